This is an optimization exercise on Yosys and OpenROAD, whose aim is small area, not a production implementation.
At most, simulation tests tie the RTL to the original design; equivalence was not proved.
The runs stand in the order in which they began. Some may have run side by side, so a run need not build on the results above it, and the first need not be the original design.
The series may have gaps, and a smaller design here may also do less where the tests do not look.
Only the layout flow was run in run 1; the RTL was not checked for function there.
Power is estimated from default activity; no workload was simulated. The clock port is modelled as an ideal driver; clocking choices that lean on that would not hold on a real chip.

[flow/run.sh]
#!/bin/bash
# synth_recipe.tcl (not shown) runs the flow's synth.tcl, then flattens the netlist and writes it again
# the make line also repeats each setting of config.mk as NAME=value (left out here)
make -C /OpenROAD-flow-scripts/flow DESIGN_CONFIG=/design/flow/config.mk WORK_HOME=/design/flow/orfs CLKGATE_MAP_FILE= SYNTH_SCRIPT=/design/flow/synth_recipe.tcl finish
[flow/config.mk]
export PLATFORM = sky130hd
export DESIGN_NAME = top
export DESIGN_NICKNAME = top
export VERILOG_FILES = /design/flow/design.v
export SDC_FILE = /design/flow/constraint.sdc
export NUM_CORES = 4
export LEC_CHECK = 0
export CAP_MARGIN = 20
export CORE_MARGIN = 2
export CORE_UTILIZATION = 40
export CTS_BUF_LIST = sky130_fd_sc_hd__clkbuf_4
export CTS_CLUSTER_SIZE = 20
export SLEW_MARGIN = 20
[flow/constraint.sdc]
create_clock -name core_clock -period 20.0 [get_ports {sysclk_in}]
set_input_delay 4.0000 -clock core_clock [delete_from_list [all_inputs] [get_ports {sysclk_in}]]
set_output_delay 4.0000 -clock core_clock [all_outputs]
set_load 0.01 [all_outputs]
[flow/design.v]
module freq_counter
    (
        input clk,
        input reset,
        input SIGNAL,
        output [15:0] frequency
    );
    reg [2:0] SIGr;
    reg [15:0] cnt1;
    reg [15:0] freq;
    assign frequency = freq;
    wire rise = (SIGr[2:1] == 2'b01);
    wire [16:0] c;
    assign c[0] = 1'b1;
    genvar i;
    generate
        for (i = 0; i < 16; i = i + 1) begin : g_inc
            assign c[i+1] = c[i] & cnt1[i];
        end
    endgenerate
    always @(posedge clk) begin
        if (reset) begin
            SIGr <= 3'd0;
            cnt1 <= 16'd1;
            freq <= 16'd0;
        end else begin
            SIGr <= {SIGr[1:0], SIGNAL};
            if (rise) begin
                freq <= cnt1;
                cnt1 <= 16'd1;
            end else begin
                cnt1 <= cnt1 ^ c[15:0];
            end
        end
    end
endmodule
module spi_slave
    (
        input clk,
        input reset,
        input SPI_SCK,
        input SPI_SSEL,
        input SPI_MOSI,
        input [199:0] tx_data,       
        output [207:0] rx_data,      
        output SPI_MISO,
        output pkg_timeout
    );
    reg [2:0] SCKr;
    reg [2:0] SSELr;
    wire SCK_risingedge = (SCKr[2:1] == 2'b01);
    wire SCK_fallingedge = (SCKr[2:1] == 2'b10);
    wire SSEL_active = ~SSELr[1];
    wire SSEL_startmessage = (SSELr[2:1] == 2'b10);
    wire SSEL_endmessage = (SSELr[2:1] == 2'b01);
    reg [15:0] bitcnt;
    wire bitcnt_fb = bitcnt[15] ^ bitcnt[13] ^ bitcnt[12] ^ bitcnt[10] ^ ~|bitcnt[14:0];
    wire bitcnt_zero = ~|bitcnt;
    reg [207:0] rxs;
    reg [5:0] ms;                
    reg [4:0] mf;                
    wire [31:0] MPAT = 32'hee4e962e;     
    always @* begin
        case (ms[4:0])
            5'd0: mf = 5'd0;   5'd1: mf = 5'd1;   5'd2: mf = 5'd1;   5'd3: mf = 5'd1;
            5'd4: mf = 5'd0;   5'd5: mf = 5'd1;   5'd6: mf = 5'd3;   5'd7: mf = 5'd2;
            5'd8: mf = 5'd2;   5'd9: mf = 5'd1;   5'd10: mf = 5'd1;  5'd11: mf = 5'd4;
            5'd12: mf = 5'd1;  5'd13: mf = 5'd3;  5'd14: mf = 5'd2;  5'd15: mf = 5'd1;
            5'd16: mf = 5'd3;  5'd17: mf = 5'd1;  5'd18: mf = 5'd1;  5'd19: mf = 5'd1;
            5'd20: mf = 5'd0;  5'd21: mf = 5'd6;  5'd22: mf = 5'd1;  5'd23: mf = 5'd3;
            5'd24: mf = 5'd2;  5'd25: mf = 5'd1;  5'd26: mf = 5'd1;  5'd27: mf = 5'd1;
            5'd28: mf = 5'd0;  5'd29: mf = 5'd1;  5'd30: mf = 5'd7;  default: mf = 5'd1;
        endcase
    end
    wire mbit = rxs[207];
    wire [5:0] ms_next = ms[5] ? (mbit ? 6'd0 : 6'd5) :
                         (mbit == MPAT[ms[4:0]]) ? ms + 6'd1 : {1'b0, mf};
    wire match = ms[5];
    reg [207:0] cmd;
    assign rx_data = cmd;
    reg [15:0] tcnt;
    wire tcnt_fb = tcnt[15] ^ tcnt[13] ^ tcnt[12] ^ tcnt[10] ^ ~|tcnt[14:0];
    wire timeout = (tcnt == 16'h8625);   
    assign pkg_timeout = timeout;
    wire accept = SSEL_endmessage & match;
    reg [199:0] txs;
    reg [5:0] hc;
    reg txz;
    wire [31:0] HPAT = 32'h26862e86;     
    wire hdone = hc[5];
    assign SPI_MISO = ~txz & (hdone ? txs[199] : HPAT[hc[4:0]]);
    always @(posedge clk) begin
        if (reset) begin
            SCKr <= 3'd0;
            SSELr <= 3'd0;
            bitcnt <= 16'd0;
            rxs <= 208'd0;
            ms <= 6'd1;
            cmd <= 208'd0;
            tcnt <= 16'd0;
            txz <= 1'b1;
        end else begin
            SCKr <= {SCKr[1:0], SPI_SCK};
            SSELr <= {SSELr[1:0], SPI_SSEL};
            if (~SSEL_active) begin
                bitcnt <= 16'd0;
            end else if (SCK_risingedge) begin
                bitcnt <= {bitcnt[14:0], bitcnt_fb};
                rxs <= {rxs[206:0], SPI_MOSI};
                ms <= ms_next;
            end
            if (accept) begin
                cmd <= rxs;
                tcnt <= 16'd1;
            end else if (~timeout) begin
                tcnt <= {tcnt[14:0], tcnt_fb};
            end
            if (SSEL_startmessage) begin
                txz <= 1'b0;
            end else if (SSEL_active & SCK_fallingedge & bitcnt_zero) begin
                txz <= 1'b1;
            end
        end
        if (SSEL_startmessage) begin
            txs <= tx_data;
            hc <= 6'd0;
        end else if (SSEL_active & SCK_fallingedge) begin
            if (hdone)
                txs <= {txs[198:0], 1'b0};
            else
                hc <= hc + 6'd1;
        end
    end
endmodule
module stepgen
    (
        input clk,
        input reset,
        input jointEnable,
        input signed [31:0] jointFreqCmd,
        output signed [31:0] jointFeedback,
        output DIR,
        output STP
    );
    wire [31:0] u = jointFreqCmd;
    wire nz = |u;
    assign DIR = ~u[31] & nz;
    wire special = u[31] & ~|u[30:0];
    wire [31:0] v = {u[31], u[31:1]} ^ {32{DIR}};
    reg [31:0] cnt;
    reg [31:0] pos;
    reg step;
    wire [32:0] k;
    assign k[0] = DIR | u[0];
    genvar i;
    generate
        for (i = 0; i < 32; i = i + 1) begin : g_cmp
            assign k[i+1] = (cnt[i] & v[i]) | (k[i] & (cnt[i] | v[i]));
        end
    endgenerate
    wire ge = special ? (cnt[31] & cnt[30]) : k[32];
    wire hit = jointEnable & nz & ge;
    wire [32:0] ci;
    assign ci[0] = 1'b1;
    generate
        for (i = 0; i < 32; i = i + 1) begin : g_inc
            assign ci[i+1] = ci[i] & cnt[i];
        end
    endgenerate
    wire [32:0] t;
    assign t[0] = hit & step;
    generate
        for (i = 0; i < 32; i = i + 1) begin : g_pos
            assign t[i+1] = t[i] & (pos[i] ~^ DIR);
        end
    endgenerate
    assign STP = step;
    assign jointFeedback = pos;
    always @(posedge clk) begin
        if (reset) begin
            cnt <= 32'd0;
            pos <= 32'd0;
            step <= 1'b0;
        end else begin
            cnt <= hit ? 32'd0 : (cnt ^ ci[31:0]);
            pos <= pos ^ t[31:0];
            step <= step ^ hit;
        end
    end
endmodule
module pwm
    (
        input clk,
        input reset,
        input [15:0] dty0,
        input [15:0] dty1,
        output pwm0,
        output pwm1
    );
    reg [15:0] cnt;
    reg rPwm0, rPwm1;
    wire [16:0] c;
    assign c[0] = 1'b1;
    genvar i;
    generate
        for (i = 0; i < 16; i = i + 1) begin : g_inc
            assign c[i+1] = c[i] & cnt[i];
        end
    endgenerate
    always @(posedge clk) begin
        if (reset) begin
            cnt <= 16'd0;
            rPwm0 <= 1'b0;
            rPwm1 <= 1'b0;
        end else begin
            cnt <= cnt ^ c[15:0];
            rPwm0 <= cnt < dty0;
            rPwm1 <= cnt < dty1;
        end
    end
    assign pwm0 = rPwm0;
    assign pwm1 = rPwm1;
endmodule
module top (
        input sysclk_in,
        input reset,
        output ERROR_OUT,
        input VIN0,
        input VIN1,
        input SPI_MOSI,
        output SPI_MISO,
        input SPI_SCK,
        input SPI_SSEL,
        output STP0,
        output DIR0,
        output STP1,
        output DIR1,
        output STP2,
        output DIR2,
        output STP3,
        output DIR3,
        output STP4,
        output DIR4,
        output DOUT0,
        output DOUT1,
        output DOUT2,
        output DOUT3,
        output DOUT4,
        output DOUT5,
        input DIN0,
        input DIN1,
        input DIN2,
        input DIN3,
        input DIN4,
        output PWMOUT0,
        output PWMOUT1,
        output ENA
    );
    wire ERROR;
    assign ERROR_OUT = ERROR;
    wire [207:0] rx_data;
    wire [31:0] jointFreqCmd0 = {rx_data[183:176], rx_data[191:184], rx_data[199:192], rx_data[207:200]};
    wire [31:0] jointFreqCmd1 = {rx_data[151:144], rx_data[159:152], rx_data[167:160], rx_data[175:168]};
    wire [31:0] jointFreqCmd2 = {rx_data[119:112], rx_data[127:120], rx_data[135:128], rx_data[143:136]};
    wire [31:0] jointFreqCmd3 = {rx_data[87:80], rx_data[95:88], rx_data[103:96], rx_data[111:104]};
    wire [31:0] jointFreqCmd4 = {rx_data[55:48], rx_data[63:56], rx_data[71:64], rx_data[79:72]};
    wire [15:0] setPoint0 = {rx_data[39:32], rx_data[47:40]};
    wire [15:0] setPoint1 = {rx_data[23:16], rx_data[31:24]};
    wire [4:0] jointEnable = rx_data[12:8];
    assign DOUT5 = rx_data[5];
    assign DOUT4 = rx_data[4];
    assign DOUT3 = rx_data[3];
    assign DOUT2 = rx_data[2];
    assign DOUT1 = rx_data[1];
    assign DOUT0 = rx_data[0];
    assign ENA = (|jointEnable) & ~ERROR;
    wire [31:0] jointFeedback0;
    wire [31:0] jointFeedback1;
    wire [31:0] jointFeedback2;
    wire [31:0] jointFeedback3;
    wire [31:0] jointFeedback4;
    wire [15:0] processVariable0;
    wire [15:0] processVariable1;
    wire [199:0] tx_data = {
        jointFeedback0[7:0], jointFeedback0[15:8], jointFeedback0[23:16], jointFeedback0[31:24],
        jointFeedback1[7:0], jointFeedback1[15:8], jointFeedback1[23:16], jointFeedback1[31:24],
        jointFeedback2[7:0], jointFeedback2[15:8], jointFeedback2[23:16], jointFeedback2[31:24],
        jointFeedback3[7:0], jointFeedback3[15:8], jointFeedback3[23:16], jointFeedback3[31:24],
        jointFeedback4[7:0], jointFeedback4[15:8], jointFeedback4[23:16], jointFeedback4[31:24],
        processVariable0[7:0], processVariable0[15:8],
        processVariable1[7:0], processVariable1[15:8],
        3'b000, DIN4, DIN3, DIN2, DIN1, DIN0
    };
    freq_counter freq_counter0 (
        .clk (sysclk_in),
        .reset (reset),
        .frequency (processVariable0),
        .SIGNAL (VIN0)
    );
    freq_counter freq_counter1 (
        .clk (sysclk_in),
        .reset (reset),
        .frequency (processVariable1),
        .SIGNAL (VIN1)
    );
    spi_slave spi1 (
        .clk (sysclk_in),
        .reset (reset),
        .SPI_SCK (SPI_SCK),
        .SPI_SSEL (SPI_SSEL),
        .SPI_MOSI (SPI_MOSI),
        .SPI_MISO (SPI_MISO),
        .rx_data (rx_data),
        .tx_data (tx_data),
        .pkg_timeout (ERROR)
    );
    stepgen stepgen0 (
        .clk (sysclk_in),
        .reset (reset),
        .jointEnable (jointEnable[0] & ~ERROR),
        .jointFreqCmd (jointFreqCmd0),
        .jointFeedback (jointFeedback0),
        .DIR (DIR0),
        .STP (STP0)
    );
    stepgen stepgen1 (
        .clk (sysclk_in),
        .reset (reset),
        .jointEnable (jointEnable[1] & ~ERROR),
        .jointFreqCmd (jointFreqCmd1),
        .jointFeedback (jointFeedback1),
        .DIR (DIR1),
        .STP (STP1)
    );
    stepgen stepgen2 (
        .clk (sysclk_in),
        .reset (reset),
        .jointEnable (jointEnable[2] & ~ERROR),
        .jointFreqCmd (jointFreqCmd2),
        .jointFeedback (jointFeedback2),
        .DIR (DIR2),
        .STP (STP2)
    );
    stepgen stepgen3 (
        .clk (sysclk_in),
        .reset (reset),
        .jointEnable (jointEnable[3] & ~ERROR),
        .jointFreqCmd (jointFreqCmd3),
        .jointFeedback (jointFeedback3),
        .DIR (DIR3),
        .STP (STP3)
    );
    stepgen stepgen4 (
        .clk (sysclk_in),
        .reset (reset),
        .jointEnable (jointEnable[4] & ~ERROR),
        .jointFreqCmd (jointFreqCmd4),
        .jointFeedback (jointFeedback4),
        .DIR (DIR4),
        .STP (STP4)
    );
    pwm pwm01 (
        .clk (sysclk_in),
        .reset (reset),
        .dty0 (setPoint0),
        .dty1 (setPoint1),
        .pwm0 (PWMOUT0),
        .pwm1 (PWMOUT1)
    );
endmodule
==> out/metrics.csv, run 1 <==
metric,value,unit
outcome,no timing/DRC/antenna violations,
seq_area_frac_synth,47.3,%
worstPathBufferInverterCount,3,
max_slew_margin,17.1,%
grt_max_degree,204,
met1_usage,23.5,%
rows,129,
die_w,357,um
routedWlPerCell,14.3,um
multiplexer_share_of_the_synthesized_area,1.18,%
worstSetupStartpointType,flip-flop,
synth_cells,5833,
cp_data_required_time,16000,ps
hold_violations,0,
cts_resized,0,
critical_path.endpoint_type,output pin,
grtUsageMet2,26.6,%
synth-warning-count,4,
cell_with_the_most_instances_after_synthesis,sky130_fd_sc_hd__nand2_1,
cts_inserted_buffers,310,
holdCritPathClass,flip-flop to flip-flop,
clockBufferDepth,4,
setup_viol,0,
cts_setup_buffers,0,
floorplan.initialDensity,40.3,%
synth_compound_area_share,14.4,%
antenna_violating_nets_post_route,0,
grt_overflow_total,0,
largestRegisters,"spi1.rxs: 208 flops, spi1.cmd: 203 flops, spi1.txs: 200 flops",
initial_antenna_violation_count,3,
top_usage_layer,met2,
fillCellCount,12420,
synthAdderAreaFrac,6.11,%
via_count,39261,
smallest_hold_slack,389,ps
critical_path_class,flip-flop to output pin,
synth_nets,6081,
worstPathCellList,nor4_1 > nand4_1 > o21ai_4 > buf_4 > inv_2 > clkdlybuf4s50_1,
number_of_global_route_vias_before_repair,37389,
final_skew,90.5,ps
timing.fmax,132,MHz
report.final.slew_viol_count,0,
tritoncts,built,
synth-simple-area-share,20.9,%
max_cap_viol_count,0,
async_set_or_reset_register_ratio_after_synthesis,0,%
place_hpwl,63.1,mm
min_period_over_period,38.0,%
critPathArrivalTime,3600,ps
grt_setup_unrepaired,false,
critical_path.max_fanout,34,
post_synth_xor_area_fraction,6.16,%
number_of_flip_flops_in_the_largest_register,208,
floorplan.die_area,0.127,sq mm
io_pins,33,
globalRouteTotalUtil,17.1,%
remaining_drc_errors,0,
final_layout_size_suffix_gt1_share,9.54,%
max_stage_delay,500,ps
synth_top_cell_by_area,sky130_fd_sc_hd__dfxtp_1,
clock_latency,1200,ps
place.gp.congestion,0.782,
number_of_enable_type_register_cells_in_the_synthesized_netlist,197,
yosys.area.top_type_share,35.4,%
nNetsFinal,6076,
avgViaCountPerCell,5.11,
place.port_buffers,32,
netlist-cell-type-count,84,
worst_pin_slew,1240,ps
ys_dominant_reg_cell,sky130_fd_sc_hd__dfxtp_1,
critical-path-top-delay-family,buffers and inverters,
core_area,0.124,sq mm
synth_top_family_by_area,simple AND/OR/NAND/NOR gates,
clk_root_buffer_cell,sky130_fd_sc_hd__clkbuf_4,
routed_wirelength,110,mm
top_register,spi1.rxs,
post_cts_hold_buffer_count,0,
grtUsageMet3,3.20,%
power.density,78.4,mW/mm^2
slowest_stage,sky130_fd_sc_hd__clkdlybuf4s50_1,
clock-sinks,1078,
cts.htree.levels,5,
first_pass_grt_wire_length,185,mm
detailedRoute.firstPassIterationCount,5,
irDropWorstVdd,0.0541,mV
chipHeight,357,um
worst_setup_hold_path_clk_slew,60,ps
synth.top_cells.by_count,"1447 x sky130_fd_sc_hd__nand2_1, 881 x sky130_fd_sc_hd__dfxtp_1, 686 x sky130_fd_sc_hd__a21oi_1",
areaGrowthSynthToFinish,10.3,%
synth_seq_cells,1078,
mean_cell_area_of_the_mapped_netlist,8.53,sq um
finalWorstPathRequiredPeriod,7600,ps
standby_leakage_power,20.5,nW
synth.top_cells.by_area,"sky130_fd_sc_hd__dfxtp_1 35%, sky130_fd_sc_hd__edfxtp_1 12%, sky130_fd_sc_hd__nand2_1 11%, sky130_fd_sc_hd__a21oi_1 6.9%, sky130_fd_sc_hd__ha_1 5.9%",
tns,0,ps
netlist_area,0.0498,sq mm
drt_iter0_drc,2566,
-- worst register-to-register path, delay by kind of cell, from the launching register on --
family / cells / cell delay [ps]
adder cells (fa/ha/maj): 30 / 5600
flip-flops: 1 / 340
AO/OA/AOI/OAI: 1 / 190
XOR/XNOR: 1 / 120
-- path summary, 6_finish.rpt --
check,from,end,slack (ps),cells past startpoint
max reg2reg,stepgen4.cnt[0]$_SDFF_PP0_,stepgen4.cnt[31]$_SDFF_PP0_,13630,32
min reg2reg,spi1.rxs[162]$_SDFFE_PP0P_,spi1.rxs[163]$_SDFFE_PP0P_,390,2
max,spi1.cmd[52]$_SDFFE_PP0P_,DIR4,12400,6
min,spi1.rxs[162]$_SDFFE_PP0P_,spi1.rxs[163]$_SDFFE_PP0P_,390,2
-- final cells by class --
class                      count  area (sq um)  area share [%]
clock buffer                 461          3460            6.30
sequential                  1078         23600            42.9
multi-input combinational   4250         24400            44.5
tap                         1637          2050            3.73
clock inverter                59           258           0.469
inverter                     113           424           0.772
antenna                        7          17.5          0.0319
timing repair buffer          75           711            1.29
-- cell families (layout without fill, tap and decap cells) --
| group | count (synthesis) | count (layout) |
|---|---|---|
| XOR/XNOR | 350 | 350 |
| flip-flops | 1078 | 1078 |
| AND/OR/NAND/NOR | 2339 | 2339 |
| adder cells (fa/ha/maj) | 245 | 245 |
| other | 0 | 7 |
| multiplexers | 58 | 58 |
| buffers and inverters | 505 | 708 |
| AO/OA/AOI/OAI | 1258 | 1258 |
-- metrics by stage --
| stage | std cells | setup WS (ps) | utilization (%) | total power [mW] | cell area [sq um] |
|---|---|---|---|---|---|
| final | 7680 | 12400 | 44.4 | 4.30 | 54900 |
| after global routing | 7680 | 12110 | 44.4 | 4.51 | 54900 |
| after CTS | 7673 | 12210 | 44.4 | 4.38 | 54900 |
| after detailed placement | 7153 | 13110 | 41.4 | 2.38 | 51200 |
| after global placement | 7153 | 13110 | 41.4 | 2.38 | 51200 |
| after floorplan | 5833 | 13760 | - | 2.35 | 49800 |
-- where the power goes --
| part | total, mW | switching [mW] | internal, mW |
|---|---|---|---|
| logic | 0.100 | 0.0696 | 0.0303 |
| registers | 2.23 | 0.0117 | 2.22 |
| clock network | 1.97 | 0.915 | 1.06 |
-- layer usage --
| layer | vias to the layer above | share of wire [%] |
|---|---|---|
| met2 | 627 | 44 |
| met5 | - | 0 |
| li1 | 20011 | - |
| met3 | 207 | 3.9 |
| met1 | 18416 | 50 |
| met4 | 0 | 2.1 |
-- cell usage in the layout (no fill, tap or decap), types with 11 or more instances in the layout --
cell,count
sky130_fd_sc_hd__a211oi_1,25
sky130_fd_sc_hd__a21o_1,20
sky130_fd_sc_hd__a21oi_1,685
sky130_fd_sc_hd__a221oi_1,16
sky130_fd_sc_hd__a22oi_1,28
sky130_fd_sc_hd__and2_1,49
sky130_fd_sc_hd__and3_1,30
sky130_fd_sc_hd__and4_1,16
sky130_fd_sc_hd__buf_4,38
sky130_fd_sc_hd__clkbuf_4,461
sky130_fd_sc_hd__clkdlybuf4s50_1,31
sky130_fd_sc_hd__clkinv_1,48
sky130_fd_sc_hd__dfxtp_1,881
sky130_fd_sc_hd__edfxtp_1,197
sky130_fd_sc_hd__ha_1,236
sky130_fd_sc_hd__inv_1,109
sky130_fd_sc_hd__mux2i_1,52
sky130_fd_sc_hd__nand2_1,1445
sky130_fd_sc_hd__nand2b_1,179
sky130_fd_sc_hd__nand3_1,63
sky130_fd_sc_hd__nand4_1,30
sky130_fd_sc_hd__nor2_1,263
sky130_fd_sc_hd__nor2b_1,50
sky130_fd_sc_hd__nor3_1,54
sky130_fd_sc_hd__nor4_1,62
sky130_fd_sc_hd__o2111ai_1,14
sky130_fd_sc_hd__o211ai_1,21
sky130_fd_sc_hd__o21ai_0,262
sky130_fd_sc_hd__o221ai_1,12
sky130_fd_sc_hd__o22ai_1,75
sky130_fd_sc_hd__or2_2,11
sky130_fd_sc_hd__or3_1,36
sky130_fd_sc_hd__or4_1,19
sky130_fd_sc_hd__xnor2_1,251
sky130_fd_sc_hd__xor2_1,99
==> run 2: changes to the inputs <==
--- a/flow/design.v
+++ b/flow/design.v
@@ -45,2 +45,3 @@
         output [207:0] rx_data,      
+        output rx_valid,             
         output SPI_MISO,
@@ -74,3 +75,6 @@
     end
-    wire mbit = rxs[207];
+    reg [7:0] sc;                
+    wire sc_fb = sc[7] ^ sc[5] ^ sc[4] ^ sc[3] ^ ~|sc[6:0];
+    wire sc_done = (sc == 8'hab);
+    wire mbit = sc_done & rxs[207];
     wire [5:0] ms_next = ms[5] ? (mbit ? 6'd0 : 6'd5) :
@@ -79,3 +83,5 @@
     reg [207:0] cmd;
+    reg cmd_valid;
     assign rx_data = cmd;
+    assign rx_valid = cmd_valid;
     reg [15:0] tcnt;
@@ -86,7 +92,13 @@
     reg [199:0] txs;
-    reg [5:0] hc;
+    reg [7:0] txi;
     reg txz;
-    wire [31:0] HPAT = 32'h26862e86;     
-    wire hdone = hc[5];
-    assign SPI_MISO = ~txz & (hdone ? txs[199] : HPAT[hc[4:0]]);
+    wire [255:0] txall = {32'h61746164, txs, 24'd0};
+    wire [255:0] txrev;
+    genvar gi;
+    generate
+        for (gi = 0; gi < 256; gi = gi + 1) begin : g_rev
+            assign txrev[gi] = txall[255 - gi];
+        end
+    endgenerate
+    assign SPI_MISO = ~txz & txrev[txi];
     always @(posedge clk) begin
@@ -96,5 +108,5 @@
             bitcnt <= 16'd0;
-            rxs <= 208'd0;
+            sc <= 8'd0;
             ms <= 6'd1;
-            cmd <= 208'd0;
+            cmd_valid <= 1'b0;
             tcnt <= 16'd0;
@@ -108,7 +120,8 @@
                 bitcnt <= {bitcnt[14:0], bitcnt_fb};
-                rxs <= {rxs[206:0], SPI_MOSI};
                 ms <= ms_next;
+                if (~sc_done)
+                    sc <= {sc[6:0], sc_fb};
             end
             if (accept) begin
-                cmd <= rxs;
+                cmd_valid <= 1'b1;
                 tcnt <= 16'd1;
@@ -123,10 +136,11 @@
         end
+        if (SSEL_active & SCK_risingedge)
+            rxs <= {rxs[206:0], SPI_MOSI};
+        if (accept)
+            cmd <= rxs;
         if (SSEL_startmessage) begin
             txs <= tx_data;
-            hc <= 6'd0;
-        end else if (SSEL_active & SCK_fallingedge) begin
-            if (hdone)
-                txs <= {txs[198:0], 1'b0};
-            else
-                hc <= hc + 6'd1;
+            txi <= 8'd0;
+        end else if (SSEL_active & SCK_fallingedge & (txi != 8'd232)) begin
+            txi <= txi + 8'd1;
         end
@@ -139,2 +153,3 @@
         input jointEnable,
+        input cmdValid,              
         input signed [31:0] jointFreqCmd,
@@ -146,3 +161,3 @@
     wire nz = |u;
-    assign DIR = ~u[31] & nz;
+    assign DIR = ~u[31] & nz & cmdValid;
     wire special = u[31] & ~|u[30:0];
@@ -194,2 +209,3 @@
         input reset,
+        input valid,                 
         input [15:0] dty0,
@@ -216,4 +232,4 @@
             cnt <= cnt ^ c[15:0];
-            rPwm0 <= cnt < dty0;
-            rPwm1 <= cnt < dty1;
+            rPwm0 <= valid & (cnt < dty0);
+            rPwm1 <= valid & (cnt < dty1);
         end
@@ -261,2 +277,3 @@
     wire [207:0] rx_data;
+    wire rx_valid;
     wire [31:0] jointFreqCmd0 = {rx_data[183:176], rx_data[191:184], rx_data[199:192], rx_data[207:200]};
@@ -268,9 +285,9 @@
     wire [15:0] setPoint1 = {rx_data[23:16], rx_data[31:24]};
-    wire [4:0] jointEnable = rx_data[12:8];
-    assign DOUT5 = rx_data[5];
-    assign DOUT4 = rx_data[4];
-    assign DOUT3 = rx_data[3];
-    assign DOUT2 = rx_data[2];
-    assign DOUT1 = rx_data[1];
-    assign DOUT0 = rx_data[0];
+    wire [4:0] jointEnable = rx_data[12:8] & {5{rx_valid}};
+    assign DOUT5 = rx_data[5] & rx_valid;
+    assign DOUT4 = rx_data[4] & rx_valid;
+    assign DOUT3 = rx_data[3] & rx_valid;
+    assign DOUT2 = rx_data[2] & rx_valid;
+    assign DOUT1 = rx_data[1] & rx_valid;
+    assign DOUT0 = rx_data[0] & rx_valid;
     assign ENA = (|jointEnable) & ~ERROR;
@@ -313,2 +330,3 @@
         .rx_data (rx_data),
+        .rx_valid (rx_valid),
         .tx_data (tx_data),
@@ -320,2 +338,3 @@
         .jointEnable (jointEnable[0] & ~ERROR),
+        .cmdValid (rx_valid),
         .jointFreqCmd (jointFreqCmd0),
@@ -329,2 +348,3 @@
         .jointEnable (jointEnable[1] & ~ERROR),
+        .cmdValid (rx_valid),
         .jointFreqCmd (jointFreqCmd1),
@@ -338,2 +358,3 @@
         .jointEnable (jointEnable[2] & ~ERROR),
+        .cmdValid (rx_valid),
         .jointFreqCmd (jointFreqCmd2),
@@ -347,2 +368,3 @@
         .jointEnable (jointEnable[3] & ~ERROR),
+        .cmdValid (rx_valid),
         .jointFreqCmd (jointFreqCmd3),
@@ -356,2 +378,3 @@
         .jointEnable (jointEnable[4] & ~ERROR),
+        .cmdValid (rx_valid),
         .jointFreqCmd (jointFreqCmd4),
@@ -364,2 +387,3 @@
         .reset (reset),
+        .valid (rx_valid),
         .dty0 (setPoint0),
--- a/flow/config.mk
+++ b/flow/config.mk
@@ -7,2 +7,3 @@
 export LEC_CHECK = 0
+export ABC_AREA = 1
 export CAP_MARGIN = 20
==> out/metrics.csv, run 2 <==
metric,value,unit,change
outcome,no timing/DRC/antenna violations,,
grt_max_degree,161,,-21%
report.final.slew_viol_count,0,,unchanged
irDropWorstVdd,0.0563,mV,+4.0%
critical-path-top-delay-family,buffers and inverters,,
final_cells,6957,,-9.4%
power.density,86.6,mW/mm^2,+11%
io_pins,33,,unchanged
via_count,32799,,-16%
place.port_buffers,32,,unchanged
max_cap_viol_count,0,,unchanged
rr_startpoint,spi1.cmd_valid$_SDFFE_PP0P_,,
number_of_flip_flops_in_the_largest_register,208,,unchanged
drt_iter0_drc,1857,,-28%
avgViaCountPerCell,4.71,,-7.8%
grt_setup_unrepaired,false,,
floorplan.initialDensity,40.4,%,+0.098 points
postLayoutCellArea,0.0534,sq mm,-2.7%
most_common_cell_after_layout_fill_and_taps_aside,sky130_fd_sc_hd__nand2_1,,
finalWorstPathRequiredPeriod,9010,ps,+1410 ps
synth_nets,5215,,-14%
timing.fmax,111,MHz,-16%
seq_area_frac_synth,58.3,%,+11 points
clk_root_buffer_cell,sky130_fd_sc_hd__clkbuf_4,,
nNetsFinal,5436,,-11%
initial_antenna_violation_count,3,,unchanged
commonest_non_fill_non_tap_cells_in_the_layout,"814 x sky130_fd_sc_hd__nand2_1, 735 x sky130_fd_sc_hd__inv_1, 608 x sky130_fd_sc_hd__edfxtp_1",,
r2r_setup_slack,12800,ps,-830 ps
final_layout_size_suffix_gt1_share,12.0,%,+2.5 points
critPathArrivalTime,5010,ps,+1410 ps
post_cts_hold_buffer_count,0,,unchanged
placedInstanceArea,0.0496,sq mm,-3.2%
r2r_cells,56,,+75%
netlist-cell-type-count,64,,-24%
yosys.area.top_type_share,38.3,%,+2.8 points
standby_leakage_power,22.6,nW,+10%
tritoncts,built,,
top_register,spi1.rxs,,
largestRegisters,"spi1.rxs: 208 flops, spi1.cmd: 203 flops, spi1.txs: 197 flops",,
areaGrowthSynthToFinish,12.0,%,
endpoint,SPI_MISO,,
synth_top_cell_by_area,sky130_fd_sc_hd__edfxtp_1,,
core_area,0.118,sq mm,-4.4%
netlist_area,0.0477,sq mm,-4.1%
crit_start,spi1.txi[0]$_SDFFE_PP0P_,,
place_hpwl,59.3,mm,-5.9%
min_period_over_period,45.0,%,+7.0 points
synth-warning-count,4,,unchanged
first_pass_grt_wire_length,156,mm,-16%
number_of_enable_type_register_cells_in_the_synthesized_netlist,608,,+210%
clockBufferDepth,4,,unchanged
routedWlPerCell,13.6,um,-4.5%
async_set_or_reset_register_ratio_after_synthesis,0,%,unchanged
worst_setup_hold_path_clk_slew,60,ps,about the same
critical_path.endpoint_type,output pin,,
critical_path.max_fanout,101,,+200%
synth_seq_cells,1086,,+0.74%
cts_resized,0,,unchanged
mean_cell_area_of_the_mapped_netlist,9.61,sq um,+13%
synth_cells,4966,,-15%
detailedRoute.firstPassIterationCount,7,,+2
cell_with_the_most_instances_after_synthesis,sky130_fd_sc_hd__nand2_1,,
remaining_drc_errors,0,,unchanged
cts.htree.levels,5,,unchanged
setup_viol,0,,unchanged
final_skew,85.7,ps,-4.74 ps
placed_cells,6418,,-10%
worstPathBufferInverterCount,3,,unchanged
worstPathCellList,inv_2 > buf_4 > o21ai_0 > o221ai_1 > nand3_1 > nand3_1 > nand3_1 > a31oi_1 > o21ai_0 > a21oi_1 > clkdlybuf4s50_1,,
globalRouteTotalUtil,15.7,%,-1.4 points
routed_wirelength,94.7,mm,-14%
antenna_violating_nets_post_route,0,,unchanged
clock-sinks,1086,,+0.74%
synth.top_cells.by_count,"816 x sky130_fd_sc_hd__nand2_1, 738 x sky130_fd_sc_hd__inv_1, 608 x sky130_fd_sc_hd__edfxtp_1",,
holdCritPathClass,flip-flop to flip-flop,,
grt_overflow_total,0,,unchanged
chipHeight,349,um,-2.1%
cts_setup_buffers,0,,unchanged
max_stage_delay,750,ps,+250 ps
place.gp.congestion,0.805,,+3.0%
number_of_global_route_vias_before_repair,31711,,-15%
path_common_cell,sky130_fd_sc_hd__nand3_1,,
synth.top_cells.by_area,"sky130_fd_sc_hd__edfxtp_1 38%, sky130_fd_sc_hd__dfxtp_1 20%, sky130_fd_sc_hd__nand2_1 6.4%, sky130_fd_sc_hd__ha_1 6.2%, sky130_fd_sc_hd__inv_1 5.8%",,
cts_inserted_buffers,303,,-2.3%
capture_point_of_the_worst_reg_to_reg_path,stepgen2.pos[21]$_SDFF_PP0_,,
slowest_stage,sky130_fd_sc_hd__inv_2,,
worst_pin_slew,1110,ps,-136 ps
design_power_total,4.63,mW,+7.5%
clock_latency,1180,ps,-20 ps
ys_dominant_reg_cell,sky130_fd_sc_hd__edfxtp_1,,
tns,0,ps,unchanged
die_w,349,um,-2.1%
total_number_of_cells_along_the_worst_setup_path,11,,+5
max_slew_margin,26.1,%,+9.0 points
hold_violations,0,,unchanged
rows,126,,-2.3%
floorplan.die_area,0.122,sq mm,-4.1%
critical_path_class,flip-flop to output pin,,
cp_data_required_time,16000,ps,about the same
worstSetupStartpointType,flip-flop,,
[run 2: cell count changes after synthesis, sizes merged, moves of 169 or more]
cell / before / now
a21oi: 686 / 242
clkbuf: 338 / 99
dfxtp: 881 / 478
edfxtp: 197 / 608
inv: 113 / 772
nand2: 1448 / 839
nand2b: 181 / 0
nor2: 265 / 611
xnor2: 251 / 82
[run 2: power breakdown]
group	switching [mW]	internal, mW	total, mW
Sequential	0.0330	2.38	2.41
Combinational	0.138	0.0650	0.203
Clock	0.905	1.11	2.02
[run 2: cells by family after synthesis]
kind of cell    count (synthesis)  share of synthesized area (%)
buf+inv                       914                           7.45
fa+ha+maj                     237                           6.21
compound gates                803                           9.33
flops                        1086                           58.3
simple gates                 1743                           15.3
xor+xnor                      183                           3.36
[run 2: worst register-to-register path: cells and delay by family, from the launching register on]
| kind | cells | cell delay, ps |
|---|---|---|
| AOI/OAI and AO/OA | 8 | 1280 |
| DFF | 1 | 690 |
| xor gates and xnor gates | 1 | 210 |
| and+or+nand+nor | 41 | 3720 |
| adders and majority gates | 1 | 270 |
| buffers and inverters | 5 | 950 |
[run 2: layout make-up]
type,instances,area [sq um]
antenna,8,20.0
clock buffer,467,3510
clock inverter,64,358
fill,11307,64800
inverter,774,2920
multi-input combinational,2966,16400
sequential,1086,27800
tap,1536,1920
timing repair buffer,56,531
[run 2: stage by stage]
step / setup WS (ps) / util, % / hold slack, ps
after floorplan: 3700 / - / 384
after global placement: 12220 / 41.9 / 391
after detailed placement: 12190 / 41.9 / 394
after CTS: 10860 / 45.2 / 395
after global routing: 10470 / 45.2 / 411
final: 10990 / 45.2 / 390
[run 2: layer usage]
metal / vias up / part of all wire, % / track usage, %
met5: - / 0 / 0
met4: 0 / 2.6 / 6.49
met3: 204 / 4.3 / 3.40
met2: 597 / 45 / 25.2
met1: 14956 / 48 / 20.5
li1: 17042 / - / -
[run 2: worst min path at each step]
stage                                                  end  slack [ps]                                 from  cells after the start
after floorplan           freq_counter0.cnt1[0]$_SDFF_PP1_         380     freq_counter0.cnt1[0]$_SDFF_PP1_                      1
after global placement    freq_counter1.SIGr[1]$_SDFF_PP0_         390     freq_counter1.SIGr[0]$_SDFF_PP0_                      2
after detailed placement  freq_counter1.SIGr[1]$_SDFF_PP0_         390     freq_counter1.SIGr[0]$_SDFF_PP0_                      2
after CTS                 freq_counter0.SIGr[1]$_SDFF_PP0_         390     freq_counter0.SIGr[0]$_SDFF_PP0_                      2
after global routing                spi1.txs[11]$_DFFE_PP_         410  freq_counter1.freq[11]$_SDFFE_PP0P_                      0
final                     freq_counter0.SIGr[1]$_SDFF_PP0_         390     freq_counter0.SIGr[0]$_SDFF_PP0_                      2
==> run 3: changes to the inputs <==
==> flow/flow/run.sh (new file) <==
#!/bin/bash
# Own layout flow: the standard layout (standard.sh, all ORFS steps) with two
# changes: synthesis maps the logic with an area-oriented ABC script (see
# area_synth.tcl; the registers are the standard synthesis's), and clock tree
# synthesis gets its own arguments (CTS_ARGS below: clkbuf_16 sink clusters,
# no dummy loads). The make output goes to flow_make.log in the work folder;
# each ORFS step's own log is under orfs/logs/.
set -euo pipefail
W=$(pwd)
export AREA_ABC_SCRIPT="$W/flow/abc_area.script"
export FLOW_SYNTH_TCL="$W/synth_recipe.tcl"
CTS='-sink_clustering_enable -repair_clock_nets -sink_clustering_size 25 -sink_clustering_max_diameter 60 -buf_list sky130_fd_sc_hd__clkbuf_16 -dont_use_dummy_load'
sed "s#SYNTH_SCRIPT=[^ ]*#SYNTH_SCRIPT=$W/flow/area_synth.tcl 'CTS_ARGS=$CTS'#" standard.sh > area_standard.sh
grep -q "SYNTH_SCRIPT=$W/flow/area_synth.tcl" area_standard.sh
bash area_standard.sh > flow_make.log 2>&1
test -f out/final.def
==> flow/flow/abc_area.script (new file) <==
strash
dch -f
amap
topo
==> flow/flow/area_synth.tcl (new file) <==
# The standard synthesis script (synth_recipe.tcl), run unchanged except that
# ABC maps the logic with an area-oriented script (abc_area.script) instead of
# ORFS's delay-oriented one. ABC only maps combinational logic: the registers
# are mapped before it runs, so they are exactly the standard synthesis's.
proc abc {args} {
  set i [lsearch -exact $args -script]
  if { $i >= 0 } {
    lset args [expr {$i + 1}] $::env(AREA_ABC_SCRIPT)
  }
  yosys abc {*}$args
}
source $::env(FLOW_SYNTH_TCL)
==> flow/standard.sh (new file) <==
#!/bin/bash
# synth_recipe.tcl (not shown) runs the flow's synth.tcl, then flattens the netlist and writes it again
# the make line also repeats each setting of config.mk as NAME=value (left out here)
make -C /OpenROAD-flow-scripts/flow DESIGN_CONFIG=/design/flow/config.mk WORK_HOME=/design/flow/orfs CLKGATE_MAP_FILE= SYNTH_SCRIPT=/design/flow/synth_recipe.tcl "${@:-finish}"
==> flow/config.mk (replaced) <==
export PLATFORM = sky130hd
export DESIGN_NAME = top
export DESIGN_NICKNAME = top
export VERILOG_FILES = /design/flow/design.v
export SDC_FILE = /design/flow/constraint.sdc
export NUM_CORES = 4
export LEC_CHECK = 0
export CAP_MARGIN = 20
export CORE_MARGIN = 2
export CORE_UTILIZATION = 60
export SLEW_MARGIN = 20
removed: flow/run.sh
==> out/metrics.csv, run 3 <==
metric,value,unit,change
number_of_global_route_vias_before_repair,27653,,-13%
design_power_total,3.95,mW,-15%
switchingPower,863,uW,-20%
timing.fmax,57.7,MHz,-48%
sequentialPowerShare,60.1,%,+8.0 points
tns,0,ps,unchanged
place.gp.congestion,0.804,,about the same
standby_leakage_power,16.3,nW,-28%
io_pins,33,,unchanged
detailedRoute.firstPassIterationCount,8,,+1
max_stage_delay,750,ps,about the same
avgViaCountPerCell,5.99,,+27%
sw_frac_of_total,21.8,%,-1.4 points
cts_inserted_buffers,74,,-76%
synth.top_cells.by_area,"sky130_fd_sc_hd__edfxtp_1 41%, sky130_fd_sc_hd__dfxtp_1 22%, sky130_fd_sc_hd__ha_1 6.7%, sky130_fd_sc_hd__clkinv_1 4.6%, sky130_fd_sc_hd__o221ai_1 3.7%",,
final_skew,49.8,ps,-35.9 ps
p_int,3.09,mW,-13%
tritoncts,built,,
smallest_hold_slack,405,ps,+15.2 ps
number_of_enable_type_register_cells_in_the_synthesized_netlist,608,,unchanged
largestRegisters,"spi1.rxs: 208 flops, spi1.cmd: 203 flops, spi1.txs: 197 flops",,
number_of_flip_flops_in_the_largest_register,208,,unchanged
cp_data_required_time,20500,ps,+4500 ps
clockBufferDepth,3,,-1
chipHeight,275,um,-21%
cts_resized,0,,unchanged
floorplan.initialDensity,60.5,%,+20 points
synth-warning-count,4,,unchanged
grt_overflow_total,0,,unchanged
routed_wirelength,84.0,mm,-11%
netlist-cell-type-count,47,,-27%
critical_path_class,flip-flop to flip-flop,,
comb_power_share,6.0,%,+1.6 points
setup_ws,2660,ps,-8330 ps
critical_path.endpoint_type,flip-flop,,
clock_latency,620,ps,-560 ps
netlist_area,0.0441,sq mm,-7.6%
yosys.area.top_type_share,41.4,%,+3.1 points
slowest_stage,sky130_fd_sc_hd__clkinv_1,,
fillCellCount,5488,,-51%
most_common_cell_after_layout_fill_and_taps_aside,sky130_fd_sc_hd__edfxtp_1,,
rows,99,,-21%
max_cap_viol_count,0,,unchanged
initial_antenna_violation_count,0,,-3
via_count,28482,,-13%
place.port_buffers,32,,unchanged
synth.top_cells.by_count,"608 x sky130_fd_sc_hd__edfxtp_1, 538 x sky130_fd_sc_hd__clkinv_1, 478 x sky130_fd_sc_hd__dfxtp_1",,
grt_setup_unrepaired,false,,
holdCritPathClass,flip-flop to flip-flop,,
die_w,275,um,-21%
pre_cts_slack,2920,ps,-9270 ps
worst_setup_hold_path_clk_slew,90,ps,+30 ps
final_layout_size_suffix_gt1_share,3.34,%,-8.7 points
hold_violations,0,,unchanged
layout.area.seq,0.0278,sq mm,unchanged
path_common_cell,sky130_fd_sc_hd__clkinv_1,,
antenna_violating_nets_post_route,0,,unchanged
multi_input_area,0.0143,sq mm,-13%
antenna_cells_inserted,0,,-8
outcome,no timing/DRC/antenna violations,,
synth_top_cell_by_area,sky130_fd_sc_hd__edfxtp_1,,
seq_area_frac_synth,63.1,%,+4.8 points
mean_cell_area_of_the_mapped_netlist,12.1,sq um,+25%
finalWorstPathRequiredPeriod,17340,ps,+8330 ps
top_register,spi1.rxs,,
irDropWorstVdd,0.0796,mV,+41%
globalRouteTotalUtil,22.4,%,+6.8 points
finalCoreUtilization,65.7,%,+20 points
worstSetupStartpointType,flip-flop,,
synth_nets,3907,,-25%
nNetsFinal,4049,,-26%
areaGrowthSynthToFinish,8.47,%,
critPathArrivalTime,17840,ps,+12830 ps
async_set_or_reset_register_ratio_after_synthesis,0,%,unchanged
first_pass_grt_wire_length,139,mm,-11%
post_cts_hold_buffer_count,0,,unchanged
cts_setup_buffers,0,,unchanged
ys_dominant_reg_cell,sky130_fd_sc_hd__edfxtp_1,,
drt_iter0_drc,1826,,-1.7%
clock_network_fraction_of_total_power,34.0,%,-9.6 points
cts.htree.levels,3,,-2
power.density,82.6,mW/mm^2,-4.6%
worst_pin_slew,1030,ps,-82.1 ps
setup_viol,0,,unchanged
critical_path.max_fanout,59,,-42%
commonest_non_fill_non_tap_cells_in_the_layout,"608 x sky130_fd_sc_hd__edfxtp_1, 533 x sky130_fd_sc_hd__clkinv_1, 476 x sky130_fd_sc_hd__dfxtp_1",,
remaining_drc_errors,0,,unchanged
grt_max_degree,150,,-6.8%
clock-sinks,1086,,unchanged
place_hpwl,52.3,mm,-12%
routedWlPerCell,17.7,um,+30%
cell_with_the_most_instances_after_synthesis,sky130_fd_sc_hd__edfxtp_1,,
report.final.slew_viol_count,0,,unchanged
min_period_over_period,86.7,%,+42 points
clk_root_buffer_cell,sky130_fd_sc_hd__clkbuf_16,,
core_area,0.0728,sq mm,-38%
synth_cells,3658,,-26%
floorplan.die_area,0.0757,sq mm,-38%
max_slew_margin,31.6,%,+5.5 points
synth_seq_cells,1086,,unchanged
run 3: worst paths after layout:
kind,slack (ps),from,depth (start not counted),endpoint
max reg2reg,2660,spi1.cmd_valid$_SDFFE_PP0P_,122,stepgen2.pos[31]$_SDFF_PP0_
min,410,freq_counter1.SIGr[1]$_SDFF_PP0_,2,freq_counter1.SIGr[2]$_SDFF_PP0_
max,2660,spi1.cmd_valid$_SDFFE_PP0P_,122,stepgen2.pos[31]$_SDFF_PP0_
min reg2reg,410,freq_counter1.SIGr[1]$_SDFF_PP0_,2,freq_counter1.SIGr[2]$_SDFF_PP0_
run 3: layout make-up:
cell class	count	area share, %
clock buffer	74	3.87
inverter	538	4.24
multi-input combinational	2032	29.9
sequential	1086	58.2
tap	959	2.51
timing repair buffer	68	1.30
run 3: worst max-delay path, delay by kind of cell, from the launching register on:
kind | cells | cell delay (ps)
DFF | 1 | 450
buffers and inverters | 32 | 5630
AOI/OAI and AO/OA | 76 | 9450
adders and majority gates | 1 | 260
and+or+nand+nor | 13 | 1340
run 3: power groups by stage:
stage          registers (mW)  logic, mW  clock network, mW
5_1_grt                  2.38      0.259               1.46
3_5_place_dp             2.42      0.237                  0
2_1_floorplan            2.44      0.130                  0
4_1_cts                  2.37      0.238               1.38
3_3_place_gp             2.42      0.234                  0
6_report                 2.37      0.236               1.34
run 3: layer usage:
metal	track usage, %	wire [um]
met1	30.6	38700
met2	38.1	40300
met3	2.92	3160
met4	5.87	1820
met5	0	0
run 3: cells by family after synthesis:
family | count (synthesis) | share of synthesized area (%)
and+or+nand+nor | 781 | 8.70
xor gates and xnor gates | 1 | 0.0199
buffers and inverters | 540 | 4.60
adders and majority gates | 237 | 6.72
AOI/OAI and AO/OA | 1013 | 16.9
DFF | 1086 | 63.1
run 3: metrics by stage:
stage | area [sq um] | std cells
floorplan | 44100 | 3658
global placement | 46000 | 4683
detailed placement | 46000 | 4683
CTS | 47800 | 4757
global route | 47800 | 4757
finish | 47800 | 4757
==> run 4: changes to the inputs <==
--- a/flow/flow/run.sh
+++ b/flow/flow/run.sh
@@ -11,3 +11,3 @@
 export FLOW_SYNTH_TCL="$W/synth_recipe.tcl"
-CTS='-sink_clustering_enable -repair_clock_nets -sink_clustering_size 25 -sink_clustering_max_diameter 60 -buf_list sky130_fd_sc_hd__clkbuf_16 -dont_use_dummy_load'
+CTS='-sink_clustering_enable -repair_clock_nets -sink_clustering_size 20 -sink_clustering_max_diameter 50 -buf_list sky130_fd_sc_hd__clkbuf_8 sky130_fd_sc_hd__clkbuf_16 -dont_use_dummy_load'
 sed "s#SYNTH_SCRIPT=[^ ]*#SYNTH_SCRIPT=$W/flow/area_synth.tcl 'CTS_ARGS=$CTS'#" standard.sh > area_standard.sh
==> out/metrics.csv, run 4 <==
metric,value,unit,change
firstError,[ERROR STA-0564] clock_tree_synthesis positional arguments not supported.,,
last-stage-reached,clock tree synthesis,,
place.gp.congestion,0.804,,unchanged
yosys.area.top_type_share,41.4,%,unchanged
synth_seq_cells,1086,,unchanged
io_pins,33,,unchanged
synth-warning-count,4,,unchanged
synth.top_cells.by_area,"sky130_fd_sc_hd__edfxtp_1 41%, sky130_fd_sc_hd__dfxtp_1 22%, sky130_fd_sc_hd__ha_1 6.7%, sky130_fd_sc_hd__clkinv_1 4.6%, sky130_fd_sc_hd__o221ai_1 3.7%",,
synth_nets,3907,,unchanged
netlist-cell-type-count,47,,unchanged
seq_area_frac_synth,63.1,%,unchanged
mean_cell_area_of_the_mapped_netlist,12.1,sq um,unchanged
async_set_or_reset_register_ratio_after_synthesis,0,%,unchanged
die_w,275,um,unchanged
place_hpwl,52.3,mm,unchanged
synth_cells,3658,,unchanged
outcome,stopped before the end,,
floorplan.initialDensity,60.5,%,unchanged
cell_with_the_most_instances_after_synthesis,sky130_fd_sc_hd__edfxtp_1,,
synth.top_cells.by_count,"608 x sky130_fd_sc_hd__edfxtp_1, 538 x sky130_fd_sc_hd__clkinv_1, 478 x sky130_fd_sc_hd__dfxtp_1",,
place.port_buffers,32,,unchanged
rows,99,,unchanged
synth_top_cell_by_area,sky130_fd_sc_hd__edfxtp_1,,
ys_dominant_reg_cell,sky130_fd_sc_hd__edfxtp_1,,
chipHeight,275,um,unchanged
pre_cts_slack,2920,ps,unchanged
number_of_enable_type_register_cells_in_the_synthesized_netlist,608,,unchanged
netlist_area,0.0441,sq mm,unchanged
==> run 4: cell counts after synthesis <==
Identical to the previous run, type by type.
==> run 4: per-stage QoR <==
stage	cells	instance area, sq um	hold WS, ps	util [%]
2_1_floorplan	3658	44100	400	-
3_3_place_gp	4683	46000	412	63.1
3_5_place_dp	4683	46000	407	63.1
==> run 4: power groups by stage <==
stage / combinational, mW / sequential [mW] / clock, mW
3_5_place_dp: 0.237 / 2.42 / 0
3_3_place_gp: 0.234 / 2.42 / 0
2_1_floorplan: 0.130 / 2.44 / 0
==> run 4: how the worst max path moves through the flow <==
stage | start | to | slack [ps] | cells past startpoint
after global placement | spi1.cmd_valid$_SDFFE_PP0P_ | stepgen2.pos[31]$_SDFF_PP0_ | 3610 | 122
after detailed placement | spi1.cmd_valid$_SDFFE_PP0P_ | stepgen2.pos[31]$_SDFF_PP0_ | 2920 | 122
after floorplan | spi1.cmd_valid$_SDFFE_PP0P_ | stepgen1.pos[31]$_SDFF_PP0_ | -2160 | 118
==> run 4: cells by family after synthesis <==
group                      share of synthesized area (%)
and+or+nand+nor                                     8.70
xor gates and xnor gates                          0.0199
AOI/OAI and AO/OA                                   16.9
DFF                                                 63.1
buffers and inverters                               4.60
adders and majority gates                           6.72
==> run 5: changes to the inputs <==
==> flow/flow/run.sh (replaced) <==
#!/bin/bash
# Own layout flow: the standard layout (standard.sh, all ORFS steps) with
# these changes:
# - synthesis maps the logic with an area-oriented ABC script (see
#   area_synth.tcl); the registers are exactly the standard synthesis's;
# - clock tree synthesis gets its own arguments (CTS below: clkbuf_16 sink
#   clusters, no dummy loads);
# - the port buffers are buf_1 cells (PORTBUF below); every port still gets one.
# The make output goes to flow_make.log in the work folder; each ORFS step's
# own log is under orfs/logs/.
set -euo pipefail
W=$(pwd)
export AREA_ABC_SCRIPT="$W/flow/abc_area.script"
export FLOW_SYNTH_TCL="$W/synth_recipe.tcl"
CTS='-sink_clustering_enable -repair_clock_nets -sink_clustering_size 30 -sink_clustering_max_diameter 70 -buf_list {sky130_fd_sc_hd__clkbuf_8 sky130_fd_sc_hd__clkbuf_16} -dont_use_dummy_load'
PORTBUF='-buffer_cell sky130_fd_sc_hd__buf_1'
sed "s#SYNTH_SCRIPT=[^ ]*#SYNTH_SCRIPT=$W/flow/area_synth.tcl 'CTS_ARGS=$CTS' 'BUFFER_PORTS_ARGS=$PORTBUF'#" standard.sh > area_standard.sh
grep -q "SYNTH_SCRIPT=$W/flow/area_synth.tcl" area_standard.sh
bash area_standard.sh > flow_make.log 2>&1
test -f out/final.def
==> out/metrics.csv, run 5 <==
metric,value,unit,change
detailedRoute.firstPassIterationCount,6,,
finalCoreUtilization,64.7,%,
top_register,spi1.rxs,,
synth_seq_cells,1086,,unchanged
globalRouteTotalUtil,22.1,%,
hold_violations,0,,
smallest_hold_slack,392,ps,
avgViaCountPerCell,5.95,,
synth_compound_area_share,16.9,%,unchanged
worst_setup_hold_path_clk_slew,100,ps,
antenna_cells_inserted,0,,
placed_cells,4683,,unchanged
number_of_global_route_vias_before_repair,27540,,
clock_latency,650,ps,
timing.hold.worst.start,freq_counter1.SIGr[1]$_SDFF_PP0_,,
grt_setup_unrepaired,false,,
ys_dominant_reg_cell,sky130_fd_sc_hd__edfxtp_1,,
max_slew_margin,28.7,%,
initial_antenna_violation_count,0,,
core_area,0.0728,sq mm,
antenna_violating_nets_post_route,0,,
tritoncts,built,,
path_common_cell,sky130_fd_sc_hd__o221ai_1,,
tns,0,ps,
met1_usage,30.1,%,
nNetsFinal,4027,,
sequentialPowerShare,63.9,%,
max_cap_viol_count,0,,
comb_power_share,6.2,%,
switchingPower,826,uW,
critical_path_class,flip-flop to flip-flop,,
power.density,79.0,mW/mm^2,
largestRegisters,"spi1.rxs: 208 flops, spi1.cmd: 203 flops, spi1.txs: 197 flops",,
clockBufferDepth,3,,
synth-warning-count,4,,unchanged
number_of_flip_flops_in_the_largest_register,208,,
max_stage_delay,520,ps,
post_synth_xor_area_fraction,0.0199,%,unchanged
seq_area_frac_synth,63.1,%,unchanged
synth_top_cell_by_area,sky130_fd_sc_hd__edfxtp_1,,
p_int,2.89,mW,
synth_cells,3658,,unchanged
irDropWorstVdd,0.0947,mV,
areaGrowthSynthToFinish,6.80,%,
holdCritPathClass,flip-flop to flip-flop,,
r2r_setup_slack,2730,ps,
final_skew,57.1,ps,
place.gp.congestion,0.802,,-0.27%
place.port_buffers,32,,unchanged
report.final.slew_viol_count,0,,
synth-simple-area-share,8.70,%,unchanged
capture_point_of_the_worst_reg_to_reg_path,stepgen4.pos[31]$_SDFF_PP0_,,
rows,99,,unchanged
netlist-cell-type-count,47,,unchanged
outcome,no timing/DRC/antenna violations,,
multiplexer_share_of_the_synthesized_area,0,%,unchanged
clock_network_fraction_of_total_power,29.9,%,
grtUsageMet2,38.0,%,
grtUsageMet3,2.44,%,
remaining_drc_errors,0,,
timing.fmax,57.9,MHz,
worstSetupStartpointType,flip-flop,,
async_set_or_reset_register_ratio_after_synthesis,0,%,unchanged
die_w,275,um,unchanged
netlist_area,0.0441,sq mm,unchanged
grt_max_degree,170,,
routedWlPerCell,17.6,um,
post_cts_hold_buffer_count,0,,
rr_startpoint,spi1.cmd_valid$_SDFFE_PP0P_,,
synthAdderAreaFrac,6.72,%,unchanged
standby_leakage_power,15.9,nW,
drt_iter0_drc,1753,,
clk_root_buffer_cell,sky130_fd_sc_hd__clkbuf_16,,
min_period_over_period,86.3,%,
chipHeight,275,um,unchanged
io_pins,33,,unchanged
design_power_total,3.72,mW,
cts.htree.levels,2,,
place_hpwl,52.4,mm,+0.15%
number_of_enable_type_register_cells_in_the_synthesized_netlist,608,,unchanged
first_pass_grt_wire_length,137,mm,
yosys.area.top_type_share,41.4,%,unchanged
sw_frac_of_total,22.2,%,
routed_wirelength,83.4,mm,
cts_inserted_buffers,52,,
critPathArrivalTime,17830,ps,
final_layout_size_suffix_gt1_share,2.83,%,
synth.top_cells.by_area,"sky130_fd_sc_hd__edfxtp_1 41%, sky130_fd_sc_hd__dfxtp_1 22%, sky130_fd_sc_hd__ha_1 6.7%, sky130_fd_sc_hd__clkinv_1 4.6%, sky130_fd_sc_hd__o221ai_1 3.7%",,
synth.top_cells.by_count,"608 x sky130_fd_sc_hd__edfxtp_1, 538 x sky130_fd_sc_hd__clkinv_1, 478 x sky130_fd_sc_hd__dfxtp_1",,
top_usage_layer,met2,,
hold_path_depth,2,,
worst_pin_slew,1070,ps,
floorplan.die_area,0.0757,sq mm,
synth_top_family_by_area,compound AO/OA/AOI/OAI gates,,
clock-sinks,1086,,
floorplan.initialDensity,60.5,%,unchanged
slowest_stage,sky130_fd_sc_hd__buf_4,,
mean_cell_area_of_the_mapped_netlist,12.1,sq um,unchanged
critical_path.endpoint_type,flip-flop,,
grt_overflow_total,0,,
setup_viol,0,,
r2r_cells,129,,
final_cells,4735,,
most_common_cell_after_layout_fill_and_taps_aside,sky130_fd_sc_hd__edfxtp_1,,
synth_nets,3907,,unchanged
commonest_non_fill_non_tap_cells_in_the_layout,"608 x sky130_fd_sc_hd__edfxtp_1, 532 x sky130_fd_sc_hd__clkinv_1, 476 x sky130_fd_sc_hd__dfxtp_1",,
min_to,freq_counter1.SIGr[2]$_SDFF_PP0_,,
cell_with_the_most_instances_after_synthesis,sky130_fd_sc_hd__edfxtp_1,,
finalWorstPathRequiredPeriod,17270,ps,
via_count,28174,,
critical_path.max_fanout,42,,
cp_data_required_time,20560,ps,
## run 5: power groups by stage
stage	registers (mW)	clock network, mW	logic [mW]
after global placement	2.43	0	0.229
after detailed placement	2.43	0	0.233
after global routing	2.38	1.22	0.253
after CTS	2.38	1.15	0.234
after floorplan	2.44	0	0.130
final	2.38	1.11	0.232
## run 5: kinds of logic after synthesis
| kind of cell | Yosys count |
|---|---|
| AO/OA/AOI/OAI | 1013 |
| XOR/XNOR | 1 |
| adder cells (fa/ha/maj) | 237 |
| buffers and inverters | 540 |
| flip-flops | 1086 |
| AND/OR/NAND/NOR | 781 |
## run 5: cell type report
type                    instances  area, sq um
flip-flops and latches       1086        27800
fillers                      5482        25700
multi-input cells            2032        14300
inverters                     538         2030
clock buffers                  52         1300
well taps                     959         1200
repair buffers                 68          427
## run 5: timing repair
item                                    in CTS  in global routing
endpoints found under the setup margin       0                  6
resized for setup                            0                  6
buffers inserted                             0                  0
## run 5: stage by stage
step	setup slack (ps)	cell area [sq um]
2_1_floorplan	-2160	44100
3_3_place_gp	3010	45800
3_5_place_dp	2360	45800
4_1_cts	2250	47100
5_1_grt	30.6	47100
6_report	2730	47100
## run 5: critical path: cells and delay by family, from the launching register on
kind                     cells  cell delay, ps
adder cells (fa/ha/maj)      1             290
buffers and inverters       32            4250
AO/OA/AOI/OAI               80           10520
flip-flops                   1             480
AND/OR/NAND/NOR             16            1700
## run 5: metal layers
| layer | part of all wire [%] | wire length (um) |
|---|---|---|
| met1 | 47 | 39100 |
| met2 | 48 | 39900 |
| met3 | 3.5 | 2950 |
| met4 | 1.8 | 1480 |
| met5 | 0 | 0 |
## run 5: how the worst max path moves through the flow
| stage | startpoint | to | cells past startpoint |
|---|---|---|---|
| 6_report | spi1.cmd_valid$_SDFFE_PP0P_ | stepgen4.pos[31]$_SDFF_PP0_ | 129 |
| 5_1_grt | spi1.cmd[79]$_DFFE_PP_ | stepgen4.pos[31]$_SDFF_PP0_ | 131 |
| 4_1_cts | spi1.cmd_valid$_SDFFE_PP0P_ | stepgen2.pos[31]$_SDFF_PP0_ | 123 |
| 3_5_place_dp | spi1.cmd_valid$_SDFFE_PP0P_ | stepgen2.pos[31]$_SDFF_PP0_ | 123 |
| 3_3_place_gp | spi1.cmd_valid$_SDFFE_PP0P_ | stepgen2.pos[31]$_SDFF_PP0_ | 123 |
| 2_1_floorplan | spi1.cmd_valid$_SDFFE_PP0P_ | stepgen1.pos[31]$_SDFF_PP0_ | 118 |
==> run 6: changes to the inputs <==
--- a/flow/flow/run.sh
+++ b/flow/flow/run.sh
@@ -14,3 +14,3 @@
 export FLOW_SYNTH_TCL="$W/synth_recipe.tcl"
-CTS='-sink_clustering_enable -repair_clock_nets -sink_clustering_size 30 -sink_clustering_max_diameter 70 -buf_list {sky130_fd_sc_hd__clkbuf_8 sky130_fd_sc_hd__clkbuf_16} -dont_use_dummy_load'
+CTS='-sink_clustering_enable -repair_clock_nets -sink_clustering_size 30 -sink_clustering_max_diameter 70 -buf_list sky130_fd_sc_hd__clkbuf_16 -dont_use_dummy_load'
 PORTBUF='-buffer_cell sky130_fd_sc_hd__buf_1'
--- a/flow/config.mk
+++ b/flow/config.mk
@@ -9,3 +9,3 @@
 export CORE_MARGIN = 2
-export CORE_UTILIZATION = 60
+export CORE_UTILIZATION = 70
 export SLEW_MARGIN = 20
==> out/metrics.csv, run 6 <==
metric,value,unit,change
cts_setup_buffers,0,,unchanged
drt_iter0_drc,2108,,+20%
smallest_hold_slack,421,ps,+28.5 ps
final_layout_size_suffix_gt1_share,2.89,%,+0.051 points
critical_path.max_fanout,45,,+7.1%
post_cts_hold_buffer_count,0,,unchanged
most_common_cell_after_layout_fill_and_taps_aside,sky130_fd_sc_hd__edfxtp_1,,
place.port_buffers,32,,unchanged
worstSetupStartpointType,flip-flop,,
timing.hold.worst.start,spi1.rxs[189]$_DFFE_PP_,,
die_w,255,um,-7.3%
synth.top_cells.by_area,"sky130_fd_sc_hd__edfxtp_1 41%, sky130_fd_sc_hd__dfxtp_1 22%, sky130_fd_sc_hd__ha_1 6.7%, sky130_fd_sc_hd__clkinv_1 4.6%, sky130_fd_sc_hd__o221ai_1 3.7%",,
synth_seq_cells,1086,,unchanged
largestRegisters,"spi1.rxs: 208 flops, spi1.cmd: 203 flops, spi1.txs: 197 flops",,
async_set_or_reset_register_ratio_after_synthesis,0,%,unchanged
cp_data_required_time,20560,ps,about the same
critical_path.endpoint_type,flip-flop,,
grt_setup_unrepaired,false,,
routed_wirelength,83.2,mm,-0.22%
min_period_over_period,87.0,%,+0.63 points
slowest_stage,sky130_fd_sc_hd__nor4b_1,,
setup_viol,0,,unchanged
yosys.area.top_type_share,41.4,%,unchanged
final_skew,48.7,ps,-8.49 ps
number_of_enable_type_register_cells_in_the_synthesized_netlist,608,,unchanged
path_common_cell,sky130_fd_sc_hd__o221ai_1,,
place_hpwl,54.9,mm,+4.7%
remaining_drc_errors,0,,unchanged
holdCritPathClass,flip-flop to flip-flop,,
irDropWorstVdd,0.106,mV,+12%
cts_inserted_buffers,49,,-5.8%
cts.htree.levels,2,,unchanged
commonest_non_fill_non_tap_cells_in_the_layout,"608 x sky130_fd_sc_hd__edfxtp_1, 532 x sky130_fd_sc_hd__clkinv_1, 476 x sky130_fd_sc_hd__dfxtp_1",,
netlist-cell-type-count,47,,unchanged
io_pins,33,,unchanged
avgViaCountPerCell,6.22,,+4.5%
grt_overflow_total,0,,unchanged
crit_start,spi1.cmd[79]$_DFFE_PP_,,
number_of_global_route_vias_before_repair,28243,,+2.6%
fillCellCount,4215,,-23%
synth_nets,3907,,unchanged
mean_cell_area_of_the_mapped_netlist,12.1,sq um,unchanged
initial_antenna_violation_count,1,,+1
rows,92,,-7.1%
chipHeight,255,um,-7.3%
nNetsFinal,4029,,+0.050%
worst_pin_slew,1140,ps,+66.0 ps
floorplan.initialDensity,70.4,%,+9.9 points
areaGrowthSynthToFinish,6.32,%,
first_pass_grt_wire_length,137,mm,about the same
grt_max_degree,129,,-24%
number_of_flip_flops_in_the_largest_register,208,,unchanged
clk_root_buffer_cell,sky130_fd_sc_hd__clkbuf_16,,
globalRouteTotalUtil,25.8,%,+3.8 points
floorplan.die_area,0.0650,sq mm,-14%
clockBufferDepth,3,,unchanged
synth_top_cell_by_area,sky130_fd_sc_hd__edfxtp_1,,
standby_leakage_power,15.9,nW,about the same
clock-sinks,1086,,unchanged
core_area,0.0626,sq mm,-14%
worst_setup_hold_path_clk_slew,110,ps,about the same
max_cap_viol_count,0,,unchanged
antenna_violating_nets_post_route,0,,unchanged
power.density,78.4,mW/mm^2,-0.74%
synth-warning-count,4,,unchanged
outcome,no timing/DRC/antenna violations,,
rr_startpoint,spi1.cmd[79]$_DFFE_PP_,,
report.final.slew_viol_count,0,,unchanged
layout.area.seq,0.0278,sq mm,unchanged
detailedRoute.firstPassIterationCount,6,,unchanged
routedWlPerCell,18.0,um,+2.2%
finalCoreUtilization,74.9,%,+10 points
critical_path_class,flip-flop to flip-flop,,
max_stage_delay,590,ps,+70 ps
antenna_cells_inserted,0,,unchanged
clock_latency,640,ps,about the same
cell_with_the_most_instances_after_synthesis,sky130_fd_sc_hd__edfxtp_1,,
top_register,spi1.rxs,,
synth_cells,3658,,unchanged
place.gp.congestion,0.826,,+3.0%
via_count,28745,,+2.0%
critPathArrivalTime,17950,ps,+120 ps
netlist_area,0.0441,sq mm,unchanged
hold_violations,0,,unchanged
tritoncts,built,,
finalWorstPathRequiredPeriod,17390,ps,+126 ps
ys_dominant_reg_cell,sky130_fd_sc_hd__edfxtp_1,,
max_slew_margin,22.3,%,-6.4 points
synth.top_cells.by_count,"608 x sky130_fd_sc_hd__edfxtp_1, 538 x sky130_fd_sc_hd__clkinv_1, 478 x sky130_fd_sc_hd__dfxtp_1",,
seq_area_frac_synth,63.1,%,unchanged
multi_input_area,0.0143,sq mm,about the same
timing.fmax,57.5,MHz,-0.73%
[run 6: final timing paths]
check / endpoint / slack (ps) / depth (start not counted)
worst max-delay path: stepgen4.pos[31]$_SDFF_PP0_ / 2610 / 131
worst min-delay path: spi1.rxs[190]$_DFFE_PP_ / 420 / 0
worst max register to register: stepgen4.pos[31]$_SDFF_PP0_ / 2610 / 131
worst min register to register: spi1.rxs[190]$_DFFE_PP_ / 420 / 0
[run 6: final cells by class]
| class | count | area share, % |
|---|---|---|
| flip-flops and latches | 1086 | 59.4 |
| repair buffers | 73 | 0.929 |
| well taps | 846 | 2.26 |
| clock buffers | 49 | 2.62 |
| inverters | 538 | 4.34 |
| multi-input cells | 2032 | 30.5 |
[run 6: logic make-up (layout without fill, tap and decap cells)]
logic type / after synthesis / in the layout / synth area share (%)
fa+ha+maj: 237 / 237 / 6.72
buf+inv: 540 / 660 / 4.60
compound gates: 1013 / 1013 / 16.9
simple gates: 781 / 781 / 8.70
flops: 1086 / 1086 / 63.1
xor+xnor: 1 / 1 / 0.0199
[run 6: power breakdown]
group / leakage [nW] / switching, mW / internal, mW / total [mW]
Combinational: 6.94 / 0.154 / 0.0748 / 0.229
Sequential: 8.36 / 0.0212 / 2.36 / 2.38
Clock: 0.604 / 0.631 / 0.439 / 1.07
Total: 15.9 / 0.807 / 2.87 / 3.68
[run 6: metrics by stage]
step	instances	power [mW]	cell area (sq um)	worst slack (ps)	TNS [ps]
floorplan	3658	2.57	44100	-2160	-27480
global route	4624	3.80	46900	44.2	0
detailed placement	4575	2.66	45600	2570	0
CTS	4624	3.70	46900	2400	0
global placement	4575	2.65	45600	3360	0
finish	4624	3.68	46900	2610	0
[run 6: worst max-delay path: cells and delay by family (launching register included)]
| kind | cells | cell delay (ps) |
|---|---|---|
| AOI/OAI and AO/OA | 79 | 10440 |
| and+or+nand+nor | 21 | 2870 |
| DFF | 1 | 450 |
| buffers and inverters | 30 | 3230 |
| adders and majority gates | 1 | 340 |
[run 6: timing repair]
action                                 CTS  global route
setup endpoints to repair                0             4
gates resized for setup                  0             5
endpoints found under the hold margin    0             0
[run 6: routing by layer]
layer	track usage (%)	routed length [um]	vias to the layer above
li1	-	-	14080
met1	33.7	36000	13830
met2	45.8	41400	697
met3	2.95	3820	138
met4	7.50	1970	0
met5	0	0	-
==> run 7: changes to the inputs <==
--- a/flow/config.mk
+++ b/flow/config.mk
@@ -10,2 +10,3 @@
 export CORE_UTILIZATION = 70
+export GPL_TIMING_DRIVEN = 0
 export SLEW_MARGIN = 20
==> out/metrics.csv, run 7 <==
metric,value,unit,change
timing.hold.worst.start,spi1.rxs[188]$_DFFE_PP_,,
core_area,0.0626,sq mm,unchanged
placedInstanceArea,0.0465,sq mm,+1.8%
cp_data_required_time,20570,ps,about the same
netlist_area,0.0441,sq mm,unchanged
postLayoutCellArea,0.0477,sq mm,+1.8%
worst_setup_hold_path_clk_slew,110,ps,about the same
max_slew_margin,26.9,%,+4.6 points
io_pins,33,,unchanged
antenna_violating_nets_post_route,0,,unchanged
critical_path.max_fanout,48,,+6.7%
routed_wirelength,81.1,mm,-2.5%
synth_top_cell_by_area,sky130_fd_sc_hd__edfxtp_1,,
final_skew,66.2,ps,+17.6 ps
smallest_hold_slack,405,ps,-15.8 ps
detailedRoute.firstPassIterationCount,5,,-1
synth_seq_cells,1086,,unchanged
synth_nets,3907,,unchanged
floorplan.die_area,0.0650,sq mm,unchanged
remaining_drc_errors,0,,unchanged
most_common_cell_after_layout_fill_and_taps_aside,sky130_fd_sc_hd__edfxtp_1,,
netlist-cell-type-count,47,,unchanged
antenna_cells_inserted,0,,unchanged
number_of_enable_type_register_cells_in_the_synthesized_netlist,608,,unchanged
clockBufferDepth,3,,unchanged
chipHeight,255,um,unchanged
worst_pin_slew,1090,ps,-42.2 ps
place.port_buffers,32,,unchanged
report.final.slew_viol_count,0,,unchanged
setup_viol,0,,unchanged
place.gp.congestion,0.802,,-2.9%
seq_area_frac_synth,63.1,%,unchanged
worstSetupStartpointType,flip-flop,,
clock_latency,650,ps,about the same
initial_antenna_violation_count,1,,unchanged
rows,92,,unchanged
mean_cell_area_of_the_mapped_netlist,12.1,sq um,unchanged
cts.htree.levels,2,,unchanged
fillCellCount,3987,,-5.4%
grt_setup_unrepaired,false,,
critical_path.endpoint_type,flip-flop,,
clock-sinks,1086,,unchanged
synth.top_cells.by_area,"sky130_fd_sc_hd__edfxtp_1 41%, sky130_fd_sc_hd__dfxtp_1 22%, sky130_fd_sc_hd__ha_1 6.7%, sky130_fd_sc_hd__clkinv_1 4.6%, sky130_fd_sc_hd__o221ai_1 3.7%",,
grt_overflow_total,0,,unchanged
critPathArrivalTime,18130,ps,+180 ps
avgViaCountPerCell,6.12,,-1.6%
tritoncts,built,,
standby_leakage_power,16.3,nW,+2.4%
outcome,no timing/DRC/antenna violations,,
globalRouteTotalUtil,25.0,%,-0.83 points
first_pass_grt_wire_length,133,mm,-2.9%
drt_iter0_drc,1992,,-5.5%
nNetsFinal,4066,,+0.92%
hold_violations,0,,unchanged
cell_with_the_most_instances_after_synthesis,sky130_fd_sc_hd__edfxtp_1,,
slowest_stage,sky130_fd_sc_hd__nor3_2,,
synth_cells,3658,,unchanged
place_hpwl,55.3,mm,+0.72%
final_layout_size_suffix_gt1_share,3.98,%,+1.1 points
commonest_non_fill_non_tap_cells_in_the_layout,"608 x sky130_fd_sc_hd__edfxtp_1, 528 x sky130_fd_sc_hd__clkinv_1, 475 x sky130_fd_sc_hd__dfxtp_1",,
synth-warning-count,4,,unchanged
path_common_cell,sky130_fd_sc_hd__o221ai_1,,
min_period_over_period,87.8,%,+0.87 points
timing.fmax,56.9,MHz,-0.99%
areaGrowthSynthToFinish,8.22,%,
crit_start,spi1.cmd_valid$_SDFFE_PP0P_,,
design_power_total,3.69,mW,+0.36%
ys_dominant_reg_cell,sky130_fd_sc_hd__edfxtp_1,,
number_of_flip_flops_in_the_largest_register,208,,unchanged
number_of_global_route_vias_before_repair,27755,,-1.7%
power.density,77.3,mW/mm^2,-1.4%
yosys.area.top_type_share,41.4,%,unchanged
grt_max_degree,88,,-32%
routedWlPerCell,17.4,um,-3.3%
rr_startpoint,spi1.cmd_valid$_SDFFE_PP0P_,,
max_cap_viol_count,0,,unchanged
cts_inserted_buffers,49,,unchanged
floorplan.initialDensity,70.4,%,unchanged
finalWorstPathRequiredPeriod,17570,ps,+174 ps
clk_root_buffer_cell,sky130_fd_sc_hd__clkbuf_16,,
top_register,spi1.rxs,,
post_cts_hold_buffer_count,0,,unchanged
largestRegisters,"spi1.rxs: 208 flops, spi1.cmd: 203 flops, spi1.txs: 197 flops",,
critical_path_class,flip-flop to flip-flop,,
irDropWorstVdd,0.113,mV,+7.0%
die_w,255,um,unchanged
max_stage_delay,630,ps,+40 ps
holdCritPathClass,flip-flop to flip-flop,,
via_count,28518,,-0.79%
async_set_or_reset_register_ratio_after_synthesis,0,%,unchanged
synth.top_cells.by_count,"608 x sky130_fd_sc_hd__edfxtp_1, 538 x sky130_fd_sc_hd__clkinv_1, 478 x sky130_fd_sc_hd__dfxtp_1",,
[run 7: repair_timing]
action / 4_1_cts / 5_1_grt
endpoints found under the setup margin: 0 / 4
buffers inserted: 0 / 0
resized for setup: 0 / 3
[run 7: cell type report]
class	instances	area (sq um)	share of cell area, %
well taps	846	1060	2.22
clock buffers	49	1230	2.57
inverters	538	2050	4.29
multi-input cells	2032	14300	30.0
flip-flops and latches	1086	27800	58.3
repair buffers	108	1240	2.59
plain buffers	2	7.51	0.0157
[run 7: power by group]
part	internal (mW)	switching (mW)	total [mW]	leakage, nW
combinational	0.0861	0.148	0.234	7.32
sequential	2.36	0.0290	2.39	8.36
clock	0.439	0.633	1.07	0.604
total	2.88	0.809	3.69	16.3
[run 7: worst paths after layout]
| check | to | slack [ps] | cells past startpoint |
|---|---|---|---|
| setup / recovery | stepgen4.pos[31]$_SDFF_PP0_ | 2430 | 129 |
| hold / removal | spi1.cmd[188]$_DFFE_PP_ | 400 | 0 |
| setup reg to reg | stepgen4.pos[31]$_SDFF_PP0_ | 2430 | 129 |
| hold reg to reg | spi1.cmd[188]$_DFFE_PP_ | 400 | 0 |
[run 7: through the flow]
step / worst slack (ps) / cells / setup TNS, ps / utilization (%)
floorplan: -2160 / 3658 / -27480 / -
global placement: -8960 / 4536 / -892830 / 72.3
detailed placement: 2060 / 4612 / 0 / 74.2
CTS: 1780 / 4661 / 0 / 76.2
global route: 96.1 / 4661 / 0 / 76.2
finish: 2430 / 4661 / 0 / 76.2
[run 7: logic make-up (layout without fill, tap and decap cells)]
family / Yosys count / in the layout / synth area share [%]
flip-flops: 1086 / 1086 / 63.1
AND/OR/NAND/NOR: 781 / 781 / 8.70
buffers and inverters: 540 / 697 / 4.60
AO/OA/AOI/OAI: 1013 / 1013 / 16.9
adder cells (fa/ha/maj): 237 / 237 / 6.72
XOR/XNOR: 1 / 1 / 0.0199
[run 7: critical path, delay by kind of cell (launching register included)]
family	cells	cell delay, ps
fa+ha+maj	1	320
compound gates	80	10580
flops	1	580
buf+inv	32	3820
simple gates	16	2110
[run 7: per-layer routing]
layer,GRT usage (%),wire [um],up-vias
met5,0,12,-
met4,6.43,1690,2
met3,3.23,3060,124
met2,45.3,41000,465
met1,31.8,35400,13762
li1,-,-,14165
==> run 8: changes to the inputs <==
==> flow/flow/abc_area.script (replaced) <==
strash
dc2
dch -f
amap -F 20 -A 20 -C 5000
topo
--- a/flow/config.mk
+++ b/flow/config.mk
@@ -10,3 +10,2 @@
 export CORE_UTILIZATION = 70
-export GPL_TIMING_DRIVEN = 0
 export SLEW_MARGIN = 20
==> out/metrics.csv, run 8 <==
metric,value,unit,change
outcome,no timing/DRC/antenna violations,,
cts_resized,0,,unchanged
io_pins,33,,unchanged
via_count,28844,,+1.1%
synth_seq_cells,1086,,unchanged
post_cts_hold_buffer_count,0,,unchanged
place_hpwl,55.5,mm,+0.41%
postLayoutCellArea,0.0462,sq mm,-3.2%
floorplan.initialDensity,70.6,%,+0.21 points
antenna_cells_inserted,0,,unchanged
setup_viol,0,,unchanged
placedInstanceArea,0.0450,sq mm,-3.2%
areaGrowthSynthToFinish,6.18,%,
detailedRoute.firstPassIterationCount,6,,+1
cell_with_the_most_instances_after_synthesis,sky130_fd_sc_hd__edfxtp_1,,
most_common_cell_after_layout_fill_and_taps_aside,sky130_fd_sc_hd__edfxtp_1,,
final_skew,44.9,ps,-21.3 ps
number_of_enable_type_register_cells_in_the_synthesized_netlist,608,,unchanged
synth_nets,3886,,-0.54%
fillCellCount,4045,,+1.5%
critical_path.endpoint_type,flip-flop,,
chipHeight,253,um,-0.66%
place.gp.congestion,0.831,,+3.6%
seq_area_frac_synth,64.0,%,+0.86 points
setup_ws,7810,ps,+5380 ps
ys_dominant_reg_cell,sky130_fd_sc_hd__edfxtp_1,,
cts_setup_buffers,0,,unchanged
worstSetupStartpointType,flip-flop,,
critical_path_class,flip-flop to flip-flop,,
synth.top_cells.by_count,"608 x sky130_fd_sc_hd__edfxtp_1, 542 x sky130_fd_sc_hd__nor2_1, 478 x sky130_fd_sc_hd__dfxtp_1",,
cts_inserted_buffers,48,,-2.0%
die_w,253,um,-0.66%
grt_overflow_total,0,,unchanged
synth.top_cells.by_area,"sky130_fd_sc_hd__edfxtp_1 42%, sky130_fd_sc_hd__dfxtp_1 22%, sky130_fd_sc_hd__ha_1 6.8%, sky130_fd_sc_hd__nor2_1 4.7%, sky130_fd_sc_hd__nor2b_1 3.7%",,
grt_max_degree,139,,+58%
slowest_stage,sky130_fd_sc_hd__clkinv_1,,
remaining_drc_errors,0,,unchanged
yosys.area.top_type_share,42.0,%,+0.56 points
worst_setup_hold_path_clk_slew,110,ps,about the same
min_period_over_period,60.9,%,-27 points
cts.htree.levels,2,,unchanged
cp_data_required_time,20530,ps,-40 ps
final_layout_size_suffix_gt1_share,2.67,%,-1.3 points
max_slew_margin,25.6,%,-1.3 points
design_power_total,3.65,mW,-1.2%
rr_startpoint,spi1.cmd_valid$_SDFFE_PP0P_,,
netlist-cell-type-count,52,,+11%
mean_cell_area_of_the_mapped_netlist,12.0,sq um,-0.78%
grt_setup_unrepaired,false,,
clockBufferDepth,3,,unchanged
capture_point_of_the_worst_reg_to_reg_path,stepgen4.pos[30]$_SDFF_PP0_,,
avgViaCountPerCell,6.29,,+2.7%
pre_cts_slack,7960,ps,+5900 ps
first_pass_grt_wire_length,138,mm,+3.8%
largestRegisters,"spi1.rxs: 208 flops, spi1.cmd: 203 flops, spi1.txs: 197 flops",,
floorplan.die_area,0.0642,sq mm,-1.3%
path_common_cell,sky130_fd_sc_hd__o221a_1,,
standby_leakage_power,15.7,nW,-3.3%
async_set_or_reset_register_ratio_after_synthesis,0,%,unchanged
max_cap_viol_count,0,,unchanged
tns,0,ps,unchanged
max_stage_delay,670,ps,+40 ps
rows,91,,-1.1%
core_area,0.0616,sq mm,-1.6%
top_register,spi1.rxs,,
initial_antenna_violation_count,1,,unchanged
synth-warning-count,4,,unchanged
r2r_setup_slack,7810,ps,+5380 ps
nNetsFinal,4003,,-1.5%
tritoncts,built,,
hold_path_depth,0,,unchanged
place.port_buffers,32,,unchanged
power.density,78.9,mW/mm^2,+2.1%
number_of_global_route_vias_before_repair,27705,,-0.18%
netlist_area,0.0435,sq mm,-1.3%
clk_root_buffer_cell,sky130_fd_sc_hd__clkbuf_16,,
placed_cells,4541,,-1.5%
number_of_flip_flops_in_the_largest_register,208,,unchanged
report.final.slew_viol_count,0,,unchanged
finalWorstPathRequiredPeriod,12190,ps,-5380 ps
commonest_non_fill_non_tap_cells_in_the_layout,"608 x sky130_fd_sc_hd__edfxtp_1, 538 x sky130_fd_sc_hd__nor2_1, 476 x sky130_fd_sc_hd__dfxtp_1",,
hold_violations,0,,unchanged
drt_iter0_drc,2330,,+17%
clock-sinks,1086,,unchanged
final_cells,4589,,-1.5%
routedWlPerCell,18.8,um,+8.1%
synth_top_cell_by_area,sky130_fd_sc_hd__edfxtp_1,,
holdCritPathClass,flip-flop to flip-flop,,
timing.fmax,82.1,MHz,+44%
globalRouteTotalUtil,26.7,%,+1.7 points
synth_cells,3637,,-0.57%
antenna_violating_nets_post_route,0,,unchanged
irDropWorstVdd,0.107,mV,-5.3%
min_to,spi1.txs[13]$_DFFE_PP_,,
r2r_cells,65,,-50%
clock_latency,620,ps,-30 ps
timing.hold.worst.start,freq_counter1.freq[13]$_SDFFE_PP0P_,,
worst_pin_slew,1120,ps,+22.0 ps
critical_path.max_fanout,64,,+33%
routed_wirelength,86.3,mm,+6.4%
critPathArrivalTime,12720,ps,-5410 ps
## run 8: worst max-delay path: cells and delay by family (launching register included)
family                     cells  cell delay, ps
buffers and inverters          4            1540
and+or+nand+nor               15            2070
adders and majority gates      1             190
DFF                            1             510
AOI/OAI and AO/OA             45            7720
## run 8: power breakdown
| part | total [mW] | switching, mW | internal (mW) |
|---|---|---|---|
| Sequential | 2.37 | 0.0123 | 2.36 |
| Combinational | 0.218 | 0.155 | 0.0629 |
| Clock | 1.06 | 0.628 | 0.430 |
| Total | 3.65 | 0.795 | 2.85 |
## run 8: area by class of cell
class	count	area, sq um	share of cell area, %
sequential	1086	27800	60.2
clock buffer	48	1200	2.60
timing repair buffer	69	414	0.897
multi-input combinational	2291	14700	31.9
tap	837	1050	2.27
inverter	258	976	2.11
## run 8: worst max path at each step
stage	end	start	slack (ps)	cells after the start
floorplan	spi1.mf[1]$_DFF_P_	spi1.SCKr[1]$_SDFF_PP0_	5080	12
global placement	stepgen4.pos[31]$_SDFF_PP0_	spi1.cmd_valid$_SDFFE_PP0P_	8380	66
detailed placement	stepgen4.pos[30]$_SDFF_PP0_	spi1.cmd_valid$_SDFFE_PP0P_	7960	65
CTS	stepgen4.pos[30]$_SDFF_PP0_	spi1.cmd_valid$_SDFFE_PP0P_	7860	65
global route	stepgen4.pos[30]$_SDFF_PP0_	spi1.cmd_valid$_SDFFE_PP0P_	6420	65
finish	stepgen4.pos[30]$_SDFF_PP0_	spi1.cmd_valid$_SDFFE_PP0P_	7810	65
## run 8: per-stage QoR
stage / utilization [%] / hold slack [ps]
final: 75.0 / 426
after global routing: 75.0 / 423
after CTS: 75.0 / 425
after detailed placement: 73.0 / 405
after global placement: 73.0 / 401
after floorplan: - / 400
## run 8: kinds of logic after synthesis
group / count (synthesis) / share of synthesized area (%)
AO/OA/AOI/OAI: 1010 / 15.6
AND/OR/NAND/NOR: 1044 / 11.4
flip-flops: 1086 / 64.0
buffers and inverters: 260 / 2.24
adder cells (fa/ha/maj): 237 / 6.82
## run 8: routing by layer
layer | share of wire, % | routed length [um] | track usage, % | up-vias
met5 | 0 | 0 | 0 | -
met4 | 2.8 | 2400 | 7.96 | 0
met3 | 5.7 | 4880 | 3.20 | 165
met2 | 49 | 41900 | 45.8 | 814
met1 | 43 | 37100 | 36.0 | 13970
li1 | - | - | - | 13895
==> run 9: changes to the inputs <==
--- a/flow/flow/run.sh
+++ b/flow/flow/run.sh
@@ -14,3 +14,3 @@
 export FLOW_SYNTH_TCL="$W/synth_recipe.tcl"
-CTS='-sink_clustering_enable -repair_clock_nets -sink_clustering_size 30 -sink_clustering_max_diameter 70 -buf_list sky130_fd_sc_hd__clkbuf_16 -dont_use_dummy_load'
+CTS='-sink_clustering_enable -repair_clock_nets -sink_clustering_size 32 -sink_clustering_max_diameter 70 -buf_list sky130_fd_sc_hd__clkbuf_16 -dont_use_dummy_load'
 PORTBUF='-buffer_cell sky130_fd_sc_hd__buf_1'
--- a/flow/config.mk
+++ b/flow/config.mk
@@ -9,3 +9,3 @@
 export CORE_MARGIN = 2
-export CORE_UTILIZATION = 70
+export CORE_UTILIZATION = 80
 export SLEW_MARGIN = 20
==> out/metrics.csv, run 9 <==
metric,value,unit,change
final_skew,38.4,ps,-6.48 ps
placed_cells,4397,,-3.2%
synth_top_cell_by_area,sky130_fd_sc_hd__edfxtp_1,,
cts.htree.levels,2,,unchanged
cell_with_the_most_instances_after_synthesis,sky130_fd_sc_hd__edfxtp_1,,
cts_setup_buffers,0,,unchanged
synth.top_cells.by_count,"608 x sky130_fd_sc_hd__edfxtp_1, 542 x sky130_fd_sc_hd__nor2_1, 478 x sky130_fd_sc_hd__dfxtp_1",,
switchingPower,800,uW,+0.64%
floorplan.initialDensity,80.8,%,+10 points
design_power_total,3.63,mW,-0.53%
synth.top_cells.by_area,"sky130_fd_sc_hd__edfxtp_1 42%, sky130_fd_sc_hd__dfxtp_1 22%, sky130_fd_sc_hd__ha_1 6.8%, sky130_fd_sc_hd__nor2_1 4.7%, sky130_fd_sc_hd__nor2b_1 3.7%",,
report.final.slew_viol_count,0,,unchanged
largestRegisters,"spi1.rxs: 208 flops, spi1.cmd: 203 flops, spi1.txs: 197 flops",,
clockBufferDepth,3,,unchanged
worst_pin_slew,1100,ps,-17.5 ps
ys_dominant_reg_cell,sky130_fd_sc_hd__edfxtp_1,,
final_cells,4443,,-3.2%
drt_iter0_drc,2786,,+20%
io_pins,33,,unchanged
top_register,spi1.rxs,,
detailedRoute.firstPassIterationCount,8,,+2
number_of_global_route_vias_before_repair,30106,,+8.7%
holdCritPathClass,flip-flop to flip-flop,,
commonest_non_fill_non_tap_cells_in_the_layout,"608 x sky130_fd_sc_hd__edfxtp_1, 538 x sky130_fd_sc_hd__nor2_1, 475 x sky130_fd_sc_hd__dfxtp_1",,
smallest_hold_slack,423,ps,-3.36 ps
post_cts_hold_buffer_count,0,,unchanged
initial_antenna_violation_count,0,,-1
final_layout_size_suffix_gt1_share,2.54,%,-0.13 points
antenna_cells_inserted,0,,unchanged
avgViaCountPerCell,6.71,,+6.8%
core_area,0.0538,sq mm,-13%
clock_latency,630,ps,about the same
number_of_enable_type_register_cells_in_the_synthesized_netlist,608,,unchanged
yosys.area.top_type_share,42.0,%,unchanged
min_period_over_period,67.2,%,+6.3 points
clock-sinks,1086,,unchanged
grt_overflow_total,0,,unchanged
slowest_stage,sky130_fd_sc_hd__clkinv_1,,
layout.area.seq,0.0278,sq mm,about the same
clock_network_fraction_of_total_power,28.5,%,-0.5 points
max_stage_delay,570,ps,-100 ps
netlist-cell-type-count,52,,unchanged
setup_viol,0,,unchanged
async_set_or_reset_register_ratio_after_synthesis,0,%,unchanged
standby_leakage_power,15.7,nW,-0.29%
comb_power_share,6.1,%,about the same
fillCellCount,2637,,-35%
critical_path.max_fanout,47,,-27%
sequentialPowerShare,65.4,%,+0.4 points
tritoncts,built,,
timing.fmax,74.4,MHz,-9.3%
irDropWorstVdd,0.0767,mV,-28%
clk_root_buffer_cell,sky130_fd_sc_hd__clkbuf_16,,
synth_cells,3637,,unchanged
max_cap_viol_count,0,,unchanged
grt_max_degree,165,,+19%
floorplan.die_area,0.0563,sq mm,-12%
netlist_area,0.0435,sq mm,unchanged
areaGrowthSynthToFinish,5.62,%,
via_count,29818,,+3.4%
multi_input_area,0.0147,sq mm,unchanged
cp_data_required_time,20520,ps,about the same
critical_path_class,flip-flop to flip-flop,,
number_of_flip_flops_in_the_largest_register,208,,unchanged
worstSetupStartpointType,flip-flop,,
chipHeight,237,um,-6.4%
place.port_buffers,32,,unchanged
nNetsFinal,3998,,-0.12%
grt_setup_unrepaired,false,,
routedWlPerCell,20.7,um,+9.9%
die_w,237,um,-6.4%
setup_ws,6560,ps,-1260 ps
synth-warning-count,4,,unchanged
place.gp.congestion,0.882,,+6.0%
cts_resized,0,,unchanged
p_int,2.83,mW,-0.85%
synth_seq_cells,1086,,unchanged
most_common_cell_after_layout_fill_and_taps_aside,sky130_fd_sc_hd__edfxtp_1,,
hold_violations,0,,unchanged
max_slew_margin,26.8,%,+1.2 points
sw_frac_of_total,22.1,%,+0.26 points
antenna_violating_nets_post_route,0,,unchanged
power.density,78.9,mW/mm^2,about the same
place_hpwl,58.3,mm,+5.1%
cts_inserted_buffers,45,,-6.3%
routed_wirelength,91.9,mm,+6.4%
remaining_drc_errors,0,,unchanged
tns,0,ps,unchanged
mean_cell_area_of_the_mapped_netlist,12.0,sq um,unchanged
seq_area_frac_synth,64.0,%,unchanged
path_common_cell,sky130_fd_sc_hd__o221a_1,,
critPathArrivalTime,13960,ps,+1240 ps
outcome,no timing/DRC/antenna violations,,
worst_setup_hold_path_clk_slew,110,ps,about the same
synth_nets,3886,,unchanged
critical_path.endpoint_type,flip-flop,,
pre_cts_slack,7050,ps,-912 ps
finalWorstPathRequiredPeriod,13440,ps,+1260 ps
globalRouteTotalUtil,32.6,%,+5.9 points
rows,85,,-6.6%
first_pass_grt_wire_length,148,mm,+7.1%
[run 9: cell counts after synthesis]
Identical to the previous run, type by type.
[run 9: logic make-up after synthesis]
logic type	after synthesis	share of synthesized area (%)
AO/OA/AOI/OAI	1010	15.6
adder cells (fa/ha/maj)	237	6.82
buffers and inverters	260	2.24
flip-flops	1086	64.0
AND/OR/NAND/NOR	1044	11.4
[run 9: layout make-up]
cell class | instances | area share (%)
clock buffers | 45 | 2.45
flip-flops and latches | 1086 | 60.6
inverters | 258 | 2.12
well taps | 696 | 1.90
multi-input cells | 2291 | 32.0
repair buffers | 67 | 0.920
[run 9: path summary, 6_finish.rpt]
| check | from | end | slack [ps] | cells after the start |
|---|---|---|---|---|
| worst max-delay path | spi1.cmd[71]$_DFFE_PP_ | stepgen4.pos[31]$_SDFF_PP0_ | 6560 | 71 |
| worst min-delay path | spi1.rxs[128]$_DFFE_PP_ | spi1.cmd[128]$_DFFE_PP_ | 420 | 0 |
| worst max register to register | spi1.cmd[71]$_DFFE_PP_ | stepgen4.pos[31]$_SDFF_PP0_ | 6560 | 71 |
| worst min register to register | spi1.rxs[128]$_DFFE_PP_ | spi1.cmd[128]$_DFFE_PP_ | 420 | 0 |
[run 9: critical path, delay by kind of cell, from the launching register on]
family                   cells  cell delay [ps]
AO/OA/AOI/OAI               46             8040
AND/OR/NAND/NOR             21             3260
buffers and inverters        3             1410
flip-flops                   1              430
adder cells (fa/ha/maj)      1              180
[run 9: power by group through the flow]
stage | clock network [mW] | registers (mW) | logic, mW
after floorplan | 0 | 2.43 | 0.114
after global placement | 0 | 2.42 | 0.205
after detailed placement | 0 | 2.42 | 0.213
after CTS | 1.04 | 2.37 | 0.216
after global routing | 1.11 | 2.37 | 0.233
final | 1.03 | 2.37 | 0.221
[run 9: layer usage]
metal  routed length [um]  part of all wire (%)  GRT usage (%)  up-vias
li1                     -                     -              -    13909
met1                35300                    38           40.3    14264
met2                46300                    50           57.9     1310
met3                 6400                   7.0           4.26      335
met4                 3870                   4.2           14.6        0
met5                    0                     0              0        -
[run 9: metrics by stage]
| stage | instance area (sq um) | utilization [%] |
|---|---|---|
| finish | 45900 | 85.4 |
| global route | 45900 | 85.4 |
| CTS | 45900 | 85.3 |
| detailed placement | 44800 | 83.2 |
| global placement | 44800 | 83.2 |
| floorplan | 43500 | - |
==> run 10: changes to the inputs <==
--- a/flow/design.v
+++ b/flow/design.v
@@ -160,6 +160,8 @@
     wire [31:0] u = jointFreqCmd;
-    wire nz = |u;
-    assign DIR = ~u[31] & nz & cmdValid;
-    wire special = u[31] & ~|u[30:0];
-    wire [31:0] v = {u[31], u[31:1]} ^ {32{DIR}};
+    wire z30 = ~|u[30:0];
+    wire nz = u[31] | ~z30;
+    wire dir = ~u[31] & ~z30;
+    assign DIR = dir & cmdValid;
+    wire special = u[31] & z30;
+    wire [31:0] v = {~special, 1'b1, u[30:1] ^ {30{dir}}};
     reg [31:0] cnt;
@@ -168,3 +170,3 @@
     wire [32:0] k;
-    assign k[0] = DIR | u[0];
+    assign k[0] = dir | u[0];
     genvar i;
@@ -175,4 +177,3 @@
     endgenerate
-    wire ge = special ? (cnt[31] & cnt[30]) : k[32];
-    wire hit = jointEnable & nz & ge;
+    wire hit = jointEnable & nz & k[32];
     wire [32:0] ci;
@@ -188,3 +189,3 @@
         for (i = 0; i < 32; i = i + 1) begin : g_pos
-            assign t[i+1] = t[i] & (pos[i] ~^ DIR);
+            assign t[i+1] = t[i] & (pos[i] ~^ dir);
         end
==> out/metrics.csv, run 10 <==
metric,value,unit,change
outcome,no timing/DRC/antenna violations,,
cp_data_required_time,20550,ps,+30 ps
antenna_violating_nets_post_route,0,,unchanged
timing.hold.worst.start,spi1.rxs[194]$_DFFE_PP_,,
timing.fmax,81.7,MHz,+9.9%
comb_power_share,6.3,%,+0.2 points
clock_latency,640,ps,about the same
placedInstanceArea,0.0450,sq mm,+0.43%
worst_setup_hold_path_clk_slew,110,ps,about the same
smallest_hold_slack,423,ps,+0.272 ps
clk_root_buffer_cell,sky130_fd_sc_hd__clkbuf_16,,
met1_usage,41.2,%,+0.96 points
sw_frac_of_total,22.1,%,about the same
seq_area_frac_synth,63.8,%,-0.21 points
worstPathBufferInverterCount,4,,+1
ys_dominant_reg_cell,sky130_fd_sc_hd__edfxtp_1,,
commonest_non_fill_non_tap_cells_in_the_layout,"608 x sky130_fd_sc_hd__edfxtp_1, 476 x sky130_fd_sc_hd__dfxtp_1, 455 x sky130_fd_sc_hd__nor2_1",,
worst_pin_slew,1000,ps,-96.4 ps
standby_leakage_power,15.6,nW,-0.40%
grt_max_degree,149,,-9.7%
routedWlPerCell,20.6,um,-0.14%
critical_path_class,flip-flop to flip-flop,,
sequentialPowerShare,65.3,%,about the same
critical_path.endpoint_type,flip-flop,,
slowest_stage,sky130_fd_sc_hd__nor4_1,,
grt_overflow_total,0,,unchanged
switchingPower,801,uW,+0.14%
clockBufferDepth,3,,unchanged
clock-sinks,1086,,unchanged
fillCellCount,2649,,+0.46%
synth_seq_cells,1086,,unchanged
avgViaCountPerCell,6.71,,about the same
areaGrowthSynthToFinish,5.66,%,about the same
setup_viol,0,,unchanged
place.port_buffers,32,,unchanged
crit_start,spi1.cmd[145]$_DFFE_PP_,,
max_slew_margin,32.8,%,+6.0 points
place.gp.congestion,0.838,,-4.9%
initial_antenna_violation_count,1,,+1
post_cts_hold_buffer_count,0,,unchanged
r2r_cells,64,,-9.9%
drt_iter0_drc,2808,,+0.79%
holdCritPathClass,flip-flop to flip-flop,,
via_count,29879,,+0.20%
final_skew,42.7,ps,+4.26 ps
worstSetupStartpointType,flip-flop,,
die_w,238,um,+0.16%
netlist_area,0.0436,sq mm,+0.33%
p_int,2.83,mW,+0.17%
grtUsageMet3,4.53,%,+0.27 points
first_pass_grt_wire_length,148,mm,+0.21%
number_of_flip_flops_in_the_largest_register,208,,unchanged
mean_cell_area_of_the_mapped_netlist,12.0,sq um,+0.17%
synth.top_cells.by_area,"sky130_fd_sc_hd__edfxtp_1 42%, sky130_fd_sc_hd__dfxtp_1 22%, sky130_fd_sc_hd__ha_1 6.8%, sky130_fd_sc_hd__nor2_1 4.0%, sky130_fd_sc_hd__nor2b_1 3.6%",,
place_hpwl,57.6,mm,-1.2%
top_register,spi1.rxs,,
report.final.slew_viol_count,0,,unchanged
remaining_drc_errors,0,,unchanged
detailedRoute.firstPassIterationCount,6,,-2
synth_nets,3892,,+0.15%
yosys.area.top_type_share,41.8,%,-0.14 points
power.density,78.8,mW/mm^2,-0.20%
globalRouteTotalUtil,32.7,%,+0.097 points
postLayoutCellArea,0.0461,sq mm,+0.36%
critical_path.max_fanout,54,,+15%
finalWorstPathRequiredPeriod,12240,ps,-1210 ps
largestRegisters,"spi1.rxs: 208 flops, spi1.cmd: 203 flops, spi1.txs: 197 flops",,
total_number_of_cells_along_the_worst_setup_path,64,,-9.9%
cts.htree.levels,2,,unchanged
rows,85,,unchanged
clock_network_fraction_of_total_power,28.4,%,about the same
top_usage_layer,met2,,
design_power_total,3.63,mW,+0.16%
final_layout_size_suffix_gt1_share,2.53,%,-0.0041 points
netlist-cell-type-count,50,,-3.8%
cts_resized,0,,unchanged
core_area,0.0539,sq mm,+0.20%
number_of_enable_type_register_cells_in_the_synthesized_netlist,608,,unchanged
tns,0,ps,unchanged
io_pins,33,,unchanged
synth_top_cell_by_area,sky130_fd_sc_hd__edfxtp_1,,
path_common_cell,sky130_fd_sc_hd__a211oi_1,,
max_cap_viol_count,0,,unchanged
tritoncts,built,,
min_period_over_period,61.2,%,-6.0 points
rr_startpoint,spi1.cmd[145]$_DFFE_PP_,,
hold_path_depth,0,,unchanged
cts_inserted_buffers,45,,unchanged
cts_setup_buffers,0,,unchanged
grtUsageMet2,57.7,%,-0.20 points
critPathArrivalTime,12790,ps,-1170 ps
max_stage_delay,610,ps,+40 ps
routed_wirelength,91.9,mm,about the same
grt_setup_unrepaired,false,,
hold_violations,0,,unchanged
async_set_or_reset_register_ratio_after_synthesis,0,%,unchanged
chipHeight,238,um,+0.16%
synth.top_cells.by_count,"608 x sky130_fd_sc_hd__edfxtp_1, 478 x sky130_fd_sc_hd__dfxtp_1, 463 x sky130_fd_sc_hd__nor2_1",,
synth_cells,3643,,+0.16%
synth-warning-count,4,,unchanged
floorplan.die_area,0.0564,sq mm,+0.32%
floorplan.initialDensity,80.9,%,+0.11 points
nNetsFinal,4004,,+0.15%
number_of_global_route_vias_before_repair,29883,,-0.74%
most_common_cell_after_layout_fill_and_taps_aside,sky130_fd_sc_hd__edfxtp_1,,
critical-path-top-delay-family,compound AO/OA/AOI/OAI gates,,
irDropWorstVdd,0.0984,mV,+28%
cell_with_the_most_instances_after_synthesis,sky130_fd_sc_hd__edfxtp_1,,
## run 10: power groups by stage
stage	combinational, mW	clock (mW)	sequential (mW)
after floorplan	0.122	0	2.43
after global routing	0.243	1.11	2.37
final	0.229	1.03	2.37
after CTS	0.225	1.05	2.37
after global placement	0.216	0	2.42
after detailed placement	0.224	0	2.42
## run 10: kinds of logic after synthesis
kind of cell	synth area share, %
buffers and inverters	2.90
adder cells (fa/ha/maj)	6.79
AO/OA/AOI/OAI	16.0
flip-flops	63.8
AND/OR/NAND/NOR	10.6
## run 10: worst paths after layout
path	endpoint	slack (ps)
setup / recovery	stepgen1.pos[30]$_SDFF_PP0_	7760
hold / removal	spi1.rxs[195]$_DFFE_PP_	420
setup reg to reg	stepgen1.pos[30]$_SDFF_PP0_	7760
hold reg to reg	spi1.rxs[195]$_DFFE_PP_	420
## run 10: layout make-up
class                      instances  area [sq um]  share of cell area, %
multi-input combinational       2220         14600                   31.7
sequential                      1086         27800                   60.3
timing repair buffer              67           403                  0.874
antenna                            1          2.50                0.00543
tap                              696           871                   1.89
clock buffer                      45          1130                   2.44
inverter                         335          1260                   2.74
## run 10: routing by layer
metal  vias up  part of all wire (%)
li1      13884                     -
met1     14421                    39
met2      1281                    50
met3       293                   6.8
met4         0                   3.7
met5         -                     0
## run 10: per-stage QoR
stage	setup slack (ps)	instances	utilization [%]
after floorplan	2260	3643	-
after global placement	8990	4404	83.4
after detailed placement	8170	4404	83.4
after CTS	8060	4449	85.5
after global routing	6600	4449	85.5
final	7760	4450	85.5
==> run 11: changes to the inputs <==
--- a/flow/config.mk
+++ b/flow/config.mk
@@ -7,5 +7,5 @@
 export LEC_CHECK = 0
-export CAP_MARGIN = 20
+export CAP_MARGIN = 0
 export CORE_MARGIN = 2
 export CORE_UTILIZATION = 80
-export SLEW_MARGIN = 20
+export SLEW_MARGIN = 0
==> out/metrics.csv, run 11 <==
metric,value,unit,change
outcome,no timing/DRC/antenna violations,,
grt_overflow_total,0,,unchanged
switchingPower,802,uW,+0.11%
avgViaCountPerCell,6.70,,-0.23%
finalWorstPathRequiredPeriod,12260,ps,+22.9 ps
most_common_cell_after_layout_fill_and_taps_aside,sky130_fd_sc_hd__edfxtp_1,,
worst_setup_hold_path_clk_slew,110,ps,about the same
number_of_enable_type_register_cells_in_the_synthesized_netlist,608,,unchanged
io_pins,33,,unchanged
largestRegisters,"spi1.rxs: 208 flops, spi1.cmd: 203 flops, spi1.txs: 197 flops",,
setup_viol,0,,unchanged
synth.top_cells.by_count,"608 x sky130_fd_sc_hd__edfxtp_1, 478 x sky130_fd_sc_hd__dfxtp_1, 463 x sky130_fd_sc_hd__nor2_1",,
mean_cell_area_of_the_mapped_netlist,12.0,sq um,unchanged
commonest_non_fill_non_tap_cells_in_the_layout,"608 x sky130_fd_sc_hd__edfxtp_1, 476 x sky130_fd_sc_hd__dfxtp_1, 455 x sky130_fd_sc_hd__nor2_1",,
synth-warning-count,4,,unchanged
floorplan.initialDensity,80.9,%,unchanged
rows,85,,unchanged
timing.hold.worst.start,spi1.rxs[194]$_DFFE_PP_,,
top_register,spi1.rxs,,
worstPathBufferInverterCount,4,,unchanged
worst_pin_slew,1160,ps,+155 ps
synth_top_cell_by_area,sky130_fd_sc_hd__edfxtp_1,,
sw_frac_of_total,22.1,%,about the same
synth.top_cells.by_area,"sky130_fd_sc_hd__edfxtp_1 42%, sky130_fd_sc_hd__dfxtp_1 22%, sky130_fd_sc_hd__ha_1 6.8%, sky130_fd_sc_hd__nor2_1 4.0%, sky130_fd_sc_hd__nor2b_1 3.6%",,
report.final.slew_viol_count,0,,unchanged
nNetsFinal,4004,,unchanged
netlist_area,0.0436,sq mm,unchanged
areaGrowthSynthToFinish,5.65,%,about the same
routed_wirelength,91.9,mm,about the same
synth_seq_cells,1086,,unchanged
p_int,2.83,mW,about the same
crit_start,spi1.cmd[145]$_DFFE_PP_,,
clock_latency,640,ps,about the same
synth_cells,3643,,unchanged
hold_violations,0,,unchanged
max_stage_delay,610,ps,about the same
critical_path_class,flip-flop to flip-flop,,
path_common_cell,sky130_fd_sc_hd__a211oi_1,,
setup_ws,7740,ps,-22.9 ps
cp_data_required_time,20550,ps,about the same
grt_max_degree,149,,unchanged
core_area,0.0539,sq mm,unchanged
yosys.area.top_type_share,41.8,%,unchanged
floorplan.die_area,0.0564,sq mm,unchanged
min_period_over_period,61.3,%,+0.11 points
max_slew_margin,22.9,%,-9.9 points
detailedRoute.firstPassIterationCount,7,,+1
first_pass_grt_wire_length,148,mm,unchanged
final_skew,43.5,ps,+0.821 ps
globalRouteTotalUtil,32.7,%,unchanged
comb_power_share,6.3,%,about the same
timing.fmax,81.6,MHz,-0.19%
rr_startpoint,spi1.cmd[145]$_DFFE_PP_,,
cts_inserted_buffers,45,,unchanged
number_of_global_route_vias_before_repair,29883,,unchanged
final_layout_size_suffix_gt1_share,2.53,%,unchanged
place.port_buffers,32,,unchanged
async_set_or_reset_register_ratio_after_synthesis,0,%,unchanged
cts_setup_buffers,0,,unchanged
antenna_violating_nets_post_route,0,,unchanged
tritoncts,built,,
worstSetupStartpointType,flip-flop,,
post_cts_hold_buffer_count,0,,unchanged
clockBufferDepth,3,,unchanged
die_w,238,um,unchanged
initial_antenna_violation_count,1,,unchanged
ys_dominant_reg_cell,sky130_fd_sc_hd__edfxtp_1,,
max_cap_viol_count,0,,unchanged
via_count,29818,,-0.20%
drt_iter0_drc,2819,,+0.39%
place.gp.congestion,0.838,,unchanged
clk_root_buffer_cell,sky130_fd_sc_hd__clkbuf_16,,
clock_network_fraction_of_total_power,28.4,%,about the same
power.density,78.8,mW/mm^2,about the same
cts_resized,0,,unchanged
standby_leakage_power,15.6,nW,about the same
critical-path-top-delay-family,compound AO/OA/AOI/OAI gates,,
slowest_stage,sky130_fd_sc_hd__nor4_1,,
grt_setup_unrepaired,false,,
routedWlPerCell,20.6,um,about the same
pre_cts_slack,8170,ps,unchanged
clock-sinks,1086,,unchanged
remaining_drc_errors,0,,unchanged
cts.htree.levels,2,,unchanged
chipHeight,238,um,unchanged
seq_area_frac_synth,63.8,%,unchanged
critPathArrivalTime,12810,ps,+20 ps
critical_path.max_fanout,54,,unchanged
netlist-cell-type-count,50,,unchanged
place_hpwl,57.6,mm,unchanged
holdCritPathClass,flip-flop to flip-flop,,
tns,0,ps,unchanged
synth_nets,3892,,unchanged
number_of_flip_flops_in_the_largest_register,208,,unchanged
irDropWorstVdd,0.0984,mV,about the same
critical_path.endpoint_type,flip-flop,,
sequentialPowerShare,65.2,%,about the same
cell_with_the_most_instances_after_synthesis,sky130_fd_sc_hd__edfxtp_1,,
-- run 11: cell type report --
class / count / area, sq um
Sequential cell: 1086 / 27800
Multi-Input combinational cell: 2220 / 14600
Fill cell: 2649 / 7810
Inverter: 335 / 1260
Clock buffer: 45 / 1130
Tap cell: 696 / 871
Timing Repair Buffer: 67 / 399
Antenna cell: 2 / 5.00
-- run 11: path summary, 6_finish.rpt --
kind / end / slack [ps] / cells after the start
worst max-delay path: stepgen1.pos[30]$_SDFF_PP0_ / 7740 / 64
worst min-delay path: spi1.rxs[195]$_DFFE_PP_ / 420 / 0
worst max register to register: stepgen1.pos[30]$_SDFF_PP0_ / 7740 / 64
worst min register to register: spi1.rxs[195]$_DFFE_PP_ / 420 / 0
-- run 11: through the flow --
stage | instances | hold slack, ps | area (sq um) | power (mW) | utilization (%)
after floorplan | 3643 | 400 | 43600 | 2.55 | -
after global placement | 4404 | 406 | 45000 | 2.64 | 83.4
after detailed placement | 4404 | 408 | 45000 | 2.64 | 83.4
after CTS | 4449 | 417 | 46100 | 3.64 | 85.5
after global routing | 4449 | 419 | 46100 | 3.73 | 85.5
final | 4451 | 423 | 46100 | 3.63 | 85.5
-- run 11: worst register-to-register path: cells and delay by family, from the launching register on --
| kind | cells | cell delay [ps] |
|---|---|---|
| adders and majority gates | 1 | 190 |
| buffers and inverters | 4 | 920 |
| AOI/OAI and AO/OA | 45 | 7650 |
| and+or+nand+nor | 14 | 2990 |
| DFF | 1 | 430 |
-- run 11: layer usage --
| layer | global-route usage, % | share of wire [%] | vias up |
|---|---|---|---|
| li1 | - | - | 13880 |
| met3 | 4.53 | 6.9 | 290 |
| met1 | 41.2 | 39 | 14396 |
| met2 | 57.7 | 50 | 1252 |
| met5 | 0 | 0 | - |
| met4 | 12.8 | 3.7 | 0 |
-- run 11: logic make-up after synthesis --
kind of cell | count (synthesis) | synth area share (%)
AO/OA/AOI/OAI | 1018 | 16.0
flip-flops | 1086 | 63.8
adder cells (fa/ha/maj) | 237 | 6.79
buffers and inverters | 337 | 2.90
AND/OR/NAND/NOR | 965 | 10.6
-- run 11: power groups by stage --
stage	Combinational (mW)	Sequential, mW	Clock [mW]
floorplan	0.122	2.43	0
global placement	0.216	2.42	0
detailed placement	0.224	2.42	0
CTS	0.225	2.37	1.05
global route	0.243	2.37	1.11
finish	0.229	2.37	1.03
==> run 12: changes to the inputs <==
--- a/flow/design.v
+++ b/flow/design.v
@@ -56,5 +56,3 @@
     wire SSEL_endmessage = (SSELr[2:1] == 2'b01);
-    reg [15:0] bitcnt;
-    wire bitcnt_fb = bitcnt[15] ^ bitcnt[13] ^ bitcnt[12] ^ bitcnt[10] ^ ~|bitcnt[14:0];
-    wire bitcnt_zero = ~|bitcnt;
+    reg bitseen;                 
     reg [207:0] rxs;
@@ -76,4 +74,4 @@
     reg [7:0] sc;                
-    wire sc_fb = sc[7] ^ sc[5] ^ sc[4] ^ sc[3] ^ ~|sc[6:0];
-    wire sc_done = (sc == 8'hab);
+    wire sc_fb = sc[7] ^ sc[5] ^ sc[4] ^ sc[3];
+    wire sc_done = (sc == 8'h57);
     wire mbit = sc_done & rxs[207];
@@ -87,4 +85,4 @@
     reg [15:0] tcnt;
-    wire tcnt_fb = tcnt[15] ^ tcnt[13] ^ tcnt[12] ^ tcnt[10] ^ ~|tcnt[14:0];
-    wire timeout = (tcnt == 16'h8625);   
+    wire tcnt_fb = tcnt[15] ^ tcnt[13] ^ tcnt[12] ^ tcnt[10];
+    wire timeout = (tcnt == 16'h0c4a);   
     assign pkg_timeout = timeout;
@@ -102,3 +100,11 @@
     endgenerate
-    assign SPI_MISO = ~txz & txrev[txi];
+    wire [15:0] txlo, txhi, txrow;
+    generate
+        for (gi = 0; gi < 16; gi = gi + 1) begin : g_sel
+            assign txlo[gi] = (txi[3:0] == gi);
+            assign txhi[gi] = (txi[7:4] == gi);
+            assign txrow[gi] = |(txrev[16*gi +: 16] & txlo);
+        end
+    endgenerate
+    assign SPI_MISO = ~txz & |(txrow & txhi);
     always @(posedge clk) begin
@@ -107,7 +113,7 @@
             SSELr <= 3'd0;
-            bitcnt <= 16'd0;
-            sc <= 8'd0;
+            bitseen <= 1'b0;
+            sc <= 8'd1;
             ms <= 6'd1;
             cmd_valid <= 1'b0;
-            tcnt <= 16'd0;
+            tcnt <= 16'd1;
             txz <= 1'b1;
@@ -117,5 +123,5 @@
             if (~SSEL_active) begin
-                bitcnt <= 16'd0;
+                bitseen <= 1'b0;
             end else if (SCK_risingedge) begin
-                bitcnt <= {bitcnt[14:0], bitcnt_fb};
+                bitseen <= 1'b1;
                 ms <= ms_next;
@@ -126,3 +132,3 @@
                 cmd_valid <= 1'b1;
-                tcnt <= 16'd1;
+                tcnt <= 16'd2;       
             end else if (~timeout) begin
@@ -132,3 +138,3 @@
                 txz <= 1'b0;
-            end else if (SSEL_active & SCK_fallingedge & bitcnt_zero) begin
+            end else if (SSEL_active & SCK_fallingedge & ~bitseen) begin
                 txz <= 1'b1;
--- a/flow/config.mk
+++ b/flow/config.mk
@@ -7,5 +7,5 @@
 export LEC_CHECK = 0
-export CAP_MARGIN = 0
+export CAP_MARGIN = 20
 export CORE_MARGIN = 2
 export CORE_UTILIZATION = 80
-export SLEW_MARGIN = 0
+export SLEW_MARGIN = 20
==> out/metrics.csv, run 12 <==
metric,value,unit,change
outcome,no timing/DRC/antenna violations,,
design_power_total,3.49,mW,-4.0%
critical_path.max_fanout,34,,-37%
nNetsFinal,3889,,-2.9%
cts_inserted_buffers,44,,-2.2%
place.gp.congestion,0.897,,+7.0%
netlist-cell-type-count,47,,-6.0%
rr_startpoint,spi1.cmd[105]$_DFFE_PP_,,
synth_cells,3521,,-3.3%
worst_setup_hold_path_clk_slew,110,ps,about the same
max_slew_margin,23.1,%,+0.19 points
number_of_flip_flops_in_the_largest_register,208,,unchanged
routedWlPerCell,20.7,um,+0.34%
cts_setup_buffers,0,,unchanged
number_of_enable_type_register_cells_in_the_synthesized_netlist,608,,unchanged
synth_seq_cells,1071,,-1.4%
antenna_violating_nets_post_route,0,,unchanged
cell_with_the_most_instances_after_synthesis,sky130_fd_sc_hd__edfxtp_1,,
grt_overflow_total,0,,unchanged
worst_pin_slew,1150,ps,-7.05 ps
path_common_cell,sky130_fd_sc_hd__o221a_1,,
critical_path.endpoint_type,flip-flop,,
slowest_stage,sky130_fd_sc_hd__nor4_1,,
placedInstanceArea,0.0441,sq mm,-2.0%
floorplan.initialDensity,81.1,%,+0.11 points
report.final.slew_viol_count,0,,unchanged
grt_max_degree,161,,+8.1%
final_skew,51.6,ps,+8.12 ps
floorplan.die_area,0.0552,sq mm,-2.2%
postLayoutCellArea,0.0452,sq mm,-2.1%
antenna_cells_inserted,0,,-2
final_cells,4325,,-2.8%
clock-sinks,1071,,-1.4%
placed_cells,4281,,-2.8%
synth_nets,3771,,-3.1%
number_of_global_route_vias_before_repair,28234,,-5.5%
hold_violations,0,,unchanged
place.port_buffers,32,,unchanged
post_cts_hold_buffer_count,0,,unchanged
synth_top_cell_by_area,sky130_fd_sc_hd__edfxtp_1,,
commonest_non_fill_non_tap_cells_in_the_layout,"608 x sky130_fd_sc_hd__edfxtp_1, 463 x sky130_fd_sc_hd__dfxtp_1, 437 x sky130_fd_sc_hd__nor2_1",,
async_set_or_reset_register_ratio_after_synthesis,0,%,unchanged
cts_resized,0,,unchanged
tns,0,ps,unchanged
synth.top_cells.by_count,"608 x sky130_fd_sc_hd__edfxtp_1, 463 x sky130_fd_sc_hd__dfxtp_1, 449 x sky130_fd_sc_hd__nor2_1",,
die_w,235,um,-1.1%
setup_viol,0,,unchanged
rows,84,,-1.2%
netlist_area,0.0427,sq mm,-2.2%
detailedRoute.firstPassIterationCount,9,,+2
most_common_cell_after_layout_fill_and_taps_aside,sky130_fd_sc_hd__edfxtp_1,,
via_count,28663,,-3.9%
seq_area_frac_synth,64.5,%,+0.74 points
standby_leakage_power,15.3,nW,-2.2%
initial_antenna_violation_count,1,,unchanged
worstSetupStartpointType,flip-flop,,
smallest_hold_slack,428,ps,+5.34 ps
drt_iter0_drc,2713,,-3.8%
tritoncts,built,,
top_register,spi1.rxs,,
synth-warning-count,4,,unchanged
fillCellCount,2601,,-1.8%
clock_latency,630,ps,about the same
power.density,77.2,mW/mm^2,-2.0%
synth.top_cells.by_area,"sky130_fd_sc_hd__edfxtp_1 43%, sky130_fd_sc_hd__dfxtp_1 22%, sky130_fd_sc_hd__ha_1 7.0%, sky130_fd_sc_hd__nor2_1 3.9%, sky130_fd_sc_hd__nor2b_1 3.7%",,
io_pins,33,,unchanged
irDropWorstVdd,0.0865,mV,-12%
min_period_over_period,64.0,%,+2.7 points
chipHeight,235,um,-1.1%
place_hpwl,59.0,mm,+2.3%
largestRegisters,"spi1.rxs: 208 flops, spi1.cmd: 203 flops, spi1.txs: 197 flops",,
grt_setup_unrepaired,false,,
max_stage_delay,720,ps,+110 ps
critPathArrivalTime,13330,ps,+520 ps
final_layout_size_suffix_gt1_share,2.86,%,+0.33 points
routed_wirelength,89.6,mm,-2.5%
avgViaCountPerCell,6.63,,-1.1%
max_cap_viol_count,0,,unchanged
timing.hold.worst.start,freq_counter1.freq[7]$_SDFFE_PP0P_,,
globalRouteTotalUtil,32.0,%,-0.69 points
critical_path_class,flip-flop to flip-flop,,
areaGrowthSynthToFinish,5.83,%,
timing.fmax,78.1,MHz,-4.2%
core_area,0.0527,sq mm,-2.3%
yosys.area.top_type_share,42.8,%,+0.95 points
finalWorstPathRequiredPeriod,12800,ps,+539 ps
ys_dominant_reg_cell,sky130_fd_sc_hd__edfxtp_1,,
clockBufferDepth,3,,unchanged
cp_data_required_time,20530,ps,-20 ps
crit_start,spi1.cmd[105]$_DFFE_PP_,,
clk_root_buffer_cell,sky130_fd_sc_hd__clkbuf_16,,
holdCritPathClass,flip-flop to flip-flop,,
remaining_drc_errors,0,,unchanged
cts.htree.levels,2,,unchanged
first_pass_grt_wire_length,143,mm,-3.4%
mean_cell_area_of_the_mapped_netlist,12.1,sq um,+1.2%
[run 12: critical path: cells and delay by family, from the launching register on]
kind	cells	cell delay [ps]
AND/OR/NAND/NOR	10	2080
flip-flops	1	460
buffers and inverters	2	690
AO/OA/AOI/OAI	54	9240
adder cells (fa/ha/maj)	1	200
[run 12: cell type report]
| class | instances | area (sq um) | area share [%] |
|---|---|---|---|
| multi-input combinational | 2118 | 14000 | 30.9 |
| timing repair buffer | 74 | 452 | 1.00 |
| tap | 688 | 861 | 1.91 |
| clock buffer | 44 | 1100 | 2.44 |
| inverter | 330 | 1250 | 2.78 |
| sequential | 1071 | 27500 | 60.9 |
[run 12: report_power, final]
| group | switching [mW] | internal (mW) | total [mW] |
|---|---|---|---|
| registers | 0.0109 | 2.33 | 2.34 |
| clock network | 0.616 | 0.397 | 1.01 |
| logic | 0.0975 | 0.0409 | 0.138 |
| total | 0.724 | 2.76 | 3.49 |
[run 12: cell families (layout without fill, tap and decap cells)]
| family | count (synthesis) | count (layout) | share of synthesized area [%] |
|---|---|---|---|
| simple gates | 936 | 936 | 10.7 |
| compound gates | 944 | 944 | 15.0 |
| flops | 1071 | 1071 | 64.5 |
| fa+ha+maj | 238 | 238 | 6.98 |
| buf+inv | 332 | 448 | 2.92 |
[run 12: worst paths after layout]
path | to | cells after the start | slack (ps)
max | stepgen3.pos[30]$_SDFF_PP0_ | 67 | 7200
min reg2reg | spi1.txs[23]$_DFFE_PP_ | 0 | 430
min | spi1.txs[23]$_DFFE_PP_ | 0 | 430
max reg2reg | stepgen3.pos[30]$_SDFF_PP0_ | 67 | 7200
[run 12: layer usage]
metal,share of wire [%],GRT usage (%),up-vias
met5,0.013,0,-
li1,-,-,13394
met3,7.6,5.19,265
met4,3.8,12.8,2
met1,39,40.9,13800
met2,50,55.1,1202
[run 12: through the flow]
stage | utilization (%) | worst slack [ps]
finish | 85.8 | 7200
global route | 85.8 | 5960
CTS | 85.8 | 7240
detailed placement | 83.7 | 7530
global placement | 83.7 | 8320
floorplan | - | 4410
==> run 13: changes to the inputs <==
--- a/flow/config.mk
+++ b/flow/config.mk
@@ -9,3 +9,3 @@
 export CORE_MARGIN = 2
-export CORE_UTILIZATION = 80
+export CORE_UTILIZATION = 85
 export SLEW_MARGIN = 20
==> out/metrics.csv, run 13 <==
metric,value,unit,change
outcome,no timing/DRC/antenna violations,,
post_cts_hold_buffer_count,0,,unchanged
slowest_stage,sky130_fd_sc_hd__nor4_1,,
min_to,spi1.SSELr[1]$_SDFF_PP0_,,
areaGrowthSynthToFinish,5.70,%,
grtUsageMet2,65.1,%,+9.9 points
grt_setup_unrepaired,false,,
synth_nets,3771,,unchanged
capture_point_of_the_worst_reg_to_reg_path,stepgen3.pos[31]$_SDFF_PP0_,,
worstSetupStartpointType,flip-flop,,
number_of_global_route_vias_before_repair,29952,,+6.1%
power.density,77.3,mW/mm^2,+0.16%
yosys.area.top_type_share,42.8,%,unchanged
clockBufferDepth,3,,unchanged
synth_top_cell_by_area,sky130_fd_sc_hd__edfxtp_1,,
nNetsFinal,3887,,-0.051%
design_power_total,3.49,mW,about the same
setup_ws,6350,ps,-848 ps
critical_path.max_fanout,15,,-56%
switchingPower,734,uW,+1.3%
clock_latency,630,ps,about the same
cts_setup_buffers,0,,unchanged
cts_inserted_buffers,43,,-2.3%
hold_violations,0,,unchanged
drt_iter0_drc,3967,,+46%
timing.fmax,73.3,MHz,-6.2%
synth_cells,3521,,unchanged
min_period_over_period,68.2,%,+4.2 points
standby_leakage_power,15.3,nW,about the same
synth-warning-count,4,,unchanged
die_w,228,um,-2.9%
synth_compound_area_share,15.0,%,unchanged
r2r_cells,66,,-1.5%
io_pins,33,,unchanged
via_count,29966,,+4.5%
grt_max_degree,140,,-13%
synth.top_cells.by_area,"sky130_fd_sc_hd__edfxtp_1 43%, sky130_fd_sc_hd__dfxtp_1 22%, sky130_fd_sc_hd__ha_1 7.0%, sky130_fd_sc_hd__nor2_1 3.9%, sky130_fd_sc_hd__nor2b_1 3.7%",,
p_int,2.75,mW,-0.30%
largestRegisters,"spi1.rxs: 208 flops, spi1.cmd: 203 flops, spi1.txs: 197 flops",,
place.port_buffers,32,,unchanged
cell_with_the_most_instances_after_synthesis,sky130_fd_sc_hd__edfxtp_1,,
max_slew_margin,21.9,%,-1.1 points
tns,0,ps,unchanged
seq_area_frac_synth,64.5,%,unchanged
met1_usage,47.3,%,+6.4 points
place.gp.congestion,0.871,,-2.8%
grt_overflow_total,0,,unchanged
worst_pin_slew,1170,ps,+21.0 ps
mean_cell_area_of_the_mapped_netlist,12.1,sq um,unchanged
detailedRoute.firstPassIterationCount,9,,unchanged
holdCritPathClass,flip-flop to flip-flop,,
number_of_enable_type_register_cells_in_the_synthesized_netlist,608,,unchanged
clock-sinks,1071,,unchanged
commonest_non_fill_non_tap_cells_in_the_layout,"608 x sky130_fd_sc_hd__edfxtp_1, 463 x sky130_fd_sc_hd__dfxtp_1, 439 x sky130_fd_sc_hd__nor2_1",,
place_hpwl,62.2,mm,+5.5%
rr_startpoint,spi1.cmd[101]$_DFFE_PP_,,
synthAdderAreaFrac,6.98,%,unchanged
core_area,0.0499,sq mm,-5.3%
r2r_setup_slack,6350,ps,-850 ps
sw_frac_of_total,21.0,%,+0.27 points
final_layout_size_suffix_gt1_share,2.75,%,-0.11 points
clk_root_buffer_cell,sky130_fd_sc_hd__clkbuf_16,,
floorplan.initialDensity,85.6,%,+4.5 points
final_skew,36.8,ps,-14.8 ps
report.final.slew_viol_count,0,,unchanged
cts_resized,0,,unchanged
globalRouteTotalUtil,37.8,%,+5.8 points
hold_path_depth,1,,+1
setup_viol,0,,unchanged
first_pass_grt_wire_length,156,mm,+9.3%
netlist_area,0.0427,sq mm,unchanged
top_register,spi1.rxs,,
irDropWorstVdd,0.0811,mV,-6.3%
synth_top_family_by_area,compound AO/OA/AOI/OAI gates,,
clock_network_fraction_of_total_power,29.0,%,about the same
timing.hold.worst.start,spi1.SSELr[0]$_SDFF_PP0_,,
rows,82,,-2.4%
post_synth_xor_area_fraction,0,%,unchanged
pre_cts_slack,7480,ps,-42.5 ps
fillCellCount,1973,,-24%
synth-simple-area-share,10.7,%,unchanged
cp_data_required_time,20510,ps,-20 ps
crit_start,spi1.cmd[101]$_DFFE_PP_,,
grtUsageMet3,6.88,%,+1.7 points
ys_dominant_reg_cell,sky130_fd_sc_hd__edfxtp_1,,
most_common_cell_after_layout_fill_and_taps_aside,sky130_fd_sc_hd__edfxtp_1,,
floorplan.die_area,0.0520,sq mm,-5.8%
number_of_flip_flops_in_the_largest_register,208,,unchanged
max_cap_viol_count,0,,unchanged
netlist-cell-type-count,47,,unchanged
critical_path_class,flip-flop to flip-flop,,
multiplexer_share_of_the_synthesized_area,0,%,unchanged
cts.htree.levels,2,,unchanged
async_set_or_reset_register_ratio_after_synthesis,0,%,unchanged
initial_antenna_violation_count,2,,+1
top_usage_layer,met2,,
antenna_violating_nets_post_route,0,,unchanged
critPathArrivalTime,14160,ps,+830 ps
finalWorstPathRequiredPeriod,13650,ps,+848 ps
path_common_cell,sky130_fd_sc_hd__o221a_1,,
max_stage_delay,690,ps,-30 ps
routedWlPerCell,22.9,um,+10%
synth.top_cells.by_count,"608 x sky130_fd_sc_hd__edfxtp_1, 463 x sky130_fd_sc_hd__dfxtp_1, 449 x sky130_fd_sc_hd__nor2_1",,
tritoncts,built,,
sequentialPowerShare,67.0,%,about the same
synth_seq_cells,1071,,unchanged
routed_wirelength,98.5,mm,+10%
comb_power_share,4.0,%,about the same
remaining_drc_errors,0,,unchanged
critical_path.endpoint_type,flip-flop,,
avgViaCountPerCell,6.95,,+4.9%
worst_setup_hold_path_clk_slew,120,ps,about the same
chipHeight,228,um,-2.9%
[run 13: cell count changes in the layout (fill, tap and decap cells not counted), sizes merged]
cell and delta:
buf -1, clkbuf -1, clkinv -1, diode +2
inv +1
[run 13: power by group through the flow]
stage                     sequential [mW]  clock, mW  combinational (mW)
after floorplan                      2.39          0              0.0732
after global placement               2.38          0               0.123
after detailed placement             2.39          0               0.131
after CTS                            2.34       1.01               0.134
after global routing                 2.34       1.08               0.147
final                                2.34       1.01               0.140
[run 13: worst max path at each step]
stage                                        endpoint  slack, ps  cells after the start
final                     stepgen3.pos[31]$_SDFF_PP0_       6350                     66
after global routing      stepgen3.pos[31]$_SDFF_PP0_       5700                     66
after CTS                 stepgen3.pos[31]$_SDFF_PP0_       6890                     66
after detailed placement  stepgen3.pos[31]$_SDFF_PP0_       7480                     68
after global placement    stepgen3.pos[31]$_SDFF_PP0_       8880                     68
after floorplan             spi1.tcnt[2]$_SDFFE_PP0N_       4410                      4
[run 13: critical path: cells and delay by family (launching register included)]
family | cells | cell delay (ps)
AOI/OAI and AO/OA | 55 | 10270
adders and majority gates | 1 | 190
buffers and inverters | 1 | 320
DFF | 1 | 470
and+or+nand+nor | 9 | 2290
[run 13: area by class of cell]
class,count,area [sq um],area share (%)
Inverter,330,1250,2.78
Multi-Input combinational cell,2118,14000,31.0
Clock buffer,43,1080,2.39
Antenna cell,2,5.00,0.0111
Tap cell,672,841,1.86
Timing Repair Buffer,73,444,0.985
Sequential cell,1071,27500,61.0
[run 13: layer usage]
metal  vias to the layer above  share of wire [%]
li1                      13352                  -
met1                     14323                 36
met2                      1871                 50
met3                       418                9.5
met4                         2                4.7
met5                         -             0.0091
[run 13: stage by stage]
stage	cell area, sq um	hold slack, ps	utilization (%)	std cells
finish	45100	424	90.5	4309
global route	45100	436	90.5	4307
CTS	45100	432	90.5	4307
detailed placement	44000	406	88.3	4264
global placement	44000	402	88.3	4264
floorplan	42700	400	-	3521
[run 13: cells by family after synthesis]
group / count (synthesis)
AO/OA/AOI/OAI: 944
flip-flops: 1071
AND/OR/NAND/NOR: 936
buffers and inverters: 332
adder cells (fa/ha/maj): 238
==> run 14: changes to the inputs <==
--- a/flow/design.v
+++ b/flow/design.v
@@ -57,3 +57,4 @@
     reg bitseen;                 
-    reg [207:0] rxs;
+    reg [207:0] rxsn;                
+    wire [207:0] rxs = ~rxsn;
     reg [5:0] ms;                
@@ -80,3 +81,4 @@
     wire match = ms[5];
-    reg [207:0] cmd;
+    reg [207:0] cmdn;                
+    wire [207:0] cmd = ~cmdn;
     reg cmd_valid;
@@ -143,5 +145,5 @@
         if (SSEL_active & SCK_risingedge)
-            rxs <= {rxs[206:0], SPI_MOSI};
+            rxsn <= {rxsn[206:0], ~SPI_MOSI};
         if (accept)
-            cmd <= rxs;
+            cmdn <= rxsn;
         if (SSEL_startmessage) begin
--- a/flow/config.mk
+++ b/flow/config.mk
@@ -9,3 +9,3 @@
 export CORE_MARGIN = 2
-export CORE_UTILIZATION = 85
+export CORE_UTILIZATION = 80
 export SLEW_MARGIN = 20
==> out/metrics.csv, run 14 <==
metric,value,unit,change
switchingPower,719,uW,-2.0%
irDropWorstVdd,0.0921,mV,+14%
report.final.slew_viol_count,0,,unchanged
io_pins,33,,unchanged
setup_viol,0,,unchanged
number_of_global_route_vias_before_repair,27738,,-7.4%
via_count,28030,,-6.5%
top_signal_layer_used,met4,,
pre_cts_slack,7940,ps,+455 ps
power.density,77.8,mW/mm^2,+0.67%
ys_dominant_reg_cell,sky130_fd_sc_hd__edfxtp_1,,
synth_seq_cells,1071,,unchanged
post_cts_hold_buffer_count,0,,unchanged
largestRegisters,"spi1.rxsn: 208 flops, spi1.cmdn: 203 flops, spi1.txs: 197 flops",,
place.gp.congestion,0.850,,-2.5%
comb_power_share,3.8,%,-0.2 points
tritoncts,built,,
detailedRoute.firstPassIterationCount,6,,-3
synth.top_cells.by_count,"608 x sky130_fd_sc_hd__edfxtp_1, 518 x sky130_fd_sc_hd__nor2_1, 463 x sky130_fd_sc_hd__dfxtp_1",,
max_stage_delay,580,ps,-110 ps
clk_root_buffer_cell,sky130_fd_sc_hd__clkbuf_16,,
standby_leakage_power,15.0,nW,-2.1%
cts.htree.levels,2,,unchanged
cts_inserted_buffers,44,,+2.3%
rows,84,,+2.4%
timing.fmax,80.9,MHz,+10%
dr_wl_met2,44.1,mm,-10%
seq_area_frac_synth,65.1,%,+0.57 points
commonest_non_fill_non_tap_cells_in_the_layout,"608 x sky130_fd_sc_hd__edfxtp_1, 505 x sky130_fd_sc_hd__nor2_1, 463 x sky130_fd_sc_hd__dfxtp_1",,
core_area,0.0524,sq mm,+5.2%
synth_top_cell_by_area,sky130_fd_sc_hd__edfxtp_1,,
sequentialPowerShare,67.1,%,about the same
place.port_buffers,32,,unchanged
top_register,spi1.rxsn,,
finalWorstPathRequiredPeriod,12360,ps,-1290 ps
placed_cells,4181,,-1.9%
chipHeight,234,um,+2.6%
worst_setup_hold_path_clk_slew,110,ps,about the same
synth_nets,3683,,-2.3%
antenna_cells_inserted,0,,-2
number_of_enable_type_register_cells_in_the_synthesized_netlist,608,,unchanged
netlist_area,0.0423,sq mm,-0.87%
clock-sinks,1071,,unchanged
layout.area.seq,0.0275,sq mm,unchanged
grt_overflow_total,0,,unchanged
areaGrowthSynthToFinish,5.65,%,about the same
p_int,2.76,mW,+0.21%
r2r_cells,70,,+6.1%
drt_iter0_drc,2899,,-27%
clockBufferDepth,3,,unchanged
number_of_flip_flops_in_the_largest_register,208,,unchanged
critPathArrivalTime,12840,ps,-1320 ps
outcome,no timing/DRC/antenna violations,,
slowest_stage,sky130_fd_sc_hd__clkinv_1,,
place_hpwl,56.2,mm,-9.6%
sw_frac_of_total,20.7,%,-0.37 points
hold_violations,0,,unchanged
first_pass_grt_wire_length,138,mm,-12%
timing.hold.worst.start,freq_counter1.freq[1]$_SDFFE_PP0P_,,
hold_path_depth,0,,-1
avgViaCountPerCell,6.63,,-4.6%
grt_max_degree,158,,+13%
floorplan.die_area,0.0547,sq mm,+5.2%
cts_resized,0,,unchanged
mean_cell_area_of_the_mapped_netlist,12.3,sq um,+1.7%
cell_with_the_most_instances_after_synthesis,sky130_fd_sc_hd__edfxtp_1,,
yosys.area.top_type_share,43.2,%,+0.38 points
synth-warning-count,4,,unchanged
antenna_violating_nets_post_route,0,,unchanged
remaining_drc_errors,0,,unchanged
route.layer.met1.wl,34.5,mm,-2.7%
multi_input_area,0.0141,sq mm,+0.61%
r2r_setup_slack,7640,ps,+1290 ps
critical_path.max_fanout,26,,+11
min_to,spi1.txs[17]$_DFFE_PP_,,
grt_setup_unrepaired,false,,
setup_ws,7640,ps,+1290 ps
dr_wl_met3,5.77,mm,-38%
capture_point_of_the_worst_reg_to_reg_path,stepgen4.pos[31]$_SDFF_PP0_,,
globalRouteTotalUtil,31.9,%,-5.9 points
holdCritPathClass,flip-flop to flip-flop,,
final_cells,4225,,-1.9%
most_common_cell_after_layout_fill_and_taps_aside,sky130_fd_sc_hd__edfxtp_1,,
die_w,234,um,+2.6%
floorplan.initialDensity,80.7,%,-4.9 points
nNetsFinal,3789,,-2.5%
max_slew_margin,20.8,%,-1.1 points
netlist-cell-type-count,47,,unchanged
routed_wirelength,87.6,mm,-11%
fillCellCount,2631,,+33%
critical_path_class,flip-flop to flip-flop,,
initial_antenna_violation_count,0,,-2
critical_path.endpoint_type,flip-flop,,
min_period_over_period,61.8,%,-6.5 points
max_cap_viol_count,0,,unchanged
cts_setup_buffers,0,,unchanged
routedWlPerCell,20.7,um,-9.4%
clock_network_fraction_of_total_power,29.1,%,about the same
final_layout_size_suffix_gt1_share,2.80,%,+0.048 points
tns,0,ps,unchanged
async_set_or_reset_register_ratio_after_synthesis,0,%,unchanged
clock_latency,620,ps,about the same
synth_cells,3433,,-2.5%
cp_data_required_time,20480,ps,-30 ps
path_common_cell,sky130_fd_sc_hd__o221a_1,,
synth.top_cells.by_area,"sky130_fd_sc_hd__edfxtp_1 43%, sky130_fd_sc_hd__dfxtp_1 22%, sky130_fd_sc_hd__ha_1 7.0%, sky130_fd_sc_hd__nor2_1 4.6%, sky130_fd_sc_hd__nor2b_1 3.7%",,
worst_pin_slew,1190,ps,+15.1 ps
worstSetupStartpointType,flip-flop,,
final_skew,35.8,ps,-1.03 ps
rr_startpoint,spi1.cmdn[78]$_DFFE_PP_,,
run 14: cell types whose count changed after synthesis, moves of 7 or more:
cell and change:
sky130_fd_sc_hd__clkinv_1 -123, sky130_fd_sc_hd__nor2_1 +69, sky130_fd_sc_hd__a21oi_1 +61, sky130_fd_sc_hd__o22ai_1 -61
sky130_fd_sc_hd__nand2_1 -31, sky130_fd_sc_hd__a211oi_1 -26, sky130_fd_sc_hd__nand4_1 +14, sky130_fd_sc_hd__nor4_1 -14
sky130_fd_sc_hd__a221oi_1 +11, sky130_fd_sc_hd__a21boi_0 +9, sky130_fd_sc_hd__a31oi_1 +9, sky130_fd_sc_hd__o221a_1 +9
sky130_fd_sc_hd__and4_1 -7
run 14: final cells by class:
cell class	count	area share, %
inverters	207	1.77
multi-input cells	2153	31.4
repair buffers	62	0.817
well taps	688	1.93
flip-flops and latches	1071	61.6
clock buffers	44	2.46
run 14: how the worst max path moves through the flow:
stage / startpoint / cells after the start / slack [ps] / to
floorplan: spi1.SSELr[1]$_SDFF_PP0_ / 4 / 4390 / spi1.tcnt[12]$_SDFFE_PP0N_
global placement: spi1.cmdn[51]$_DFFE_PP_ / 70 / 8660 / stepgen4.pos[31]$_SDFF_PP0_
detailed placement: spi1.cmdn[59]$_DFFE_PP_ / 67 / 7940 / stepgen4.pos[30]$_SDFF_PP0_
CTS: spi1.cmdn[78]$_DFFE_PP_ / 69 / 7810 / stepgen4.pos[30]$_SDFF_PP0_
global route: spi1.cmdn[77]$_DFFE_PP_ / 68 / 6430 / stepgen4.pos[31]$_SDFF_PP0_
finish: spi1.cmdn[78]$_DFFE_PP_ / 70 / 7640 / stepgen4.pos[31]$_SDFF_PP0_
run 14: kinds of logic after synthesis:
logic type	share of synthesized area, %
AO/OA/AOI/OAI	15.0
adder cells (fa/ha/maj)	7.04
buffers and inverters	1.85
flip-flops	65.1
AND/OR/NAND/NOR	11.1
run 14: worst max-delay path: cells and delay by family (launching register included):
family                   cells  cell delay [ps]
flip-flops                   1              390
adder cells (fa/ha/maj)      1              180
AO/OA/AOI/OAI               48             7680
AND/OR/NAND/NOR             19             3250
buffers and inverters        2              680
run 14: power groups by stage:
stage	clock [mW]	combinational, mW	sequential, mW
2_1_floorplan	0	0.0731	2.39
3_3_place_gp	0	0.121	2.38
3_5_place_dp	0	0.127	2.39
4_1_cts	1.02	0.128	2.34
5_1_grt	1.08	0.140	2.34
6_report	1.01	0.131	2.34
run 14: metal layers:
metal	vias up	GRT usage [%]
li1	13142	-
met4	0	12.9
met5	-	0
met3	239	3.64
met1	13520	40.6
met2	1129	56.2
run 14: stage by stage:
stage                     hold slack, ps  util [%]  total power [mW]  area, sq um
final                                415      85.2              3.48        44700
after global routing                 436      85.2              3.56        44700
after CTS                            414      85.2              3.48        44700
after detailed placement             405      83.1              2.51        43600
after global placement               406      83.1              2.51        43600
after floorplan                      398         -              2.46        42300
==> run 15: changes to the inputs <==
--- a/flow/flow/run.sh
+++ b/flow/flow/run.sh
@@ -14,3 +14,3 @@
 export FLOW_SYNTH_TCL="$W/synth_recipe.tcl"
-CTS='-sink_clustering_enable -repair_clock_nets -sink_clustering_size 32 -sink_clustering_max_diameter 70 -buf_list sky130_fd_sc_hd__clkbuf_16 -dont_use_dummy_load'
+CTS='-sink_clustering_enable -repair_clock_nets -sink_clustering_size 36 -sink_clustering_max_diameter 72 -buf_list sky130_fd_sc_hd__clkbuf_16 -dont_use_dummy_load'
 PORTBUF='-buffer_cell sky130_fd_sc_hd__buf_1'
==> out/metrics.csv, run 15 <==
metric,value,unit,change
capture_point_of_the_worst_reg_to_reg_path,stepgen4.pos[30]$_SDFF_PP0_,,
ys_dominant_reg_cell,sky130_fd_sc_hd__edfxtp_1,,
core_area,0.0524,sq mm,unchanged
grt_max_degree,158,,unchanged
holdCritPathClass,flip-flop to flip-flop,,
worst_pin_slew,1170,ps,-16.3 ps
min_period_over_period,61.8,%,about the same
hold_path_depth,0,,unchanged
cts.htree.levels,2,,unchanged
crit_start,spi1.cmdn[56]$_DFFE_PP_,,
first_pass_grt_wire_length,137,mm,-0.70%
standby_leakage_power,14.9,nW,-0.33%
critical_path_class,flip-flop to flip-flop,,
routed_wirelength,87.2,mm,-0.44%
areaGrowthSynthToFinish,5.40,%,
netlist-cell-type-count,47,,unchanged
worstPathBufferInverterCount,1,,-1
largestRegisters,"spi1.rxsn: 208 flops, spi1.cmdn: 203 flops, spi1.txs: 197 flops",,
fillCellCount,2648,,+0.65%
setup_viol,0,,unchanged
yosys.area.top_type_share,43.2,%,unchanged
number_of_flip_flops_in_the_largest_register,208,,unchanged
seq_area_frac_synth,65.1,%,unchanged
synth.top_cells.by_count,"608 x sky130_fd_sc_hd__edfxtp_1, 518 x sky130_fd_sc_hd__nor2_1, 463 x sky130_fd_sc_hd__dfxtp_1",,
routedWlPerCell,20.7,um,-0.35%
place_hpwl,56.2,mm,unchanged
synth.top_cells.by_area,"sky130_fd_sc_hd__edfxtp_1 43%, sky130_fd_sc_hd__dfxtp_1 22%, sky130_fd_sc_hd__ha_1 7.0%, sky130_fd_sc_hd__nor2_1 4.6%, sky130_fd_sc_hd__nor2b_1 3.7%",,
grt_setup_unrepaired,false,,
irDropWorstVdd,0.0866,mV,-5.9%
max_cap_viol_count,0,,unchanged
chipHeight,234,um,unchanged
pre_cts_slack,7940,ps,unchanged
critical_path.endpoint_type,flip-flop,,
slowest_stage,sky130_fd_sc_hd__clkinv_1,,
endpoint,stepgen4.pos[30]$_SDFF_PP0_,,
critical_path.max_fanout,26,,unchanged
antenna_violating_nets_post_route,0,,unchanged
place.gp.congestion,0.850,,unchanged
worstSetupStartpointType,flip-flop,,
path_common_cell,sky130_fd_sc_hd__o221a_1,,
number_of_global_route_vias_before_repair,27536,,-0.73%
netlist_area,0.0423,sq mm,unchanged
synth_top_cell_by_area,sky130_fd_sc_hd__edfxtp_1,,
via_count,27896,,-0.48%
die_w,234,um,unchanged
top_register,spi1.rxsn,,
critical-path-top-delay-family,compound AO/OA/AOI/OAI gates,,
rr_startpoint,spi1.cmdn[56]$_DFFE_PP_,,
synth-warning-count,4,,unchanged
tritoncts,built,,
antenna_cells_inserted,0,,unchanged
cts_setup_buffers,0,,unchanged
floorplan.die_area,0.0547,sq mm,unchanged
async_set_or_reset_register_ratio_after_synthesis,0,%,unchanged
cts_resized,0,,unchanged
detailedRoute.firstPassIterationCount,7,,+1
final_layout_size_suffix_gt1_share,2.69,%,-0.11 points
clockBufferDepth,3,,unchanged
final_skew,49.3,ps,+13.6 ps
clock_latency,630,ps,about the same
most_common_cell_after_layout_fill_and_taps_aside,sky130_fd_sc_hd__edfxtp_1,,
critPathArrivalTime,12880,ps,+40 ps
finalWorstPathRequiredPeriod,12350,ps,-4.57 ps
total_number_of_cells_along_the_worst_setup_path,69,,-1.4%
r2r_cells,69,,-1.4%
synth_nets,3683,,unchanged
power.density,77.0,mW/mm^2,-1.0%
synth_cells,3433,,unchanged
setup_ws,7650,ps,+4.57 ps
cell_with_the_most_instances_after_synthesis,sky130_fd_sc_hd__edfxtp_1,,
place.port_buffers,32,,unchanged
cts_inserted_buffers,40,,-9.1%
clock-sinks,1071,,unchanged
max_slew_margin,21.9,%,+1.1 points
rows,84,,unchanged
synth_seq_cells,1071,,unchanged
initial_antenna_violation_count,0,,unchanged
number_of_enable_type_register_cells_in_the_synthesized_netlist,608,,unchanged
remaining_drc_errors,0,,unchanged
outcome,no timing/DRC/antenna violations,,
post_cts_hold_buffer_count,0,,unchanged
cp_data_required_time,20520,ps,+40 ps
timing.fmax,81.0,MHz,about the same
max_stage_delay,570,ps,about the same
hold_violations,0,,unchanged
nNetsFinal,3785,,-0.11%
clk_root_buffer_cell,sky130_fd_sc_hd__clkbuf_16,,
commonest_non_fill_non_tap_cells_in_the_layout,"608 x sky130_fd_sc_hd__edfxtp_1, 505 x sky130_fd_sc_hd__nor2_1, 463 x sky130_fd_sc_hd__dfxtp_1",,
r2r_setup_slack,7650,ps,about the same
tns,0,ps,unchanged
worst_setup_hold_path_clk_slew,120,ps,about the same
floorplan.initialDensity,80.7,%,unchanged
avgViaCountPerCell,6.61,,-0.38%
report.final.slew_viol_count,0,,unchanged
grt_overflow_total,0,,unchanged
drt_iter0_drc,2947,,+1.7%
io_pins,33,,unchanged
mean_cell_area_of_the_mapped_netlist,12.3,sq um,unchanged
globalRouteTotalUtil,31.7,%,-0.27 points
## run 15: changes by cell type in the layout (fill, tap and decap cells not counted)
| cell | before | now |
|---|---|---|
| sky130_fd_sc_hd__nor2_4 | 1 | 0 |
| sky130_fd_sc_hd__clkbuf_16 | 44 | 40 |
| sky130_fd_sc_hd__nor2_2 | 12 | 13 |
## run 15: stage by stage
step	instances	hold WS, ps	area [sq um]	utilization, %	power, mW
floorplan	3433	398	42300	-	2.46
global placement	4181	406	43600	83.1	2.51
detailed placement	4181	405	43600	83.1	2.51
CTS	4221	425	44600	85.0	3.44
global route	4221	428	44600	85.0	3.52
finish	4221	420	44600	85.0	3.44
## run 15: routing by layer
layer  global-route usage (%)  vias up  part of all wire (%)
met5                        0        -                     0
met4                     11.6        0                   3.2
met3                     3.94      206                   6.7
met2                     56.0     1099                    50
met1                     40.3    13453                    40
li1                         -    13138                     -
## run 15: worst min path at each step
stage	to	startpoint	slack, ps
after floorplan	freq_counter0.SIGr[2]$_SDFF_PP0_	freq_counter0.SIGr[1]$_SDFF_PP0_	400
after global placement	freq_counter0.SIGr[2]$_SDFF_PP0_	freq_counter0.SIGr[1]$_SDFF_PP0_	410
after detailed placement	spi1.rxsn[16]$_DFFE_PP_	spi1.rxsn[15]$_DFFE_PP_	410
after CTS	spi1.cmdn[200]$_DFFE_PP_	spi1.rxsn[200]$_DFFE_PP_	420
after global routing	spi1.cmdn[200]$_DFFE_PP_	spi1.rxsn[200]$_DFFE_PP_	430
final	spi1.cmdn[200]$_DFFE_PP_	spi1.rxsn[200]$_DFFE_PP_	420
## run 15: cell families after synthesis
family / after synthesis / share of synthesized area [%]
DFF: 1071 / 65.1
and+or+nand+nor: 973 / 11.1
AOI/OAI and AO/OA: 942 / 15.0
adders and majority gates: 238 / 7.04
buffers and inverters: 209 / 1.85
## run 15: area by class of cell
type | count | area, sq um | share of cell area [%]
Timing Repair Buffer | 62 | 365 | 0.819
Multi-Input combinational cell | 2153 | 14000 | 31.5
Clock buffer | 40 | 1000 | 2.24
Inverter | 207 | 790 | 1.77
Sequential cell | 1071 | 27500 | 61.7
Tap cell | 688 | 861 | 1.93
## run 15: worst register-to-register path, delay by kind of cell, from the launching register on
kind / cells / cell delay (ps)
compound gates: 47 / 7840
fa+ha+maj: 1 / 180
buf+inv: 1 / 570
flops: 1 / 420
simple gates: 20 / 3290
## run 15: power breakdown
group          total, mW  leakage, nW  internal, mW  switching [mW]
logic              0.131         6.19        0.0386          0.0923
registers           2.34         8.24          2.33          0.0106
clock network      0.969        0.493         0.363           0.605
==> run 16: changes to the inputs <==
--- a/flow/flow/run.sh
+++ b/flow/flow/run.sh
@@ -14,3 +14,3 @@
 export FLOW_SYNTH_TCL="$W/synth_recipe.tcl"
-CTS='-sink_clustering_enable -repair_clock_nets -sink_clustering_size 36 -sink_clustering_max_diameter 72 -buf_list sky130_fd_sc_hd__clkbuf_16 -dont_use_dummy_load'
+CTS='-sink_clustering_enable -repair_clock_nets -sink_clustering_size 32 -sink_clustering_max_diameter 70 -buf_list sky130_fd_sc_hd__clkbuf_16 -dont_use_dummy_load'
 PORTBUF='-buffer_cell sky130_fd_sc_hd__buf_1'
--- a/flow/config.mk
+++ b/flow/config.mk
@@ -10,2 +10,3 @@
 export CORE_UTILIZATION = 80
+export PLACE_DENSITY = 0.85
 export SLEW_MARGIN = 20
==> out/metrics.csv, run 16 <==
metric,value,unit,change
number_of_flip_flops_in_the_largest_register,208,,unchanged
smallest_hold_slack,415,ps,-4.16 ps
globalRouteTotalUtil,31.9,%,+0.27 points
chipHeight,234,um,unchanged
drt_iter0_drc,2899,,-1.6%
synth_top_cell_by_area,sky130_fd_sc_hd__edfxtp_1,,
commonest_non_fill_non_tap_cells_in_the_layout,"608 x sky130_fd_sc_hd__edfxtp_1, 505 x sky130_fd_sc_hd__nor2_1, 463 x sky130_fd_sc_hd__dfxtp_1",,
remaining_drc_errors,0,,unchanged
place.port_buffers,32,,unchanged
rr_startpoint,spi1.cmdn[78]$_DFFE_PP_,,
hold_violations,0,,unchanged
seq_area_frac_synth,65.1,%,unchanged
clk_root_buffer_cell,sky130_fd_sc_hd__clkbuf_16,,
capture_point_of_the_worst_reg_to_reg_path,stepgen4.pos[31]$_SDFF_PP0_,,
critical-path-top-delay-family,compound AO/OA/AOI/OAI gates,,
io_pins,33,,unchanged
number_of_enable_type_register_cells_in_the_synthesized_netlist,608,,unchanged
worst_pin_slew,1190,ps,+16.3 ps
post_cts_hold_buffer_count,0,,unchanged
place.gp.congestion,0.850,,unchanged
synth_cells,3433,,unchanged
largestRegisters,"spi1.rxsn: 208 flops, spi1.cmdn: 203 flops, spi1.txs: 197 flops",,
placedInstanceArea,0.0436,sq mm,unchanged
cp_data_required_time,20480,ps,-40 ps
irDropWorstVdd,0.0921,mV,+6.3%
synth.top_cells.by_count,"608 x sky130_fd_sc_hd__edfxtp_1, 518 x sky130_fd_sc_hd__nor2_1, 463 x sky130_fd_sc_hd__dfxtp_1",,
min_period_over_period,61.8,%,about the same
mean_cell_area_of_the_mapped_netlist,12.3,sq um,unchanged
most_common_cell_after_layout_fill_and_taps_aside,sky130_fd_sc_hd__edfxtp_1,,
worstPathBufferInverterCount,2,,+1
clock_latency,620,ps,about the same
cts.htree.levels,2,,unchanged
path_common_cell,sky130_fd_sc_hd__o221a_1,,
netlist-cell-type-count,47,,unchanged
async_set_or_reset_register_ratio_after_synthesis,0,%,unchanged
power.density,77.8,mW/mm^2,+1.0%
synth_seq_cells,1071,,unchanged
max_cap_viol_count,0,,unchanged
r2r_cells,70,,+1.4%
critical_path.endpoint_type,flip-flop,,
timing.fmax,80.9,MHz,about the same
timing.hold.worst.start,freq_counter1.freq[1]$_SDFFE_PP0P_,,
grt_setup_unrepaired,false,,
routed_wirelength,87.6,mm,+0.44%
initial_antenna_violation_count,0,,unchanged
critical_path_class,flip-flop to flip-flop,,
postLayoutCellArea,0.0447,sq mm,+0.24%
r2r_setup_slack,7640,ps,about the same
routedWlPerCell,20.7,um,+0.35%
grt_overflow_total,0,,unchanged
outcome,no timing/DRC/antenna violations,,
cell_with_the_most_instances_after_synthesis,sky130_fd_sc_hd__edfxtp_1,,
cts_inserted_buffers,44,,+10%
final_layout_size_suffix_gt1_share,2.80,%,+0.11 points
floorplan.initialDensity,80.7,%,unchanged
cts_resized,0,,unchanged
avgViaCountPerCell,6.63,,+0.39%
setup_viol,0,,unchanged
max_slew_margin,20.8,%,-1.1 points
netlist_area,0.0423,sq mm,unchanged
slowest_stage,sky130_fd_sc_hd__clkinv_1,,
tns,0,ps,unchanged
worst_setup_hold_path_clk_slew,110,ps,about the same
floorplan.die_area,0.0547,sq mm,unchanged
synth_nets,3683,,unchanged
critPathArrivalTime,12840,ps,-40 ps
final_skew,35.8,ps,-13.6 ps
antenna_cells_inserted,0,,unchanged
critical_path.max_fanout,26,,unchanged
core_area,0.0524,sq mm,unchanged
place_hpwl,56.2,mm,unchanged
ys_dominant_reg_cell,sky130_fd_sc_hd__edfxtp_1,,
grt_max_degree,158,,unchanged
min_to,spi1.txs[17]$_DFFE_PP_,,
number_of_global_route_vias_before_repair,27738,,+0.73%
report.final.slew_viol_count,0,,unchanged
nNetsFinal,3789,,+0.11%
max_stage_delay,580,ps,about the same
standby_leakage_power,15.0,nW,+0.33%
rows,84,,unchanged
clockBufferDepth,3,,unchanged
top_register,spi1.rxsn,,
worstSetupStartpointType,flip-flop,,
antenna_violating_nets_post_route,0,,unchanged
synth-warning-count,4,,unchanged
detailedRoute.firstPassIterationCount,6,,-1
synth.top_cells.by_area,"sky130_fd_sc_hd__edfxtp_1 43%, sky130_fd_sc_hd__dfxtp_1 22%, sky130_fd_sc_hd__ha_1 7.0%, sky130_fd_sc_hd__nor2_1 4.6%, sky130_fd_sc_hd__nor2b_1 3.7%",,
yosys.area.top_type_share,43.2,%,unchanged
tritoncts,built,,
via_count,28030,,+0.48%
die_w,234,um,unchanged
clock-sinks,1071,,unchanged
finalWorstPathRequiredPeriod,12360,ps,+4.57 ps
first_pass_grt_wire_length,138,mm,+0.71%
fillCellCount,2631,,-0.64%
hold_path_depth,0,,unchanged
cts_setup_buffers,0,,unchanged
areaGrowthSynthToFinish,5.65,%,
holdCritPathClass,flip-flop to flip-flop,,
==> run 16: cell types whose count changed in the layout (fill, tap and decap cells not counted) <==
cell	delta
sky130_fd_sc_hd__clkbuf_16	+4
sky130_fd_sc_hd__nor2_2	-1
sky130_fd_sc_hd__nor2_4	+1
==> run 16: kinds of logic (layout without fill, tap and decap cells) <==
kind of cell               Yosys count  in the layout  share of synthesized area [%]
DFF                               1071           1071                           65.1
and+or+nand+nor                    973            973                           11.1
AOI/OAI and AO/OA                  942            942                           15.0
adders and majority gates          238            238                           7.04
buffers and inverters              209            313                           1.85
==> run 16: report_power, final <==
part | total, mW | internal (mW) | switching (mW)
Combinational | 0.131 | 0.0386 | 0.0922
Clock | 1.01 | 0.397 | 0.616
Sequential | 2.34 | 2.32 | 0.0107
==> run 16: through the flow <==
stage                     utilization [%]  power, mW  cells  worst slack [ps]
after global routing                 85.2       3.56   4225              6430
after CTS                            85.2       3.48   4225              7810
after detailed placement             83.1       2.51   4181              7940
final                                85.2       3.48   4225              7640
after global placement               83.1       2.51   4181              8660
after floorplan                         -       2.46   3433              4390
==> run 16: worst max-delay path by stage <==
stage	from	end	slack [ps]	cells past startpoint
after detailed placement	spi1.cmdn[59]$_DFFE_PP_	stepgen4.pos[30]$_SDFF_PP0_	7940	67
final	spi1.cmdn[78]$_DFFE_PP_	stepgen4.pos[31]$_SDFF_PP0_	7640	70
after CTS	spi1.cmdn[78]$_DFFE_PP_	stepgen4.pos[30]$_SDFF_PP0_	7810	69
after floorplan	spi1.SSELr[1]$_SDFF_PP0_	spi1.tcnt[12]$_SDFFE_PP0N_	4390	4
after global placement	spi1.cmdn[51]$_DFFE_PP_	stepgen4.pos[31]$_SDFF_PP0_	8660	70
after global routing	spi1.cmdn[77]$_DFFE_PP_	stepgen4.pos[31]$_SDFF_PP0_	6430	68
==> run 16: worst reg2reg max path: cells and delay by family (launching register included) <==
| family | cells | cell delay, ps |
|---|---|---|
| buffers and inverters | 2 | 680 |
| AO/OA/AOI/OAI | 48 | 7690 |
| flip-flops | 1 | 390 |
| adder cells (fa/ha/maj) | 1 | 180 |
| AND/OR/NAND/NOR | 19 | 3250 |
==> run 16: final cells by class <==
class	count	area (sq um)	share of cell area (%)
Clock buffer	44	1100	2.46
Inverter	207	790	1.77
Multi-Input combinational cell	2153	14100	31.4
Sequential cell	1071	27500	61.6
Tap cell	688	861	1.93
Timing Repair Buffer	62	365	0.817
==> run 16: metal layers <==
metal	vias to the layer above	wire (um)	part of all wire [%]	GRT usage, %
met5	-	0	0	0
met4	0	3210	3.7	12.9
met3	239	5770	6.6	3.64
met2	1129	44100	50	56.2
met1	13520	34500	39	40.6
li1	13142	-	-	-
==> run 17: changes to the inputs <==
--- a/flow/flow/run.sh
+++ b/flow/flow/run.sh
@@ -14,3 +14,3 @@
 export FLOW_SYNTH_TCL="$W/synth_recipe.tcl"
-CTS='-sink_clustering_enable -repair_clock_nets -sink_clustering_size 32 -sink_clustering_max_diameter 70 -buf_list sky130_fd_sc_hd__clkbuf_16 -dont_use_dummy_load'
+CTS='-sink_clustering_enable -repair_clock_nets -sink_clustering_size 34 -sink_clustering_max_diameter 72 -buf_list sky130_fd_sc_hd__clkbuf_16 -dont_use_dummy_load'
 PORTBUF='-buffer_cell sky130_fd_sc_hd__buf_1'
==> out/metrics.csv, run 17 <==
metric,value,unit,change
placedInstanceArea,0.0436,sq mm,unchanged
postLayoutCellArea,0.0446,sq mm,-0.12%
netlist-cell-type-count,47,,unchanged
floorplan.die_area,0.0547,sq mm,unchanged
place.gp.congestion,0.850,,unchanged
report.final.slew_viol_count,0,,unchanged
tritoncts,built,,
standby_leakage_power,14.9,nW,-0.17%
r2r_cells,69,,-1.4%
areaGrowthSynthToFinish,5.52,%,
first_pass_grt_wire_length,137,mm,-0.79%
core_area,0.0524,sq mm,unchanged
place.port_buffers,32,,unchanged
worst_pin_slew,1170,ps,-18.9 ps
irDropWorstVdd,0.0888,mV,-3.6%
detailedRoute.firstPassIterationCount,6,,unchanged
critical_path.endpoint_type,flip-flop,,
floorplan.initialDensity,80.7,%,unchanged
clockBufferDepth,3,,unchanged
cell_with_the_most_instances_after_synthesis,sky130_fd_sc_hd__edfxtp_1,,
max_stage_delay,580,ps,about the same
number_of_flip_flops_in_the_largest_register,208,,unchanged
critical_path_class,flip-flop to flip-flop,,
io_pins,33,,unchanged
largestRegisters,"spi1.rxsn: 208 flops, spi1.cmdn: 203 flops, spi1.txs: 197 flops",,
fillCellCount,2644,,+0.49%
chipHeight,234,um,unchanged
via_count,27971,,-0.21%
antenna_cells_inserted,0,,unchanged
initial_antenna_violation_count,1,,+1
min_period_over_period,61.9,%,+0.071 points
capture_point_of_the_worst_reg_to_reg_path,stepgen4.pos[30]$_SDFF_PP0_,,
setup_ws,7630,ps,-14.2 ps
critPathArrivalTime,12840,ps,about the same
mean_cell_area_of_the_mapped_netlist,12.3,sq um,unchanged
most_common_cell_after_layout_fill_and_taps_aside,sky130_fd_sc_hd__edfxtp_1,,
design_power_total,3.45,mW,-0.76%
synth-warning-count,4,,unchanged
r2r_setup_slack,7630,ps,about the same
finalWorstPathRequiredPeriod,12370,ps,+14.2 ps
rr_startpoint,spi1.cmdn[56]$_DFFE_PP_,,
ys_dominant_reg_cell,sky130_fd_sc_hd__edfxtp_1,,
timing.hold.worst.start,spi1.rxsn[37]$_DFFE_PP_,,
avgViaCountPerCell,6.62,,-0.16%
power.density,77.4,mW/mm^2,-0.64%
synth_top_cell_by_area,sky130_fd_sc_hd__edfxtp_1,,
max_slew_margin,21.9,%,+1.1 points
clock_latency,630,ps,about the same
async_set_or_reset_register_ratio_after_synthesis,0,%,unchanged
grt_overflow_total,0,,unchanged
seq_area_frac_synth,65.1,%,unchanged
worstSetupStartpointType,flip-flop,,
synth_seq_cells,1071,,unchanged
netlist_area,0.0423,sq mm,unchanged
number_of_enable_type_register_cells_in_the_synthesized_netlist,608,,unchanged
globalRouteTotalUtil,31.6,%,-0.32 points
worst_setup_hold_path_clk_slew,110,ps,about the same
commonest_non_fill_non_tap_cells_in_the_layout,"608 x sky130_fd_sc_hd__edfxtp_1, 505 x sky130_fd_sc_hd__nor2_1, 463 x sky130_fd_sc_hd__dfxtp_1",,
synth_nets,3683,,unchanged
antenna_violating_nets_post_route,0,,unchanged
final_layout_size_suffix_gt1_share,2.74,%,-0.055 points
routedWlPerCell,20.6,um,-0.86%
yosys.area.top_type_share,43.2,%,unchanged
setup_viol,0,,unchanged
timing.fmax,80.8,MHz,-0.12%
cp_data_required_time,20470,ps,about the same
min_to,spi1.rxsn[38]$_DFFE_PP_,,
cts_inserted_buffers,42,,-4.5%
tns,0,ps,unchanged
post_cts_hold_buffer_count,0,,unchanged
nNetsFinal,3787,,-0.053%
synth.top_cells.by_count,"608 x sky130_fd_sc_hd__edfxtp_1, 518 x sky130_fd_sc_hd__nor2_1, 463 x sky130_fd_sc_hd__dfxtp_1",,
final_skew,55.5,ps,+19.8 ps
hold_path_depth,0,,unchanged
grt_setup_unrepaired,false,,
routed_wirelength,86.8,mm,-0.90%
place_hpwl,56.2,mm,unchanged
rows,84,,unchanged
hold_violations,0,,unchanged
clk_root_buffer_cell,sky130_fd_sc_hd__clkbuf_16,,
grt_max_degree,158,,unchanged
remaining_drc_errors,0,,unchanged
critical_path.max_fanout,26,,unchanged
pre_cts_slack,7940,ps,unchanged
number_of_global_route_vias_before_repair,27535,,-0.73%
top_register,spi1.rxsn,,
slowest_stage,sky130_fd_sc_hd__clkinv_1,,
holdCritPathClass,flip-flop to flip-flop,,
outcome,no timing/DRC/antenna violations,,
die_w,234,um,unchanged
cts_resized,0,,unchanged
cts.htree.levels,2,,unchanged
synth.top_cells.by_area,"sky130_fd_sc_hd__edfxtp_1 43%, sky130_fd_sc_hd__dfxtp_1 22%, sky130_fd_sc_hd__ha_1 7.0%, sky130_fd_sc_hd__nor2_1 4.6%, sky130_fd_sc_hd__nor2b_1 3.7%",,
synth_cells,3433,,unchanged
clock-sinks,1071,,unchanged
cts_setup_buffers,0,,unchanged
path_common_cell,sky130_fd_sc_hd__o221a_1,,
drt_iter0_drc,3087,,+6.5%
max_cap_viol_count,0,,unchanged
run 17: changes by cell type in the layout (fill, tap and decap cells not counted):
cell                        delta
sky130_fd_sc_hd__clkbuf_16     -2
sky130_fd_sc_hd__nor2_2        +1
sky130_fd_sc_hd__nor2_4        -1
run 17: final cells by class:
type | count | area (sq um) | share of cell area [%]
Clock buffer | 42 | 1050 | 2.35
Tap cell | 688 | 861 | 1.93
Inverter | 207 | 790 | 1.77
Timing Repair Buffer | 62 | 365 | 0.818
Multi-Input combinational cell | 2153 | 14000 | 31.5
Sequential cell | 1071 | 27500 | 61.7
run 17: worst max-delay path by stage:
stage | start | to | slack, ps | depth (start not counted)
2_1_floorplan | spi1.SSELr[1]$_SDFF_PP0_ | spi1.tcnt[12]$_SDFFE_PP0N_ | 4390 | 4
3_3_place_gp | spi1.cmdn[51]$_DFFE_PP_ | stepgen4.pos[31]$_SDFF_PP0_ | 8660 | 70
3_5_place_dp | spi1.cmdn[59]$_DFFE_PP_ | stepgen4.pos[30]$_SDFF_PP0_ | 7940 | 67
4_1_cts | spi1.cmdn[59]$_DFFE_PP_ | stepgen4.pos[30]$_SDFF_PP0_ | 7730 | 67
5_1_grt | spi1.cmdn[56]$_DFFE_PP_ | stepgen4.pos[30]$_SDFF_PP0_ | 6380 | 67
6_report | spi1.cmdn[56]$_DFFE_PP_ | stepgen4.pos[30]$_SDFF_PP0_ | 7630 | 69
run 17: worst max-delay path: cells and delay by family (launching register included):
kind | cells | cell delay (ps)
compound gates | 47 | 7780
simple gates | 20 | 3290
fa+ha+maj | 1 | 180
flops | 1 | 400
buf+inv | 1 | 580
run 17: cells by family (layout without fill, tap and decap cells):
family          after synthesis  after routing  share of synthesized area, %
fa+ha+maj                   238            238                          7.04
simple gates                973            973                          11.1
flops                      1071           1071                          65.1
compound gates              942            942                          15.0
buf+inv                     209            311                          1.85
run 17: where the power goes:
group | switching, mW | internal (mW)
Sequential | 0.0106 | 2.33
Combinational | 0.0924 | 0.0386
Clock | 0.606 | 0.380
run 17: routing by layer:
layer | GRT usage, % | share of wire (%) | up-vias
met1 | 40.3 | 40 | 13481
met2 | 55.6 | 50 | 1102
met5 | 0 | 0.015 | -
met4 | 11.8 | 3.4 | 2
li1 | - | - | 13150
met3 | 4.29 | 7.0 | 236
run 17: metrics by stage:
step / std cells / utilization [%] / hold slack [ps]
after CTS: 4223 / 85.1 / 420
after global placement: 4181 / 83.1 / 406
final: 4223 / 85.1 / 416
after floorplan: 3433 / - / 398
after detailed placement: 4181 / 83.1 / 405
after global routing: 4223 / 85.1 / 428

what the ideal ports hide:
The flow's constraints put no driver on any port. The routed layouts listed below were extracted and timed again, unchanged, in two steps.
Step 1, drivers: a clkbuf_16 drives sysclk_in and a buf_2 each remaining input, both assumed.
Step 2 also shifts input and output timing later by t, the mid clock arrival at the registers, as if the neighbouring blocks saw the same clock.
Slacks: ideal / step 1 / step 2; pairs: ideal / step 1.
run | t, ns | slack for setup (ns) | worst data-port slew with drivers (ns)
run 1 | 1.220 | 12.401 / 12.336 / 12.956 | 0.05
run 2 | 1.203 | 10.995 / 10.933 / 12.136 | 0.04
run 3 | 0.669 | 2.661 / 2.661 / 2.661 | 0.04
run 5 | 0.690 | 2.734 / 2.734 / 2.734 | 0.04
run 6 | 0.672 | 2.608 / 2.608 / 2.608 | 0.05
run 7 | 0.681 | 2.435 / 2.435 / 2.435 | 0.04
run 8 | 0.669 | 7.812 / 7.812 / 7.812 | 0.05
run 9 | 0.674 | 6.556 / 6.556 / 6.556 | 0.04
run 10 | 0.686 | 7.762 / 7.762 / 7.762 | 0.05
run 11 | 0.685 | 7.740 / 7.740 / 7.740 | 0.05
run 12 | 0.673 | 7.200 / 7.200 / 7.200 | 0.03
run 13 | 0.678 | 6.352 / 6.352 / 6.352 | 0.04
run 14 | 0.674 | 7.643 / 7.643 / 7.643 | 0.04
run 15 | 0.669 | 7.647 / 7.647 / 7.647 | 0.03
run 16 | 0.674 | 7.643 / 7.643 / 7.643 | 0.04
run 17 | 0.664 | 7.628 / 7.628 / 7.628 | 0.03
After both steps every run listed still meets setup and hold.
